This is an optimization exercise on Yosys and OpenROAD, whose aim is small area, not a production implementation.
At most, simulation tests tie the RTL to the original design; equivalence was not proved.
Order is by start time. A run may have started before the one above it ended, and the first run may already hold edits.
The series may have gaps, and a smaller design here may also do less where the tests do not look.
The RTL of runs 2 and 3 was laid out without a check of its function.
In runs 16 and 17 the design's own scripts or RTL, not TritonCTS, make the clock network.
The clock input has no modelled driver; a real chip could not lean on it and would need a root buffer or a full tree.
Power figures rest on the tool's default switching activity, not on a simulated workload.

==> flow/design.v <==
`timescale 1ns / 1ps
module debouncer(
    input               clk,
    input               reset,
    input               btnI,
    output              btnO
);
	parameter 	TIMER_COUNT 	= 32'd1000_000;
    reg             state;
    reg   [31:0]	timer;
    assign btnO = state;
    always@(posedge clk or posedge reset) begin
      if(reset) begin
        state  	    <= 1'b0;
        timer 		<= 32'd0;
      end
      else begin
         if (btnI != state) begin
            if(timer == TIMER_COUNT) begin
                state <= btnI;
                timer <= 32'd0;
            end
            else
                timer <= timer + 1;
         end
         else begin
            timer <= 32'd0;
         end
	  end
    end
endmodule
`timescale 1ns / 1ps
module code_detection(
    input               clk,
    input               reset,
    input               btnR,
    input               btnL,
    input               btnU,
    input               btnD,
    input               sw,
    output reg  [6:0]   SSG_D,
    output      [2:0]   SSG_EN   
    );
    parameter   IDLE    =   0;
    parameter   BTR1    =   1;
    parameter   BTL1    =   1;
	parameter   BTU1    =   1;
	parameter   BTD1    =   1;
    parameter   BTR0    =   2;
    parameter   BTL0    =   2;
	parameter   BTU0    =   2;
	parameter   BTD0    =   2;
    parameter   STATE_IDLE      = 0;
    parameter   STATE_TOP       = 1;
    parameter   STATE_LEFT1     = 2;
    parameter   STATE_LEFT2     = 3;
    parameter   STATE_ERROR     = 4;
    parameter   STATE_SUCC      = 5;
    parameter   STATE_FAILED    = 6;
	parameter 	TIMEOUT_COUNT 	= 32'd1000_000_000;
    reg   [3:0]     state;
    reg   [3:0]     next_state;
    reg   [1:0]     buttonR;
	reg   [1:0]     next_buttonR;
    reg   [1:0]     buttonL;
    reg   [1:0]     next_buttonL;
    reg   [1:0]     buttonU;
    reg   [1:0]     next_buttonU;
    reg   [1:0]     buttonD;
    reg   [1:0]     next_buttonD;
    reg   [2:0]     count;
    reg   [2:0]     next_count;
    reg   [3:0]     character;
    reg   [3:0]     next_character;
    reg   [31:0]	timer;
    reg   [1:0] 	attempt;
    reg             timer_en;
    wire        pressed;
    wire        timeout;
    wire        timer_start;
    wire        timer_rst;
    wire        attempt_plus;
    wire        valid;
    wire        bit0, bit1, bit2, bit3;
    wire [3:0]  button_bits;
    assign pressed      = ((buttonR == BTR0) || (buttonL == BTL0) || (buttonU == BTU0) || (buttonD == BTD0));
    assign bit0         = (buttonR == BTR0);
    assign bit1         = (buttonL == BTL0);
    assign bit2         = (buttonU == BTU0);
    assign bit3         = (buttonD == BTD0);
    assign button_bits  = {bit3, bit2, bit1, bit0};
    assign valid        = ((button_bits == 0) || (button_bits == 1) || (button_bits == 2) || (button_bits == 4) || (button_bits == 8));
    always@(*)begin
        case(buttonR)
            IDLE:
                if(btnR)
                    next_buttonR = BTR1;
                else 
                    next_buttonR = IDLE;
            BTR1:
                if(!btnR)
                    next_buttonR = BTR0;
                else 
                    next_buttonR = BTR1;
            BTR0:
                next_buttonR = IDLE;
            default:
                next_buttonR = IDLE;      
        endcase
    end
    always@(posedge clk or posedge reset) begin
        if(reset)
            buttonR  <=  IDLE;
        else 
            buttonR <=  next_buttonR;
    end
   always@(*)begin
        case(buttonL)
            IDLE:
                if(btnL)
                    next_buttonL = BTL1;
                else 
                    next_buttonL = IDLE;
            BTL1:
                if(!btnL)
                    next_buttonL = BTL0;
                else 
                    next_buttonL = BTL1;
            BTL0:
                next_buttonL = IDLE;
            default:
              next_buttonL = IDLE;      
        endcase
    end
    always@(posedge clk or posedge reset) begin
        if(reset)
            buttonL  <=  IDLE;
        else 
            buttonL <=  next_buttonL;
    end
    always@(*)begin
        case(buttonU)
            IDLE:
                if(btnU)
                    next_buttonU = BTU1;
                else 
                    next_buttonU = IDLE;
            BTU1:
                if(!btnU)
                    next_buttonU = BTU0;
                else 
                    next_buttonU = BTU1;
            BTU0:
                next_buttonU = IDLE;
            default:
                next_buttonU = IDLE;      
        endcase
    end
    always@(posedge clk or posedge reset) begin
        if(reset)
            buttonU  <=  IDLE;
        else 
            buttonU <=  next_buttonU;
    end
    always@(*)begin
        case(buttonD)
            IDLE:
                if(btnD)
                    next_buttonD = BTD1;
                else 
                    next_buttonD = IDLE;
            BTD1:
                if(!btnD)
                    next_buttonD = BTD0;
                else 
                    next_buttonD = BTD1;
            BTD0:
                next_buttonD = IDLE;
            default:
                next_buttonD = IDLE;      
        endcase
    end
    always@(posedge clk or posedge reset) begin
        if(reset)
            buttonD  <=  IDLE;
        else 
            buttonD <=  next_buttonD;
    end
    always@(*)begin
        case(state)
            STATE_IDLE: begin
                if(pressed) begin
                    next_character = 4'b0000;
                    next_count = count + 1;
                    if((((buttonU == BTU0) && !sw) || ((buttonD == BTD0) && sw)) && valid)
                        next_state = STATE_TOP;
                    else 
                        next_state = STATE_ERROR;
                end
                else begin
                    next_character = character;
                    next_count = 0;
                    next_state = STATE_IDLE;
                end
            end
            STATE_TOP: begin
                next_character = character;
                if(pressed) begin
                    next_count = count + 1;
                    if((((buttonL == BTL0) && !sw) || ((buttonR == BTR0) && sw)) && valid)
                        next_state = STATE_LEFT1;
                    else 
                        next_state = STATE_ERROR;
                end
                else begin
                    next_count = count;
                    next_state = STATE_TOP;
                end
            end
            STATE_LEFT1: begin
                next_character = character;
                if(pressed) begin
                    next_count = count + 1;
                    if((((buttonL == BTL0) && !sw) || ((buttonR == BTR0) && sw)) && valid)
                        next_state = STATE_LEFT2;
                    else 
                        next_state = STATE_ERROR;
                end
                else begin
                    next_count = count;
                    next_state = STATE_LEFT1;
                end
            end
            STATE_LEFT2: begin
                next_character = character;
                if(pressed) begin
                    next_count = count + 1;
                    if((((buttonR == BTR0) && !sw) || ((buttonL == BTL0) && sw)) && valid)
                        next_state = STATE_SUCC;
                    else 
                        next_state = STATE_ERROR;
                end
                else begin
                    next_count = count;
                    next_state = STATE_LEFT2;
                end
            end
            STATE_SUCC: begin
                next_character = 4'b1001;
                next_count = count;
                next_state = STATE_SUCC;
            end
            STATE_ERROR: begin
                if(pressed)
                    next_count = count + 1;
                else
                    next_count = count;
                if(next_count == 4) begin
                    next_character = 4'b1010;
                    if(attempt == 2)
                        next_state = STATE_FAILED;
                    else
                        next_state = STATE_IDLE;
				end
                else begin
                    next_character = character;
                    next_state = STATE_ERROR;
                end
            end
            STATE_FAILED: begin
                next_character = 4'b1010;
                next_count = count;
                next_state = STATE_FAILED;
            end
            default: begin
                next_character = 4'b0000;
                next_count = 0;
                next_state = STATE_IDLE;
            end    
        endcase
    end
    always@(posedge clk or posedge reset) begin
        if(reset) begin
            state  	  <=  STATE_IDLE;
        end
        else begin
            if(timeout)
                state <=  STATE_FAILED;
            else
                state <=  next_state;
	    end
    end
    assign timeout      = (timer == TIMEOUT_COUNT);
    assign timer_start  = ((state == STATE_IDLE) && pressed);
    assign timer_rst    = (((next_state == STATE_IDLE) && (state == STATE_ERROR)) || (state == STATE_SUCC));
    always@(posedge clk or posedge reset) begin
        if(reset) begin
            timer 		<= 32'd0;
            timer_en    <= 1'b0;
        end
        else begin
            if(timer_rst) begin
                timer 	 <= 32'd0;
                timer_en <= 1'b0;
            end
            else if(timer_start) begin
                timer_en <= 1'b1;
            end
            else if(!timeout && timer_en) begin
                timer 	 <= timer + 1;
            end
	   end
    end
    assign attempt_plus = ((state == STATE_ERROR) && (next_count == 4));
    always@(posedge clk or posedge reset) begin
        if(reset) begin
            attempt     <= 2'd0;
        end
        else begin         
            if(attempt_plus)
                attempt <= attempt + 1;
        end
    end
    always@(posedge clk or posedge reset) begin
        if(reset)
            count  <=  0;
        else 
           count <=  next_count;
    end
    always@(posedge clk or posedge reset) begin
        if(reset)
             character  <=  4'b0000;
        else 
             character <=  next_character;
    end
    always@(*)begin                 
        case(character)
            4'b0000: SSG_D = 7'b1000000;  
            4'b0001: SSG_D = 7'b1111001;  
            4'b0010: SSG_D = 7'b0100100;  
            4'b0011: SSG_D = 7'b0110000;  
            4'b0100: SSG_D = 7'b0011001;  
            4'b0101: SSG_D = 7'b0010010;  
            4'b0110: SSG_D = 7'b0000010;  
            4'b0111: SSG_D = 7'b1111000;  
            4'b1000: SSG_D = 7'b0000000;  
            4'b1001: SSG_D = 7'b0010000;  
			4'b1010: SSG_D = 7'b0000110;  
            default: SSG_D = 7'b1111111;  
        endcase
    end 
    assign      SSG_EN  =   3'b111;    
endmodule
`timescale 1ns / 1ps
module top_module(
    input               clk,
    input               reset,
    input               btnR,
    input               btnL,
    input               btnU,
    input               btnD,
    input               sw,
    output      [6:0]   SSG_D,
    output      [2:0]   SSG_EN
);
parameter   TIMEOUT_COUNT   = 200;
parameter   TIMER_COUNT     = 10;
wire DbtnR;
wire DbtnL;
wire DbtnU;
wire DbtnD;
code_detection #(
   .TIMEOUT_COUNT  (TIMEOUT_COUNT)
) uut (
    .clk        (clk),
    .reset      (reset),
    .btnR       (DbtnR),
    .btnL       (DbtnL),
    .btnU       (DbtnU),
    .btnD       (DbtnD),
    .sw         (sw),
    .SSG_D      (SSG_D),
    .SSG_EN     (SSG_EN)
);
debouncer #(
    .TIMER_COUNT    (TIMER_COUNT)
) uut1 (
    .clk        (clk),
    .reset      (reset),
    .btnI       (btnR),
    .btnO       (DbtnR)
);
debouncer #(
    .TIMER_COUNT    (TIMER_COUNT)
) uut2 (
    .clk        (clk),
    .reset      (reset),
    .btnI       (btnL),
    .btnO       (DbtnL)
);
debouncer #(
    .TIMER_COUNT    (TIMER_COUNT)
) uut3 (
    .clk        (clk),
    .reset      (reset),
    .btnI       (btnU),
    .btnO       (DbtnU)
);
debouncer #(
    .TIMER_COUNT    (TIMER_COUNT)
) uut4 (
    .clk        (clk),
    .reset      (reset),
    .btnI       (btnD),
    .btnO       (DbtnD)
);
endmodule
==> flow/run.sh <==
#!/bin/bash
# synth_recipe.tcl (not shown) runs the flow's synth.tcl, then flattens the netlist and writes it again
# the make line also repeats each setting of config.mk as NAME=value (left out here)
make -C /OpenROAD-flow-scripts/flow DESIGN_CONFIG=/design/flow/config.mk WORK_HOME=/design/flow/orfs CLKGATE_MAP_FILE= SYNTH_SCRIPT=/design/flow/synth_recipe.tcl finish
==> flow/config.mk <==
export PLATFORM = sky130hd
export DESIGN_NAME = top_module
export DESIGN_NICKNAME = top_module
export VERILOG_FILES = /design/flow/design.v
export SDC_FILE = /design/flow/constraint.sdc
export NUM_CORES = 4
export LEC_CHECK = 0
export CAP_MARGIN = 20
export CORE_MARGIN = 2
export CORE_UTILIZATION = 40
export SLEW_MARGIN = 20
==> flow/constraint.sdc <==
create_clock -name core_clock -period 6.0 [get_ports {clk}]
set_input_delay 1.2000 -clock core_clock [delete_from_list [all_inputs] [get_ports {clk}]]
set_output_delay 1.2000 -clock core_clock [all_outputs]
set_load 0.01 [all_outputs]
==> flow_summary_export.csv, run 1 <==
group,metric,value,unit
detailed_routing,via_per_inst,5.33,
power_and_ir_drop,cellLeakagePower,4.69,nW
cells_and_area,fillerInstances,2368,
setup_path,endpoint_kind,"flop",
logic_synthesis,seq_area_frac_synth,47.2,%
logic_synthesis,synth_area_leader_cell,"dfrtp_1",
worst_hold_path,hold_path_end,"uut.buttonL[0]$_DFF_PP0_",
floorplanning,dieArea,25600,µm²
power_and_ir_drop,power.total,2.50,mW
setup_path,reg2reg_depth,8,
floorplanning,core,24100,µm²
grt,grtUsageTotal,15.6,%
clock_tree,clock-sinks,184,
logic_synthesis,netlist_area,9750,µm²
clock_tree,clock_latency,0.43,ns
detailed_routing,drt-pass1-iter-count,4,
detailed_routing,ant_nets,0,
clock_tree,root_buffer,"clkbuf_16",
setup_path,r2r-end,"uut.timer[28]$_DFFE_PP0P_",
power_and_ir_drop,power_density,231,nW/µm²
worst_hold_path,hp-start,"uut.buttonL[1]$_DFF_PP0_",
setup_path,r2r_start,"uut.buttonL[1]$_DFF_PP0_",
logic_synthesis,synth.top_cells.by_count,"dfrtp_1, nor2_1, xor2_1, nand3_1, nand4_1",
sta,rsz0062_at_grt,"false",
cells_and_area,layout-drive-gt1-share,6.40,%
power_and_ir_drop,vdd_ir_drop_max,0.000119,V
detailed_routing,routed_wire_length_per_instance,14.0,µm
sta,drv_slew,0,
detailed_routing,drc_errors,0,
detailed_routing,first_iter_violations,458,
cells_and_area,design_area,10800,µm²
cells_and_area,areaGrowthSynthToFinish,10.8,%
outcome,status,"finished clean",
grt,grt_pass1_vias,7082,
sta,finalSetupTns,0,ns
setup_path,crit_required,6.29,ns
floorplanning,row_count,57,
logic_synthesis,synthArstFlopShare,100,%
grt,grt_antenna_before_repair,0,
job,maxCapViolations,0,
setup_path,worstSetupPathType,"reg -> reg",
sta,layout_worst_path_cycle_share,53.4,%
logic_synthesis,ys.flop_type,"dfrtp_1",
sta,max_freq,312,MHz
sta,min_period,3.20,ns
clock_tree,cts_resized,0,
logic_synthesis,syn_inst,1021,
sta,hold_violations,0,
detailed_routing,num_vias,7222,
clock_tree,cts-hold-fix-buffers,0,
floorplanning,die_y,160,µm
setup_path,reg2reg_slack,2.80,ns
logic_synthesis,yosys_warnings,2,
logic_synthesis,synth-edff-count,0,
place,placed_cells,1324,
floorplanning,fp.dieW,160,µm
worst_hold_path,holdPathStages,1,
cells_and_area,fin_util,44.8,%
floorplanning,io_pins,17,
sta,tightest_slew,1.02,ns
setup_path,start_kind,"flop",
logic_synthesis,synth-seq-cells,184,
worst_hold_path,hold_class,"reg -> reg",
clock_tree,cts_tree,"yes",
grt,overflow,0,
clock_tree,clk_pin_slew,0.07,ns
place,placed_area,10200,µm²
grt,grt_max_degree,185,
logic_synthesis,avgSynthCellArea,9.55,µm²
cells_and_area,finalNonFillerCells,1356,
cells_and_area,num_antenna_cells,0,
logic_synthesis,ys_types,59,
clock_tree,postCtsSetupRepairBufs,0,
place,hpwlAfterDp,12300,µm
clock_tree,cts_buffer_depth,2,
setup_path,path_max_fanout,18,
sta,setup_violations,0,
logic_synthesis,yosysMostFrequentCell,"dfrtp_1",
sta,worst_clock_skew,0.0124,ns
cells_and_area,finish.net_count,1040,
sta,slew_headroom,31.6,%
floorplanning,initial_utilization,40.5,%
logic_synthesis,netlist.area_leader.share,47.2,%
clock_tree,numCtsBuffers,17,
detailed_routing,finalWirelength,19000,µm
logic_synthesis,synthTopCellsByArea,"dfrtp_1, xor2_1, nor2_1",
setup_path,cp_data_arrival_time,3.49,ns
place,place_congestion,0.795,
place,port_buffers,13,
clock_tree,cts_htree_levels,4,
grt,grt_pass1_wl,33600,µm
[worst max-delay path, stage by stage (launching register included)]
cell and delay [ns]:
dfrtp_1 0.41, nand2b_1 0.18, nand4_1 0.50, ha_1 0.56, nand3b_1 0.08, mux2i_1 0.43
a21o_1 0.56, buf_8 0.24, a22oi_1 0.10
[cell usage in the layout (no fill, tap or decap), types with 4 or more instances in the layout]
master	instances
and2_1	12
mux2_2	4
o21ai_2	4
nor2b_1	8
and3_1	23
nor4_1	34
clkbuf_16	17
inv_6	5
o21ai_0	8
nand2b_1	4
nor4b_1	8
xnor2_1	43
a211oi_1	4
nor3_1	20
and4_1	18
clkdlybuf4s50_1	13
inv_1	26
xor2_1	111
a21oi_1	42
dfrtp_1	184
or3_1	6
nand4_1	69
nor3b_1	5
ha_1	13
mux2i_1	5
nor2_1	159
nand2_1	43
buf_4	10
nand3_1	70
[power breakdown]
part           internal [mW]  total (mW)  switching [mW]
logic                 0.0303       0.103          0.0731
clock network          0.630        1.12           0.495
registers               1.25        1.27          0.0165
[logic make-up after synthesis]
kind of cell | count (synthesis) | share of synthesized area, %
flops | 184 | 47.2
xor+xnor | 154 | 13.8
simple gates | 500 | 27.6
fa+ha+maj | 15 | 1.87
compound gates | 84 | 5.36
buf+inv | 74 | 3.13
other cells | 1 | 0.0384
mux | 9 | 0.975
[metal layers]
metal / track usage, % / routed length [µm] / vias up
li1: - / - / 3592
met1: 22.0 / 9640 / 3542
met4: 4.91 / 171 / 0
met3: 2.81 / 446 / 15
met5: 0 / 0 / -
met2: 24.6 / 8750 / 73
[through the flow]
step	setup WS, ns	hold WS [ns]
final	2.80	0.476
after global routing	2.45	0.493
after CTS	2.51	0.478
after detailed placement	2.52	0.464
after global placement	2.63	0.452
after floorplan	2.44	0.440
[worst max path at each step]
stage | from | to | slack, ns | cells past startpoint
after floorplan | reset | uut.attempt[0]$_DFFE_PP0P_ | 2.44 | 1
after global placement | uut.buttonL[1]$_DFF_PP0_ | uut.timer[31]$_DFFE_PP0P_ | 2.63 | 7
after detailed placement | uut.buttonL[1]$_DFF_PP0_ | uut.timer[28]$_DFFE_PP0P_ | 2.52 | 7
after CTS | uut.buttonL[1]$_DFF_PP0_ | uut.timer[31]$_DFFE_PP0P_ | 2.51 | 7
after global routing | uut.buttonL[0]$_DFF_PP0_ | uut.timer[29]$_DFFE_PP0P_ | 2.45 | 8
final | uut.buttonL[1]$_DFF_PP0_ | uut.timer[28]$_DFFE_PP0P_ | 2.80 | 8
[final cells by class]
type	instances	area [µm²]	area share (%)
Clock buffer	19	443	4.10
Clock inverter	12	141	1.31
Inverter	27	105	0.972
Multi-Input combinational cell	765	4870	45.0
Sequential cell	184	4600	42.6
Tap cell	324	405	3.75
Timing Repair Buffer	25	240	2.22
[sequential cells by signal, indices dropped and copies added (netlist names), 2 cells and up]
signal	count
uut1.timer	32
uut.count	3
uut.timer	32
uut.state	3
uut.buttonL	2
uut2.timer	32
uut.character	3
uut.buttonD	2
uut.attempt	2
uut3.timer	32
uut.buttonU	2
uut.buttonR	2
uut4.timer	32
==> run 2: changes to the inputs <==
==> flow/design.v (replaced) <==
module debouncer(
    input       clk,
    input       reset,
    input       btnI,
    output      stroke
);
    parameter TIMER_COUNT = 10;
    localparam [3:0] F  = 4'd12;
    localparam [3:0] R0 = 4'd14;
    localparam [3:0] R1 = 4'd15;
    reg       db;
    reg [3:0] cnt;
    assign stroke = cnt[3] & cnt[2] & cnt[1];
    always @(posedge clk or posedge reset) begin
        if (reset) begin
            db  <= 1'b0;
            cnt <= 4'd0;
        end else if (cnt == F) begin
            cnt <= btnI ? R1 : R0;
        end else if (cnt == R0) begin
            cnt <= btnI ? 4'd1 : 4'd0;
        end else if (cnt == R1) begin
            cnt <= btnI ? 4'd2 : 4'd0;
        end else if (btnI != db) begin
            if (cnt == TIMER_COUNT) begin
                db  <= btnI;
                cnt <= db ? F : 4'd0;
            end else
                cnt <= cnt + 4'd1;
        end else
            cnt <= 4'd0;
    end
endmodule
module code_detection(
    input               clk,
    input               reset,
    input               sR,
    input               sL,
    input               sU,
    input               sD,
    input               sw,
    output      [6:0]   SSG_D,
    output      [2:0]   SSG_EN
    );
    parameter TIMEOUT_COUNT = 200;
    localparam [1:0] ENTER = 2'd0;
    localparam [1:0] ERR   = 2'd1;
    localparam [1:0] SUCC  = 2'd2;
    localparam [1:0] FAIL  = 2'd3;
    reg [1:0] mode;
    reg [2:0] cnt;
    reg [1:0] attempt;
    reg       c9, cE;        
    reg [7:0] timer;         
    wire pressed = sR | sL | sU | sD;
    wire multi   = (sR & (sL | sU | sD)) | (sL & (sU | sD)) | (sU & sD);
    wire [1:0] step = cnt[1:0];
    wire idle    = (mode == ENTER) && (step == 2'd0);
    reg  key;
    always @(*) begin
        case (step)
            2'd0:    key = sw ? sD : sU;
            2'd1,
            2'd2:    key = sw ? sR : sL;
            default: key = sw ? sL : sR;
        endcase
    end
    wire good    = key & ~multi;
    wire [2:0] ecnt = cnt + {2'd0, pressed};
    wire hit4    = (ecnt == 3'd4);
    wire timeout = (timer == TIMEOUT_COUNT) && !idle;
    always @(posedge clk) begin
        if (idle || mode == SUCC)
            timer <= 8'd0;
        else
            timer <= timer + 8'd1;
    end
    always @(posedge clk or posedge reset) begin
        if (reset) begin
            mode    <= ENTER;
            cnt     <= 3'd0;
            attempt <= 2'd0;
            c9      <= 1'b0;
            cE      <= 1'b0;
        end else begin
            case (mode)
                ENTER: begin
                    if (pressed) begin
                        cnt <= cnt + 3'd1;
                        if (step == 2'd0) cE <= 1'b0;
                        if (!good)
                            mode <= ERR;
                        else if (step == 2'd3)
                            mode <= SUCC;
                    end else if (step == 2'd0)
                        cnt <= 3'd0;
                end
                ERR: begin
                    cnt <= ecnt;
                    if (hit4) begin
                        cE      <= 1'b1;
                        attempt <= attempt + 2'd1;
                        mode    <= (attempt == 2'd2) ? FAIL : ENTER;
                    end
                end
                SUCC: c9 <= 1'b1;
                default: cE <= 1'b1;
            endcase
            if (timeout) mode <= FAIL;
        end
    end
    assign SSG_D  = {~(c9 | cE), 1'b0, c9, 1'b0, cE, cE, 1'b0};
    assign SSG_EN = 3'b111;
endmodule
module top_module(
    input               clk,
    input               reset,
    input               btnR,
    input               btnL,
    input               btnU,
    input               btnD,
    input               sw,
    output      [6:0]   SSG_D,
    output      [2:0]   SSG_EN
);
parameter   TIMEOUT_COUNT   = 200;
parameter   TIMER_COUNT     = 10;
wire sR, sL, sU, sD;
code_detection #(
   .TIMEOUT_COUNT  (TIMEOUT_COUNT)
) uut (
    .clk        (clk),
    .reset      (reset),
    .sR         (sR),
    .sL         (sL),
    .sU         (sU),
    .sD         (sD),
    .sw         (sw),
    .SSG_D      (SSG_D),
    .SSG_EN     (SSG_EN)
);
debouncer #(.TIMER_COUNT(TIMER_COUNT)) uut1 (.clk(clk), .reset(reset), .btnI(btnR), .stroke(sR));
debouncer #(.TIMER_COUNT(TIMER_COUNT)) uut2 (.clk(clk), .reset(reset), .btnI(btnL), .stroke(sL));
debouncer #(.TIMER_COUNT(TIMER_COUNT)) uut3 (.clk(clk), .reset(reset), .btnI(btnU), .stroke(sU));
debouncer #(.TIMER_COUNT(TIMER_COUNT)) uut4 (.clk(clk), .reset(reset), .btnI(btnD), .stroke(sD));
endmodule
--- a/flow/config.mk
+++ b/flow/config.mk
@@ -7,2 +7,3 @@
 export LEC_CHECK = 0
+export ABC_AREA = 1
 export CAP_MARGIN = 20
==> run 2 against run 1 <==
Net effect: still clean on timing, DRC and antenna; first-iteration DRC count shrank 78%; area after synthesis shrank 75%; die area shrank 74%; clock power shrank 83%; register-to-register slack gained 0.99 ns; hold slack gained 0.019 ns; synthesized cell count shrank 68%; critical path depth shrank 6; maximum frequency grew 26%; clock skew shrank 0.0084 ns; critical endpoint is now SSG_D[6]; largest cell class unchanged; highest routed layer unchanged.
==> flow_summary_export.csv, run 2 <==
group,metric,value,unit
clock_tree,postCtsSetupRepairBufs,0,
floorplanning,initial_utilization,41.3,%
setup_path,cp_slowest_cell,"clkdlybuf4s50_1",
job,maxCapViolations,0,
sta,min_period,2.54,ns
cells_and_area,finish.net_count,361,
power_and_ir_drop,power_density,233,nW/µm²
logic_synthesis,avgSynthCellArea,7.53,µm²
detailed_routing,via_per_inst,4.84,
detailed_routing,drt-pass1-iter-count,4,
cells_and_area,finalNonFillerCells,410,
sta,setup_violations,0,
sta,hold_violations,0,
setup_path,endpoint_kind,"primary output",
floorplanning,fp.dieW,82.0,µm
detailed_routing,ant_nets,0,
logic_synthesis,synthTopCellsByArea,"dfrtp_1, nand2_1, ha_1",
setup_path,path_delay_family,"buffers and inverters",
cells_and_area,largest_reg_flops,8,
cells_and_area,final_common_cell,"nand2_1",
logic_synthesis,synth-edff-count,0,
floorplanning,die_y,82.0,µm
grt,grt_antenna_before_repair,0,
detailed_routing,drc_errors,0,
logic_synthesis,syn_inst,323,
clock_tree,cts_resized,0,
place,place_congestion,0.819,
logic_synthesis,synthArstFlopShare,78.4,%
setup_path,cp_data_arrival_time,1.34,ns
sta,max_freq,394,MHz
setup_path,worstSetupPathType,"reg -> out",
sta,layout_worst_path_cycle_share,42.3,%
clock_tree,clock-sinks,37,
cells_and_area,fillerInstances,587,
sta,worst_clock_skew,0.00407,ns
floorplanning,core,5890,µm²
clock_tree,numCtsBuffers,5,
grt,grtUsageTotal,14.5,%
logic_synthesis,synth-seq-cells,37,
detailed_routing,finalWirelength,4430,µm
logic_synthesis,netlist_area,2430,µm²
setup_path,path_max_fanout,4,
place,port_buffers,10,
logic_synthesis,seq_area_frac_synth,36.4,%
detailed_routing,first_iter_violations,100,
grt,grt_pass1_wl,7630,µm
logic_synthesis,ys.flop_type,"dfrtp_1",
detailed_routing,num_vias,1984,
cells_and_area,areaGrowthSynthToFinish,9.62,%
setup_path,reg2reg_slack,3.79,ns
cells_and_area,largest-register,"uut.timer",
grt,overflow,0,
clock_tree,clk_pin_slew,0.07,ns
logic_synthesis,netlist.area_leader.share,29.8,%
detailed_routing,routed_wire_length_per_instance,10.8,µm
clock_tree,cts-hold-fix-buffers,0,
logic_synthesis,ys_types,34,
power_and_ir_drop,cellLeakagePower,1.32,nW
grt,grt_max_degree,30,
logic_synthesis,synth.top_cells.by_count,"nand2_1, inv_1, dfrtp_1, o21ai_0, nand3_1",
clock_tree,cts_buffer_depth,2,
clock_tree,cts_tree,"yes",
cells_and_area,layout-drive-gt1-share,5.67,%
floorplanning,dieArea,6720,µm²
power_and_ir_drop,vdd_ir_drop_max,0.0000849,V
clock_tree,cts_htree_levels,2,
setup_path,cp_num_buf_inv,1,
floorplanning,io_pins,17,
place,placed_cells,402,
sta,drv_slew,0,
setup_path,slowest_delay,0.54,ns
grt,grt_pass1_vias,1794,
cells_and_area,num_antenna_cells,0,
clock_tree,root_buffer,"clkbuf_8",
setup_path,worstPathCellList,"nor2_1, clkdlybuf4s50_1",
logic_synthesis,yosys_warnings,2,
logic_synthesis,yosysMostFrequentCell,"nand2_1",
place,hpwlAfterDp,3350,µm
logic_synthesis,synth_area_leader_cell,"dfrtp_1",
worst_hold_path,hold_class,"reg -> reg",
setup_path,crit_required,4.80,ns
outcome,status,"finished clean",
sta,finalSetupTns,0,ns
clock_tree,clock_latency,0.29,ns
floorplanning,row_count,28,
sta,rsz0062_at_grt,"false",
setup_path,start_kind,"flop",
cells_and_area,fin_util,45.3,%
cells_and_area,layout_common_cells,"nand2_1, inv_1, dfrtp_1",
[run 2: cell types whose count changed in the layout (fill, tap and decap cells not counted), moves of 25 or more]
cell,previous run,this run
dfrtp_1,184,29
nand3_1,70,21
nand2_1,43,80
xor2_1,111,8
a21oi_1,42,10
nor2_1,159,20
nand4_1,69,5
inv_1,26,51
nor4_1,34,1
xnor2_1,43,2
[run 2: routing by layer]
layer	vias up	GRT usage, %	wire (µm)
met4	0	5.00	59
li1	1049	-	-
met3	5	3.30	125
met5	-	0	0
met1	900	18.3	2160
met2	30	24.4	2090
[run 2: stage by stage]
step / hold slack [ns] / setup slack [ns] / area (µm²) / power (mW)
after detailed placement: 0.488 / 3.44 / 2560 / 0.434
after global placement: 0.476 / 3.47 / 2560 / 0.432
after global routing: 0.541 / 3.41 / 2670 / 0.665
final: 0.495 / 3.46 / 2670 / 0.622
after CTS: 0.508 / 3.44 / 2670 / 0.631
after floorplan: 0.457 / 4.11 / 2450 / 0.404
[run 2: kinds of logic (layout without fill, tap and decap cells)]
| logic type | after synthesis | after routing | share of synthesized area, % |
|---|---|---|---|
| simple gates | 138 | 138 | 24.7 |
| buf+inv | 62 | 70 | 11.3 |
| compound gates | 54 | 54 | 13.3 |
| flops | 37 | 37 | 36.4 |
| fa+ha+maj | 20 | 20 | 10.3 |
| xor+xnor | 10 | 10 | 3.60 |
| other cells | 2 | 6 | 0.309 |
[run 2: final timing paths]
kind | from | to | cells after the start
min | uut.c9$_DFFE_PP0P_ | uut.c9$_DFFE_PP0P_ | 2
max in group asynchronous | reset | uut.attempt[1]$_DFFE_PP0P_ | 3
max reg2reg | uut4.cnt[2]$_DFF_PP0_ | uut.mode[1]$_DFFE_PP0P_ | 13
max | uut.cE$_DFFE_PP0P_ | SSG_D[6] | 2
min in group asynchronous | reset | uut2.cnt[0]$_DFF_PP0_ | 3
min reg2reg | uut.c9$_DFFE_PP0P_ | uut.c9$_DFFE_PP0P_ | 2
[run 2: where the power goes]
group | switching [mW] | total [mW] | leakage [nW] | internal, mW
Clock | 0.0890 | 0.193 | 0.0542 | 0.104
Sequential | 0.0388 | 0.313 | 0.425 | 0.275
Combinational | 0.0661 | 0.115 | 0.841 | 0.0493
[run 2: layout make-up]
type / count / area [µm²] / area share [%]
Inverter: 51 / 191 / 7.18
Clock buffer: 7 / 96.3 / 3.61
Clock inverter: 1 / 5.00 / 0.188
Tap cell: 75 / 93.8 / 3.52
Multi-Input combinational cell: 228 / 1290 / 48.2
Sequential cell: 37 / 886 / 33.2
Timing Repair Buffer: 11 / 108 / 4.04
[run 2: tightest hold or removal path: cells and delay by family, from the launching register on]
family | cells | cell delay (ns)
flops | 1 | 0.37
buf+inv | 1 | 0.05
simple gates | 1 | 0.05
==> run 3: changes to the inputs <==
--- a/flow/config.mk
+++ b/flow/config.mk
@@ -7,3 +7,2 @@
 export LEC_CHECK = 0
-export ABC_AREA = 1
 export CAP_MARGIN = 20
==> run 3 against run 2 <==
Net effect: setup slack got worse by 0.47 ns; area after synthesis rose by 6.0%; clock-buffer cell count rose by 1; hold slack got worse by 0.026 ns; cell area rose by 4.2%; register-to-register slack got worse by 0.80 ns; still clean on timing, DRC and antenna; wire length rose by 3.3%; clock skew barely moved; sequential share of layout area fell by 1.3 points; global-route usage fell by 0.86 points; synthesized cell count fell by 9.3%; clock power rose by 8%.
==> flow_summary_export.csv, run 3 <==
group,metric,value,unit
clock_tree,cts_buffer_depth,2,
logic_synthesis,synth.top_cells.by_count,"dfrtp_1, inv_1, nor2_1, ha_1, o21ai_0",
setup_path,slowest_delay,0.49,ns
cells_and_area,layout-drive-gt1-share,7.41,%
setup_path,cp_slowest_cell,"dfrtp_1",
logic_synthesis,synth-seq-cells,37,
cells_and_area,layout_common_cells,"dfrtp_1, inv_1, nor2_1",
worst_hold_path,hold_class,"reg -> reg",
detailed_routing,routed_wire_length_per_instance,12.2,µm
cells_and_area,finish.net_count,323,
grt,grt_max_degree,30,
place,place_congestion,0.850,
sta,min_period,3.01,ns
setup_path,cp_data_arrival_time,3.17,ns
setup_path,r2r_start,"uut3.cnt[3]$_DFF_PP0_",
clock_tree,cts_tree,"yes",
setup_path,critPathLaunch,"uut3.cnt[3]$_DFF_PP0_",
logic_synthesis,netlist_area,2580,µm²
sta,finalSetupTns,0,ns
power_and_ir_drop,vdd_ir_drop_max,0.000125,V
cells_and_area,largest_reg_flops,8,
cells_and_area,final_common_cell,"dfrtp_1",
sta,slew_headroom,65.4,%
clock_tree,cts_resized,0,
setup_path,worstPathCellList,"and3_1, nor4_4, inv_1, ha_1, ha_1, or4b_1, o21ai_1, o211ai_1, o21ai_0, o21ai_1",
clock_tree,cts-hold-fix-buffers,0,
logic_synthesis,avgSynthCellArea,8.80,µm²
clock_tree,clock_latency,0.29,ns
place,port_buffers,10,
place,hpwlAfterDp,3410,µm
floorplanning,core,6280,µm²
setup_path,worstSetupPathType,"reg -> reg",
power_and_ir_drop,p_switching,0.190,mW
logic_synthesis,yosys_warnings,2,
clock_tree,numCtsBuffers,5,
setup_path,crit_required,6.16,ns
floorplanning,fp.dieW,84.3,µm
logic_synthesis,netlist.area_leader.share,28.1,%
power_and_ir_drop,switching_share,30.2,%
power_and_ir_drop,p_int,0.438,mW
clock_tree,clock-sinks,37,
setup_path,path_max_fanout,11,
cells_and_area,seqCellArea,886,µm²
worst_hold_path,hp-start,"uut.attempt[0]$_DFFE_PP0P_",
detailed_routing,num_vias,1994,
detailed_routing,ant_nets,0,
cells_and_area,multi_input_comb_area,1480,µm²
logic_synthesis,synth_area_leader_cell,"dfrtp_1",
grt,grt_pass1_vias,1803,
floorplanning,io_pins,17,
logic_synthesis,synthArstFlopShare,78.4,%
cells_and_area,fillerInstances,613,
sta,rsz0062_at_grt,"false",
power_and_ir_drop,cellLeakagePower,1.18,nW
detailed_routing,drt-pass1-iter-count,4,
logic_synthesis,syn_inst,293,
logic_synthesis,yosysMostFrequentCell,"dfrtp_1",
sta,max_freq,333,MHz
outcome,status,"finished clean",
floorplanning,die_y,84.3,µm
detailed_routing,via_per_inst,5.33,
floorplanning,initial_utilization,41.1,%
setup_path,start_kind,"flop",
detailed_routing,finalWirelength,4580,µm
cells_and_area,largest-register,"uut.timer",
grt,grtUsageTotal,13.7,%
sta,drv_slew,0,
grt,grt_pass1_wl,8120,µm
clock_tree,root_buffer,"clkbuf_8",
power_and_ir_drop,power.total,0.628,mW
clock_tree,postCtsSetupRepairBufs,0,
logic_synthesis,ys.flop_type,"dfrtp_1",
grt,grt_antenna_before_repair,0,
sta,hold_violations,0,
clock_tree,cts_htree_levels,2,
floorplanning,dieArea,7100,µm²
floorplanning,row_count,29,
power_and_ir_drop,p_seq_share,47.6,%
detailed_routing,drc_errors,0,
sta,tightest_slew,0.517,ns
logic_synthesis,seq_area_frac_synth,34.4,%
sta,setup_violations,0,
sta,worst_clock_skew,0.00402,ns
detailed_routing,first_iter_violations,87,
logic_synthesis,ys_types,56,
power_and_ir_drop,combPwrFrac,19.1,%
power_and_ir_drop,clkPwrFrac,33.2,%
logic_synthesis,synth-edff-count,0,
cells_and_area,areaGrowthSynthToFinish,7.71,%
sta,layout_worst_path_cycle_share,50.1,%
grt,overflow,0,
setup_path,endpoint_kind,"flop",
power_and_ir_drop,power_density,226,nW/µm²
cells_and_area,num_antenna_cells,0,
job,maxCapViolations,0,
logic_synthesis,synthTopCellsByArea,"dfrtp_1, ha_1, dfxtp_1",
clock_tree,clk_pin_slew,0.08,ns
## run 3: cell types whose count changed after synthesis, sizes merged, moves of 4 or more
cell,change
nand2,-62
inv,-26
a21oi,+9
and3,+8
buf,+7
nand3,-7
o21ai,-6
a31oi,+5
nor3b,+5
xnor2,+5
mux2,+4
nand2b,+4
## run 3: power groups by stage
| stage | combinational (mW) | clock (mW) | sequential, mW |
|---|---|---|---|
| 6_report | 0.120 | 0.209 | 0.299 |
| 5_1_grt | 0.139 | 0.227 | 0.305 |
| 4_1_cts | 0.120 | 0.217 | 0.299 |
| 3_5_place_dp | 0.120 | 0 | 0.304 |
| 3_3_place_gp | 0.119 | 0 | 0.304 |
| 2_1_floorplan | 0.109 | 0 | 0.289 |
## run 3: final timing paths
path / to / slack, ns / cells after the start
setup reg to reg: uut.mode[0]$_DFFE_PP0P_ / 2.99 / 10
hold / removal: uut.attempt[0]$_DFFE_PP0P_ / 0.47 / 1
setup / recovery: uut.mode[0]$_DFFE_PP0P_ / 2.99 / 10
min in group asynchronous: uut3.cnt[2]$_DFF_PP0_ / 1.29 / 3
hold reg to reg: uut.attempt[0]$_DFFE_PP0P_ / 0.47 / 1
max in group asynchronous: uut4.cnt[3]$_DFF_PP0_ / 4.43 / 3
## run 3: cell families (layout without fill, tap and decap cells)
group	Yosys count	count (layout)	synth area share, %
muxes	5	5	2.13
AOI/OAI and AO/OA	79	79	20.6
other	2	6	0.291
buffers and inverters	44	44	8.73
adders and majority gates	20	20	9.70
xor gates and xnor gates	15	15	5.09
and+or+nand+nor	91	91	19.1
DFF	37	37	34.4
## run 3: cell type report
type	count	area share, %
clock buffer	8	4.01
inverter	25	3.38
multi-input combinational	216	53.4
sequential	37	31.9
tap	77	3.47
timing repair buffer	11	3.87
## run 3: worst max-delay path, delay by kind of cell (launching register included)
kind,cells,cell delay [ns]
flops,1,0.49
simple gates,3,1.20
buf+inv,1,0.15
compound gates,4,0.52
fa+ha+maj,2,0.52
## run 3: per-layer routing
layer | global-route usage (%) | vias to the layer above | routed length [µm]
li1 | - | 1030 | -
met1 | 18.8 | 936 | 2290
met2 | 21.3 | 22 | 2110
met3 | 3.34 | 6 | 131
met4 | 4.11 | 0 | 47
met5 | 0 | - | 0
## run 3: metrics by stage
step	area [µm²]	hold slack (ns)	util [%]	setup WS [ns]	instances
detailed placement	2670	0.463	42.5	2.99	366
global route	2780	0.501	44.2	2.71	374
CTS	2780	0.478	44.2	2.98	374
floorplan	2590	0.446	-	3.31	297
global placement	2670	0.465	42.5	3.06	366
finish	2780	0.468	44.2	2.99	374
==> run 4: changes to the inputs <==
--- a/flow/design.v
+++ b/flow/design.v
@@ -1,33 +1,24 @@
-module debouncer(
-    input       clk,
-    input       reset,
-    input       btnI,
-    output      stroke
-);
-    parameter TIMER_COUNT = 10;
-    localparam [3:0] F  = 4'd12;
-    localparam [3:0] R0 = 4'd14;
-    localparam [3:0] R1 = 4'd15;
-    reg       db;
-    reg [3:0] cnt;
-    assign stroke = cnt[3] & cnt[2] & cnt[1];
-    always @(posedge clk or posedge reset) begin
-        if (reset) begin
-            db  <= 1'b0;
-            cnt <= 4'd0;
-        end else if (cnt == F) begin
-            cnt <= btnI ? R1 : R0;
-        end else if (cnt == R0) begin
-            cnt <= btnI ? 4'd1 : 4'd0;
-        end else if (cnt == R1) begin
-            cnt <= btnI ? 4'd2 : 4'd0;
-        end else if (btnI != db) begin
-            if (cnt == TIMER_COUNT) begin
-                db  <= btnI;
-                cnt <= db ? F : 4'd0;
-            end else
-                cnt <= cnt + 4'd1;
-        end else
-            cnt <= 4'd0;
-    end
+module debouncer #(parameter TIMER_COUNT = 10) (input clk, input reset, input btnI, output stroke);
+    reg a, b;            
+    reg [3:0] r;         
+    localparam [3:0] POL = 4'b1010, START = 4'b1011;
+    wire [3:0] q = r ^ POL;
+    wire D   = b & ~a;
+    wire m   = btnI ^ D;
+    wire c10 = q[0] & ~q[1] & q[2];
+    wire e   = m & c10;
+    reg f;
+    always @(*) case ({q[0], q[1], q[3]})
+        3'b000: f = 1; 3'b001: f = 0; 3'b010: f = 0; 3'b011: f = 1;
+        3'b100: f = 1; 3'b101: f = 1; 3'b110: f = 1; default: f = 0;
+    endcase
+    wire [3:0] qn = m ? {q[2:0], f} : START;
+    assign stroke = a & ~b;
+    always @(posedge clk or posedge reset)
+        if (reset) begin a <= 0; b <= 0; r <= START ^ POL; end
+        else begin
+            a <= b & (a | e);
+            b <= ~a & (b | e);
+            r <= qn ^ POL;
+        end
 endmodule
@@ -44,3 +35,3 @@
     );
-    parameter TIMEOUT_COUNT = 200;
+    parameter TIMEOUT_COUNT = 200;    
     localparam [1:0] ENTER = 2'd0;
@@ -53,3 +44,3 @@
     reg       c9, cE;        
-    reg [7:0] timer;         
+    reg [7:0] timer;
     wire pressed = sR | sL | sU | sD;
@@ -70,3 +61,4 @@
     wire hit4    = (ecnt == 3'd4);
-    wire timeout = (timer == TIMEOUT_COUNT) && !idle;
+    wire timeout = !idle && !timer[1] && !timer[2] && !timer[3] &&
+                   timer[5] && timer[6] && !timer[7];
     always @(posedge clk) begin
@@ -75,3 +67,3 @@
         else
-            timer <= timer + 8'd1;
+            timer <= {~timer[6:0], timer[7] ^ (timer[3] & ~timer[0])};
     end
@@ -106,3 +98,3 @@
                 SUCC: c9 <= 1'b1;
-                default: cE <= 1'b1;
+                default: begin c9 <= 1'b0; cE <= 1'b1; end
             endcase
--- a/flow/config.mk
+++ b/flow/config.mk
@@ -7,2 +7,3 @@
 export LEC_CHECK = 0
+export ABC_AREA = 1
 export CAP_MARGIN = 20
==> run 4 against run 3 <==
Net effect: still clean on timing, DRC and antenna; first-iteration DRC count is 28% lower; non-clock buffer count stayed put; clock-buffer cell count is 1 lower.
==> flow_summary_export.csv, run 4 <==
group,metric,value,unit
grt,grtUsageTotal,13.6,%
setup_path,cp.depth,2,
detailed_routing,num_vias,1422,
cells_and_area,finish.net_count,253,
power_and_ir_drop,vdd_ir_drop_max,0.000160,V
place,place_ws,3.43,ns
grt,grt_max_degree,34,
cells_and_area,fin_util,46.4,%
setup_path,cp_slowest_cell,"clkdlybuf4s50_1",
cells_and_area,largest_reg_flops,8,
clock_tree,cts-hold-fix-buffers,0,
clock_tree,cts_resized,0,
setup_path,r2r_start,"uut2.a$_DFF_PP0_",
place,place_congestion,0.812,
setup_path,cp_data_arrival_time,1.34,ns
cells_and_area,num_antenna_cells,0,
clock_tree,clk_pin_slew,0.08,ns
clock_tree,cts_buffer_depth,2,
setup_path,slowest_delay,0.53,ns
logic_synthesis,ys.flop_type,"dfrtp_1",
clock_tree,root_buffer,"clkbuf_8",
detailed_routing,ant_nets,0,
logic_synthesis,synth-edff-count,0,
floorplanning,dieArea,5500,µm²
setup_path,reg2reg_depth,12,
detailed_routing,drc_errors,0,
grt,grt_pass1_wl,5600,µm
logic_synthesis,yosysMostFrequentCell,"nand2_1",
clock_tree,cts_htree_levels,2,
outcome,status,"finished clean",
logic_synthesis,syn_inst,227,
cells_and_area,layout-drive-gt1-share,14.9,%
clock_tree,clock_latency,0.29,ns
detailed_routing,via_per_inst,4.62,
detailed_routing,routed_wire_length_per_instance,10.2,µm
detailed_routing,first_iter_violations,63,
floorplanning,core,4720,µm²
setup_path,start_kind,"flop",
cells_and_area,largest-register,"uut.timer",
sta,layout_worst_path_cycle_share,42.3,%
logic_synthesis,netlist.area_leader.share,36.8,%
sta,min_period,2.54,ns
floorplanning,io_pins,17,
logic_synthesis,netlist_area,1970,µm²
sta,worst_slack,3.46,ns
power_and_ir_drop,cellLeakagePower,1.11,nW
clock_tree,postCtsSetupRepairBufs,0,
grt,grt_pass1_vias,1331,
clock_tree,clock-sinks,41,
logic_synthesis,synth_area_leader_cell,"dfrtp_1",
sta,finalSetupTns,0,ns
cells_and_area,final_common_cell,"nand2_1",
place,hpwlAfterDp,2390,µm
worst_hold_path,hold_class,"reg -> reg",
sta,rsz0062_at_grt,"false",
sta,drv_slew,0,
setup_path,crit_required,4.80,ns
clock_tree,numCtsBuffers,5,
setup_path,cp_num_buf_inv,1,
setup_path,path_delay_family,"buffers and inverters",
setup_path,path_max_fanout,4,
logic_synthesis,synth.top_cells.by_count,"nand2_1, dfrtp_1, inv_1, nor2_1, a21oi_1",
sta,hold_violations,0,
floorplanning,initial_utilization,41.7,%
detailed_routing,drt-pass1-iter-count,4,
logic_synthesis,seq_area_frac_synth,50.3,%
setup_path,worstSetupPathType,"reg -> out",
logic_synthesis,synthTopCellsByArea,"dfrtp_1, dfxtp_1, nand2_1",
logic_synthesis,avgSynthCellArea,8.68,µm²
setup_path,r2r-end,"uut.mode[0]$_DFFE_PP0P_",
job,maxCapViolations,0,
logic_synthesis,yosys_warnings,2,
setup_path,critPathLaunch,"uut.cE$_DFFE_PP0P_",
clock_tree,cts_tree,"yes",
sta,setup_violations,0,
setup_path,reg2reg_slack,3.84,ns
logic_synthesis,ys_types,30,
place,port_buffers,10,
power_and_ir_drop,power_density,336,nW/µm²
setup_path,endpoint,"SSG_D[6]",
sta,max_freq,394,MHz
setup_path,worstPathCellList,"nor2_1, clkdlybuf4s50_1",
grt,grt_antenna_before_repair,0,
logic_synthesis,synthArstFlopShare,80.5,%
floorplanning,die_y,74.2,µm
sta,worst_clock_skew,0.00933,ns
detailed_routing,finalWirelength,3140,µm
cells_and_area,areaGrowthSynthToFinish,11.2,%
grt,overflow,0,
logic_synthesis,synth-seq-cells,41,
setup_path,endpoint_kind,"primary output",
floorplanning,row_count,25,
cells_and_area,layout_common_cells,"nand2_1, dfrtp_1, inv_1",
floorplanning,fp.dieW,74.2,µm
==> run 4: changes by cell type in the layout (fill, tap and decap cells not counted), sizes merged, moves of 5 or more <==
| cell | delta |
|---|---|
| o21ai | -9 |
| ha | -14 |
| nand4 | +5 |
| nor3b | -5 |
| and3 | -8 |
| nand3 | -7 |
| xor2 | -6 |
| a31oi | -5 |
| xnor2 | -6 |
| inv | +11 |
| or2 | +6 |
| nand2 | +22 |
==> run 4: cells by family after synthesis <==
| group | Yosys count | synth area share [%] |
|---|---|---|
| flops | 41 | 50.3 |
| simple gates | 90 | 21.8 |
| other cells | 2 | 0.381 |
| xor+xnor | 3 | 1.33 |
| fa+ha+maj | 6 | 3.81 |
| compound gates | 40 | 12.1 |
| buf+inv | 45 | 10.3 |
==> run 4: stage by stage <==
step	cell area (µm²)	hold slack, ns	std cells	power, mW
CTS	2190	0.429	308	0.749
global route	2190	0.450	308	0.802
detailed placement	2110	0.417	300	0.577
finish	2190	0.420	308	0.737
global placement	2110	0.407	300	0.572
floorplan	1980	0.403	231	0.537
==> run 4: where the power goes <==
| group | internal [mW] | total, mW | leakage, nW | switching [mW] |
|---|---|---|---|---|
| sequential | 0.354 | 0.407 | 0.473 | 0.0528 |
| clock | 0.0815 | 0.167 | 0.0422 | 0.0858 |
| combinational | 0.0682 | 0.162 | 0.590 | 0.0940 |
| total | 0.504 | 0.737 | 1.11 | 0.233 |
==> run 4: final cells by class <==
cell class                      instances  area (µm²)
Timing Repair Buffer                   11         108
Clock buffer                            7        76.3
Tap cell                               67        83.8
Fill cell                             467        2530
Sequential cell                        41         991
Inverter                               36         135
Multi-Input combinational cell        145         791
Clock inverter                          1        5.00
==> run 4: worst min path at each step <==
stage	startpoint	endpoint	slack (ns)	cells past startpoint
after global placement	uut2.r[2]$_DFF_PP0_	uut2.r[3]$_DFF_PP0_	0.41	1
final	uut3.r[2]$_DFF_PP0_	uut3.r[3]$_DFF_PP0_	0.42	1
after detailed placement	uut3.r[2]$_DFF_PP0_	uut3.r[3]$_DFF_PP0_	0.42	1
after floorplan	uut1.r[2]$_DFF_PP0_	uut1.r[3]$_DFF_PP0_	0.40	1
after CTS	uut3.r[2]$_DFF_PP0_	uut3.r[3]$_DFF_PP0_	0.43	1
after global routing	uut1.r[2]$_DFF_PP0_	uut1.r[3]$_DFF_PP0_	0.45	1
==> run 4: worst register-to-register path, stage by stage, from the launching register on <==
cell and delay, ns:
dfrtp_1 0.41, nand2_1 0.20, nand4_1 0.22, ha_1 0.26, ha_1 0.27, inv_1 0.07, nand2_1 0.05, nor2_1 0.17
nand2_2 0.10, o21ai_1 0.08, nand2_1 0.09, nand3_1 0.07, nand2_1 0.05
==> run 4: metal layers <==
| layer | part of all wire, % | global-route usage [%] |
|---|---|---|
| met1 | 51 | 17.8 |
| met2 | 43 | 20.4 |
| met3 | 3.4 | 4.20 |
| met4 | 2.1 | 6.46 |
| met5 | 0 | 0 |
==> run 5: changes to the inputs <==
--- a/flow/design.v
+++ b/flow/design.v
@@ -41,5 +41,6 @@
     reg [1:0] mode;
-    reg [2:0] cnt;
-    reg [1:0] attempt;
-    reg       c9, cE;        
+    reg [2:0] cnt;           
+    reg [1:0] att;           
+    reg       was_succ;      
+    reg       showE;         
     reg [7:0] timer;
@@ -59,4 +60,4 @@
     wire good    = key & ~multi;
-    wire [2:0] ecnt = cnt + {2'd0, pressed};
-    wire hit4    = (ecnt == 3'd4);
+    wire [2:0] ncnt = cnt + {2'd0, pressed};
+    wire hit4    = (mode == ERR) && (ncnt == 3'd4);
     wire timeout = !idle && !timer[1] && !timer[2] && !timer[3] &&
@@ -71,35 +72,28 @@
         if (reset) begin
-            mode    <= ENTER;
-            cnt     <= 3'd0;
-            attempt <= 2'd0;
-            c9      <= 1'b0;
-            cE      <= 1'b0;
+            mode     <= ENTER;
+            cnt      <= 3'd0;
+            att      <= 2'd0;
+            was_succ <= 1'b0;
+            showE    <= 1'b0;
         end else begin
-            case (mode)
-                ENTER: begin
-                    if (pressed) begin
-                        cnt <= cnt + 3'd1;
-                        if (step == 2'd0) cE <= 1'b0;
-                        if (!good)
-                            mode <= ERR;
-                        else if (step == 2'd3)
-                            mode <= SUCC;
-                    end else if (step == 2'd0)
-                        cnt <= 3'd0;
-                end
-                ERR: begin
-                    cnt <= ecnt;
-                    if (hit4) begin
-                        cE      <= 1'b1;
-                        attempt <= attempt + 2'd1;
-                        mode    <= (attempt == 2'd2) ? FAIL : ENTER;
-                    end
-                end
-                SUCC: c9 <= 1'b1;
-                default: begin c9 <= 1'b0; cE <= 1'b1; end
+            cnt      <= (idle && !pressed) ? 3'd0 : ncnt;
+            was_succ <= (mode == SUCC);
+            showE    <= (mode == FAIL) || hit4;
+            if (hit4) att <= {att[0], 1'b1};
+            if (timeout)
+                mode <= FAIL;
+            else case (mode)
+                ENTER: if (pressed) begin
+                           if (!good)
+                               mode <= ERR;
+                           else if (step == 2'd3)
+                               mode <= SUCC;
+                       end
+                ERR:   if (hit4) mode <= att[1] ? FAIL : ENTER;
+                default: ;
             endcase
-            if (timeout) mode <= FAIL;
         end
     end
-    assign SSG_D  = {~(c9 | cE), 1'b0, c9, 1'b0, cE, cE, 1'b0};
+    wire dispE = showE | (idle & att[0]);
+    assign SSG_D  = {~(was_succ | dispE), 1'b0, was_succ, 1'b0, dispE, dispE, 1'b0};
     assign SSG_EN = 3'b111;
==> run 5 against run 4 <==
Net effect: clock-buffer cell count unchanged; maximum frequency is 16% lower; area after synthesis shrank 4.6%; synthesized cell count decreased by 4.0%; clock power is 16% higher; combinational power is 38% higher.
==> flow_summary_export.csv, run 5 <==
group,metric,value,unit
logic_synthesis,synth-edff-count,0,
logic_synthesis,ys.flop_type,"dfrtp_1",
clock_tree,cts-hold-fix-buffers,0,
cells_and_area,largest_reg_flops,8,
power_and_ir_drop,cellLeakagePower,1.10,nW
logic_synthesis,yosysMostFrequentCell,"inv_1",
logic_synthesis,synth_area_leader_cell,"dfrtp_1",
logic_synthesis,seq_area_frac_synth,52.8,%
detailed_routing,num_vias,1339,
grt,grtUsageTotal,12.7,%
detailed_routing,ant_nets,0,
logic_synthesis,netlist_area,1880,µm²
setup_path,path_max_fanout,3,
worst_hold_path,hold_class,"reg -> reg",
clock_tree,numCtsBuffers,5,
sta,drv_slew,0,
logic_synthesis,synthArstFlopShare,80.5,%
detailed_routing,drt-pass1-iter-count,4,
logic_synthesis,ys_types,24,
grt,grt_pass1_vias,1201,
floorplanning,dieArea,5260,µm²
clock_tree,clock-sinks,41,
detailed_routing,routed_wire_length_per_instance,10.2,µm
floorplanning,core,4440,µm²
clock_tree,cts_htree_levels,2,
cells_and_area,layout_common_cells,"inv_1, nand2_1, dfrtp_1",
sta,finalSetupTns,0,ns
sta,holdWs,0.418,ns
sta,setup_violations,0,
setup_path,cp_data_arrival_time,1.82,ns
floorplanning,io_pins,17,
floorplanning,row_count,24,
grt,grt_use_met1,16.6,%
grt,grt-busiest-layer,"met2",
detailed_routing,first_iter_violations,76,
clock_tree,cts_resized,0,
detailed_routing,drc_errors,0,
sta,hold_violations,0,
cells_and_area,finalNonFillerCells,284,
cells_and_area,final_common_cell,"inv_1",
floorplanning,fp.dieW,72.5,µm
grt,grt_pass1_wl,5130,µm
logic_synthesis,synth.top_cells.by_count,"inv_1, nand2_1, dfrtp_1, nor2_1, nand3_1",
place,placed_cells,276,
clock_tree,postCtsSetupRepairBufs,0,
sta,layout_worst_path_cycle_share,50.3,%
setup_path,crit_required,4.80,ns
sta,min_period,3.02,ns
place,place_ws,3.27,ns
grt,overflow,0,
floorplanning,initial_utilization,42.3,%
detailed_routing,finalWirelength,2890,µm
logic_synthesis,yosys_warnings,2,
floorplanning,die_y,72.5,µm
cells_and_area,areaGrowthSynthToFinish,11.8,%
sta,max_freq,331,MHz
logic_synthesis,avgSynthCellArea,8.61,µm²
detailed_routing,via_per_inst,4.71,
place,place_congestion,0.749,
power_and_ir_drop,power_density,399,nW/µm²
cells_and_area,largest-register,"uut.timer",
setup_path,endpoint_kind,"primary output",
clock_tree,clk_pin_slew,0.07,ns
power_and_ir_drop,vdd_ir_drop_max,0.000151,V
place,port_buffers,10,
logic_synthesis,netlist.area_leader.share,38.6,%
setup_path,start_kind,"flop",
setup_path,worstSetupPathType,"reg -> out",
job,maxCapViolations,0,
grt,grt_max_degree,34,
clock_tree,cts_tree,"yes",
grt,grt_antenna_before_repair,0,
clock_tree,cts_buffer_depth,2,
logic_synthesis,synthTopCellsByArea,"dfrtp_1, dfxtp_1, inv_1",
grt,use_met2,19.6,%
sta,worst_slack,2.98,ns
sta,worst_clock_skew,0.00515,ns
outcome,status,"finished clean",
logic_synthesis,syn_inst,218,
cells_and_area,layout-drive-gt1-share,13.8,%
cells_and_area,finish.net_count,242,
grt,use_met3,4.17,%
clock_tree,clock_latency,0.28,ns
place,hpwlAfterDp,2150,µm
cells_and_area,num_antenna_cells,0,
sta,rsz0062_at_grt,"false",
logic_synthesis,synth-seq-cells,41,
clock_tree,root_buffer,"clkbuf_8",
-- run 5: through the flow --
stage,utilization [%],cell area (µm²),power (mW)
6_report,47.2,2100,0.839
2_1_floorplan,-,1890,0.603
3_3_place_gp,45.0,2000,0.646
3_5_place_dp,45.0,2000,0.654
4_1_cts,47.2,2100,0.852
5_1_grt,47.2,2100,0.915
-- run 5: cell families (layout without fill, tap and decap cells) --
| group | after synthesis | after routing | synth area share [%] |
|---|---|---|---|
| and+or+nand+nor | 96 | 96 | 23.9 |
| buffers and inverters | 48 | 58 | 11.4 |
| DFF | 41 | 41 | 52.8 |
| AOI/OAI and AO/OA | 25 | 25 | 7.93 |
| adders and majority gates | 4 | 4 | 2.66 |
| other | 2 | 6 | 0.400 |
| xor gates and xnor gates | 2 | 2 | 0.933 |
-- run 5: final timing paths --
path / startpoint / endpoint / slack (ns) / cells after the start
setup / recovery: uut.cnt[0]$_DFF_PP0_ / SSG_D[1] / 2.98 / 5
max in group asynchronous: reset / uut3.r[0]$_DFF_PP1_ / 4.36 / 3
hold reg to reg: uut3.r[2]$_DFF_PP0_ / uut3.r[3]$_DFF_PP0_ / 0.42 / 1
setup reg to reg: uut1.a$_DFF_PP0_ / uut.mode[0]$_DFFE_PP0P_ / 4.02 / 10
hold / removal: uut3.r[2]$_DFF_PP0_ / uut3.r[3]$_DFF_PP0_ / 0.42 / 1
min in group asynchronous: reset / uut2.r[2]$_DFF_PP0_ / 1.31 / 3
-- run 5: where the power goes --
| part | leakage [nW] | internal, mW | switching (mW) |
|---|---|---|---|
| Sequential | 0.470 | 0.364 | 0.0573 |
| Clock | 0.0542 | 0.104 | 0.0892 |
| Combinational | 0.579 | 0.0919 | 0.132 |
-- run 5: cell type report --
class | instances | area (µm²)
repair buffers | 11 | 108
flip-flops and latches | 41 | 991
multi-input cells | 133 | 688
clock buffers | 7 | 96.3
inverters | 39 | 146
clock inverters | 1 | 5.00
well taps | 52 | 65.1
fillers | 432 | 2340
-- run 5: metal layers --
layer	routed length, µm	up-vias	part of all wire (%)
met5	0	-	0
met4	41	0	1.4
met3	114	5	4.0
met2	1290	29	45
met1	1440	608	50
li1	-	697	-
-- run 5: critical path: stages, from the launching register on --
cell	delay [ns]
dfrtp_1	0.40
inv_1	0.06
ha_1	0.20
nand2_2	0.09
o21bai_1	0.21
clkdlybuf4s50_1	0.57
==> run 6: changes to the inputs <==
==> flow/flow/run.sh (new file) <==
#!/bin/bash
# Layout flow: the standard ORFS flow (standard.sh) with three changes:
#  - ABC maps with an area-recovering script (flow/abc_area.script) and
#    Yosys does not pre-extract adders (ABC maps the logic itself);
#  - ports are buffered with the smallest buffer, sky130_fd_sc_hd__buf_1;
#  - CTS does not add dummy clock loads.
# Each tool's output stays in orfs/logs; make's output goes to standard.log.
set -euo pipefail
HERE=$(pwd)
rm -rf "$HERE/orfs_scripts"
cp -r "$FLOW_HOME/scripts" "$HERE/orfs_scripts"
cp "$HERE/flow/abc_area.script" "$HERE/orfs_scripts/abc_area.script"
export SCRIPTS_DIR="$HERE/orfs_scripts"
export ADDER_MAP_FILE=
export BUFFER_PORTS_ARGS="-buffer_cell sky130_fd_sc_hd__buf_1"
export CTS_ARGS="-sink_clustering_enable -repair_clock_nets -dont_use_dummy_load"
bash standard.sh > standard.log 2>&1
==> flow/flow/abc_area.script (new file) <==
strash
dc2
&get -n
&dch
&nf -R 1000
&put
==> flow/standard.sh (new file) <==
#!/bin/bash
# synth_recipe.tcl (not shown) runs the flow's synth.tcl, then flattens the netlist and writes it again
# the make line also repeats each setting of config.mk as NAME=value (left out here)
make -C /OpenROAD-flow-scripts/flow DESIGN_CONFIG=/design/flow/config.mk WORK_HOME=/design/flow/orfs CLKGATE_MAP_FILE= SYNTH_SCRIPT=/design/flow/synth_recipe.tcl "${@:-finish}"
removed: flow/run.sh
==> run 6 against run 5 <==
Net effect: sequential share of layout area increased by 7.4 points; non-clock buffer count decreased by 1; still clean on timing, DRC and antenna; clock power decreased by 19%; first-iteration DRC count decreased by 3.9%; cell area decreased by 14%; wire length decreased by 9.3%; synthesized cell count decreased by 27%; critical path type unchanged; cell count decreased by 23%; clock skew increased by 0.0086 ns; area after synthesis decreased by 9.6%; register-to-register slack got worse by 0.64 ns; core utilization decreased by 2.2 points.
==> flow_summary_export.csv, run 6 <==
group,metric,value,unit
clock_tree,clock_latency,0.29,ns
clock_tree,root_buffer,"clkbuf_8",
clock_tree,cts_buffer_depth,2,
power_and_ir_drop,power.total,0.936,mW
detailed_routing,drc_errors,0,
outcome,status,"finished clean",
clock_tree,cts-hold-fix-buffers,0,
setup_path,path_max_fanout,6,
sta,min_period,2.94,ns
power_and_ir_drop,clkPwrFrac,16.6,%
cells_and_area,fillerInstances,397,
setup_path,slowest_delay,0.61,ns
logic_synthesis,ys_types,29,
worst_hold_path,holdPathStages,1,
detailed_routing,finalWirelength,2620,µm
power_and_ir_drop,cellLeakagePower,0.810,nW
logic_synthesis,netlist_area,1700,µm²
power_and_ir_drop,vdd_ir_drop_max,0.000199,V
place,hpwlAfterDp,1940,µm
place,port_buffers,10,
logic_synthesis,synth-seq-cells,41,
logic_synthesis,synth-simple-area-share,19.0,%
place,place_congestion,0.820,
sta,tightest_slew,0.752,ns
detailed_routing,routed_wire_length_per_instance,11.9,µm
power_and_ir_drop,p_seq_share,52.7,%
clock_tree,cts_resized,0,
cells_and_area,largest-register,"uut.timer",
cells_and_area,largest_reg_flops,8,
logic_synthesis,synth.top_cells.by_count,"dfrtp_1, nor2_1, buf_4, dfxtp_1, nand2b_1",
floorplanning,row_count,23,
floorplanning,dieArea,4780,µm²
logic_synthesis,synth-edff-count,0,
cells_and_area,layout-drive-gt1-share,5.88,%
power_and_ir_drop,power_density,516,nW/µm²
cells_and_area,areaGrowthSynthToFinish,6.85,%
place,placed_area,1750,µm²
clock_tree,clk_pin_slew,0.07,ns
grt,grt_pass1_wl,4660,µm
clock_tree,postCtsSetupRepairBufs,0,
sta,rsz0062_at_grt,"false",
cells_and_area,layout_common_cells,"nor2_1, dfrtp_1, buf_1",
logic_synthesis,synth_xor_area_share,4.64,%
job,maxCapViolations,0,
logic_synthesis,avgSynthCellArea,10.6,µm²
floorplanning,die_y,69.2,µm
setup_path,r2r_start,"uut4.b$_DFF_PP0_",
logic_synthesis,synth_top_family_by_area,"simple AND/OR/NAND/NOR gates",
clock_tree,cts_htree_levels,2,
power_and_ir_drop,p_switching,0.332,mW
sta,finalSetupTns,0,ns
setup_path,path_delay_family,"simple AND/OR/NAND/NOR gates",
cells_and_area,finalNonFillerCells,220,
detailed_routing,first_iter_violations,73,
logic_synthesis,syn_inst,160,
grt,grt_max_degree,34,
logic_synthesis,synthTopCellsByArea,"dfrtp_1, dfxtp_1, nor2_1",
detailed_routing,num_vias,1089,
power_and_ir_drop,combPwrFrac,30.6,%
power_and_ir_drop,switching_share,35.5,%
logic_synthesis,seq_area_frac_synth,58.4,%
cells_and_area,num_antenna_cells,0,
clock_tree,numCtsBuffers,5,
sta,drv_slew,0,
sta,hold_violations,0,
cells_and_area,design_area,1810,µm²
grt,overflow,0,
floorplanning,io_pins,17,
sta,layout_worst_path_cycle_share,48.9,%
logic_synthesis,synthMuxAreaShare,1.92,%
logic_synthesis,ys.flop_type,"dfrtp_1",
detailed_routing,via_per_inst,4.95,
worst_hold_path,hp-start,"uut.timer[4]$_SDFF_PP0_",
clock_tree,clock-sinks,41,
cells_and_area,fin_util,45.0,%
grt,grt_antenna_before_repair,0,
sta,worst_clock_skew,0.0138,ns
detailed_routing,ant_nets,0,
setup_path,r2r-end,"uut.mode[0]$_DFFE_PP0P_",
floorplanning,core,4030,µm²
setup_path,cp_data_arrival_time,1.74,ns
worst_hold_path,hold_path_end,"uut.timer[5]$_SDFF_PP0_",
sta,setup_violations,0,
power_and_ir_drop,p_int,0.604,mW
grt,grtUsageTotal,12.5,%
logic_synthesis,synthArstFlopShare,80.5,%
cells_and_area,finish.net_count,179,
setup_path,cp_num_buf_inv,1,
setup_path,cp_slowest_cell,"nor4_1",
logic_synthesis,netlist.area_leader.share,42.7,%
logic_synthesis,synth_compound_area_share,8.62,%
detailed_routing,drt-pass1-iter-count,4,
grt,grt_pass1_vias,1131,
place,placed_cells,215,
setup_path,worstPathCellList,"nor4_1, a21o_1, nor2_1, buf_1",
setup_path,worstSetupPathType,"reg -> out",
floorplanning,initial_utilization,42.1,%
setup_path,endpoint_kind,"primary output",
setup_path,start_kind,"flop",
logic_synthesis,synth_area_leader_cell,"dfrtp_1",
logic_synthesis,yosys_warnings,2,
floorplanning,fp.dieW,69.2,µm
worst_hold_path,hold_class,"reg -> reg",
clock_tree,cts_tree,"yes",
setup_path,reg2reg_slack,3.38,ns
sta,slew_headroom,49.2,%
sta,max_freq,341,MHz
setup_path,crit_required,4.80,ns
setup_path,reg2reg_depth,9,
logic_synthesis,synth-adder-area-share,2.36,%
[run 6: cell types whose count changed in the layout (fill, tap and decap cells not counted), sizes merged, moves of 8 or more]
cell,previous run,this run
nand2,38,6
inv,39,1
nand4,8,0
clkdlybuf4s50,10,0
buf,1,10
nand3,14,5
[run 6: power groups by stage]
stage / clock network, mW / logic, mW / registers [mW]
2_1_floorplan: 0 / 0.247 / 0.474
3_3_place_gp: 0 / 0.270 / 0.487
3_5_place_dp: 0 / 0.290 / 0.498
4_1_cts: 0.162 / 0.292 / 0.492
5_1_grt: 0.177 / 0.329 / 0.512
6_report: 0.156 / 0.287 / 0.494
[run 6: area by class of cell]
cell class	instances	area (µm²)	area share (%)
flip-flops and latches	41	991	54.6
multi-input cells	111	643	35.4
clock buffers	5	68.8	3.79
well taps	50	62.6	3.45
repair buffers	10	37.5	2.07
inverters	3	11.3	0.621
[run 6: through the flow]
| step | hold slack [ns] | worst slack [ns] |
|---|---|---|
| 2_1_floorplan | 0.368 | 3.43 |
| 3_3_place_gp | 0.373 | 3.20 |
| 3_5_place_dp | 0.379 | 3.08 |
| 4_1_cts | 0.389 | 3.06 |
| 5_1_grt | 0.412 | 2.93 |
| 6_report | 0.384 | 3.06 |
[run 6: worst max-delay path by stage]
stage                          from                 endpoint  slack, ns  depth (start not counted)
2_1_floorplan                    sw  uut.mode[0]$_DFFE_PP0P_       3.43                          6
3_3_place_gp                     sw  uut.mode[0]$_DFFE_PP0P_       3.20                          8
3_5_place_dp                     sw  uut.mode[0]$_DFFE_PP0P_       3.08                          8
4_1_cts        uut.cnt[0]$_DFF_PP0_                 SSG_D[6]       3.06                          4
5_1_grt        uut.cnt[0]$_DFF_PP0_                 SSG_D[6]       2.93                          4
6_report       uut.cnt[0]$_DFF_PP0_                 SSG_D[6]       3.06                          4
[run 6: logic make-up (layout without fill, tap and decap cells)]
family	Yosys count	in the layout
adders and majority gates	4	4
muxes	3	3
DFF	41	41
AOI/OAI and AO/OA	23	23
xor gates and xnor gates	9	9
and+or+nand+nor	66	66
other	2	6
buffers and inverters	12	18
[run 6: worst register-to-register path: cells and delay by family, from the launching register on]
kind,cells,cell delay (ns)
and+or+nand+nor,5,1.40
DFF,1,0.36
muxes,1,0.36
AOI/OAI and AO/OA,1,0.18
buffers and inverters,1,0.10
xor gates and xnor gates,1,0.09
[run 6: layer usage]
metal | GRT usage (%) | up-vias | routed length (µm)
li1 | - | 544 | -
met1 | 13.3 | 523 | 1160
met2 | 20.8 | 16 | 1330
met3 | 3.80 | 6 | 79
met4 | 9.15 | 0 | 55
met5 | 0 | - | 0
==> run 7: changes to the inputs <==
--- a/flow/flow/run.sh
+++ b/flow/flow/run.sh
@@ -15,3 +15,3 @@
 export BUFFER_PORTS_ARGS="-buffer_cell sky130_fd_sc_hd__buf_1"
-export CTS_ARGS="-sink_clustering_enable -repair_clock_nets -dont_use_dummy_load"
+export CTS_ARGS="-sink_clustering_enable -sink_clustering_size 50 -sink_clustering_max_diameter 500 -repair_clock_nets -dont_use_dummy_load"
 bash standard.sh > standard.log 2>&1
==> run 7 against run 6 <==
Net effect: still clean on timing, DRC and antenna; cell count unchanged; wire length did not move; non-clock buffer count stayed put; clock-buffer cell count did not move; cell area unchanged; area after synthesis did not move; clock skew unchanged.
==> flow_summary_export.csv, run 7 <==
group,metric,value,unit
outcome,status,"finished clean",
logic_synthesis,seq_area_frac_synth,58.4,%
grt,grt_pass1_vias,1131,
sta,worst_slack,3.06,ns
logic_synthesis,syn_inst,160,
cells_and_area,finish.net_count,179,
place,hpwlAfterDp,1940,µm
logic_synthesis,ys_types,29,
cells_and_area,largest_reg_flops,8,
place,place_congestion,0.820,
clock_tree,postCtsSetupRepairBufs,0,
sta,setup_violations,0,
logic_synthesis,synth_area_leader_cell,"dfrtp_1",
power_and_ir_drop,power_density,516,nW/µm²
floorplanning,row_count,23,
logic_synthesis,synthTopCellsByArea,"dfrtp_1, dfxtp_1, nor2_1",
clock_tree,cts_tree,"yes",
setup_path,crit_required,4.80,ns
clock_tree,root_buffer,"clkbuf_8",
place,placed_area,1750,µm²
power_and_ir_drop,cellLeakagePower,0.810,nW
grt,grt_max_degree,34,
setup_path,endpoint_kind,"primary output",
setup_path,path_delay_family,"simple AND/OR/NAND/NOR gates",
cells_and_area,areaGrowthSynthToFinish,6.85,%
power_and_ir_drop,vdd_ir_drop_max,0.000199,V
sta,slew_headroom,49.2,%
logic_synthesis,avgSynthCellArea,10.6,µm²
logic_synthesis,netlist.area_leader.share,42.7,%
clock_tree,cts-hold-fix-buffers,0,
clock_tree,clock-sinks,41,
cells_and_area,design_area,1810,µm²
sta,layout_worst_path_cycle_share,48.9,%
place,placed_cells,215,
setup_path,slowest_delay,0.61,ns
setup_path,cp_slowest_cell,"nor4_1",
cells_and_area,finalNonFillerCells,220,
clock_tree,clk_pin_slew,0.07,ns
setup_path,path_max_fanout,6,
sta,tightest_slew,0.752,ns
floorplanning,fp.dieW,69.2,µm
cells_and_area,layout_common_cells,"nor2_1, dfrtp_1, buf_1",
sta,rsz0062_at_grt,"false",
logic_synthesis,synthArstFlopShare,80.5,%
logic_synthesis,synth-seq-cells,41,
logic_synthesis,ys.flop_type,"dfrtp_1",
cells_and_area,layout-drive-gt1-share,5.88,%
sta,finalSetupTns,0,ns
detailed_routing,routed_wire_length_per_instance,11.9,µm
detailed_routing,num_vias,1089,
grt,grt_pass1_wl,4660,µm
clock_tree,clock_latency,0.29,ns
clock_tree,numCtsBuffers,5,
grt,grt_antenna_before_repair,0,
place,port_buffers,10,
sta,worst_clock_skew,0.0138,ns
clock_tree,cts_buffer_depth,2,
detailed_routing,finalWirelength,2620,µm
setup_path,cp_data_arrival_time,1.74,ns
floorplanning,dieArea,4780,µm²
floorplanning,core,4030,µm²
clock_tree,cts_resized,0,
detailed_routing,via_per_inst,4.95,
setup_path,start_kind,"flop",
sta,max_freq,341,MHz
floorplanning,initial_utilization,42.1,%
setup_path,worstPathCellList,"nor4_1, a21o_1, nor2_1, buf_1",
worst_hold_path,hold_class,"reg -> reg",
sta,drv_slew,0,
cells_and_area,largest-register,"uut.timer",
setup_path,cp_num_buf_inv,1,
grt,overflow,0,
grt,grtUsageTotal,12.5,%
logic_synthesis,synth.top_cells.by_count,"dfrtp_1, nor2_1, buf_4, dfxtp_1, nand2b_1",
cells_and_area,num_antenna_cells,0,
sta,min_period,2.94,ns
setup_path,reg2reg_slack,3.38,ns
setup_path,worstSetupPathType,"reg -> out",
job,maxCapViolations,0,
logic_synthesis,synth-edff-count,0,
clock_tree,cts_htree_levels,2,
floorplanning,io_pins,17,
place,place_ws,3.08,ns
logic_synthesis,netlist_area,1700,µm²
logic_synthesis,yosys_warnings,2,
floorplanning,die_y,69.2,µm
detailed_routing,drt-pass1-iter-count,4,
sta,hold_violations,0,
detailed_routing,first_iter_violations,73,
detailed_routing,ant_nets,0,
detailed_routing,drc_errors,0,
==> run 7: cell counts in the layout (fill, tap and decap cells not counted) <==
No cell type changed its count.
==> run 7: cell families after synthesis <==
logic type	count (synthesis)	synth area share, %
buffers and inverters	12	4.64
DFF	41	58.4
muxes	3	1.92
adders and majority gates	4	2.36
and+or+nand+nor	66	19.0
other	2	0.442
AOI/OAI and AO/OA	23	8.62
xor gates and xnor gates	9	4.64
==> run 7: cell type report <==
type | instances | area [µm²]
Tap cell | 50 | 62.6
Inverter | 3 | 11.3
Multi-Input combinational cell | 111 | 643
Clock buffer | 5 | 68.8
Sequential cell | 41 | 991
Timing Repair Buffer | 10 | 37.5
Fill cell | 397 | 2210
==> run 7: per-layer routing <==
layer	vias to the layer above	track usage, %	routed length, µm
met2	16	20.8	1330
met3	6	3.80	79
met1	523	13.3	1160
met4	0	9.15	55
li1	544	-	-
met5	-	0	0
==> run 7: through the flow <==
step	hold slack [ns]	total power [mW]	utilization (%)
2_1_floorplan	0.368	0.721	-
3_3_place_gp	0.373	0.758	43.3
3_5_place_dp	0.379	0.788	43.3
4_1_cts	0.389	0.946	45.0
5_1_grt	0.412	1.02	45.0
6_report	0.384	0.936	45.0
==> run 7: report_power, final <==
part	switching (mW)	internal, mW
combinational	0.162	0.125
clock	0.0807	0.0748
sequential	0.0894	0.404
total	0.332	0.604
==> run 7: final timing paths <==
| kind | from | end | cells after the start |
|---|---|---|---|
| worst min register to register | uut.timer[4]$_SDFF_PP0_ | uut.timer[5]$_SDFF_PP0_ | 1 |
| max in group asynchronous | reset | uut.cnt[2]$_DFF_PP0_ | 2 |
| min in group asynchronous | reset | uut.cnt[1]$_DFF_PP0_ | 2 |
| worst max register to register | uut4.b$_DFF_PP0_ | uut.mode[0]$_DFFE_PP0P_ | 9 |
| worst min-delay path | uut.timer[4]$_SDFF_PP0_ | uut.timer[5]$_SDFF_PP0_ | 1 |
| worst max-delay path | uut.cnt[0]$_DFF_PP0_ | SSG_D[6] | 4 |
==> run 8: changes to the inputs <==
--- a/flow/flow/run.sh
+++ b/flow/flow/run.sh
@@ -15,3 +15,3 @@
 export BUFFER_PORTS_ARGS="-buffer_cell sky130_fd_sc_hd__buf_1"
-export CTS_ARGS="-sink_clustering_enable -sink_clustering_size 50 -sink_clustering_max_diameter 500 -repair_clock_nets -dont_use_dummy_load"
+export CTS_ARGS="-root_buf sky130_fd_sc_hd__clkbuf_4 -buf_list sky130_fd_sc_hd__clkbuf_4 -sink_clustering_enable -sink_clustering_size 50 -sink_clustering_max_diameter 500 -repair_clock_nets -dont_use_dummy_load"
 bash standard.sh > standard.log 2>&1
==> run 8 against run 7 <==
Net effect: area after synthesis did not move; core utilization decreased by 0.78 points; register-to-register slack about the same; maximum frequency down 2.1%; cell area fell by 1.7%; die area unchanged; sequential share of layout area grew 0.96 points; critical path depth stayed put; combinational power barely moved; critical path type unchanged; sequential cell count stayed put.
==> flow_summary_export.csv, run 8 <==
group,metric,value,unit
outcome,status,"finished clean",
floorplanning,core,4030,µm²
logic_synthesis,synth-edff-count,0,
setup_path,cp_slowest_cell,"nor4_1",
grt,grt_pass1_vias,1121,
clock_tree,root_buffer,"clkbuf_4",
cells_and_area,finish.net_count,179,
sta,rsz0062_at_grt,"false",
cells_and_area,fillerInstances,398,
floorplanning,row_count,23,
detailed_routing,finalWirelength,2610,µm
sta,slew_headroom,49.2,%
grt,grt_max_degree,34,
cells_and_area,layout_common_cells,"nor2_1, dfrtp_1, buf_1",
clock_tree,cts_tree,"yes",
grt,grt-busiest-layer,"met2",
clock_tree,clock-sinks,41,
sta,hold_violations,0,
floorplanning,io_pins,17,
setup_path,reg2reg_slack,3.39,ns
clock_tree,numCtsBuffers,5,
power_and_ir_drop,vdd_ir_drop_max,0.000196,V
power_and_ir_drop,cellLeakagePower,0.797,nW
clock_tree,clk_pin_slew,0.11,ns
worst_hold_path,hold_class,"reg -> reg",
floorplanning,dieArea,4780,µm²
clock_tree,cts_htree_levels,2,
sta,drv_slew,0,
setup_path,r2r_start,"uut4.b$_DFF_PP0_",
sta,min_period,3.00,ns
logic_synthesis,seq_area_frac_synth,58.4,%
logic_synthesis,netlist.area_leader.share,42.7,%
setup_path,critPathLaunch,"uut.cnt[0]$_DFF_PP0_",
grt,use_met2,20.7,%
floorplanning,initial_utilization,42.1,%
sta,setup_violations,0,
detailed_routing,via_per_inst,4.92,
grt,use_met3,5.56,%
grt,grt_use_met1,13.3,%
power_and_ir_drop,power_density,503,nW/µm²
logic_synthesis,synth_area_leader_cell,"dfrtp_1",
sta,tightest_slew,0.751,ns
detailed_routing,drt-pass1-iter-count,4,
power_and_ir_drop,power.total,0.896,mW
sta,finalSetupTns,0,ns
cells_and_area,largest_reg_flops,8,
cells_and_area,areaGrowthSynthToFinish,5.01,%
detailed_routing,routed_wire_length_per_instance,11.9,µm
place,place_congestion,0.820,
setup_path,reg2reg_depth,9,
clock_tree,cts-hold-fix-buffers,0,
grt,grt_pass1_wl,4650,µm
logic_synthesis,ys.flop_type,"dfrtp_1",
sta,max_freq,334,MHz
cells_and_area,num_antenna_cells,0,
setup_path,endpoint_kind,"primary output",
clock_tree,cts_resized,0,
setup_path,r2r-end,"uut.mode[0]$_DFFE_PP0P_",
logic_synthesis,netlist_area,1700,µm²
sta,layout_worst_path_cycle_share,49.9,%
detailed_routing,num_vias,1082,
detailed_routing,drc_errors,0,
cells_and_area,layout-drive-gt1-share,5.88,%
detailed_routing,ant_nets,0,
floorplanning,fp.dieW,69.2,µm
sta,worst_clock_skew,0.0233,ns
setup_path,worstPathCellList,"nor4_1, a21o_1, nor2_1, buf_1",
logic_synthesis,synth-seq-cells,41,
job,maxCapViolations,0,
clock_tree,cts_buffer_depth,2,
setup_path,crit_required,4.80,ns
grt,grtUsageTotal,12.6,%
setup_path,path_max_fanout,6,
clock_tree,clock_latency,0.34,ns
grt,overflow,0,
setup_path,start_kind,"flop",
logic_synthesis,ys_types,29,
logic_synthesis,syn_inst,160,
setup_path,worstSetupPathType,"reg -> out",
logic_synthesis,avgSynthCellArea,10.6,µm²
floorplanning,die_y,69.2,µm
detailed_routing,first_iter_violations,91,
grt,grt_antenna_before_repair,0,
place,hpwlAfterDp,1940,µm
clock_tree,postCtsSetupRepairBufs,0,
cells_and_area,largest-register,"uut.timer",
setup_path,slowest_delay,0.60,ns
setup_path,endpoint,"SSG_D[6]",
place,port_buffers,10,
logic_synthesis,synthArstFlopShare,80.5,%
setup_path,cp_data_arrival_time,1.80,ns
logic_synthesis,synthTopCellsByArea,"dfrtp_1, dfxtp_1, nor2_1",
logic_synthesis,yosys_warnings,2,
logic_synthesis,synth.top_cells.by_count,"dfrtp_1, nor2_1, buf_4, dfxtp_1, nand2b_1",
run 8: cell counts after synthesis:
Identical to the previous run, type by type.
run 8: power breakdown:
part	switching, mW	internal (mW)
registers	0.0894	0.403
logic	0.162	0.125
clock network	0.0772	0.0392
run 8: how the worst min path moves through the flow:
stage,from,endpoint,cells past startpoint
5_1_grt,uut.timer[4]$_SDFF_PP0_,uut.timer[5]$_SDFF_PP0_,1
6_report,uut.timer[4]$_SDFF_PP0_,uut.timer[5]$_SDFF_PP0_,1
3_3_place_gp,uut.timer[4]$_SDFF_PP0_,uut.timer[5]$_SDFF_PP0_,1
2_1_floorplan,uut.timer[4]$_SDFF_PP0_,uut.timer[5]$_SDFF_PP0_,1
4_1_cts,uut.timer[4]$_SDFF_PP0_,uut.timer[5]$_SDFF_PP0_,1
3_5_place_dp,uut.timer[4]$_SDFF_PP0_,uut.timer[5]$_SDFF_PP0_,1
run 8: kinds of logic after synthesis:
group	synth area share (%)
AO/OA/AOI/OAI	8.62
XOR/XNOR	4.64
adder cells (fa/ha/maj)	2.36
buffers and inverters	4.64
flip-flops	58.4
multiplexers	1.92
other	0.442
AND/OR/NAND/NOR	19.0
run 8: routing by layer:
layer | wire [µm] | vias up
met5 | 0 | -
met4 | 64 | 0
met3 | 116 | 6
met2 | 1300 | 16
met1 | 1130 | 514
li1 | - | 546
run 8: per-stage QoR:
step	instances	hold WS, ns	area [µm²]	utilization [%]	setup slack, ns
after floorplan	164	0.368	1710	-	3.43
after global placement	215	0.373	1750	43.3	3.20
after detailed placement	215	0.379	1750	43.3	3.08
after CTS	220	0.396	1780	44.3	2.98
after global routing	220	0.418	1780	44.3	2.84
final	220	0.390	1780	44.3	3.00
run 8: worst max-delay path: cells and delay by family (launching register included):
kind            cells  cell delay, ns
compound gates      1            0.24
buf+inv             1            0.12
flops               1            0.45
simple gates        2            0.64
run 8: area by class of cell:
type,instances,area [µm²],area share (%)
timing repair buffer,10,37.5,2.11
inverter,3,11.3,0.632
multi-input combinational,111,643,36.1
tap,50,62.6,3.51
sequential,41,991,55.6
clock buffer,5,37.5,2.11
==> run 9: changes to the inputs <==
--- a/flow/design.v
+++ b/flow/design.v
@@ -1,24 +1,47 @@
-module debouncer #(parameter TIMER_COUNT = 10) (input clk, input reset, input btnI, output stroke);
-    reg a, b;            
-    reg [3:0] r;         
-    localparam [3:0] POL = 4'b1010, START = 4'b1011;
-    wire [3:0] q = r ^ POL;
-    wire D   = b & ~a;
-    wire m   = btnI ^ D;
-    wire c10 = q[0] & ~q[1] & q[2];
-    wire e   = m & c10;
-    reg f;
-    always @(*) case ({q[0], q[1], q[3]})
-        3'b000: f = 1; 3'b001: f = 0; 3'b010: f = 0; 3'b011: f = 1;
-        3'b100: f = 1; 3'b101: f = 1; 3'b110: f = 1; default: f = 0;
-    endcase
-    wire [3:0] qn = m ? {q[2:0], f} : START;
-    assign stroke = a & ~b;
-    always @(posedge clk or posedge reset)
-        if (reset) begin a <= 0; b <= 0; r <= START ^ POL; end
-        else begin
-            a <= b & (a | e);
-            b <= ~a & (b | e);
-            r <= qn ^ POL;
+module debouncer #(parameter TIMER_COUNT = 10) (
+    input       clk,
+    input       reset,
+    input       btnI,
+    output      stroke
+);
+    localparam [3:0] N0 = 4'd12;
+    reg        db;
+    reg  [3:0] r;                  
+    wire [3:0] q   = r ^ N0;
+    wire m   = btnI ^ db;          
+    wire c10 = ~q[0] & q[1] & ~q[3];    
+    wire isF = ~q[0] & ~q[1] & ~q[2];    
+    reg  f;
+    always @(*) begin
+        case (q)
+        4'd0: f = 1'b1;
+        4'd1: f = 1'b1;
+        4'd2: f = 1'b0;
+        4'd3: f = 1'b1;
+        4'd4: f = 1'b1;
+        4'd5: f = 1'b1;
+        4'd6: f = 1'b0;
+        4'd7: f = 1'b1;
+        4'd8: f = 1'b1;
+        4'd9: f = 1'b1;
+        4'd10: f = 1'b1;
+        4'd11: f = 1'b0;
+        4'd12: f = 1'b1;
+        4'd13: f = 1'b0;
+        4'd14: f = 1'b1;
+        4'd15: f = 1'b0;
+        endcase
+    end
+    wire [3:0] qn = m ? ({q[2:0], f} ^ {1'b0, db & c10, 2'b00})
+                      : (N0 ^ {isF, 3'b000});
+    assign stroke = (~q[0] & ~q[1] & ~q[3]) | (~q[1] & ~q[2] & ~q[3]);
+    always @(posedge clk or posedge reset) begin
+        if (reset) begin
+            db <= 1'b0;
+            r  <= 4'd0;
+        end else begin
+            if (c10) db <= btnI;    
+            r  <= qn ^ N0;
         end
+    end
 endmodule
--- a/flow/flow/run.sh
+++ b/flow/flow/run.sh
@@ -1,3 +1,3 @@
 #!/bin/bash
-# Layout flow: the standard ORFS flow (standard.sh) with three changes:
+# Layout flow: the standard ORFS flow (standard.sh) with these changes:
 #  - ABC maps with an area-recovering script (flow/abc_area.script) and
@@ -5,3 +5,4 @@
 #  - ports are buffered with the smallest buffer, sky130_fd_sc_hd__buf_1;
-#  - CTS does not add dummy clock loads.
+#  - CTS uses clkbuf_4 and no dummy clock loads;
+#  - tie cells are not duplicated per port (one TIEHI and one TIELO cell).
 # Each tool's output stays in orfs/logs; make's output goes to standard.log.
@@ -15,2 +16,3 @@
 export BUFFER_PORTS_ARGS="-buffer_cell sky130_fd_sc_hd__buf_1"
+export SKIP_REPAIR_TIE_FANOUT=1
 export CTS_ARGS="-root_buf sky130_fd_sc_hd__clkbuf_4 -buf_list sky130_fd_sc_hd__clkbuf_4 -sink_clustering_enable -sink_clustering_size 50 -sink_clustering_max_diameter 500 -repair_clock_nets -dont_use_dummy_load"
==> run 9 against run 8 <==
Net effect: sequential power decreased by 21%; cell area down 6.9%; non-clock buffer count unchanged; hold slack improved by 0.0035 ns; setup slack improved by 0.061 ns; clock power decreased by 7%; register-to-register slack better by 0.09 ns; maximum frequency is 2.1% higher; cell count fell by 4.1%.
==> flow_summary_export.csv, run 9 <==
group,metric,value,unit
outcome,status,"finished clean",
cells_and_area,largest-register,"uut.timer",
clock_tree,postCtsSetupRepairBufs,0,
grt,overflow,0,
logic_synthesis,syn_inst,157,
sta,max_freq,341,MHz
grt,grt_max_degree,30,
cells_and_area,finish.net_count,172,
place,place_congestion,0.826,
cells_and_area,num_antenna_cells,0,
logic_synthesis,synthTopCellsByArea,"dfrtp_1, dfxtp_1, nor2_1",
clock_tree,cts_tree,"yes",
grt,use_met2,21.2,%
place,hpwlAfterDp,1830,µm
floorplanning,row_count,22,
sta,rsz0062_at_grt,"false",
setup_path,endpoint_kind,"primary output",
clock_tree,numCtsBuffers,5,
power_and_ir_drop,p_int,0.483,mW
detailed_routing,ant_nets,0,
cells_and_area,layout_common_cells,"dfrtp_1, nor2_1, clkinv_1, buf_1",
logic_synthesis,synth_area_leader_cell,"dfrtp_1",
sta,min_period,2.94,ns
detailed_routing,num_vias,1061,
cells_and_area,fin_util,44.4,%
detailed_routing,finalWirelength,2430,µm
clock_tree,cts_buffer_depth,2,
floorplanning,initial_utilization,42.5,%
grt,grt_antenna_before_repair,0,
setup_path,path_max_fanout,6,
logic_synthesis,synth.top_cells.by_count,"dfrtp_1, nor2_1, clkinv_1, buf_4",
power_and_ir_drop,p_switching,0.281,mW
floorplanning,dieArea,4500,µm²
grt,grt_pass1_vias,1049,
sta,hold_violations,0,
cells_and_area,areaGrowthSynthToFinish,4.24,%
power_and_ir_drop,cellLeakagePower,0.681,nW
job,maxCapViolations,0,
power_and_ir_drop,vdd_ir_drop_max,0.000195,V
logic_synthesis,netlist.area_leader.share,45.6,%
sta,slew_headroom,59.6,%
power_and_ir_drop,switching_share,36.8,%
clock_tree,cts-hold-fix-buffers,0,
detailed_routing,first_iter_violations,48,
clock_tree,clock_latency,0.32,ns
setup_path,path_delay_family,"simple AND/OR/NAND/NOR gates",
setup_path,worstPathCellList,"nor4_1, a21o_1, nor2_1, buf_1",
logic_synthesis,yosysMostFrequentCell,"dfrtp_1",
logic_synthesis,synth-seq-cells,37,
clock_tree,clk_pin_slew,0.10,ns
sta,layout_worst_path_cycle_share,48.9,%
clock_tree,clock-sinks,37,
logic_synthesis,avgSynthCellArea,10.1,µm²
setup_path,cp_num_buf_inv,1,
grt,use_met3,4.56,%
setup_path,cp_slowest_cell,"nor4_1",
cells_and_area,finalNonFillerCells,211,
logic_synthesis,synth-edff-count,0,
cells_and_area,largest_reg_flops,8,
setup_path,start_kind,"flop",
logic_synthesis,ys.flop_type,"dfrtp_1",
power_and_ir_drop,power_density,460,nW/µm²
logic_synthesis,seq_area_frac_synth,55.6,%
power_and_ir_drop,p_seq_share,50.9,%
clock_tree,cts_htree_levels,2,
cells_and_area,layout-drive-gt1-share,3.68,%
setup_path,crit_required,4.80,ns
power_and_ir_drop,power.total,0.764,mW
grt,grt-busiest-layer,"met2",
power_and_ir_drop,clkPwrFrac,14.2,%
setup_path,cp_data_arrival_time,1.74,ns
floorplanning,core,3740,µm²
clock_tree,cts_resized,0,
sta,finalSetupTns,0,ns
sta,setup_violations,0,
place,port_buffers,10,
place,placed_cells,206,
detailed_routing,drt-pass1-iter-count,4,
logic_synthesis,netlist_area,1590,µm²
logic_synthesis,yosys_warnings,2,
setup_path,worstSetupPathType,"reg -> out",
detailed_routing,routed_wire_length_per_instance,11.5,µm
logic_synthesis,synthArstFlopShare,78.4,%
sta,worst_clock_skew,0.0171,ns
logic_synthesis,ys_types,33,
setup_path,slowest_delay,0.57,ns
grt,grtUsageTotal,13.2,%
sta,drv_slew,0,
grt,grt_use_met1,16.2,%
clock_tree,root_buffer,"clkbuf_4",
power_and_ir_drop,combPwrFrac,35.0,%
floorplanning,die_y,67.1,µm
detailed_routing,drc_errors,0,
sta,tightest_slew,0.597,ns
worst_hold_path,hold_class,"reg -> reg",
grt,grt_pass1_wl,4330,µm
floorplanning,fp.dieW,67.1,µm
cells_and_area,final_common_cell,"dfrtp_1",
floorplanning,io_pins,17,
detailed_routing,via_per_inst,5.03,
[run 9: changes by cell type after synthesis, moves of 4 or more]
cell	previous run	this run
and2_0	0	5
clkinv_1	3	11
dfstp_2	4	0
maj3_1	4	0
nand2b_1	7	1
nor2_1	29	24
o31ai_1	4	0
xor2_1	6	2
[run 9: metal layers]
metal / part of all wire (%) / vias up
met5: 0 / -
met4: 0.74 / 0
met3: 4.4 / 2
met2: 49 / 13
met1: 45 / 507
li1: - / 539
[run 9: area by class of cell]
type,instances,area (µm²)
tap,48,60.1
multi-input combinational,100,598
clock buffer,5,37.5
timing repair buffer,10,37.5
sequential,37,886
fill,382,2080
inverter,11,41.3
[run 9: path summary, 6_finish.rpt]
kind                            slack [ns]                    start                 endpoint  cells after the start
worst max register to register        3.48    uut2.r[0]$_DFFE_PP0P_  uut.mode[1]$_DFFE_PP0P_                      8
min in group asynchronous             0.91                    reset      uut2.db$_DFFE_PP0P_                      2
max in group asynchronous             4.69                    reset      uut4.db$_DFFE_PP0P_                      2
worst max-delay path                  3.06  uut.mode[1]$_DFFE_PP0P_                 SSG_D[6]                      4
worst min-delay path                  0.39  uut.timer[4]$_SDFF_PP0_  uut.timer[5]$_SDFF_PP0_                      1
worst min register to register        0.39  uut.timer[4]$_SDFF_PP0_  uut.timer[5]$_SDFF_PP0_                      1
[run 9: worst register-to-register path, cell delays in order (launching register included)]
cell	delay [ns]
dfrtp_1	0.40
clkinv_1	0.11
o211ai_1	0.36
and3_1	0.33
nor2_1	0.08
xnor2_1	0.15
nor4b_1	0.58
nor2_1	0.16
a22o_1	0.26
[run 9: cells by family (layout without fill, tap and decap cells)]
family          count (synthesis)  count (layout)  synth area share (%)
simple gates                   53              53                  16.6
flops                          37              37                  55.6
compound gates                 34              34                  14.0
buf+inv                        20              26                  6.83
xor+xnor                        8               8                  4.40
mux                             3               3                  2.12
other cells                     2               2                 0.472
[run 9: through the flow]
stage	cell area [µm²]	setup slack (ns)	hold slack, ns
5_1_grt	1660	2.94	0.410
4_1_cts	1660	3.03	0.399
6_report	1660	3.06	0.394
3_5_place_dp	1620	3.41	0.384
2_1_floorplan	1590	3.66	0.368
3_3_place_gp	1620	3.39	0.377
[run 9: power by group through the flow]
stage | clock network [mW] | logic (mW) | registers, mW
floorplan | 0 | 0.225 | 0.379
global placement | 0 | 0.257 | 0.391
detailed placement | 0 | 0.270 | 0.393
CTS | 0.113 | 0.269 | 0.389
global route | 0.126 | 0.312 | 0.402
finish | 0.108 | 0.267 | 0.388
==> run 10: changes to the inputs <==
--- a/flow/design.v
+++ b/flow/design.v
@@ -61,9 +61,9 @@
     localparam [1:0] ERR   = 2'd1;
-    localparam [1:0] SUCC  = 2'd2;
-    localparam [1:0] FAIL  = 2'd3;
+    localparam [1:0] SUCC  = 2'd3;
+    localparam [1:0] FAIL  = 2'd2;
     reg [1:0] mode;
-    reg [2:0] cnt;           
-    reg [1:0] att;           
-    reg       was_succ;      
-    reg       showE;         
+    reg [1:0] cnt10;         
+    reg       cnt2;          
+    wire [2:0] cnt = {cnt2, cnt10};
+    reg [1:0] att;
     reg [7:0] timer;
@@ -72,2 +72,3 @@
     wire [1:0] step = cnt[1:0];
+    wire locked  = (mode == SUCC) || (mode == FAIL);
     wire idle    = (mode == ENTER) && (step == 2'd0);
@@ -87,2 +88,18 @@
                    timer[5] && timer[6] && !timer[7];
+    reg [1:0] nmode;
+    always @(*) begin
+        nmode = mode;
+        if (timeout)
+            nmode = FAIL;
+        else case (mode)
+            ENTER: if (pressed) begin
+                       if (!good)
+                           nmode = ERR;
+                       else if (step == 2'd3)
+                           nmode = SUCC;
+                   end
+            ERR:   if (hit4) nmode = att[1] ? FAIL : ENTER;
+            default: ;
+        endcase
+    end
     always @(posedge clk) begin
@@ -93,2 +110,4 @@
     end
+    always @(posedge clk)
+        cnt2 <= !(idle && !pressed) && ncnt[2];
     always @(posedge clk or posedge reset) begin
@@ -96,27 +115,16 @@
             mode     <= ENTER;
-            cnt      <= 3'd0;
+            cnt10    <= 2'd0;
             att      <= 2'd0;
-            was_succ <= 1'b0;
-            showE    <= 1'b0;
         end else begin
-            cnt      <= (idle && !pressed) ? 3'd0 : ncnt;
-            was_succ <= (mode == SUCC);
-            showE    <= (mode == FAIL) || hit4;
-            if (hit4) att <= {att[0], 1'b1};
-            if (timeout)
-                mode <= FAIL;
-            else case (mode)
-                ENTER: if (pressed) begin
-                           if (!good)
-                               mode <= ERR;
-                           else if (step == 2'd3)
-                               mode <= SUCC;
-                       end
-                ERR:   if (hit4) mode <= att[1] ? FAIL : ENTER;
-                default: ;
-            endcase
+            mode     <= nmode;
+            cnt10    <= (idle && !pressed) ? 2'd0 : ncnt[1:0];
+            if (nmode == SUCC || nmode == FAIL)
+                att <= {mode == FAIL || hit4, mode == SUCC};
+            else if (hit4)
+                att <= {att[0], 1'b1};
         end
     end
-    wire dispE = showE | (idle & att[0]);
-    assign SSG_D  = {~(was_succ | dispE), 1'b0, was_succ, 1'b0, dispE, dispE, 1'b0};
+    wire disp9 = locked & att[0];
+    wire dispE = (locked & att[1]) | (idle & att[0]);
+    assign SSG_D  = {~(disp9 | dispE), 1'b0, disp9, 1'b0, dispE, dispE, 1'b0};
     assign SSG_EN = 3'b111;
--- a/flow/config.mk
+++ b/flow/config.mk
@@ -10,3 +10,3 @@
 export CORE_MARGIN = 2
-export CORE_UTILIZATION = 40
+export CORE_UTILIZATION = 75
 export SLEW_MARGIN = 20
==> run 10 against run 9 <==
Net effect: core utilization increased by 37 points; largest cell class unchanged; sequential power decreased by 4%; highest routed layer unchanged; via count increased by 1.5%.
==> flow_summary_export.csv, run 10 <==
group,metric,value,unit
floorplanning,row_count,16,
power_and_ir_drop,power.total,0.715,mW
outcome,status,"finished clean",
logic_synthesis,synth-simple-area-share,19.8,%
logic_synthesis,synth.top_cells.by_count,"nor2_1, dfrtp_1, nand2_1, o21ai_0",
clock_tree,root_buffer,"clkbuf_4",
clock_tree,clk_pin_slew,0.09,ns
sta,layout_worst_path_cycle_share,44.0,%
grt,grt_pass1_vias,1107,
grt,grtUsageTotal,24.3,%
setup_path,critPathLaunch,"uut.cnt10[0]$_DFF_PP0_",
floorplanning,fp.dieW,49.2,µm
grt,grt_max_degree,27,
setup_path,crit_required,4.80,ns
logic_synthesis,synth-seq-cells,35,
sta,rsz0062_at_grt,"false",
detailed_routing,via_per_inst,5.58,
logic_synthesis,avgSynthCellArea,9.58,µm²
power_and_ir_drop,vdd_ir_drop_max,0.000368,V
worst_hold_path,hp-start,"uut.timer[4]$_SDFF_PP0_",
worst_hold_path,hold_class,"reg -> reg",
power_and_ir_drop,cellLeakagePower,0.658,nW
clock_tree,postCtsSetupRepairBufs,0,
setup_path,endpoint_kind,"primary output",
cells_and_area,num_antenna_cells,0,
place,place_congestion,0.802,
setup_path,r2r_start,"uut1.r[2]$_DFF_PP0_",
sta,max_freq,379,MHz
logic_synthesis,synth_xor_area_share,4.00,%
power_and_ir_drop,p_switching,0.261,mW
grt,grt_pass1_wl,4430,µm
cells_and_area,largest-register,"uut.timer",
clock_tree,cts-hold-fix-buffers,0,
floorplanning,initial_utilization,78.9,%
clock_tree,numCtsBuffers,5,
sta,holdWs,0.400,ns
logic_synthesis,yosys_warnings,2,
place,port_buffers,10,
cells_and_area,layout-drive-gt1-share,3.01,%
logic_synthesis,yosysMostFrequentCell,"nor2_1",
cells_and_area,layout_common_cells,"nor2_1, dfrtp_1, o21ai_0, nand2_1, buf_1",
setup_path,worstSetupPathType,"reg -> out",
sta,min_period,2.64,ns
sta,setup_violations,0,
logic_synthesis,synth-adder-area-share,0.653,%
place,hpwlAfterDp,1820,µm
logic_synthesis,ys.flop_type,"dfrtp_1",
logic_synthesis,synth-edff-count,0,
cells_and_area,fin_util,81.1,%
setup_path,start_kind,"flop",
cells_and_area,fillerInstances,140,
logic_synthesis,ys_types,27,
logic_synthesis,synth_top_family_by_area,"simple AND/OR/NAND/NOR gates",
sta,worst_clock_skew,0.0119,ns
detailed_routing,drc_errors,0,
floorplanning,dieArea,2420,µm²
logic_synthesis,synth_area_leader_cell,"dfrtp_1",
sta,drv_slew,0,
floorplanning,die_y,49.2,µm
detailed_routing,ant_nets,0,
grt,grt_antenna_before_repair,0,
clock_tree,cts_resized,0,
logic_synthesis,synthTopCellsByArea,"dfrtp_1, dfxtp_1, nor2_1",
sta,tightest_slew,0.886,ns
logic_synthesis,synth_compound_area_share,13.1,%
logic_synthesis,netlist.area_leader.share,42.4,%
sta,hold_violations,0,
logic_synthesis,synthMuxAreaShare,1.47,%
logic_synthesis,synthArstFlopShare,74.3,%
sta,slew_headroom,40.6,%
detailed_routing,first_iter_violations,16,
floorplanning,core,1940,µm²
power_and_ir_drop,p_int,0.454,mW
sta,finalSetupTns,0,ns
clock_tree,clock-sinks,35,
floorplanning,io_pins,17,
cells_and_area,areaGrowthSynthToFinish,2.69,%
logic_synthesis,syn_inst,160,
clock_tree,cts_tree,"yes",
cells_and_area,largest_reg_flops,8,
detailed_routing,finalWirelength,2420,µm
setup_path,path_max_fanout,4,
detailed_routing,drt-pass1-iter-count,4,
detailed_routing,routed_wire_length_per_instance,12.5,µm
setup_path,cp_data_arrival_time,1.44,ns
detailed_routing,num_vias,1077,
grt,overflow,0,
clock_tree,clock_latency,0.32,ns
logic_synthesis,seq_area_frac_synth,54.2,%
logic_synthesis,netlist_area,1530,µm²
cells_and_area,final_common_cell,"nor2_1",
power_and_ir_drop,power_density,454,nW/µm²
power_and_ir_drop,switching_share,36.5,%
clock_tree,cts_htree_levels,2,
power_and_ir_drop,p_seq_share,52.1,%
setup_path,reg2reg_slack,3.54,ns
clock_tree,cts_buffer_depth,2,
power_and_ir_drop,combPwrFrac,33.6,%
power_and_ir_drop,clkPwrFrac,14.3,%
job,maxCapViolations,0,
cells_and_area,finish.net_count,175,
==> run 10: cell types whose count changed in the layout (fill, tap and decap cells not counted), sizes merged, moves of 3 or more <==
cell / delta
nand2: +7
nor3: +6
a21o: -3
and2: +3
dfrtp: -3
nor2: +3
o21ai: +3
==> run 10: kinds of logic after synthesis <==
family,after synthesis
compound gates,31
mux,2
simple gates,65
xor+xnor,7
other cells,2
fa+ha+maj,1
flops,35
buf+inv,17
==> run 10: routing by layer <==
layer / GRT usage (%) / vias up / share of wire [%]
li1: - / 543 / -
met1: 27.7 / 506 / 44
met2: 42.1 / 22 / 50
met3: 6.44 / 6 / 3.9
met4: 11.4 / 0 / 1.8
met5: 0 / - / 0
==> run 10: final cells by class <==
cell class                 instances  area [µm²]  share of cell area (%)
sequential                        35         831                    52.8
multi-input combinational        108         604                    38.4
clock buffer                       5        37.5                    2.38
timing repair buffer              10        37.5                    2.38
tap                               27        33.8                    2.15
inverter                           8        30.0                    1.91
==> run 10: final timing paths <==
path,end,cells after the start
worst max-delay path,SSG_D[2],3
worst min-delay path,uut.timer[5]$_SDFF_PP0_,1
worst max register to register,uut.att[0]$_DFFE_PP0P_,9
worst min register to register,uut.timer[5]$_SDFF_PP0_,1
max in group asynchronous,uut2.r[1]$_DFF_PP0_,2
min in group asynchronous,uut1.r[0]$_DFFE_PP0P_,2
==> run 10: per-stage QoR <==
step                      instances  area (µm²)  setup slack (ns)
after global placement          188        1540              3.38
final                           193        1570              3.36
after floorplan                 160        1530              3.65
after global routing            193        1570              3.25
after CTS                       193        1570              3.35
after detailed placement        188        1540              3.30
==> run 10: power by group through the flow <==
stage	sequential, mW	clock (mW)	combinational (mW)
after floorplan	0.362	0	0.199
after global placement	0.370	0	0.227
after detailed placement	0.377	0	0.238
after CTS	0.372	0.106	0.241
after global routing	0.383	0.117	0.272
final	0.373	0.102	0.240
==> run 10: critical path, stage by stage, from the launching register on <==
cell,delay (ns)
dfrtp_1,0.42
nor2_1,0.25
a32o_1,0.26
buf_1,0.18
==> run 11: changes to the inputs <==
--- a/flow/config.mk
+++ b/flow/config.mk
@@ -10,3 +10,3 @@
 export CORE_MARGIN = 2
-export CORE_UTILIZATION = 75
+export CORE_UTILIZATION = 40
 export SLEW_MARGIN = 20
==> run 11 against run 10 <==
Net effect: critical path type unchanged; clock skew is 0.016 ns higher; critical endpoint unchanged; wire length is 0.91% higher; sequential power hardly changed; still clean on timing, DRC and antenna; largest power group unchanged; cell area is 1.7% higher; power is 0.30% lower; clock-buffer cell count stayed put; maximum frequency is 1.4% lower; highest routed layer unchanged.
==> flow_summary_export.csv, run 11 <==
group,metric,value,unit
clock_tree,numCtsBuffers,5,
sta,layout_worst_path_cycle_share,44.6,%
power_and_ir_drop,p_int,0.454,mW
grt,grt_pass1_vias,1098,
grt,grt_antenna_before_repair,0,
sta,max_freq,374,MHz
clock_tree,cts_buffer_depth,2,
detailed_routing,routed_wire_length_per_instance,11.4,µm
logic_synthesis,netlist_area,1530,µm²
power_and_ir_drop,p_seq_share,52.0,%
clock_tree,postCtsSetupRepairBufs,0,
power_and_ir_drop,clkPwrFrac,14.8,%
floorplanning,initial_utilization,41.9,%
power_and_ir_drop,combPwrFrac,33.2,%
logic_synthesis,synth-seq-cells,35,
logic_synthesis,netlist.area_leader.share,42.4,%
setup_path,r2r_start,"uut4.r[0]$_DFFE_PP0P_",
cells_and_area,finalNonFillerCells,214,
sta,tightest_slew,0.911,ns
floorplanning,dieArea,4340,µm²
detailed_routing,drt-pass1-iter-count,4,
grt,grt_max_degree,27,
clock_tree,cts-hold-fix-buffers,0,
setup_path,cp_data_arrival_time,1.48,ns
floorplanning,row_count,22,
sta,finalSetupTns,0,ns
clock_tree,clk_pin_slew,0.11,ns
cells_and_area,design_area,1600,µm²
sta,min_period,2.68,ns
clock_tree,clock_latency,0.33,ns
outcome,status,"finished clean",
logic_synthesis,synth.top_cells.by_count,"nor2_1, dfrtp_1, nand2_1, o21ai_0",
cells_and_area,final_common_cell,"nor2_1",
detailed_routing,drc_errors,0,
floorplanning,fp.dieW,65.9,µm
detailed_routing,finalWirelength,2440,µm
cells_and_area,layout_common_cells,"nor2_1, dfrtp_1, o21ai_0, nand2_1, buf_1",
setup_path,endpoint_kind,"primary output",
logic_synthesis,synthArstFlopShare,74.3,%
setup_path,reg2reg_depth,10,
place,place_congestion,0.721,
cells_and_area,finish.net_count,175,
setup_path,path_max_fanout,4,
place,place_ws,3.27,ns
worst_hold_path,hold_path_end,"uut.timer[5]$_SDFF_PP0_",
sta,drv_slew,0,
setup_path,crit_required,4.80,ns
worst_hold_path,holdPathStages,1,
detailed_routing,first_iter_violations,25,
floorplanning,core,3660,µm²
power_and_ir_drop,power_density,445,nW/µm²
grt,overflow,0,
place,port_buffers,10,
sta,setup_violations,0,
power_and_ir_drop,p_switching,0.259,mW
sta,rsz0062_at_grt,"false",
detailed_routing,num_vias,1079,
grt,grtUsageTotal,13.6,%
cells_and_area,areaGrowthSynthToFinish,4.41,%
power_and_ir_drop,vdd_ir_drop_max,0.000171,V
detailed_routing,via_per_inst,5.04,
setup_path,r2r-end,"uut.att[0]$_DFFE_PP0P_",
cells_and_area,layout-drive-gt1-share,3.01,%
sta,slew_headroom,38.9,%
logic_synthesis,synth-edff-count,0,
place,hpwlAfterDp,1850,µm
setup_path,reg2reg_slack,3.58,ns
job,maxCapViolations,0,
cells_and_area,largest_reg_flops,8,
floorplanning,io_pins,17,
detailed_routing,ant_nets,0,
setup_path,start_kind,"flop",
clock_tree,cts_htree_levels,2,
logic_synthesis,seq_area_frac_synth,54.2,%
clock_tree,clock-sinks,35,
logic_synthesis,synthTopCellsByArea,"dfrtp_1, dfxtp_1, nor2_1",
floorplanning,die_y,65.9,µm
cells_and_area,num_antenna_cells,0,
power_and_ir_drop,cellLeakagePower,0.658,nW
sta,worst_clock_skew,0.0281,ns
logic_synthesis,syn_inst,160,
logic_synthesis,ys.flop_type,"dfrtp_1",
clock_tree,root_buffer,"clkbuf_4",
worst_hold_path,hp-start,"uut.timer[4]$_SDFF_PP0_",
clock_tree,cts_resized,0,
logic_synthesis,yosysMostFrequentCell,"nor2_1",
setup_path,worstSetupPathType,"reg -> out",
place,placed_cells,209,
worst_hold_path,hold_class,"reg -> reg",
clock_tree,cts_tree,"yes",
sta,hold_violations,0,
grt,grt_pass1_wl,4490,µm
cells_and_area,fillerInstances,350,
power_and_ir_drop,switching_share,36.3,%
power_and_ir_drop,power.total,0.713,mW
sta,worst_slack,3.32,ns
logic_synthesis,ys_types,27,
place,placed_area,1560,µm²
logic_synthesis,yosys_warnings,2,
logic_synthesis,avgSynthCellArea,9.58,µm²
logic_synthesis,synth_area_leader_cell,"dfrtp_1",
cells_and_area,largest-register,"uut.timer",
[run 11: cell counts after synthesis]
No cell type changed its count.
[run 11: cells by family (layout without fill, tap and decap cells)]
family	count (synthesis)	in the layout	synth area share, %
buffers and inverters	17	23	6.37
DFF	35	35	54.2
muxes	2	2	1.47
other	2	2	0.490
AOI/OAI and AO/OA	31	31	13.1
and+or+nand+nor	65	65	19.8
adders and majority gates	1	1	0.653
xor gates and xnor gates	7	7	4.00
[run 11: power groups by stage]
| stage | combinational, mW | sequential (mW) | clock, mW |
|---|---|---|---|
| global route | 0.276 | 0.381 | 0.123 |
| finish | 0.236 | 0.371 | 0.106 |
| CTS | 0.241 | 0.370 | 0.112 |
| floorplan | 0.199 | 0.362 | 0 |
| global placement | 0.226 | 0.370 | 0 |
| detailed placement | 0.240 | 0.375 | 0 |
[run 11: layout make-up]
| cell class | count | area [µm²] | share of cell area, % |
|---|---|---|---|
| Clock buffer | 5 | 37.5 | 2.35 |
| Multi-Input combinational cell | 108 | 604 | 37.8 |
| Timing Repair Buffer | 10 | 37.5 | 2.35 |
| Inverter | 8 | 30.0 | 1.88 |
| Sequential cell | 35 | 831 | 51.9 |
| Tap cell | 48 | 60.1 | 3.75 |
[run 11: stage by stage]
step | util (%) | hold WS (ns)
2_1_floorplan | - | 0.368
3_3_place_gp | 42.7 | 0.370
3_5_place_dp | 42.7 | 0.379
4_1_cts | 43.7 | 0.395
5_1_grt | 43.7 | 0.420
6_report | 43.7 | 0.389
[run 11: worst max path at each step]
stage               cells past startpoint                      to                   start
floorplan                              11  uut.att[0]$_DFFE_PP0P_                      sw
global placement                       12  uut.att[0]$_DFFE_PP0P_                      sw
detailed placement                     12  uut.att[0]$_DFFE_PP0P_                      sw
CTS                                     3                SSG_D[2]  uut.cnt10[0]$_DFF_PP0_
global route                            3                SSG_D[2]  uut.cnt10[0]$_DFF_PP0_
finish                                  3                SSG_D[2]  uut.cnt10[0]$_DFF_PP0_
[run 11: critical path, stage by stage (launching register included)]
cell and delay, ns:
dfrtp_1 0.43, nor2_1 0.28, a32o_1 0.26, buf_1 0.17
[run 11: routing by layer]
metal	global-route usage [%]	wire (µm)
met4	6.51	48
met3	4.77	83
met5	0	0
met2	23.2	1170
met1	14.9	1140
==> run 12: changes to the inputs <==
--- a/flow/design.v
+++ b/flow/design.v
@@ -70,3 +70,2 @@
     wire pressed = sR | sL | sU | sD;
-    wire multi   = (sR & (sL | sU | sD)) | (sL & (sU | sD)) | (sU & sD);
     wire [1:0] step = cnt[1:0];
@@ -74,12 +73,8 @@
     wire idle    = (mode == ENTER) && (step == 2'd0);
-    reg  key;
-    always @(*) begin
-        case (step)
-            2'd0:    key = sw ? sD : sU;
-            2'd1,
-            2'd2:    key = sw ? sR : sL;
-            default: key = sw ? sL : sR;
-        endcase
-    end
-    wire good    = key & ~multi;
+    wire s0 = (step == 2'd0), s3 = (step == 2'd3), s12 = !s0 && !s3;
+    wire eU = s0 & ~sw, eD = s0 & sw;
+    wire eL = (s12 & ~sw) | (s3 & sw);
+    wire eR = (s12 & sw) | (s3 & ~sw);
+    wire wrong   = (sR & ~eR) | (sL & ~eL) | (sU & ~eU) | (sD & ~eD);
+    wire good    = ~wrong;
     wire [2:0] ncnt = cnt + {2'd0, pressed};
==> flow/flow/abc_area.script (replaced) <==
strash
dc2
&get -n
&dc2
&dch
&nf -R 1000
&put
==> run 12 against run 11 <==
Net effect: still clean on timing, DRC and antenna; cell area grew 0.94%; die area rose by 0.93%; critical path depth rose by 2; synthesized cell count fell by 3.1%; critical endpoint is now SSG_D[6]; highest routed layer unchanged.
==> flow_summary_export.csv, run 12 <==
group,metric,value,unit
setup_path,slowest_delay,0.58,ns
sta,setup_violations,0,
floorplanning,fp.dieW,66.2,µm
worst_hold_path,hold_class,"reg -> reg",
place,port_buffers,10,
power_and_ir_drop,p_seq_share,51.8,%
sta,hold_violations,0,
outcome,status,"finished clean",
clock_tree,clock_latency,0.32,ns
logic_synthesis,ys_types,31,
grt,grt_pass1_wl,4440,µm
sta,tightest_slew,0.907,ns
cells_and_area,final_common_cell,"dfrtp_1",
setup_path,worstPathCellList,"nor4_1, nand2_1, o21ai_0, nor2_1, buf_1",
power_and_ir_drop,p_int,0.474,mW
setup_path,path_delay_family,"simple AND/OR/NAND/NOR gates",
sta,worst_slack,2.99,ns
clock_tree,postCtsSetupRepairBufs,0,
clock_tree,cts-hold-fix-buffers,0,
floorplanning,row_count,22,
sta,rsz0062_at_grt,"false",
setup_path,r2r_start,"uut2.r[0]$_DFFE_PP0P_",
sta,holdWs,0.400,ns
floorplanning,dieArea,4380,µm²
cells_and_area,layout-drive-gt1-share,3.11,%
power_and_ir_drop,switching_share,35.6,%
logic_synthesis,synth-seq-cells,35,
setup_path,critPathLaunch,"uut.cnt10[0]$_DFF_PP0_",
sta,drv_slew,0,
cells_and_area,num_antenna_cells,0,
sta,layout_worst_path_cycle_share,50.1,%
grt,grt_max_degree,27,
job,maxCapViolations,0,
logic_synthesis,syn_inst,155,
logic_synthesis,synthTopCellsByArea,"dfrtp_1, dfxtp_1, buf_4",
sta,finalSetupTns,0,ns
power_and_ir_drop,vdd_ir_drop_max,0.000157,V
clock_tree,clock-sinks,35,
power_and_ir_drop,combPwrFrac,33.8,%
power_and_ir_drop,power.total,0.737,mW
detailed_routing,via_per_inst,4.90,
grt,grt_pass1_vias,1079,
logic_synthesis,avgSynthCellArea,9.99,µm²
grt,grtUsageTotal,13.3,%
worst_hold_path,hp-start,"uut.timer[4]$_SDFF_PP0_",
cells_and_area,finish.net_count,170,
floorplanning,core,3690,µm²
logic_synthesis,synth.top_cells.by_count,"dfrtp_1, nor2_1, clkinv_1",
power_and_ir_drop,p_switching,0.262,mW
sta,slew_headroom,39.2,%
logic_synthesis,netlist.area_leader.share,42.0,%
logic_synthesis,seq_area_frac_synth,53.7,%
detailed_routing,drc_errors,0,
cells_and_area,layout_common_cells,"dfrtp_1, nor2_1, clkinv_1, buf_1",
clock_tree,clk_pin_slew,0.10,ns
setup_path,path_max_fanout,6,
detailed_routing,ant_nets,0,
clock_tree,cts_htree_levels,2,
grt,overflow,0,
place,place_congestion,0.824,
logic_synthesis,yosysMostFrequentCell,"dfrtp_1",
floorplanning,die_y,66.2,µm
clock_tree,cts_resized,0,
detailed_routing,num_vias,1024,
clock_tree,numCtsBuffers,5,
place,hpwlAfterDp,1830,µm
cells_and_area,fillerInstances,358,
setup_path,reg2reg_slack,3.34,ns
place,place_ws,3.06,ns
cells_and_area,largest_reg_flops,8,
detailed_routing,first_iter_violations,41,
setup_path,endpoint,"SSG_D[6]",
setup_path,r2r-end,"uut.att[1]$_DFFE_PP0P_",
setup_path,cp_num_buf_inv,1,
detailed_routing,drt-pass1-iter-count,4,
setup_path,reg2reg_depth,9,
clock_tree,cts_tree,"yes",
logic_synthesis,ys.flop_type,"dfrtp_1",
logic_synthesis,yosys_warnings,2,
setup_path,worstSetupPathType,"reg -> out",
grt,grt_antenna_before_repair,0,
power_and_ir_drop,power_density,456,nW/µm²
sta,max_freq,333,MHz
setup_path,crit_required,4.80,ns
setup_path,cp_data_arrival_time,1.81,ns
cells_and_area,largest-register,"uut.timer",
setup_path,cp.depth,5,
floorplanning,io_pins,17,
sta,worst_clock_skew,0.00940,ns
logic_synthesis,synthArstFlopShare,74.3,%
logic_synthesis,synth-edff-count,0,
floorplanning,initial_utilization,42.0,%
sta,min_period,3.01,ns
logic_synthesis,synth_area_leader_cell,"dfrtp_1",
setup_path,endpoint_kind,"primary output",
setup_path,cp_slowest_cell,"nor4_1",
cells_and_area,areaGrowthSynthToFinish,4.37,%
clock_tree,cts_buffer_depth,2,
power_and_ir_drop,cellLeakagePower,0.642,nW
detailed_routing,finalWirelength,2470,µm
logic_synthesis,netlist_area,1550,µm²
detailed_routing,routed_wire_length_per_instance,11.8,µm
clock_tree,root_buffer,"clkbuf_4",
power_and_ir_drop,clkPwrFrac,14.4,%
setup_path,start_kind,"flop",
cells_and_area,fin_util,43.8,%
run 12: logic make-up after synthesis:
kind of cell / synth area share, %
other: 0.485
AOI/OAI and AO/OA: 11.8
xor gates and xnor gates: 5.09
muxes: 1.46
DFF: 53.7
buffers and inverters: 6.79
and+or+nand+nor: 20.7
run 12: cell type report:
class / count / area, µm² / share of cell area [%]
flip-flops and latches: 35 / 831 / 51.4
repair buffers: 10 / 37.5 / 2.32
clock buffers: 5 / 37.5 / 2.32
inverters: 10 / 37.5 / 2.32
multi-input cells: 101 / 612 / 37.9
well taps: 48 / 60.1 / 3.72
run 12: how the worst min path moves through the flow:
| stage | to | depth (start not counted) | slack (ns) |
|---|---|---|---|
| after detailed placement | uut.timer[5]$_SDFF_PP0_ | 1 | 0.39 |
| after global placement | uut.timer[5]$_SDFF_PP0_ | 1 | 0.37 |
| after CTS | uut.timer[5]$_SDFF_PP0_ | 1 | 0.40 |
| after global routing | uut.timer[5]$_SDFF_PP0_ | 1 | 0.41 |
| final | uut.timer[5]$_SDFF_PP0_ | 1 | 0.40 |
| after floorplan | uut.timer[5]$_SDFF_PP0_ | 1 | 0.37 |
run 12: metrics by stage:
stage	instance area (µm²)	cells
floorplan	1550	155
finish	1620	209
CTS	1620	209
detailed placement	1580	204
global route	1620	209
global placement	1580	204
run 12: metal layers:
metal  vias up  GRT usage [%]  share of wire, %
li1        523              -                 -
met1       484           15.3                46
met2        12           22.6                48
met3         5           4.09               3.9
met4         0           6.12               1.8
met5         -              0                 0
run 12: power by group through the flow:
stage / clock network [mW] / logic (mW) / registers, mW
global route: 0.122 / 0.283 / 0.394
detailed placement: 0 / 0.250 / 0.386
global placement: 0 / 0.239 / 0.383
floorplan: 0 / 0.211 / 0.370
CTS: 0.114 / 0.252 / 0.382
finish: 0.106 / 0.249 / 0.382
==> run 13: changes to the inputs <==
==> flow/flow/abc_area.script (replaced) <==
strash
dc2
&get -n
&dch
&nf -R 1000
&put
==> run 13 against run 12 <==
Net effect: still clean; sequential share of layout area is 0.77 points higher; cell count is 0.48% higher; clock power hardly changed; sequential cell count stayed put.
==> flow_summary_export.csv, run 13 <==
group,metric,value,unit
outcome,status,"finished clean",
grt,grt_antenna_before_repair,0,
grt,grtUsageTotal,13.4,%
clock_tree,cts_buffer_depth,2,
power_and_ir_drop,combPwrFrac,38.7,%
logic_synthesis,seq_area_frac_synth,54.5,%
setup_path,cp_num_buf_inv,1,
worst_hold_path,hold_class,"reg -> reg",
setup_path,cp_slowest_cell,"dfrtp_1",
clock_tree,cts_htree_levels,2,
logic_synthesis,synthTopCellsByArea,"dfrtp_1, dfxtp_1, nor2_1",
logic_synthesis,netlist_area,1520,µm²
sta,max_freq,327,MHz
floorplanning,io_pins,17,
place,place_congestion,0.742,
sta,finalSetupTns,0,ns
setup_path,path_delay_family,"simple AND/OR/NAND/NOR gates",
setup_path,worstSetupPathType,"reg -> out",
cells_and_area,finish.net_count,171,
job,maxCapViolations,0,
cells_and_area,largest-register,"uut.timer",
setup_path,start_kind,"flop",
sta,holdWs,0.388,ns
power_and_ir_drop,cellLeakagePower,0.657,nW
cells_and_area,areaGrowthSynthToFinish,4.43,%
clock_tree,clock-sinks,35,
power_and_ir_drop,clkPwrFrac,12.0,%
power_and_ir_drop,power_density,563,nW/µm²
cells_and_area,largest_reg_flops,8,
sta,hold_violations,0,
cells_and_area,design_area,1590,µm²
sta,worst_clock_skew,0.00812,ns
power_and_ir_drop,vdd_ir_drop_max,0.000207,V
sta,tightest_slew,0.888,ns
grt,grt_pass1_wl,4290,µm
logic_synthesis,ys_types,30,
logic_synthesis,syn_inst,156,
detailed_routing,ant_nets,0,
power_and_ir_drop,p_int,0.552,mW
power_and_ir_drop,switching_share,38.5,%
setup_path,worstPathCellList,"or2_0, nor3_1, a22o_1, nor2_1, buf_1",
detailed_routing,via_per_inst,4.82,
cells_and_area,final_common_cell,"nor2_1",
cells_and_area,fillerInstances,342,
detailed_routing,first_iter_violations,40,
logic_synthesis,netlist.area_leader.share,42.7,%
place,placed_cells,205,
logic_synthesis,synth-seq-cells,35,
place,hpwlAfterDp,1680,µm
setup_path,crit_required,4.80,ns
logic_synthesis,synth_area_leader_cell,"dfrtp_1",
floorplanning,fp.dieW,65.7,µm
sta,slew_headroom,40.4,%
logic_synthesis,synth.top_cells.by_count,"nor2_1, dfrtp_1, clkinv_1, buf_4, dfxtp_1",
clock_tree,cts_tree,"yes",
clock_tree,clock_latency,0.33,ns
sta,min_period,3.05,ns
setup_path,slowest_delay,0.42,ns
detailed_routing,drt-pass1-iter-count,2,
place,placed_area,1550,µm²
grt,overflow,0,
sta,layout_worst_path_cycle_share,50.9,%
clock_tree,cts_resized,0,
place,port_buffers,10,
setup_path,path_max_fanout,5,
logic_synthesis,yosys_warnings,2,
floorplanning,die_y,65.7,µm
floorplanning,core,3660,µm²
detailed_routing,drc_errors,0,
clock_tree,root_buffer,"clkbuf_4",
grt,grt_max_degree,27,
sta,rsz0062_at_grt,"false",
sta,setup_violations,0,
detailed_routing,routed_wire_length_per_instance,10.9,µm
setup_path,endpoint_kind,"primary output",
cells_and_area,finalNonFillerCells,210,
power_and_ir_drop,p_seq_share,49.2,%
power_and_ir_drop,p_switching,0.345,mW
clock_tree,cts-hold-fix-buffers,0,
cells_and_area,num_antenna_cells,0,
logic_synthesis,avgSynthCellArea,9.77,µm²
clock_tree,numCtsBuffers,5,
sta,drv_slew,0,
floorplanning,dieArea,4320,µm²
detailed_routing,finalWirelength,2280,µm
detailed_routing,num_vias,1012,
cells_and_area,layout-drive-gt1-share,3.09,%
floorplanning,row_count,22,
logic_synthesis,synthArstFlopShare,74.3,%
grt,grt_pass1_vias,1009,
logic_synthesis,synth-edff-count,0,
clock_tree,postCtsSetupRepairBufs,0,
clock_tree,clk_pin_slew,0.10,ns
logic_synthesis,ys.flop_type,"dfrtp_1",
logic_synthesis,yosysMostFrequentCell,"nor2_1",
floorplanning,initial_utilization,41.6,%
cells_and_area,layout_common_cells,"nor2_1, dfrtp_1, clkinv_1",
setup_path,cp_data_arrival_time,1.85,ns
## run 13: path summary, 6_finish.rpt
path / endpoint / slack, ns / start / cells past startpoint
worst max-delay path: SSG_D[6] / 2.95 / uut.cnt10[0]$_DFF_PP0_ / 5
worst min-delay path: uut.timer[5]$_SDFF_PP0_ / 0.39 / uut.timer[4]$_SDFF_PP0_ / 1
worst max register to register: uut.att[0]$_DFFE_PP0P_ / 3.00 / uut1.r[0]$_DFFE_PP0P_ / 11
worst min register to register: uut.timer[5]$_SDFF_PP0_ / 0.39 / uut.timer[4]$_SDFF_PP0_ / 1
max in group asynchronous: uut.att[0]$_DFFE_PP0P_ / 4.66 / reset / 2
min in group asynchronous: uut.cnt10[1]$_DFF_PP0_ / 0.92 / reset / 2
## run 13: layer usage
layer / vias to the layer above / global-route usage [%] / wire (µm)
met5: - / 0 / 0
li1: 526 / - / -
met4: 0 / 5.47 / 15
met1: 474 / 15.6 / 1100
met3: 2 / 5.65 / 99
met2: 10 / 21.6 / 1070
## run 13: kinds of logic (layout without fill, tap and decap cells)
kind of cell	count (synthesis)	in the layout	share of synthesized area (%)
other	2	2	0.493
AOI/OAI and AO/OA	25	25	10.3
DFF	35	35	54.5
xor gates and xnor gates	7	7	4.02
and+or+nand+nor	62	62	20.0
buffers and inverters	20	26	7.14
muxes	5	5	3.61
## run 13: layout make-up
type,instances,area [µm²],area share (%)
clock buffers,5,37.5,2.36
flip-flops and latches,35,831,52.2
repair buffers,10,37.5,2.36
inverters,11,41.3,2.59
well taps,48,60.1,3.77
multi-input cells,101,584,36.7
## run 13: through the flow
stage | setup WS (ns) | total power [mW] | util [%]
2_1_floorplan | 3.49 | 0.733 | -
3_3_place_gp | 3.08 | 0.785 | 42.4
3_5_place_dp | 3.03 | 0.800 | 42.4
4_1_cts | 2.92 | 0.910 | 43.5
5_1_grt | 2.59 | 0.992 | 43.5
6_report | 2.95 | 0.897 | 43.5
## run 13: power by group through the flow
stage / clock, mW / sequential, mW / combinational, mW
finish: 0.108 / 0.442 / 0.347
global route: 0.122 / 0.461 / 0.409
CTS: 0.114 / 0.442 / 0.354
detailed placement: 0 / 0.446 / 0.354
global placement: 0 / 0.442 / 0.343
floorplan: 0 / 0.424 / 0.309
==> run 14: changes to the inputs <==
==> flow/flow/abc_area.script (replaced) <==
strash
&get -n
&dch
&nf -R 1000
&put
==> run 14 against run 13 <==
Net effect: power fell by 0.20%; clock skew rose by 0.016 ns; cell count fell by 4.3%; area after synthesis fell by 0.82%; non-clock buffer count did not move; maximum frequency rose by 0.92%; core utilization barely moved; synthesized cell count fell by 5.8%; sequential power rose by 2%; critical path type unchanged; largest power group unchanged.
==> flow_summary_export.csv, run 14 <==
group,metric,value,unit
power_and_ir_drop,p_seq_share,50.4,%
place,place_congestion,0.751,
power_and_ir_drop,cellLeakagePower,0.648,nW
setup_path,worstSetupPathType,"reg -> out",
clock_tree,cts-hold-fix-buffers,0,
worst_hold_path,holdPathStages,1,
setup_path,reg2reg_depth,10,
setup_path,cp_data_arrival_time,1.83,ns
logic_synthesis,netlist.area_leader.share,43.0,%
power_and_ir_drop,combPwrFrac,37.7,%
setup_path,crit_required,4.80,ns
sta,layout_worst_path_cycle_share,50.4,%
sta,tightest_slew,0.880,ns
sta,finalSetupTns,0,ns
power_and_ir_drop,clkPwrFrac,11.9,%
cells_and_area,layout_common_cells,"dfrtp_1, nor2_1, o21ai_0, buf_1, dfxtp_1",
clock_tree,cts_tree,"yes",
logic_synthesis,synth-seq-cells,35,
clock_tree,numCtsBuffers,5,
detailed_routing,num_vias,1025,
grt,overflow,0,
detailed_routing,via_per_inst,5.10,
floorplanning,die_y,65.5,µm
setup_path,r2r_start,"uut1.r[2]$_DFF_PP0_",
logic_synthesis,ys_types,27,
detailed_routing,first_iter_violations,44,
sta,hold_violations,0,
grt,grt_pass1_wl,4370,µm
floorplanning,core,3630,µm²
place,hpwlAfterDp,1680,µm
floorplanning,initial_utilization,41.6,%
clock_tree,cts_resized,0,
detailed_routing,drt-pass1-iter-count,4,
grt,grt_max_degree,27,
sta,slew_headroom,41.0,%
detailed_routing,routed_wire_length_per_instance,11.5,µm
detailed_routing,ant_nets,0,
clock_tree,clock-sinks,35,
clock_tree,root_buffer,"clkbuf_4",
floorplanning,fp.dieW,65.5,µm
logic_synthesis,ys.flop_type,"dfrtp_1",
worst_hold_path,hold_class,"reg -> reg",
floorplanning,row_count,22,
detailed_routing,finalWirelength,2310,µm
power_and_ir_drop,p_int,0.548,mW
logic_synthesis,synth.top_cells.by_count,"dfrtp_1, nor2_1, o21ai_0, buf_4, dfxtp_1",
cells_and_area,areaGrowthSynthToFinish,4.47,%
cells_and_area,design_area,1580,µm²
clock_tree,clk_pin_slew,0.10,ns
setup_path,path_max_fanout,9,
worst_hold_path,hp-start,"uut.timer[4]$_SDFF_PP0_",
job,maxCapViolations,0,
cells_and_area,final_common_cell,"dfrtp_1",
setup_path,endpoint_kind,"primary output",
logic_synthesis,yosysMostFrequentCell,"dfrtp_1",
sta,rsz0062_at_grt,"false",
logic_synthesis,avgSynthCellArea,10.3,µm²
place,port_buffers,10,
logic_synthesis,synthTopCellsByArea,"dfrtp_1, dfxtp_1, nor2_1",
sta,worst_clock_skew,0.0237,ns
logic_synthesis,synth_area_leader_cell,"dfrtp_1",
cells_and_area,layout-drive-gt1-share,3.27,%
cells_and_area,largest-register,"uut.timer",
sta,drv_slew,0,
floorplanning,dieArea,4290,µm²
logic_synthesis,seq_area_frac_synth,55.0,%
place,place_ws,3.07,ns
logic_synthesis,yosys_warnings,2,
power_and_ir_drop,power_density,567,nW/µm²
worst_hold_path,hold_path_end,"uut.timer[5]$_SDFF_PP0_",
sta,setup_violations,0,
detailed_routing,drc_errors,0,
power_and_ir_drop,p_switching,0.347,mW
outcome,status,"finished clean",
clock_tree,clock_latency,0.34,ns
place,placed_area,1540,µm²
cells_and_area,num_antenna_cells,0,
clock_tree,postCtsSetupRepairBufs,0,
logic_synthesis,synthArstFlopShare,74.3,%
logic_synthesis,syn_inst,147,
sta,min_period,3.03,ns
sta,holdWs,0.389,ns
clock_tree,cts_htree_levels,2,
power_and_ir_drop,switching_share,38.7,%
grt,grtUsageTotal,13.5,%
sta,max_freq,330,MHz
floorplanning,io_pins,17,
logic_synthesis,netlist_area,1510,µm²
setup_path,start_kind,"flop",
cells_and_area,largest_reg_flops,8,
grt,grt_pass1_vias,1027,
power_and_ir_drop,vdd_ir_drop_max,0.000197,V
grt,grt_antenna_before_repair,0,
sta,worst_slack,2.97,ns
clock_tree,cts_buffer_depth,2,
setup_path,r2r-end,"uut.att[1]$_DFFE_PP0P_",
cells_and_area,finish.net_count,162,
setup_path,reg2reg_slack,3.08,ns
logic_synthesis,synth-edff-count,0,
## run 14: cell families after synthesis
group	synth area share, %
buf+inv	5.96
compound gates	12.9
other cells	0.497
flops	55.0
mux	2.98
simple gates	18.0
xor+xnor	4.64
## run 14: final cells by class
class	count	area [µm²]
Inverter	6	22.5
Sequential cell	35	831
Timing Repair Buffer	10	37.5
Clock buffer	5	37.5
Fill cell	364	2050
Tap cell	48	60.1
Multi-Input combinational cell	97	591
## run 14: through the flow
| step | cells | util [%] | power (mW) |
|---|---|---|---|
| 2_1_floorplan | 147 | - | 0.726 |
| 3_3_place_gp | 196 | 42.4 | 0.771 |
| 3_5_place_dp | 196 | 42.4 | 0.794 |
| 4_1_cts | 201 | 43.5 | 0.905 |
| 5_1_grt | 201 | 43.5 | 0.987 |
| 6_report | 201 | 43.5 | 0.895 |
## run 14: how the worst max path moves through the flow
stage	from	endpoint	slack [ns]
floorplan	sw	uut.att[1]$_DFFE_PP0P_	3.43
global route	uut3.r[2]$_DFF_PP0_	uut.att[1]$_DFFE_PP0P_	2.55
detailed placement	sw	uut.att[1]$_DFFE_PP0P_	3.07
CTS	uut.cnt10[0]$_DFF_PP0_	SSG_D[6]	2.92
global placement	sw	uut.att[1]$_DFFE_PP0P_	3.12
finish	uut.cnt10[0]$_DFF_PP0_	SSG_D[6]	2.97
## run 14: per-layer routing
layer  global-route usage, %  vias up  part of all wire (%)
met5                       0        -                     0
met4                    7.03        0                   2.2
met3                    5.14        6                   5.8
met2                    21.6       23                    45
met1                    15.9      481                    47
li1                        -      515                     -
## run 14: power by group through the flow
stage               Sequential [mW]  Clock [mW]  Combinational [mW]
floorplan                     0.431           0               0.295
global placement              0.447           0               0.325
detailed placement            0.454           0               0.341
CTS                           0.450       0.111               0.343
global route                  0.469       0.123               0.395
finish                        0.451       0.106               0.337
## run 14: critical path: stages (launching register included)
cell     delay, ns
dfrtp_1       0.47
nor4_1        0.60
a22o_1        0.26
nor2_1        0.05
buf_1         0.12
==> run 15: changes to the inputs <==
--- a/flow/flow/run.sh
+++ b/flow/flow/run.sh
@@ -6,3 +6,4 @@
 #  - CTS uses clkbuf_4 and no dummy clock loads;
-#  - tie cells are not duplicated per port (one TIEHI and one TIELO cell).
+#  - tie cells are not duplicated per port: one conb_1 drives all constants
+#    (flow/merge_ties.tcl).
 # Each tool's output stays in orfs/logs; make's output goes to standard.log.
@@ -17,2 +18,3 @@
 export SKIP_REPAIR_TIE_FANOUT=1
+export PRE_FLOORPLAN_TCL="$HERE/flow/merge_ties.tcl"
 export CTS_ARGS="-root_buf sky130_fd_sc_hd__clkbuf_4 -buf_list sky130_fd_sc_hd__clkbuf_4 -sink_clustering_enable -sink_clustering_size 50 -sink_clustering_max_diameter 500 -repair_clock_nets -dont_use_dummy_load"
==> flow/flow/merge_ties.tcl (new file) <==
# Drive both constants from one tie cell: synthesis leaves one conb_1 for the
# ones (HI used) and one for the zeros (LO used); move the zeros' net to the
# LO pin of the first cell and delete the second.
set block [ord::get_db_block]
set his {}
set los {}
foreach inst [$block getInsts] {
  if { [[$inst getMaster] getName] == "sky130_fd_sc_hd__conb_1" } {
    set hi_net [[$inst findITerm HI] getNet]
    set lo_net [[$inst findITerm LO] getNet]
    if { $hi_net != "NULL" && $lo_net == "NULL" } { lappend his $inst }
    if { $lo_net != "NULL" && $hi_net == "NULL" } { lappend los $inst }
  }
}
if { [llength $his] == 1 && [llength $los] == 1 } {
  set keep [lindex $his 0]
  set drop [lindex $los 0]
  set net [[$drop findITerm LO] getNet]
  [$drop findITerm LO] disconnect
  [$keep findITerm LO] connect $net
  odb::dbInst_destroy $drop
  puts "merge_ties: [$keep getName] now drives [$net getName] too"
}
==> run 15 against run 14 <==
Net effect: critical path type unchanged; sequential cell count unchanged; clock skew decreased by 0.0036 ns; clock power about the same; synthesized cell count decreased by 0.68%; power increased by 0.14%; die area decreased by 0.23%; non-clock buffer count unchanged; sequential share of layout area increased by 0.13 points; critical endpoint unchanged; cell area decreased by 0.24%; still clean on timing, DRC and antenna.
==> flow_summary_export.csv, run 15 <==
group,metric,value,unit
clock_tree,cts_resized,0,
floorplanning,core,3630,µm²
sta,hold_violations,0,
detailed_routing,num_vias,1035,
cells_and_area,design_area,1580,µm²
grt,grt_max_degree,27,
setup_path,start_kind,"flop",
place,hpwlAfterDp,1850,µm
detailed_routing,via_per_inst,5.18,
floorplanning,row_count,22,
grt,grtUsageTotal,14.0,%
grt,overflow,0,
detailed_routing,ant_nets,0,
setup_path,crit_required,4.80,ns
cells_and_area,layout_common_cells,"dfrtp_1, nor2_1, o21ai_0, buf_1, dfxtp_1",
logic_synthesis,yosys_warnings,2,
outcome,status,"finished clean",
grt,grt_antenna_before_repair,0,
power_and_ir_drop,power_density,569,nW/µm²
clock_tree,clock_latency,0.33,ns
floorplanning,fp.dieW,65.4,µm
sta,drv_slew,0,
sta,setup_violations,0,
job,maxCapViolations,0,
clock_tree,cts-hold-fix-buffers,0,
sta,tightest_slew,0.902,ns
detailed_routing,drt-pass1-iter-count,3,
sta,holdWs,0.384,ns
detailed_routing,drc_errors,0,
detailed_routing,routed_wire_length_per_instance,12.2,µm
sta,layout_worst_path_cycle_share,50.5,%
logic_synthesis,syn_inst,146,
cells_and_area,seqCellArea,831,µm²
place,placed_area,1540,µm²
clock_tree,cts_tree,"yes",
clock_tree,clk_pin_slew,0.10,ns
sta,slew_headroom,39.5,%
place,place_ws,2.93,ns
logic_synthesis,avgSynthCellArea,10.3,µm²
cells_and_area,fin_util,43.4,%
clock_tree,cts_buffer_depth,2,
cells_and_area,largest-register,"uut.timer",
grt,grt_pass1_wl,4440,µm
sta,worst_clock_skew,0.0202,ns
place,place_congestion,0.761,
cells_and_area,fillerInstances,380,
setup_path,worstSetupPathType,"reg -> out",
detailed_routing,finalWirelength,2430,µm
clock_tree,numCtsBuffers,5,
setup_path,worstPathCellList,"nor4_1, a22o_1, nor2_1, buf_1",
logic_synthesis,netlist_area,1510,µm²
power_and_ir_drop,cellLeakagePower,0.644,nW
sta,rsz0062_at_grt,"false",
clock_tree,cts_htree_levels,2,
setup_path,endpoint_kind,"primary output",
floorplanning,die_y,65.4,µm
cells_and_area,finish.net_count,162,
floorplanning,io_pins,17,
setup_path,cp_slowest_cell,"nor4_1",
sta,min_period,3.03,ns
floorplanning,dieArea,4280,µm²
worst_hold_path,hold_class,"reg -> reg",
power_and_ir_drop,vdd_ir_drop_max,0.000224,V
sta,max_freq,330,MHz
sta,finalSetupTns,0,ns
place,port_buffers,10,
clock_tree,root_buffer,"clkbuf_4",
sta,worst_slack,2.97,ns
setup_path,slowest_delay,0.59,ns
cells_and_area,areaGrowthSynthToFinish,4.48,%
cells_and_area,multi_input_comb_area,587,µm²
cells_and_area,layout-drive-gt1-share,3.29,%
cells_and_area,largest_reg_flops,8,
grt,grt_pass1_vias,1010,
clock_tree,postCtsSetupRepairBufs,0,
cells_and_area,final_common_cell,"dfrtp_1",
cells_and_area,num_antenna_cells,0,
detailed_routing,first_iter_violations,17,
clock_tree,clock-sinks,35,
setup_path,cp_data_arrival_time,1.83,ns
setup_path,path_max_fanout,9,
floorplanning,initial_utilization,41.5,%
[run 15: routing by layer]
layer,global-route usage [%],part of all wire [%],up-vias
met5,0,0,-
met3,5.14,4.1,5
met4,7.03,2.1,0
met1,16.2,43,507
met2,22.8,50,10
li1,-,-,513
[run 15: layout make-up]
| class | count | area share [%] |
|---|---|---|
| inverters | 6 | 1.43 |
| repair buffers | 10 | 2.38 |
| well taps | 48 | 3.81 |
| multi-input cells | 96 | 37.3 |
| clock buffers | 5 | 2.38 |
| flip-flops and latches | 35 | 52.7 |
[run 15: final timing paths]
check | from | endpoint | slack (ns) | cells past startpoint
max in group asynchronous | reset | uut1.r[0]$_DFFE_PP0P_ | 4.65 | 2
min in group asynchronous | reset | uut4.r[1]$_DFF_PP0_ | 0.91 | 2
worst min-delay path | uut.timer[4]$_SDFF_PP0_ | uut.timer[5]$_SDFF_PP0_ | 0.38 | 1
worst max-delay path | uut.cnt10[0]$_DFF_PP0_ | SSG_D[6] | 2.97 | 4
worst max register to register | uut1.r[2]$_DFF_PP0_ | uut.att[1]$_DFFE_PP0P_ | 2.99 | 10
worst min register to register | uut.timer[4]$_SDFF_PP0_ | uut.timer[5]$_SDFF_PP0_ | 0.38 | 1
[run 15: stage by stage]
| step | cells | power (mW) |
|---|---|---|
| 6_report | 200 | 0.896 |
| 5_1_grt | 200 | 0.992 |
| 4_1_cts | 200 | 0.909 |
| 3_5_place_dp | 195 | 0.800 |
| 3_3_place_gp | 195 | 0.776 |
| 2_1_floorplan | 146 | 0.726 |
[run 15: critical path: cells and delay by family (launching register included)]
family	cells	cell delay [ns]
buf+inv	1	0.12
flops	1	0.48
compound gates	1	0.26
simple gates	2	0.64
[run 15: power by group]
| part | switching, mW | total, mW | internal [mW] |
|---|---|---|---|
| logic | 0.187 | 0.340 | 0.153 |
| registers | 0.0926 | 0.449 | 0.356 |
| clock network | 0.0680 | 0.107 | 0.0391 |
==> run 16: changes to the inputs <==
--- a/flow/flow/run.sh
+++ b/flow/flow/run.sh
@@ -5,3 +5,5 @@
 #  - ports are buffered with the smallest buffer, sky130_fd_sc_hd__buf_1;
-#  - CTS uses clkbuf_4 and no dummy clock loads;
+#  - clock distribution: instead of clock_tree_synthesis, the clock port
+#    drives 2 clkbuf_8 buffers, each driving the registers of one
+#    region (flow/clock_buffers.tcl); the rest of the CTS step is unchanged;
 #  - tie cells are not duplicated per port: one conb_1 drives all constants
@@ -19,3 +21,11 @@
 export PRE_FLOORPLAN_TCL="$HERE/flow/merge_ties.tcl"
-export CTS_ARGS="-root_buf sky130_fd_sc_hd__clkbuf_4 -buf_list sky130_fd_sc_hd__clkbuf_4 -sink_clustering_enable -sink_clustering_size 50 -sink_clustering_max_diameter 500 -repair_clock_nets -dont_use_dummy_load"
+python3 - "$HERE/orfs_scripts/cts.tcl" "$HERE/flow/clock_buffers.tcl" <<'PY'
+import sys
+p, tcl = sys.argv[1], sys.argv[2]
+t = open(p).read()
+old = "log_cmd clock_tree_synthesis {*}$cts_args"
+assert old in t
+t = t.replace(old, "source " + tcl + "\nclock_buffers sky130_fd_sc_hd__clkbuf_8 1\nset_propagated_clock [all_clocks]")
+open(p, "w").write(t)
+PY
 bash standard.sh > standard.log 2>&1
==> flow/flow/clock_buffers.tcl (new file) <==
proc split_sinks { sinks depth } {
  if { $depth == 0 } { return [list $sinks] }
  set xs {}; set ys {}
  foreach s $sinks { lappend xs [lindex $s 1]; lappend ys [lindex $s 2] }
  set dx [expr {[tcl::mathfunc::max {*}$xs] - [tcl::mathfunc::min {*}$xs]}]
  set dy [expr {[tcl::mathfunc::max {*}$ys] - [tcl::mathfunc::min {*}$ys]}]
  set idx [expr {$dx >= $dy ? 1 : 2}]
  set sorted [lsort -integer -index $idx $sinks]
  set h [expr {[llength $sorted] / 2}]
  return [concat [split_sinks [lrange $sorted 0 [expr {$h - 1}]] [expr {$depth - 1}]] \
                 [split_sinks [lrange $sorted $h end] [expr {$depth - 1}]]]
}
proc clock_buffers { master_name depth } {
  set block [ord::get_db_block]
  set port_net [[$block findBTerm clk] getNet]
  set master [[ord::get_db] findMaster $master_name]
  set sinks {}
  foreach it [$port_net getITerms] {
    set box [[$it getInst] getBBox]
    lappend sinks [list $it [expr {([$box xMin] + [$box xMax]) / 2}] [expr {([$box yMin] + [$box yMax]) / 2}]]
  }
  set i 0
  foreach group [split_sinks $sinks $depth] {
    set buf [odb::dbInst_create $block $master clkbuf_leaf_${i}_clk]
    set net [odb::dbNet_create $block clknet_leaf_${i}_clk]
    $net setSigType CLOCK
    set sx 0; set sy 0
    foreach s $group {
      set it [lindex $s 0]
      $it disconnect
      $it connect $net
      set sx [expr {$sx + [lindex $s 1]}]; set sy [expr {$sy + [lindex $s 2]}]
    }
    [$buf findITerm A] connect $port_net
    [$buf findITerm X] connect $net
    set n [llength $group]
    $buf setLocation [expr {$sx / $n}] [expr {$sy / $n}]
    $buf setPlacementStatus PLACED
    puts "clock_buffers: $master_name clkbuf_leaf_${i}_clk drives $n clock pins"
    incr i
  }
}
==> run 16 against run 15 <==
Net effect: global-route usage down 1.5 points; cell area is 0.64% lower; critical path type is now reg -> reg; setup slack better by 0.030 ns; sequential cell count stayed put; highest routed layer unchanged; first-iteration DRC count rose by 29%; clock power shrank 18%.
==> flow_summary_export.csv, run 16 <==
group,metric,value,unit
outcome,status,"finished clean",
place,hpwlAfterDp,1850,µm
floorplanning,row_count,22,
setup_path,path_delay_family,"simple AND/OR/NAND/NOR gates",
setup_path,cp_num_buf_inv,0,
clock_tree,clock_latency,0.16,ns
logic_synthesis,yosys_warnings,2,
sta,worst_clock_skew,0.00824,ns
power_and_ir_drop,combPwrFrac,38.8,%
grt,overflow,0,
setup_path,crit_required,6.06,ns
detailed_routing,via_per_inst,5.14,
sta,layout_worst_path_cycle_share,50.0,%
grt,grt_max_degree,27,
floorplanning,dieArea,4280,µm²
place,place_congestion,0.761,
setup_path,worstSetupPathType,"reg -> reg",
place,port_buffers,10,
detailed_routing,finalWirelength,2400,µm
floorplanning,io_pins,17,
power_and_ir_drop,power_density,560,nW/µm²
grt,grt_antenna_before_repair,0,
sta,drv_slew,0,
sta,min_period,3.00,ns
power_and_ir_drop,clkPwrFrac,10.0,%
clock_tree,postCtsSetupRepairBufs,0,
detailed_routing,drt-pass1-iter-count,4,
setup_path,cp.depth,10,
setup_path,worstPathCellList,"nor2b_1, o21ai_0, nand4_1, and3_1, xnor2_1, nor4_1, a2111o_1, nor2_1, a22oi_1, nand2_1",
job,maxCapViolations,0,
power_and_ir_drop,p_seq_share,51.2,%
grt,grt_pass1_wl,4380,µm
worst_hold_path,holdPathStages,1,
cells_and_area,layout-drive-gt1-share,1.34,%
cells_and_area,areaGrowthSynthToFinish,3.82,%
detailed_routing,routed_wire_length_per_instance,12.2,µm
floorplanning,die_y,65.4,µm
cells_and_area,largest_reg_flops,8,
power_and_ir_drop,p_int,0.540,mW
logic_synthesis,netlist_area,1510,µm²
floorplanning,fp.dieW,65.4,µm
power_and_ir_drop,vdd_ir_drop_max,0.000196,V
detailed_routing,ant_nets,0,
setup_path,slowest_delay,0.73,ns
detailed_routing,first_iter_violations,22,
floorplanning,core,3630,µm²
sta,slew_headroom,38.9,%
setup_path,path_max_fanout,6,
detailed_routing,drc_errors,0,
detailed_routing,num_vias,1012,
clock_tree,cts_resized,0,
power_and_ir_drop,p_switching,0.336,mW
sta,hold_violations,0,
setup_path,reg2reg_depth,10,
grt,grtUsageTotal,12.5,%
grt,grt_pass1_vias,982,
cells_and_area,largest-register,"uut.timer",
clock_tree,clk_pin_slew,0.11,ns
sta,finalSetupTns,0,ns
logic_synthesis,syn_inst,146,
cells_and_area,num_antenna_cells,0,
floorplanning,initial_utilization,41.5,%
setup_path,cp_data_arrival_time,3.06,ns
power_and_ir_drop,switching_share,38.4,%
setup_path,start_kind,"flop",
clock_tree,cts-hold-fix-buffers,0,
cells_and_area,layout_common_cells,"dfrtp_1, nor2_1, o21ai_0, buf_1, dfxtp_1",
sta,rsz0062_at_grt,"false",
logic_synthesis,avgSynthCellArea,10.3,µm²
sta,max_freq,333,MHz
worst_hold_path,hold_class,"reg -> reg",
power_and_ir_drop,cellLeakagePower,0.636,nW
sta,holdWs,0.390,ns
sta,setup_violations,0,
cells_and_area,finish.net_count,159,
setup_path,endpoint_kind,"flop",
cells_and_area,final_common_cell,"dfrtp_1",
sta,tightest_slew,0.911,ns
setup_path,cp_slowest_cell,"nor4_1",
[run 16: area by class of cell]
| class | instances | area (µm²) |
|---|---|---|
| Tap cell | 48 | 60.1 |
| Sequential cell | 35 | 831 |
| Inverter | 6 | 22.5 |
| Timing Repair Buffer | 10 | 37.5 |
| Buffer | 2 | 27.5 |
| Fill cell | 374 | 2070 |
| Multi-Input combinational cell | 96 | 587 |
[run 16: worst paths after layout]
| path | startpoint | slack [ns] | end |
|---|---|---|---|
| min in group asynchronous | reset | 1.08 | uut1.r[1]$_DFF_PP0_ |
| setup reg to reg | uut1.r[2]$_DFF_PP0_ | 3.00 | uut.att[1]$_DFFE_PP0P_ |
| hold / removal | uut.timer[4]$_SDFF_PP0_ | 0.39 | uut.timer[5]$_SDFF_PP0_ |
| hold reg to reg | uut.timer[4]$_SDFF_PP0_ | 0.39 | uut.timer[5]$_SDFF_PP0_ |
| setup / recovery | uut1.r[2]$_DFF_PP0_ | 3.00 | uut.att[1]$_DFFE_PP0P_ |
| max in group asynchronous | reset | 4.49 | uut2.r[2]$_DFF_PP0_ |
[run 16: power by group through the flow]
stage | logic, mW | registers (mW) | clock network [mW]
floorplan | 0.295 | 0.431 | 0
global placement | 0.327 | 0.448 | 0
detailed placement | 0.346 | 0.454 | 0
CTS | 0.348 | 0.450 | 0.0908
global route | 0.398 | 0.470 | 0.101
finish | 0.340 | 0.449 | 0.0880
[run 16: layer usage]
| metal | track usage [%] | part of all wire (%) |
|---|---|---|
| met1 | 16.8 | 45 |
| met2 | 23.0 | 51 |
| met3 | 0.685 | 2.5 |
| met4 | 1.56 | 1.7 |
| met5 | 0 | 0 |
[run 16: metrics by stage]
step	instances	utilization (%)	power, mW	setup slack [ns]	area (µm²)
after floorplan	146	-	0.726	3.43	1510
after global routing	197	43.1	0.970	2.72	1570
after CTS	197	43.1	0.888	2.99	1570
after detailed placement	195	42.3	0.800	2.93	1540
after global placement	195	42.3	0.776	3.14	1540
final	197	43.1	0.876	3.00	1570
==> run 17: changes to the inputs <==
--- a/flow/flow/run.sh
+++ b/flow/flow/run.sh
@@ -6,3 +6,3 @@
 #  - clock distribution: instead of clock_tree_synthesis, the clock port
-#    drives 2 clkbuf_8 buffers, each driving the registers of one
+#    drives 4 clkbuf_4 buffers, each driving the registers of one
 #    region (flow/clock_buffers.tcl); the rest of the CTS step is unchanged;
@@ -27,3 +27,3 @@
 assert old in t
-t = t.replace(old, "source " + tcl + "\nclock_buffers sky130_fd_sc_hd__clkbuf_8 1\nset_propagated_clock [all_clocks]")
+t = t.replace(old, "source " + tcl + "\nclock_buffers sky130_fd_sc_hd__clkbuf_4 2\nset_propagated_clock [all_clocks]")
 open(p, "w").write(t)
==> run 17 against run 16 <==
Net effect: still clean; critical path depth unchanged; cell count increased by 1.0%; wire length down 0.50%; sequential share of layout area down 0.085 points; sequential cell count unchanged; die area is the same; setup slack improved by 0.013 ns; combinational power hardly changed; cell area up 0.16%; maximum frequency is 0.45% higher; critical endpoint unchanged; largest power group unchanged.
==> flow_summary_export.csv, run 17 <==
group,metric,value,unit
detailed_routing,routed_wire_length_per_instance,12.0,µm
logic_synthesis,netlist_area,1510,µm²
detailed_routing,first_iter_violations,30,
floorplanning,fp.dieW,65.4,µm
worst_hold_path,hold_class,"reg -> reg",
sta,rsz0062_at_grt,"false",
setup_path,r2r-end,"uut.att[1]$_DFFE_PP0P_",
sta,setup_violations,0,
detailed_routing,ant_nets,0,
worst_hold_path,hold_path_end,"uut.timer[5]$_SDFF_PP0_",
floorplanning,io_pins,17,
cells_and_area,fillerInstances,380,
sta,worst_clock_skew,0.0134,ns
detailed_routing,drt-pass1-iter-count,4,
power_and_ir_drop,cellLeakagePower,0.640,nW
cells_and_area,largest-register,"uut.timer",
clock_tree,clock_latency,0.15,ns
clock_tree,cts-hold-fix-buffers,0,
detailed_routing,finalWirelength,2390,µm
sta,max_freq,335,MHz
worst_hold_path,hp-start,"uut.timer[4]$_SDFF_PP0_",
cells_and_area,layout-drive-gt1-share,2.65,%
sta,tightest_slew,0.895,ns
setup_path,path_max_fanout,6,
detailed_routing,drc_errors,0,
grt,grtUsageTotal,12.5,%
sta,layout_worst_path_cycle_share,49.8,%
cells_and_area,largest_reg_flops,8,
floorplanning,dieArea,4280,µm²
place,hpwlAfterDp,1850,µm
floorplanning,initial_utilization,41.5,%
detailed_routing,via_per_inst,5.18,
worst_hold_path,holdPathStages,1,
setup_path,crit_required,6.05,ns
cells_and_area,seqCellArea,831,µm²
setup_path,cp_num_buf_inv,0,
setup_path,worstSetupPathType,"reg -> reg",
cells_and_area,num_antenna_cells,0,
cells_and_area,finalNonFillerCells,199,
sta,worst_slack,3.01,ns
place,placed_cells,195,
sta,hold_violations,0,
job,maxCapViolations,0,
grt,grt_pass1_vias,1002,
floorplanning,row_count,22,
cells_and_area,areaGrowthSynthToFinish,3.98,%
sta,min_period,2.99,ns
logic_synthesis,yosys_warnings,2,
logic_synthesis,avgSynthCellArea,10.3,µm²
floorplanning,core,3630,µm²
setup_path,cp_data_arrival_time,3.04,ns
setup_path,reg2reg_slack,3.01,ns
setup_path,worstPathCellList,"nor2b_1, o21ai_0, nand4_1, and3_1, xnor2_1, nor4_1, a2111o_1, nor2_1, a22oi_1, nand2_1",
grt,grt_antenna_before_repair,0,
power_and_ir_drop,vdd_ir_drop_max,0.000211,V
cells_and_area,fin_util,43.1,%
cells_and_area,finish.net_count,161,
cells_and_area,final_common_cell,"dfrtp_1",
sta,slew_headroom,40.0,%
cells_and_area,multi_input_comb_area,587,µm²
sta,holdWs,0.386,ns
logic_synthesis,syn_inst,146,
setup_path,cp.depth,10,
setup_path,slowest_delay,0.72,ns
detailed_routing,num_vias,1030,
setup_path,r2r_start,"uut3.r[2]$_DFF_PP0_",
setup_path,path_delay_family,"simple AND/OR/NAND/NOR gates",
clock_tree,clk_pin_slew,0.09,ns
outcome,status,"finished clean",
floorplanning,die_y,65.4,µm
place,place_congestion,0.761,
grt,overflow,0,
grt,grt_pass1_wl,4400,µm
setup_path,cp_slowest_cell,"nor4_1",
clock_tree,postCtsSetupRepairBufs,0,
power_and_ir_drop,power_density,557,nW/µm²
setup_path,reg2reg_depth,10,
place,place_ws,2.93,ns
place,port_buffers,10,
setup_path,endpoint_kind,"flop",
grt,grt_max_degree,27,
sta,drv_slew,0,
cells_and_area,layout_common_cells,"dfrtp_1, nor2_1, o21ai_0, buf_1, dfxtp_1",
clock_tree,cts_resized,0,
sta,finalSetupTns,0,ns
setup_path,start_kind,"flop",
run 17: changes by cell type in the layout (fill, tap and decap cells not counted):
| cell | previous run | this run |
|---|---|---|
| clkbuf_4 | 0 | 4 |
| clkbuf_8 | 2 | 0 |
run 17: layout make-up:
type | count | area share (%)
Multi-Input combinational cell | 96 | 37.4
Sequential cell | 35 | 53.0
Tap cell | 48 | 3.83
Timing Repair Buffer | 10 | 2.39
Buffer | 4 | 1.92
Inverter | 6 | 1.44
run 17: through the flow:
step	cell area [µm²]	power (mW)
floorplan	1510	0.726
global placement	1540	0.776
detailed placement	1540	0.800
CTS	1570	0.888
global route	1570	0.969
finish	1570	0.874
run 17: routing by layer:
layer / vias up / track usage [%] / share of wire (%)
met5: - / 0 / 0
met4: 0 / 2.60 / 2.6
met3: 6 / 1.03 / 3.2
met2: 8 / 22.6 / 52
met1: 502 / 16.3 / 42
li1: 514 / - / -
run 17: report_power, final:
| group | switching (mW) | internal (mW) | total, mW |
|---|---|---|---|
| combinational | 0.186 | 0.153 | 0.339 |
| sequential | 0.0920 | 0.356 | 0.449 |
| clock | 0.0540 | 0.0319 | 0.0858 |
run 17: worst reg2reg max path, delay by kind of cell, from the launching register on:
kind / cells / cell delay (ns)
DFF: 1 / 0.39
AOI/OAI and AO/OA: 3 / 0.78
and+or+nand+nor: 6 / 1.55
xor gates and xnor gates: 1 / 0.16
run 17: worst max path at each step:
stage | from | to | slack, ns
after floorplan | sw | uut.att[1]$_DFFE_PP0P_ | 3.43
after global placement | sw | uut.att[1]$_DFFE_PP0P_ | 3.14
after detailed placement | sw | uut.att[1]$_DFFE_PP0P_ | 2.93
after CTS | uut3.r[2]$_DFF_PP0_ | uut.att[1]$_DFFE_PP0P_ | 3.01
after global routing | uut3.r[2]$_DFF_PP0_ | uut.att[1]$_DFFE_PP0P_ | 2.73
final | uut3.r[2]$_DFF_PP0_ | uut.att[1]$_DFFE_PP0P_ | 3.01

static timing again, ports no longer ideal:
Ports are ideal in the flow. The routed layouts listed here were re-timed in OpenROAD. Step 1 (the two cells are an assumption about what drives the block):
set clk [get_ports {clk}]
set_driving_cell -lib_cell sky130_fd_sc_hd__clkbuf_16 $clk
set_driving_cell -lib_cell sky130_fd_sc_hd__buf_2 [delete_from_list [all_inputs] $clk]
Step 2 moves the port delays by t, midway between the first and last clock arrival at a register: inputs arrive t later, outputs are due t later. That takes back most of the time a late clock gives input paths. a / b / c = ideal / step 1 / step 2; a / b = the first two.
| run | shift t [ns] | slack for setup (ns) | slew at the worst register clock pin (ns) |
|---|---|---|---|
| run 1 | 0.472 | 2.798 / 2.798 / 2.798 | 0.07 / 0.07 |
| run 2 | 0.316 | 3.464 / 3.436 / 3.427 | 0.07 / 0.07 |
| run 3 | 0.312 | 2.993 / 2.993 / 2.993 | 0.08 / 0.08 |
| run 4 | 0.307 | 3.463 / 3.438 / 3.428 | 0.08 / 0.08 |
| run 5 | 0.306 | 2.981 / 2.955 / 3.262 | 0.08 / 0.08 |
| run 6 | 0.303 | 3.065 / 3.041 / 3.054 | 0.07 / 0.07 |
| run 7 | 0.303 | 3.065 / 3.041 / 3.054 | 0.07 / 0.07 |
| run 8 | 0.355 | 3.003 / 2.982 / 3.068 | 0.11 / 0.11 |
| run 9 | 0.337 | 3.064 / 3.042 / 3.379 | 0.10 / 0.10 |
| run 10 | 0.336 | 3.360 / 3.342 / 3.244 | 0.09 / 0.09 |
| run 11 | 0.341 | 3.323 / 3.301 / 3.246 | 0.11 / 0.11 |
| run 12 | 0.342 | 2.993 / 2.970 / 3.051 | 0.10 / 0.10 |
| run 13 | 0.342 | 2.946 / 2.925 / 2.996 | 0.10 / 0.10 |
| run 14 | 0.346 | 2.974 / 2.952 / 3.068 | 0.10 / 0.10 |
| run 15 | 0.344 | 2.969 / 2.947 / 2.947 | 0.10 / 0.10 |
| run 16 | 0.193 | 2.999 / 2.999 / 2.931 | 0.11 / 0.11 |
| run 17 | 0.192 | 3.012 / 3.012 / 2.940 | 0.09 / 0.09 |
After both steps setup and hold are still met in every run listed. The setup slack of run 10, which loses most, moves by -0.018 ns with the drivers and by -0.116 ns with both steps.
